From an optimization exercise on the open Yosys and OpenROAD flow, aimed at small area; shortcuts taken in it are not production practice.
RTL that was checked went through simulation tests only; none was proved equivalent to the original.
Runs are listed by start time; runs that overlapped did not see each other's results, and the first one shown may already differ from the original design.
Not every run is shown, and edits may drop behaviour that the tests do not exercise.
For runs 1 to 6, 8 and 11, only the layout was checked, not whether the RTL still works.
The clock port is modelled as an ideal driver; clocking choices that lean on that would not hold on a real chip.
Power is estimated from default activity; no workload was simulated.

===== run.sh =====
#!/bin/bash
# synth_recipe.tcl (not shown) runs the flow's synth.tcl, then flattens the netlist and writes it again
# the make line also repeats each setting of config.mk as NAME=value (left out here)
make -C /OpenROAD-flow-scripts/flow DESIGN_CONFIG=/design/flow/config.mk WORK_HOME=/design/flow/orfs CLKGATE_MAP_FILE= SYNTH_SCRIPT=/design/flow/synth_recipe.tcl finish

===== config.mk =====
export PLATFORM = sky130hd
export DESIGN_NAME = directconnection
export DESIGN_NICKNAME = directconnection
export VERILOG_FILES = /design/flow/design.v
export SDC_FILE = /design/flow/constraint.sdc
export NUM_CORES = 4
export LEC_CHECK = 0
export ABC_AREA = 1
export CAP_MARGIN = 20
export CORE_MARGIN = 2
export CORE_UTILIZATION = 40
export SLEW_MARGIN = 20

===== constraint.sdc =====
create_clock -name core_clock -period 40.0 [get_ports {clk}]
set_input_delay 8.0000 -clock core_clock [delete_from_list [all_inputs] [get_ports {clk}]]
set_output_delay 8.0000 -clock core_clock [all_outputs]
set_load 0.01 [all_outputs]

===== design.v =====
`timescale 1ns / 1ps
module ButtonDebounce
    #(
        parameter NR_OF_CLKS=4096
    )
    (
        input wire clk,
        input wire reset,
        input wire sig,
        output wire pls
    );
    localparam COUNTER_WIDTH=$clog2(NR_OF_CLKS);
    reg [COUNTER_WIDTH-1:0] counter;
    reg lastSig;
    reg stable;
    reg lastStable;
    assign pls = ((lastStable == 1'b0) && (stable == 1'b1)) ? 1'b1 : 1'b0;
    always @(posedge clk)
    begin
        if (reset)
        begin
            counter <= {COUNTER_WIDTH{1'b0}};
            lastSig <= 1'b0;
            stable <= 1'b0;
        end
        else if (sig == lastSig)
        begin
            if (counter == NR_OF_CLKS-1)
                stable <= lastSig;
            else
                counter <= counter + 1'b1;
        end
        else
        begin
            counter <= {COUNTER_WIDTH{1'b0}};
            lastSig <= sig;
        end
    end
    always @(posedge clk)
    begin
        if (reset)
            lastStable <= 1'b0;
        else
            lastStable <= stable;
    end
endmodule
`timescale 1ns / 1ps
module hex2bcd(sys_clk, reset, HexIn, BCD_out, busy);
        input [15:0] HexIn;     
    input sys_clk;
    input reset;
    output reg [15:0] BCD_out;
        output reg busy;
       reg [3:0] digit0, digit1, digit2, digit3;
       wire carry0, carry1, carry2;
       reg [4:0] counter;
       assign carry0=(digit0>4);
       assign carry1=(digit1>4);
       assign carry2=(digit2>4);
       always @(posedge sys_clk) begin
              if (reset) begin
                     BCD_out <= 16'd0;
                     busy <= 1'b0;
                     counter <= 5'd0;
                     digit0<=0;
                     digit1<=0;
                     digit2<=0;
                     digit3<=0;
              end
              else if (counter==0) begin
                     digit0<=0;
                     digit1<=0;
                     digit2<=0;
                     digit3<=0;
                     busy <= 1'b1;
                     counter <= counter + 1;
              end
              else if (counter<17) begin
                if (carry0)
                           digit0<={digit0-4'd5,HexIn[16-counter]};
                else
                           digit0<={digit0[2:0],HexIn[16-counter]};
                if (carry1)
                           digit1<={digit1-4'd5,carry0};
                else
                           digit1<={digit1[2:0],carry0};
                if (carry2)
                           digit2<={digit2-4'd5,carry1};
                else
                           digit2<={digit2[2:0],carry1};
                digit3<={digit3[2:0],carry2};
                counter <= counter + 1;
              end
              else if (counter == 17 ) begin
                     if( HexIn < 10000 )  
                           BCD_out <= {digit3,digit2,digit1,digit0};  
                     else
                           BCD_out <= 16'h9999;  
                     busy <= 1'b0;
                           counter <= 0;
              end
       end
endmodule
module LedDriver(input clk,
                 input reset,
                 input [15:0] value,
                 input [3:0] enable,
					  input bcd,
                 output reg [7:0] SSEG_CA,
                 output reg [3:0] SSEG_AN);
  reg [1:0] state;
  reg [3:0] digit;
  reg [16:0] timer;
  wire [15:0] BCD_out;
  wire busy;
  hex2bcd MyHex2BCD(clk, reset, value, BCD_out, busy);
  always @(*) begin
    case (state)
    2'd0: digit = bcd ? BCD_out[3:0] : value[3:0];
    2'd1: digit = bcd ? BCD_out[7:4] : value[7:4];
    2'd2: digit = bcd ? BCD_out[11:8] : value[11:8];
    default: digit = bcd ? BCD_out[15:12] : value[15:12];
    endcase
  end
  always @(posedge clk) begin
    if (reset) begin
      timer <= 17'd0;
      state <= 2'd0;
      SSEG_AN <= 4'b0000;
      SSEG_CA <= 8'b00000000;
    end else begin
    timer <= timer + 1'b1;
    if (timer == 17'd20000) begin
      timer <= 17'd0;
      state <= state + 1'b1;
    end
    case (state)
    2'd0: SSEG_AN <= enable[0] ? 4'b1110 : 4'b1111;
    2'd1: SSEG_AN <= enable[1] ? 4'b1101 : 4'b1111;
    2'd2: SSEG_AN <= enable[2] ? 4'b1011 : 4'b1111;
    default: SSEG_AN <= enable[3] ? 4'b0111 : 4'b1111;
    endcase
    case (digit)
    4'd0: SSEG_CA  <= 8'b11000000;
    4'd1: SSEG_CA  <= 8'b11111001;
    4'd2: SSEG_CA  <= 8'b10100100;
    4'd3: SSEG_CA  <= 8'b10110000;
    4'd4: SSEG_CA  <= 8'b10011001;
    4'd5: SSEG_CA  <= 8'b10010010;
    4'd6: SSEG_CA  <= 8'b10000010;
    4'd7: SSEG_CA  <= 8'b11111000;
    4'd8: SSEG_CA  <= 8'b10000000;
    4'd9: SSEG_CA  <= 8'b10010000;
    4'd10: SSEG_CA <= 8'b10001000;  
    4'd11: SSEG_CA <= 8'b10000011;  
    4'd12: SSEG_CA <= 8'b10100111;  
    4'd13: SSEG_CA <= 8'b10100001;  
    4'd14: SSEG_CA <= 8'b10000110;  
    default: SSEG_CA <= 8'b10001110;  
    endcase
    end
  end
endmodule
`timescale 1ns / 1ps
module directconnection(
	input wire clk,
	input wire reset,
   input wire [7:0] sw,
	input wire [4:0] btn,
   output wire [7:0] Led,
	output wire [7:0] seg,
	output wire [3:0] an
   );
	wire add;
	wire sub;
	wire mul;
	wire div;
	wire rst;
	wire [6:0] inp;
	reg [15:0] cnt;
	assign inp = sw[6:0];
	assign Led = sw;
	LedDriver Display(.clk(clk), .reset(reset), .value(cnt), .enable(4'b1111), .bcd(sw[7]), .SSEG_CA(seg), .SSEG_AN(an));
	ButtonDebounce add_button_debounce(.clk(clk), .reset(reset), .sig(btn[0]), .pls(add));
	ButtonDebounce sub_button_debounce(.clk(clk), .reset(reset), .sig(btn[4]), .pls(sub));
	ButtonDebounce mul_button_debounce(.clk(clk), .reset(reset), .sig(btn[2]), .pls(mul));
	ButtonDebounce div_button_debounce(.clk(clk), .reset(reset), .sig(btn[3]), .pls(div));
	ButtonDebounce rst_button_debounce(.clk(clk), .reset(reset), .sig(btn[1]), .pls(rst));
	always @(posedge clk)
	begin
		if (reset)
			cnt <= 16'b0;
		else if (add == 1'b1)
			cnt <= cnt + inp;
		else if (sub == 1'b1)
			cnt <= cnt - inp;
		else if (mul == 1'b1)
			cnt <= cnt * inp;
		else if (div == 1'b1)
			cnt <= (inp == 7'd0) ? 16'hFFFF : cnt / inp;
		else if (rst == 1'b1)
			cnt <= 16'b0;
	end
endmodule

==> impl_metrics.env, run 1 <==
export IMPL_post_drt_wl_per_cell_um=13.6
export IMPL_post_cts_resized=0
export IMPL_cp_startpoint="sw[0]"
export IMPL_worst_path_max_delay_cell="clkdlybuf4s50_1"
export IMPL_met2_usage_pct=34.1
export IMPL_outcome="finished clean"
export IMPL_worst_pin_slew_ns=1.04
export IMPL_place_gp_congestion=0.866
export IMPL_ys_types=65
export IMPL_dr_pass1_iters=5
export IMPL_fmax_ghz=0.0279
export IMPL_critical_path_class="in -> reg"
export IMPL_antenna_left=0
export IMPL_tritoncts="built"
export IMPL_vias=15441
export IMPL_cp_end_kind="flip-flop"
export IMPL_grt_max_degree=52
export IMPL_synthFlopType="dfxtp_1"
export IMPL_yosysSeqAreaShare_pct=19.3
export IMPL_cts_setup_buffers=0
export IMPL_clk_pin_slew_ns=0.06
export IMPL_rows=74
export IMPL_async_flop_share_pct=0
export IMPL_clkLatencyLatePin_ns=0.42
export IMPL_maxSlewHeadroom_pct=30.6
export IMPL_grt_busiest_layer="met2"
export IMPL_synth_warnings=4
export IMPL_cts_root_buffer="clkbuf_16"
export IMPL_post_route_period_util_pct=89.5
export IMPL_globalRouteMet3Util_pct=2.02
export IMPL_setup_violations=0
export IMPL_cp_max_fo=20
export IMPL_r2r_cells=182
export IMPL_synth_area_leaders="dfxtp_1 19%, ha_1 12%, nand2_1 12%"
export IMPL_critPathRequiredTime_ns=40.28
export IMPL_fin_nets=2699
export IMPL_first_global_vias=14766
export IMPL_area_growth_synth_to_final_pct=8.18
export IMPL_rrSetupSlack_ns=12.20
export IMPL_cts_htree_levels=4
export IMPL_grt_ovfl_total=0
export IMPL_crit_path_start_kind="input pin"
export IMPL_drcViolationCount=0
export IMPL_maxSlewViolCount=0
export IMPL_synth_top_area_share_pct=19.3
export IMPL_io_buffers=34
export IMPL_min_path_type="reg -> reg"
export IMPL_clkSinkCount=159
export IMPL_hpwl_um=31400
export IMPL_wl_um=41200
export IMPL_antenna_found_initial=0
export IMPL_synth_edf_count=0
export IMPL_rsz0062_at_grt="no"
export IMPL_die_y_um=207
export IMPL_layout_drive_gt1_share_pct=6.32
export IMPL_die_x_um=207
export IMPL_r2r_start="cnt[15]$_SDFFE_PP0P_"
export IMPL_synth_area_mm2=0.0165
export IMPL_slowest_delay_ns=0.46
export IMPL_crit_family="simple AND/OR/NAND/NOR gates"
export IMPL_path_depth=185
export IMPL_finalHoldViolCount=0
export IMPL_period_needed_ns=35.80
export IMPL_grt_pass1_wl_um=69600
export IMPL_syn_area_per_cell_um2=6.64
export IMPL_rr_endpoint="cnt[0]$_SDFFE_PP0P_"
export IMPL_synth_cells=2483
export IMPL_grt_use_total_pct=19.1
export IMPL_arrival_ns=36.08
export IMPL_diodes=0
export IMPL_initial_core_util_pct=40.5
export IMPL_cp_common_cell="nand2_1"
export IMPL_hold_buffers=0
export IMPL_synth_seq_cells=159
export IMPL_core_area_mm2=0.0407
export IMPL_io_pins=35
export IMPL_nFillCells=4243
export IMPL_use_met1_pct=24.8
export IMPL_viasPerCell=5.12
export IMPL_cts_made_buffers=17
export IMPL_synth_largest_area_cell="dfxtp_1"
export IMPL_cap_violations=0
export IMPL_clockBufferDepth=2
export IMPL_fp_dieArea_mm2=0.0429
export IMPL_crit_end="cnt[0]$_SDFFE_PP0P_"
export IMPL_setup_tns_ns=0
export IMPL_drt_iter0_markers=911
export IMPL_finClkSkew_ns=0.00683
export IMPL_critical_path_buf_inv_count=29
## synth_stat cells (12+ instances only)
cell	count
nand3_2	17
nor2_2	12
a21oi_1	144
xor2_1	65
or2_2	18
a31oi_1	20
nand2_2	24
fa_1	54
dfxtp_1	159
nand4_1	37
inv_1	402
nand2_1	525
xnor2_1	47
clkbuf_1	56
ha_1	158
nand3_1	159
nor3_1	36
buf_4	12
o21ai_0	196
nor2_1	175
o211ai_1	21
## state kept, by name (all words and copies together) (netlist names), 4 cells and up
name	count
Display.timer	17
Display.MyHex2BCD.digit3	4
sub_button_debounce.counter	12
rst_button_debounce.counter	12
div_button_debounce.counter	12
mul_button_debounce.counter	12
Display.MyHex2BCD.digit1	4
Display.MyHex2BCD.digit2	4
Display.SSEG_AN	4
Display.SSEG_CA	8
add_button_debounce.counter	12
cnt	16
Display.MyHex2BCD.counter	5
Display.MyHex2BCD.digit0	4
Display.MyHex2BCD.BCD_out	16
## layout make-up
| cell class | count | area, um2 | area share, % |
|---|---|---|---|
| Clock inverter | 10 | 101 | 0.568 |
| Multi-Input combinational cell | 1825 | 11400 | 63.7 |
| Inverter | 416 | 1560 | 8.77 |
| Tap cell | 532 | 666 | 3.73 |
| Timing Repair Buffer | 53 | 478 | 2.68 |
| Clock buffer | 22 | 484 | 2.71 |
| Sequential cell | 159 | 3180 | 17.8 |
## worst min path at each step
stage / endpoint / cells after the start / from / slack [ns]
after detailed placement: Display.timer[0]$_SDFF_PP0_ / 1 / Display.timer[0]$_SDFF_PP0_ / 0.44
after CTS: add_button_debounce.lastStable$_SDFF_PP0_ / 2 / add_button_debounce.stable$_SDFFE_PP0P_ / 0.45
after floorplan: Display.timer[0]$_SDFF_PP0_ / 1 / Display.timer[0]$_SDFF_PP0_ / 0.42
after global placement: Display.timer[0]$_SDFF_PP0_ / 1 / Display.timer[0]$_SDFF_PP0_ / 0.43
final: add_button_debounce.lastStable$_SDFF_PP0_ / 2 / add_button_debounce.stable$_SDFFE_PP0P_ / 0.45
after global routing: add_button_debounce.lastStable$_SDFF_PP0_ / 2 / add_button_debounce.stable$_SDFFE_PP0P_ / 0.46
## worst reg2reg max path, delay by kind of cell, from the launching register on
kind | cells | cell delay, ns
and+or+nand+nor | 89 | 10.44
AOI/OAI and AO/OA | 51 | 8.43
adders and majority gates | 16 | 5.04
buffers and inverters | 26 | 3.15
DFF | 1 | 0.63
## stage by stage
stage	setup WS [ns]	instance area [um2]	instances	utilization (%)	hold slack [ns]
after floorplan	8.28	16500	2483	-	0.417
after global placement	5.06	17300	2985	42.3	0.429
after detailed placement	4.07	17300	2985	42.3	0.436
after CTS	4.41	17800	3017	43.8	0.450
after global routing	0.600	17800	3017	43.8	0.462
final	4.20	17800	3017	43.8	0.445
## cells by family after synthesis
family,after synthesis,share of synthesized area (%)
simple gates,1044,28.7
buf+inv,499,11.9
compound gates,455,15.5
fa+ha+maj,212,18.5
flops,159,19.3
xor+xnor,112,5.95
mux,2,0.121
## layer usage
| layer | wire length (um) | part of all wire, % | vias to the layer above |
|---|---|---|---|
| li1 | - | - | 8018 |
| met1 | 19600 | 48 | 7141 |
| met2 | 19800 | 48 | 240 |
| met3 | 1290 | 3.1 | 42 |
| met4 | 509 | 1.2 | 0 |
| met5 | 0 | 0 | - |
## placed cells by master, fill, tap and decap left out, types with 12 or more instances in the layout
cell	netlist	routed
a31oi_1	20	20
nand2_1	525	525
buf_4	12	19
xor2_1	65	65
clkdlybuf4s50_1	0	33
or2_2	18	18
nor3_1	36	35
clkbuf_16	0	17
fa_1	54	54
xnor2_1	47	47
nand2_2	24	24
inv_1	402	402
o21ai_0	196	196
o211ai_1	21	21
a21oi_1	144	144
dfxtp_1	159	159
ha_1	158	158
nand3_2	17	17
nor2_2	12	12
nor2_1	175	175
nand4_1	37	37
nand3_1	159	159
Power of run 1 is not shown: default switching activity piles up to over one toggle a cycle in this logic, so the estimate is an artifact.
==> run 2: changes to the inputs <==
==> design.v (replaced) <==
`timescale 1ns / 1ps
module ButtonDebounce
    (
        input wire clk,
        input wire reset,
        input wire sig,
        output reg pls
    );
    reg [11:0] lf;
    reg lastSig;
    reg stable;
    wire low_zero = ~|lf[10:0];
    wire full = low_zero & ~lf[11];
    wire fb = (lf[11] ^ lf[5] ^ lf[3] ^ lf[0]) & ~low_zero;
    wire clr = reset | (sig ^ lastSig);
    always @(posedge clk)
    begin
        lf <= clr ? 12'h001 : {lf[10:0], fb};
        lastSig <= ~reset & sig;
        if (reset)
            stable <= 1'b0;
        else if (~(sig ^ lastSig) & full)
            stable <= lastSig;
        pls <= ~reset & ~stable & sig & lastSig & full;
    end
endmodule
`timescale 1ns / 1ps
module hex2bcd(
    input wire sys_clk,
    input wire reset,
    input wire [15:0] HexIn,
    output reg [15:0] BCD_out
    );
    reg [3:0] digit0, digit1, digit2, digit3;
    reg [4:0] j;
    wire carry0 = digit0[3] | (digit0[2] & (digit0[1] | digit0[0]));
    wire carry1 = digit1[3] | (digit1[2] & (digit1[1] | digit1[0]));
    wire carry2 = digit2[3] | (digit2[2] & (digit2[1] | digit2[0]));
    function [2:0] mod5(input [3:0] d);
        mod5 = {(d[2] & ~d[1] & ~d[0]) | (d[3] & d[0]),
                (d[1] & (~d[2] | d[0])) | (d[3] & ~d[0]),
                (d[0] & ~d[2] & ~d[3]) | (d[2] & d[1] & ~d[0]) | (d[3] & ~d[0])};
    endfunction
    wire shift = ~j[4];
    wire store = j[4] & ~j[0];
    wire start = j[4] & j[0];
    wire bitin = HexIn[~j[3:0]];
    always @(posedge sys_clk) begin
        if (reset | start) begin
            digit0 <= 4'd0;
            digit1 <= 4'd0;
            digit2 <= 4'd0;
            digit3 <= 4'd0;
        end else if (shift) begin
            digit0 <= {mod5(digit0), bitin};
            digit1 <= {mod5(digit1), carry0};
            digit2 <= {mod5(digit2), carry1};
            digit3 <= {digit3[2:0], carry2};
        end
        if (reset)
            BCD_out <= 16'd0;
        else if (store)
            BCD_out <= (HexIn < 16'd10000) ? {digit3, digit2, digit1, digit0} : 16'h9999;
        if (reset | store)
            j <= 5'd31;
        else
            j <= j + 5'd1;
    end
endmodule
module LedDriver(input clk,
                 input reset,
                 input [15:0] value,
                 input bcd,
                 output [7:0] SSEG_CA,
                 output [3:0] SSEG_AN);
  reg [1:0] state;
  reg [16:0] timer;
  reg [3:0] dr;       
  reg [1:0] pos;      
  reg valid;
  wire [15:0] BCD_out;
  hex2bcd MyHex2BCD(.sys_clk(clk), .reset(reset), .HexIn(value), .BCD_out(BCD_out));
  wire [15:0] src = bcd ? BCD_out : value;
  reg [3:0] digit;
  always @(*) begin
    case (state)
    2'd0: digit = src[3:0];
    2'd1: digit = src[7:4];
    2'd2: digit = src[11:8];
    default: digit = src[15:12];
    endcase
  end
  wire term = (timer == 17'h13243);
  wire tclr = reset | term;
  always @(posedge clk) begin
    timer <= tclr ? 17'h00001 : {timer[15:0], timer[16] ^ timer[13]};
    if (reset)
      state <= 2'd0;
    else if (term)
      state <= state + 2'd1;
    valid <= ~reset;
    dr <= digit;
    pos <= state;
  end
  reg [6:0] pat;
  always @(*) begin
    case (dr)
    4'd0: pat = 7'b1000000;
    4'd1: pat = 7'b1111001;
    4'd2: pat = 7'b0100100;
    4'd3: pat = 7'b0110000;
    4'd4: pat = 7'b0011001;
    4'd5: pat = 7'b0010010;
    4'd6: pat = 7'b0000010;
    4'd7: pat = 7'b1111000;
    4'd8: pat = 7'b0000000;
    4'd9: pat = 7'b0010000;
    4'd10: pat = 7'b0001000;  
    4'd11: pat = 7'b0000011;  
    4'd12: pat = 7'b0100111;  
    4'd13: pat = 7'b0100001;  
    4'd14: pat = 7'b0000110;  
    default: pat = 7'b0001110;  
    endcase
  end
  assign SSEG_CA = valid ? {1'b1, pat} : 8'b0;
  assign SSEG_AN = valid ? ~(4'b0001 << pos) : 4'b0;
endmodule
`timescale 1ns / 1ps
module directconnection(
	input wire clk,
	input wire reset,
	input wire [7:0] sw,
	input wire [4:0] btn,
	output wire [7:0] Led,
	output wire [7:0] seg,
	output wire [3:0] an
	);
	wire add;
	wire sub;
	wire mul;
	wire div;
	wire rst;
	wire [6:0] inp;
	reg [15:0] cnt;
	assign inp = sw[6:0];
	assign Led = sw;
	LedDriver Display(.clk(clk), .reset(reset), .value(cnt), .bcd(sw[7]), .SSEG_CA(seg), .SSEG_AN(an));
	ButtonDebounce add_button_debounce(.clk(clk), .reset(reset), .sig(btn[0]), .pls(add));
	ButtonDebounce sub_button_debounce(.clk(clk), .reset(reset), .sig(btn[4]), .pls(sub));
	ButtonDebounce mul_button_debounce(.clk(clk), .reset(reset), .sig(btn[2]), .pls(mul));
	ButtonDebounce div_button_debounce(.clk(clk), .reset(reset), .sig(btn[3]), .pls(div));
	ButtonDebounce rst_button_debounce(.clk(clk), .reset(reset), .sig(btn[1]), .pls(rst));
	wire nr     = ~reset;
	wire addsel = nr & add;
	wire subsel = nr & ~add & sub;
	wire mulsel = nr & ~add & ~sub & mul;
	wire divsel = nr & ~add & ~sub & ~mul & div;
	wire keep   = nr & ~add & ~sub & ~mul & ~div & ~rst;
	wire [6:0] m;
	assign m[0] = mulsel ? inp[0] : (addsel | subsel | keep);
	assign m[6:1] = {6{mulsel}} & inp[6:1];
	wire [15:0] a = {{9{subsel}}, ({7{addsel}} & inp) | ({7{subsel}} & ~inp)};
	wire [15:0] p;
	MulAdd u_muladd(.x(cnt), .m(m), .a(a), .cin(subsel), .p(p));
	wire [15:0] q;
	Div16by7 u_div(.n(cnt), .d(inp), .q(q));
	always @(posedge clk)
		cnt <= divsel ? q : p;
endmodule
module MulAdd(
	input wire [15:0] x,
	input wire [6:0] m,
	input wire [15:0] a,
	input wire cin,
	output wire [15:0] p
	);
	wire [15:0] s [0:6];
	genvar j, i;
	wire [16:0] c0;
	assign c0[0] = cin;
	generate
		for (i = 0; i < 16; i = i + 1) begin : r0
			wire pp = x[i] & m[0];
			assign s[0][i] = pp ^ a[i] ^ c0[i];
			assign c0[i+1] = (pp & a[i]) | (pp & c0[i]) | (a[i] & c0[i]);
		end
		for (j = 1; j < 7; j = j + 1) begin : row
			wire [16:0] c;
			assign c[j] = 1'b0;
			assign s[j][j-1:0] = s[j-1][j-1:0];
			for (i = j; i < 16; i = i + 1) begin : col
				wire pp = x[i-j] & m[j];
				assign s[j][i] = pp ^ s[j-1][i] ^ c[i];
				assign c[i+1] = (pp & s[j-1][i]) | (pp & c[i]) | (s[j-1][i] & c[i]);
			end
		end
	endgenerate
	assign p = s[6];
endmodule
module Div16by7(
	input wire [15:0] n,
	input wire [6:0] d,
	output wire [15:0] q
	);
	wire [6:0] r [0:16];
	assign r[0] = 7'd0;
	genvar k, i;
	generate
		for (k = 1; k <= 16; k = k + 1) begin : st
			localparam W = (k < 8) ? k : 8;    
			wire [7:0] w = {r[k-1], n[16-k]};
			wire [W:0] b;                       
			wire [W-1:0] df;
			assign b[0] = 1'b0;
			for (i = 0; i < W; i = i + 1) begin : bit_
				wire di = (i < 7) ? d[i] : 1'b0;
				assign df[i] = w[i] ^ di ^ b[i];
				assign b[i+1] = (~w[i] & di) | (~(w[i] ^ di) & b[i]);
			end
			wire hz;   
			if (W < 7) begin : hzg
				assign hz = ~|d[6:W];
			end else begin : hzn
				assign hz = 1'b1;
			end
			assign q[16-k] = hz & ~b[W];
			wire [7:0] rn = q[16-k] ? {{(8-W){1'b0}}, df} : {{(8-W){1'b0}}, w[W-1:0]};
			assign r[k] = rn[6:0];
		end
	endgenerate
endmodule
==> run 2 against run 1 <==
  * Wire length decreased by 28%
  * Cell area decreased by 21%
  * Clock skew increased by 0.012 ns
  * First-iteration DRC count decreased by 42%
  * Sequential share of layout area increased by 4.6 points
  * Critical path type unchanged
==> impl_metrics.env, run 2 <==
export IMPL_cts_made_buffers=17
export IMPL_diodes=0
export IMPL_largest_reg_flops=17
export IMPL_die_y_um=180
export IMPL_grt_max_degree=36
export IMPL_synthFlopType="dfxtp_1"
export IMPL_place_gp_congestion=0.858
export IMPL_final_common_cell="nand2_1"
export IMPL_clkSinkCount=157
export IMPL_min_path_type="reg -> reg"
export IMPL_cp_end_kind="flip-flop"
export IMPL_clk_pin_slew_ns=0.07
export IMPL_cp_max_fo=13
export IMPL_hold_buffers=0
export IMPL_io_buffers=34
export IMPL_layout_drive_gt1_share_pct=10.6
export IMPL_finalHoldViolCount=0
export IMPL_tritoncts="built"
export IMPL_crit_path_start_kind="input pin"
export IMPL_critical_path_class="in -> reg"
export IMPL_synth_edf_count=0
export IMPL_layout_common_cells="334 x nand2_1, 280 x inv_1, 176 x nor2_1, 157 x dfxtp_1, 125 x fa_1"
export IMPL_drt_iter0_markers=531
export IMPL_die_x_um=180
export IMPL_post_route_period_util_pct=96.2
export IMPL_synth_largest_area_cell="dfxtp_1"
export IMPL_area_growth_synth_to_final_pct=13.3
export IMPL_worst_pin_slew_ns=0.823
export IMPL_async_flop_share_pct=0
export IMPL_grt_ovfl_total=0
export IMPL_post_drt_wl_per_cell_um=14.6
export IMPL_cts_root_buffer="clkbuf_16"
export IMPL_synth_top_area_share_pct=25.4
export IMPL_grt_use_total_pct=18.8
export IMPL_synth_cells=1591
export IMPL_rows=64
export IMPL_slowest_delay_ns=0.42
export IMPL_drcViolationCount=0
export IMPL_synth_area_mm2=0.0124
export IMPL_clkLatencyLatePin_ns=0.44
export IMPL_hpwl_um=23000
export IMPL_cap_violations=0
export IMPL_dr_pass1_iters=5
export IMPL_dpl_instance_area_mm2=0.0132
export IMPL_largestRegisters="Display.timer x17, Display.MyHex2BCD.BCD_out x16, cnt x16"
export IMPL_clockBufferDepth=2
export IMPL_viasPerCell=4.92
export IMPL_fin_nets=1836
export IMPL_critPathRequiredTime_ns=40.38
export IMPL_wl_um=29800
export IMPL_maxSlewHeadroom_pct=45.0
export IMPL_initial_core_util_pct=40.6
export IMPL_vias=10063
export IMPL_syn_area_per_cell_um2=7.79
export IMPL_worst_path_max_delay_cell="fa_1"
export IMPL_yosysMostFrequentCell="nand2_1"
export IMPL_cts_htree_levels=4
export IMPL_top_register="Display.timer"
export IMPL_synth_seq_cells=157
export IMPL_finClkSkew_ns=0.0188
export IMPL_synth_area_leaders="dfxtp_1 25%, fa_1 24%, nand2_1 10%"
export IMPL_first_global_vias=9902
export IMPL_io_pins=35
export IMPL_maxSlewViolCount=0
export IMPL_outcome="finished clean"
export IMPL_ys_types=47
export IMPL_fmax_ghz=0.0260
export IMPL_synthTopCellsByCount="338 x nand2_1, 282 x inv_1, 178 x nor2_1"
export IMPL_arrival_ns=38.84
export IMPL_core_area_mm2=0.0305
export IMPL_cp_common_cell="fa_1"
export IMPL_fp_dieArea_mm2=0.0324
export IMPL_yosysSeqAreaShare_pct=25.4
export IMPL_stdcell_area_mm2=0.0140
export IMPL_setup_violations=0
export IMPL_period_needed_ns=38.47
export IMPL_antenna_left=0
export IMPL_antenna_found_initial=0
export IMPL_synth_warnings=6
export IMPL_grt_pass1_wl_um=49200
[run 2: cell count changes after synthesis, sizes merged, moves of 22 or more]
| cell | before | now |
|---|---|---|
| a21oi | 148 | 37 |
| clkbuf | 56 | 24 |
| fa | 54 | 146 |
| ha | 158 | 39 |
| inv | 410 | 287 |
| nand2 | 550 | 360 |
| nand3 | 178 | 115 |
| nand4 | 42 | 20 |
| nor3 | 38 | 1 |
| o21ai | 208 | 80 |
| xnor2 | 47 | 17 |
| xor2 | 65 | 16 |
[run 2: worst paths after layout]
check                                                   start                     end  slack, ns  cells after the start
worst max-delay path                                    sw[0]          cnt[0]$_DFF_P_       1.53                    149
worst min-delay path            Display.state[1]$_SDFFE_PP0P_  Display.pos[1]$_DFF_P_       0.39                      0
worst max register to register                cnt[15]$_DFF_P_          cnt[0]$_DFF_P_       8.78                    149
worst min register to register  Display.state[1]$_SDFFE_PP0P_  Display.pos[1]$_DFF_P_       0.39                      0
[run 2: per-stage QoR]
step                setup TNS, ns  hold slack [ns]  instances  util (%)  setup WS [ns]
floorplan                       0            0.371       1591         -         0.0542
global placement                0            0.387       2001      43.2         0.0554
detailed placement         -0.662            0.386       2001      43.2         -0.662
CTS                             0            0.393       2033      45.3         0.0292
global route              -0.0576            0.400       2045      46.0        -0.0576
finish                          0            0.389       2045      46.0           1.53
[run 2: what timing repair did]
action / in CTS / in global routing
setup buffers: 0 / 12
pin swaps: 0 / 14
setup endpoints to repair: 1 / 2
gates resized for setup: 4 / 42
[run 2: critical path: cells and delay by family]
kind            cells  cell delay, ns
buf+inv            31            2.17
compound gates     19            2.71
fa+ha+maj          70           23.41
simple gates       29            2.50
[run 2: cells by family after synthesis]
| logic type | count (synthesis) | synth area share [%] |
|---|---|---|
| adders and majority gates | 185 | 27.5 |
| buffers and inverters | 348 | 11.2 |
| DFF | 157 | 25.4 |
| xor gates and xnor gates | 33 | 2.33 |
| muxes | 1 | 0.0808 |
| AOI/OAI and AO/OA | 163 | 7.82 |
| and+or+nand+nor | 704 | 25.7 |
[run 2: layout make-up]
cell class	instances	area (um2)
Multi-Input combinational cell	1086	7970
Sequential cell	157	3140
Fill cell	3053	16500
Inverter	300	1130
Clock buffer	17	425
Clock inverter	15	200
Tap cell	396	495
Timing Repair Buffer	74	666
[run 2: metal layers]
layer | global-route usage (%) | routed length [um] | up-vias
li1 | - | - | 5003
met2 | 31.6 | 14400 | 194
met4 | 6.31 | 665 | 0
met3 | 2.88 | 1170 | 47
met5 | 0 | 0 | -
met1 | 24.8 | 13600 | 4819
Power of run 2 is left out for the same reason.
==> run 3: changes to the inputs <==
--- a/design.v
+++ b/design.v
@@ -203,6 +203,7 @@
 	input wire [6:0] d,
 	output wire [15:0] q
 	);
+	wire [6:0] dn = ~d;
 	wire [6:0] r [0:16];
 	assign r[0] = 7'd0;
 	genvar k, i;
@@ -210,21 +211,21 @@
 		for (k = 1; k <= 16; k = k + 1) begin : st
 			localparam W = (k < 8) ? k : 8;    
 			wire [7:0] w = {r[k-1], n[16-k]};
-			wire [W:0] b;                       
+			wire [W:0] c;                       
 			wire [W-1:0] df;
-			assign b[0] = 1'b0;
+			assign c[0] = 1'b1;
 			for (i = 0; i < W; i = i + 1) begin : bit_
-				wire di = (i < 7) ? d[i] : 1'b0;
-				assign df[i] = w[i] ^ di ^ b[i];
-				assign b[i+1] = (~w[i] & di) | (~(w[i] ^ di) & b[i]);
+				wire di = (i < 7) ? dn[i] : 1'b1;
+				assign df[i] = w[i] ^ di ^ c[i];
+				assign c[i+1] = (w[i] & di) | (w[i] & c[i]) | (di & c[i]);
 			end
 			wire hz;   
 			if (W < 7) begin : hzg
-				assign hz = ~|d[6:W];
+				assign hz = &dn[6:W];
 			end else begin : hzn
 				assign hz = 1'b1;
 			end
-			assign q[16-k] = hz & ~b[W];
+			assign q[16-k] = hz & c[W];
 			wire [7:0] rn = q[16-k] ? {{(8-W){1'b0}}, df} : {{(8-W){1'b0}}, w[W-1:0]};
 			assign r[k] = rn[6:0];
 		end
==> run 3 against run 2 <==
  * Cell area fell by 4.7%
  * Register-to-register slack improved by 0.27 ns
  * Count of clock-buffer cells in the layout rose by 2
  * Critical path type unchanged
==> impl_metrics.env, run 3 <==
export IMPL_outcome="finished clean"
export IMPL_yosysSeqAreaShare_pct=26.4
export IMPL_period_needed_ns=38.51
export IMPL_grt_pass1_wl_um=46700
export IMPL_first_global_vias=9428
export IMPL_die_y_um=177
export IMPL_maxSlewViolCount=0
export IMPL_synth_cells=1492
export IMPL_fmax_ghz=0.0260
export IMPL_die_x_um=177
export IMPL_cts_made_buffers=17
export IMPL_wl_um=28000
export IMPL_drt_iter0_markers=686
export IMPL_synth_area_mm2=0.0119
export IMPL_cp_end_kind="flip-flop"
export IMPL_synth_top_area_share_pct=26.4
export IMPL_io_pins=35
export IMPL_hpwl_um=21600
export IMPL_cp_startpoint="sw[0]"
export IMPL_cp_max_fo=9
export IMPL_crit_path_start_kind="input pin"
export IMPL_grt_max_degree=37
export IMPL_antenna_found_initial=0
export IMPL_synth_edf_count=0
export IMPL_dr_pass1_iters=7
export IMPL_cts_root_buffer="clkbuf_16"
export IMPL_grt_use_total_pct=18.9
export IMPL_hold_start="Display.state[1]$_SDFFE_PP0P_"
export IMPL_finalHoldViolCount=0
export IMPL_worst_pin_slew_ns=1.02
export IMPL_maxSlewHeadroom_pct=31.5
export IMPL_synth_warnings=6
export IMPL_async_flop_share_pct=0
export IMPL_drcViolationCount=0
export IMPL_layout_common_cells="287 x nand2_1, 258 x inv_1, 193 x nor2_1, 157 x dfxtp_1, 131 x fa_1"
export IMPL_vias=9466
export IMPL_rows=63
export IMPL_critical_path_class="in -> reg"
export IMPL_min_path_type="reg -> reg"
export IMPL_largest_reg_flops=17
export IMPL_syn_area_per_cell_um2=7.98
export IMPL_viasPerCell=4.88
export IMPL_synthFlopType="dfxtp_1"
export IMPL_grt_ovfl_total=0
export IMPL_cts_htree_levels=4
export IMPL_synth_area_leaders="dfxtp_1 26%, fa_1 24%, nand2_1 9.0%"
export IMPL_fp_dieArea_mm2=0.0312
export IMPL_post_route_period_util_pct=96.3
export IMPL_worst_path_max_delay_cell="clkdlybuf4s50_1"
export IMPL_arrival_ns=38.87
export IMPL_diodes=0
export IMPL_setup_violations=0
export IMPL_initial_core_util_pct=40.4
export IMPL_layout_drive_gt1_share_pct=9.69
export IMPL_synthTopCellsByCount="287 x nand2_1, 258 x inv_1, 195 x nor2_1"
export IMPL_ys_types=46
export IMPL_slowest_delay_ns=0.46
export IMPL_final_cells=1938
export IMPL_top_register="Display.timer"
export IMPL_tritoncts="built"
export IMPL_io_buffers=34
export IMPL_largestRegisters="Display.timer x17, Display.MyHex2BCD.BCD_out x16, cnt x16"
export IMPL_nFillCells=2962
export IMPL_clkLatencyLatePin_ns=0.44
export IMPL_antenna_left=0
export IMPL_placed_cells=1889
export IMPL_finClkSkew_ns=0.0193
export IMPL_core_area_mm2=0.0295
export IMPL_cap_violations=0
export IMPL_clk_pin_slew_ns=0.07
export IMPL_yosysMostFrequentCell="nand2_1"
export IMPL_final_common_cell="nand2_1"
export IMPL_r2r_start="cnt[15]$_DFF_P_"
export IMPL_clkSinkCount=157
export IMPL_area_growth_synth_to_final_pct=12.3
export IMPL_clockBufferDepth=2
export IMPL_post_drt_wl_per_cell_um=14.4
export IMPL_synth_largest_area_cell="dfxtp_1"
export IMPL_hold_buffers=0
export IMPL_cp_common_cell="fa_1"
export IMPL_place_gp_congestion=0.907
export IMPL_fin_nets=1729
export IMPL_critPathRequiredTime_ns=40.37
export IMPL_synth_seq_cells=157
[run 3: worst paths after layout]
kind | end | depth (start not counted) | slack [ns]
min reg2reg | Display.pos[1]$_DFF_P_ | 0 | 0.40
max | cnt[0]$_DFF_P_ | 138 | 1.49
min | Display.pos[1]$_DFF_P_ | 0 | 0.40
max reg2reg | cnt[0]$_DFF_P_ | 138 | 9.05
[run 3: stage by stage]
stage / hold slack [ns] / worst slack (ns) / setup TNS [ns] / utilization [%] / area, um2
final: 0.400 / 1.49 / 0 / 45.3 / 13400
after detailed placement: 0.392 / -0.472 / -0.568 / 42.8 / 12600
after global routing: 0.419 / -0.115 / -0.115 / 45.3 / 13400
after global placement: 0.381 / 0.227 / 0 / 42.8 / 12600
after floorplan: 0.371 / 0.935 / 0 / - / 11900
after CTS: 0.406 / 0.0199 / 0 / 44.7 / 13200
[run 3: logic make-up after synthesis]
family                   synth area share, %
flip-flops                              26.4
XOR/XNOR                                2.65
AND/OR/NAND/NOR                         23.7
AO/OA/AOI/OAI                           8.63
buffers and inverters                   10.7
adder cells (fa/ha/maj)                 27.9
[run 3: final cells by class]
type	count	area, um2	area share [%]
timing repair buffer	66	581	4.34
tap	390	488	3.65
sequential	157	3140	23.5
inverter	277	1040	7.79
clock buffer	19	433	3.24
multi-input combinational	1016	7550	56.5
clock inverter	13	129	0.964
[run 3: routing by layer]
layer  wire length (um)  global-route usage (%)
met2              13500                    32.2
met1              12500                    24.3
met3               1460                    3.88
met4                595                    5.65
met5                  0                       0
[run 3: critical path, delay by kind of cell]
family	cells	cell delay, ns
AND/OR/NAND/NOR	30	2.95
AO/OA/AOI/OAI	14	1.49
buffers and inverters	25	2.26
adder cells (fa/ha/maj)	69	24.21
[run 3: timing repair]
item,4_1_cts,5_1_grt
setup buffers,0,17
pin swaps,0,6
gates resized for setup,1,29
setup endpoints to repair,1,2
Power of run 3 is left out for the same reason.
==> run 4: changes to the inputs <==
==> flow/run.sh (new file) <==
#!/bin/bash
# Own layout flow: the standard ORFS flow (standard.sh) with
#  - an area-oriented ABC script for the combinational logic in synthesis
#  - CTS without dummy loads
#  - port buffers of the smallest buffer cell
# Each tool's output goes to a log file in this folder.
set -euo pipefail
W=$PWD
export OWN_WORK=$W
export OWN_ABC_SCRIPT=$W/flow/area.abc
CTS="-sink_clustering_enable -repair_clock_nets -dont_use_dummy_load"
BUFP="-buffer_cell sky130_fd_sc_hd__buf_1"
export CTS_ARGS="$CTS"
export BUFFER_PORTS_ARGS="$BUFP"
bash standard.sh SYNTH_SCRIPT=$W/flow/synth.tcl "CTS_ARGS=$CTS" "BUFFER_PORTS_ARGS=$BUFP" finish > $W/orfs_make.log 2>&1
==> flow/area.abc (new file) <==
strash; dch; amap; topo; stime -c
==> flow/synth.tcl (new file) <==
# The standard synthesis (synth_recipe.tcl, sourced unchanged) with one
# difference: ABC maps the combinational logic with an area-oriented script.
proc abc {args} {
  set i [lsearch $args -script]
  if {$i >= 0} {
    set args [lreplace $args [expr {$i + 1}] [expr {$i + 1}] $::env(OWN_ABC_SCRIPT)]
  }
  yosys abc {*}$args
}
source $::env(OWN_WORK)/synth_recipe.tcl
==> standard.sh (new file) <==
#!/bin/bash
# synth_recipe.tcl (not shown) runs the flow's synth.tcl, then flattens the netlist and writes it again
# the make line also repeats each setting of config.mk as NAME=value (left out here)
make -C /OpenROAD-flow-scripts/flow DESIGN_CONFIG=/design/flow/config.mk WORK_HOME=/design/flow/orfs CLKGATE_MAP_FILE= SYNTH_SCRIPT=/design/flow/synth_recipe.tcl "${@:-finish}"
removed: run.sh
==> run 4 against run 3 <==
  * Flip-flop and latch count did not move
  * Sequential share of layout area up 1.6 points
  * Via count decreased by 7.8%
  * Still clean
  * Maximum frequency decreased by 0.18%
  * Register-to-register slack lost 0.58 ns
  * Die area shrank 9.0%
  * Setup slack got worse by 0.068 ns
  * Core utilization rose by 1.5 points
  * Clock skew increased by 0.0028 ns
  * Largest cell class unchanged
  * Highest routed layer unchanged
  * First-iteration DRC count is 31% lower
  * Global-route usage rose by 0.46 points
==> impl_metrics.env, run 4 <==
export IMPL_diodes=0
export IMPL_cap_violations=0
export IMPL_synth_largest_area_cell="dfxtp_1"
export IMPL_synth_cells=1197
export IMPL_placed_cells=1600
export IMPL_final_cells=1639
export IMPL_synth_area_leaders="dfxtp_1 29%, fa_1 27%, nor2_1 7.3%"
export IMPL_synth_seq_cells=157
export IMPL_grt_pass1_wl_um=44000
export IMPL_wl_um=26100
export IMPL_cts_made_buffers=17
export IMPL_antenna_found_initial=0
export IMPL_hold_buffers=0
export IMPL_syn_area_per_cell_um2=9.03
export IMPL_finClkSkew_ns=0.0221
export IMPL_largestRegisters="Display.timer x17, Display.MyHex2BCD.BCD_out x16, cnt x16"
export IMPL_cp_common_cell="fa_1"
export IMPL_setup_violations=0
export IMPL_maxSlewHeadroom_pct=45.5
export IMPL_yosysMostFrequentCell="nor2_1"
export IMPL_viasPerCell=5.33
export IMPL_period_needed_ns=38.57
export IMPL_whs_ns=0.403
export IMPL_arrival_ns=38.88
export IMPL_setup_tns_ns=0
export IMPL_grt_ovfl_total=0
export IMPL_cp_max_fo=8
export IMPL_synth_warnings=6
export IMPL_largest_reg_flops=17
export IMPL_async_flop_share_pct=0
export IMPL_maxSlewViolCount=0
export IMPL_synthFlopType="dfxtp_1"
export IMPL_fp_dieArea_mm2=0.0284
export IMPL_slowest_delay_ns=0.42
export IMPL_final_common_cell="nor2_1"
export IMPL_outcome="finished clean"
export IMPL_min_path_type="reg -> reg"
export IMPL_tritoncts="built"
export IMPL_synthTopCellsByCount="209 x nor2_1, 207 x clkinv_1, 157 x dfxtp_1"
export IMPL_drt_iter0_markers=473
export IMPL_critical_path_class="in -> reg"
export IMPL_clockBufferDepth=2
export IMPL_synth_edf_count=0
export IMPL_crit_path_start_kind="input pin"
export IMPL_worst_pin_slew_ns=0.813
export IMPL_core_area_mm2=0.0267
export IMPL_synth_top_area_share_pct=29.1
export IMPL_io_pins=35
export IMPL_dr_pass1_iters=5
export IMPL_top_register="Display.timer"
export IMPL_place_gp_congestion=0.869
export IMPL_synth_area_mm2=0.0108
export IMPL_crit_family="adder cells"
export IMPL_clkLatencyLatePin_ns=0.43
export IMPL_critPathRequiredTime_ns=40.31
export IMPL_io_buffers=34
export IMPL_yosysSeqAreaShare_pct=29.1
export IMPL_layout_common_cells="206 x nor2_1, 188 x clkinv_1, 157 x dfxtp_1, 122 x fa_1, 69 x nand2_1"
export IMPL_post_route_period_util_pct=96.4
export IMPL_vias=8731
export IMPL_fin_util_pct=46.9
export IMPL_grt_max_degree=30
export IMPL_fin_nets=1494
export IMPL_area_growth_synth_to_final_pct=15.9
export IMPL_rows=60
export IMPL_first_global_vias=8756
export IMPL_drcViolationCount=0
export IMPL_initial_core_util_pct=40.5
export IMPL_fmax_ghz=0.0259
export IMPL_clkSinkCount=157
export IMPL_clk_pin_slew_ns=0.07
export IMPL_post_drt_wl_per_cell_um=15.9
export IMPL_ys_types=44
export IMPL_critical_path_buf_inv_count=30
export IMPL_grt_use_total_pct=19.4
export IMPL_layout_drive_gt1_share_pct=11.4
export IMPL_cp_end_kind="flip-flop"
export IMPL_cts_htree_levels=4
export IMPL_die_y_um=168
export IMPL_finalHoldViolCount=0
export IMPL_worst_path_max_delay_cell="fa_1"
export IMPL_die_x_um=168
export IMPL_antenna_left=0
export IMPL_hpwl_um=19900
export IMPL_cts_root_buffer="clkbuf_16"
## run 4: changes by cell type after synthesis, moves of 17 or more
cell	delta
o22ai_1	+38
nand3_2	-17
nor2b_1	+20
a22o_1	+26
clkbuf_1	-27
clkinv_1	+196
nand3_1	-30
xnor2_1	-19
o21ai_0	-25
nand2_1	-217
inv_1	-258
or2_0	+19
## run 4: cell families (layout without fill, tap and decap cells)
family / after synthesis / in the layout / share of synthesized area (%)
flip-flops: 157 / 157 / 29.1
AND/OR/NAND/NOR: 385 / 385 / 15.5
buffers and inverters: 216 / 317 / 7.81
adder cells (fa/ha/maj): 179 / 179 / 30.7
XOR/XNOR: 3 / 3 / 0.243
AO/OA/AOI/OAI: 257 / 257 / 16.7
## run 4: tightest hold or removal path, stage by stage, from the launching register on
cell,delay (ns)
dfxtp_1,0.30
clkinv_1,0.05
nor2_1,0.04
## run 4: stage by stage
| stage | setup slack, ns | cell area [um2] |
|---|---|---|
| floorplan | 0.0100 | 11000 |
| global placement | -0.0708 | 11800 |
| CTS | 0.00397 | 12300 |
| detailed placement | -0.900 | 11800 |
| global route | -0.0773 | 12500 |
| finish | 1.43 | 12500 |
## run 4: area by class of cell
type	instances	area [um2]
clock buffers	17	425
fillers	2629	14200
inverters	207	801
multi-input cells	824	7140
flip-flops and latches	157	3140
well taps	341	427
repair buffers	93	591
## run 4: final timing paths
path                                                            from  cells after the start  slack (ns)                                    to
worst min register to register  add_button_debounce.lf[6]$_SDFF_PP0_                      2        0.40  add_button_debounce.lf[7]$_SDFF_PP0_
worst min-delay path            add_button_debounce.lf[6]$_SDFF_PP0_                      2        0.40  add_button_debounce.lf[7]$_SDFF_PP0_
worst max-delay path                                           sw[5]                    137        1.43                        cnt[0]$_DFF_P_
worst max register to register                       cnt[15]$_DFF_P_                    134        8.47                        cnt[0]$_DFF_P_
## run 4: routing by layer
| layer | track usage, % | wire, um | part of all wire [%] |
|---|---|---|---|
| met1 | 24.4 | 11300 | 43 |
| met2 | 33.9 | 12900 | 49 |
| met3 | 3.95 | 1290 | 5.0 |
| met4 | 5.51 | 625 | 2.4 |
| met5 | 0 | 0 | 0 |
## run 4: what timing repair did
action	CTS	global route
pin swaps	3	15
resized for setup	3	51
buffers inserted	7	15
endpoints found under the setup margin	1	2
Power of run 4 is left out for the same reason.
==> run 5: changes to the inputs <==
--- a/flow/run.sh
+++ b/flow/run.sh
@@ -12,4 +12,4 @@
 BUFP="-buffer_cell sky130_fd_sc_hd__buf_1"
 export CTS_ARGS="$CTS"
 export BUFFER_PORTS_ARGS="$BUFP"
-bash standard.sh SYNTH_SCRIPT=$W/flow/synth.tcl "CTS_ARGS=$CTS" "BUFFER_PORTS_ARGS=$BUFP" finish > $W/orfs_make.log 2>&1
+bash standard.sh SYNTH_SCRIPT=$W/flow/synth.tcl "CTS_ARGS=$CTS" "BUFFER_PORTS_ARGS=$BUFP" RECOVER_POWER=100 finish > $W/orfs_make.log 2>&1
--- a/config.mk
+++ b/config.mk
@@ -9,4 +9,6 @@
 export CAP_MARGIN = 20
 export CORE_MARGIN = 2
 export CORE_UTILIZATION = 40
+export CTS_BUF_LIST = sky130_fd_sc_hd__clkbuf_2
+export GPL_TIMING_DRIVEN = 0
 export SLEW_MARGIN = 20
==> run 5 against run 4 <==
  * Now fails the layout checks on capacitance limit, slew limit
  * First-iteration DRC count down 0.85%
  * Maximum frequency down 0.60%
  * Synthesized cell count unchanged
  * Register-to-register slack better by 0.25 ns
  * Sequential share of layout area down 0.35 points
  * Final cell count up 0.12%
  * Count of clock-buffer cells in the layout unchanged
  * Via count down 0.64%
  * Critical path depth down 1
  * Non-clock buffer count up 2
  * Flip-flop and latch count unchanged
  * Critical path type unchanged
==> impl_metrics.env, run 5 <==
export IMPL_antenna_left=0
export IMPL_arrival_ns=39.11
export IMPL_maxSlewHeadroom_pct=-27.4
export IMPL_grt_ovfl_total=0
export IMPL_syn_area_per_cell_um2=9.03
export IMPL_die_x_um=168
export IMPL_synth_area_leaders="dfxtp_1 29%, fa_1 27%, nor2_1 7.3%"
export IMPL_multiInputGateArea_mm2=0.00727
export IMPL_critical_path_class="in -> reg"
export IMPL_hold_start="Display.timer[11]$_SDFF_PP0_"
export IMPL_cp_end_kind="flip-flop"
export IMPL_stdcell_area_mm2=0.0127
export IMPL_worst_path_max_delay_cell="fa_1"
export IMPL_largestRegisters="Display.timer x17, Display.MyHex2BCD.BCD_out x16, cnt x16"
export IMPL_viasPerCell=5.29
export IMPL_ys_types=44
export IMPL_holdPathEnd="Display.timer[12]$_SDFF_PP0_"
export IMPL_vias=8675
export IMPL_outcome="finished with violations"
export IMPL_cts_htree_levels=4
export IMPL_layout_common_cells="206 x nor2_1, 189 x clkinv_1, 157 x dfxtp_1, 101 x fa_1, 69 x nand2_1"
export IMPL_fin_nets=1496
export IMPL_r2r_start="cnt[15]$_DFF_P_"
export IMPL_io_buffers=34
export IMPL_hold_depth=2
export IMPL_synthTopCellsByCount="209 x nor2_1, 207 x clkinv_1, 157 x dfxtp_1"
export IMPL_cp_common_cell="fa_2"
export IMPL_final_common_cell="nor2_1"
export IMPL_antenna_found_initial=0
export IMPL_io_pins=35
export IMPL_synthFlopType="dfxtp_1"
export IMPL_synth_cells=1197
export IMPL_period_needed_ns=38.80
export IMPL_initial_core_util_pct=40.5
export IMPL_slowest_delay_ns=0.42
export IMPL_grt_use_total_pct=18.3
export IMPL_top_register="Display.timer"
export IMPL_first_global_vias=8375
export IMPL_nFillCells=2569
export IMPL_critPathRequiredTime_ns=40.30
export IMPL_post_route_period_util_pct=97.0
export IMPL_diodes=0
export IMPL_tritoncts="built"
export IMPL_wl_um=25400
export IMPL_core_area_mm2=0.0267
export IMPL_synth_warnings=6
export IMPL_hpwl_um=18100
export IMPL_finalHoldViolCount=0
export IMPL_clockBufferDepth=2
export IMPL_finClkSkew_ns=0.0270
export IMPL_yosysMostFrequentCell="nor2_1"
export IMPL_area_growth_synth_to_final_pct=17.5
export IMPL_setup_violations=0
export IMPL_hold_buffers=0
export IMPL_synth_largest_area_cell="dfxtp_1"
export IMPL_dr_pass1_iters=5
export IMPL_grt_max_degree=30
export IMPL_cp_max_fo=14
export IMPL_synth_area_mm2=0.0108
export IMPL_cts_made_buffers=17
export IMPL_min_path_type="reg -> reg"
export IMPL_dpl_instance_area_mm2=0.0116
export IMPL_layout_drive_gt1_share_pct=13.7
export IMPL_failed_checks="capacitance limit, slew limit"
export IMPL_cp_startpoint="sw[5]"
export IMPL_maxSlewViolCount=17
export IMPL_ff_latch_area_mm2=0.00314
export IMPL_rrSetupSlack_ns=8.72
export IMPL_cap_violations=2
export IMPL_rows=60
export IMPL_synth_edf_count=0
export IMPL_largest_reg_flops=17
export IMPL_async_flop_share_pct=0
export IMPL_fmax_ghz=0.0258
export IMPL_die_y_um=168
export IMPL_clk_pin_slew_ns=0.06
export IMPL_r2r_cells=133
export IMPL_synth_top_area_share_pct=29.1
export IMPL_place_gp_congestion=0.855
export IMPL_cts_root_buffer="clkbuf_16"
export IMPL_drt_iter0_markers=469
export IMPL_clkLatencyLatePin_ns=0.42
export IMPL_drcViolationCount=0
export IMPL_worst_pin_slew_ns=1.91
export IMPL_crit_path_start_kind="input pin"
export IMPL_synth_seq_cells=157
export IMPL_fp_dieArea_mm2=0.0284
export IMPL_rr_endpoint="cnt[0]$_DFF_P_"
export IMPL_clkSinkCount=157
export IMPL_grt_pass1_wl_um=41800
export IMPL_post_drt_wl_per_cell_um=15.5
export IMPL_yosysSeqAreaShare_pct=29.1
## run 5: repair_timing
item                       in CTS  in global routing
pin swaps                       9                 19
hold endpoints to repair        0                  0
resized for setup              57                 42
setup endpoints to repair       2                  2
buffers inserted               32                 19
## run 5: cell families (layout without fill, tap and decap cells)
logic type                 after synthesis  after routing  synth area share (%)
AOI/OAI and AO/OA                      257            257                  16.7
DFF                                    157            157                  29.1
xor gates and xnor gates                 3              3                 0.243
and+or+nand+nor                        385            385                  15.5
adders and majority gates              179            179                  30.7
buffers and inverters                  216            319                  7.81
## run 5: final cells by class
type	instances	share of cell area (%)
flip-flops and latches	157	24.7
repair buffers	86	4.36
plain buffers	9	0.532
well taps	341	3.36
multi-input cells	824	57.2
clock buffers	17	3.35
inverters	207	6.44
## run 5: how the worst max path moves through the flow
stage                     end  slack (ns)  cells after the start
2_1_floorplan  cnt[0]$_DFF_P_        0.01                    134
3_3_place_gp   cnt[0]$_DFF_P_       -4.47                    130
3_5_place_dp   cnt[0]$_DFF_P_       -3.88                    138
4_1_cts        cnt[0]$_DFF_P_        0.04                    134
5_1_grt        cnt[0]$_DFF_P_       -0.02                    137
6_report       cnt[0]$_DFF_P_        1.20                    136
## run 5: critical path, delay by kind of cell
family,cells,cell delay [ns]
AO/OA/AOI/OAI,32,4.19
adder cells (fa/ha/maj),68,22.87
buffers and inverters,25,2.46
AND/OR/NAND/NOR,11,1.55
## run 5: per-layer routing
layer | wire (um) | track usage, %
met4 | 390 | 4.31
met1 | 11300 | 23.4
met5 | 0 | 0
met2 | 12800 | 31.8
met3 | 962 | 3.69
## run 5: metrics by stage
step / hold WS (ns) / setup slack (ns) / TNS (ns) / util (%) / std cells
detailed placement: 0.403 / -3.88 / -6.17 / 43.3 / 1573
global placement: 0.395 / -4.47 / -7.31 / 43.1 / 1572
CTS: 0.400 / 0.0376 / 0 / 46.5 / 1622
floorplan: 0.386 / 0.0100 / 0 / - / 1197
finish: 0.401 / 1.20 / 0 / 47.5 / 1641
global route: 0.416 / -0.0235 / -0.0235 / 47.5 / 1641
Power of run 5 is left out for the same reason.
==> run 6: changes to the inputs <==
==> design.v (replaced) <==
`timescale 1ns / 1ps
module ButtonDebounce
    (
        input wire clk,
        input wire reset,
        input wire sig,
        output reg pls
    );
    localparam [11:0] INV = 12'hAAA;
    reg [11:0] s;
    reg lastSig;
    reg stable;
    wire [11:0] lf = s ^ INV;
    wire low_zero = ~|lf[10:0];
    wire full = low_zero & ~lf[11];
    wire fb = (lf[11] ^ lf[5] ^ lf[3] ^ lf[0]) & ~low_zero;
    wire clr = reset | (sig ^ lastSig);
    wire [11:0] lf_next = clr ? 12'h001 : {lf[10:0], fb};
    always @(posedge clk)
    begin
        s <= lf_next ^ INV;
        lastSig <= ~reset & sig;
        if (reset)
            stable <= 1'b0;
        else if (~(sig ^ lastSig) & full)
            stable <= lastSig;
        pls <= ~reset & ~stable & sig & lastSig & full;
    end
endmodule
`timescale 1ns / 1ps
module hex2bcd(
    input wire sys_clk,
    input wire reset,
    input wire [15:0] HexIn,
    output reg [15:0] BCD_out
    );
    reg [3:0] digit0, digit1, digit2, digit3;
    reg [4:0] j;
    wire carry0 = digit0[3] | (digit0[2] & (digit0[1] | digit0[0]));
    wire carry1 = digit1[3] | (digit1[2] & (digit1[1] | digit1[0]));
    wire carry2 = digit2[3] | (digit2[2] & (digit2[1] | digit2[0]));
    function [2:0] mod5(input [3:0] d);
        mod5 = {(d[2] & ~d[1] & ~d[0]) | (d[3] & d[0]),
                (d[1] & (~d[2] | d[0])) | (d[3] & ~d[0]),
                (d[0] & ~d[2] & ~d[3]) | (d[2] & d[1] & ~d[0]) | (d[3] & ~d[0])};
    endfunction
    wire store = j[4] & ~j[0];
    wire start = j[4] & j[0];
    wire bitin = HexIn[~j[3:0]];
    always @(posedge sys_clk) begin
        if (start) begin
            digit0 <= 4'd0;
            digit1 <= 4'd0;
            digit2 <= 4'd0;
            digit3 <= 4'd0;
        end else begin
            digit0 <= {mod5(digit0), bitin};
            digit1 <= {mod5(digit1), carry0};
            digit2 <= {mod5(digit2), carry1};
            digit3 <= {digit3[2:0], carry2};
        end
        if (reset)
            BCD_out <= 16'd0;
        else if (store)
            BCD_out <= (HexIn < 16'd10000) ? {digit3, digit2, digit1, digit0} : 16'h9999;
        if (reset | store)
            j <= 5'd31;
        else
            j <= j + 5'd1;
    end
endmodule
module LedDriver(input clk,
                 input reset,
                 input [15:0] value,
                 input bcd,
                 output [7:0] SSEG_CA,
                 output [3:0] SSEG_AN);
  reg [1:0] state;
  reg [3:0] dr;       
  reg [1:0] pos;      
  reg valid;
  wire [15:0] BCD_out;
  hex2bcd MyHex2BCD(.sys_clk(clk), .reset(reset), .HexIn(value), .BCD_out(BCD_out));
  wire [15:0] src = bcd ? BCD_out : value;
  wire [3:0] sel = {state[1] & state[0], state[1] & ~state[0],
                    ~state[1] & state[0], ~state[1] & ~state[0]};
  wire [3:0] digit = ({4{sel[0]}} & src[3:0]) | ({4{sel[1]}} & src[7:4]) |
                     ({4{sel[2]}} & src[11:8]) | ({4{sel[3]}} & src[15:12]);
  localparam [16:0] TINV = 17'h0AAAA;
  reg [16:0] tq;
  wire [16:0] timer = tq ^ TINV;
  wire term = (timer == 17'h13243);
  wire tclr = reset | term;
  wire [16:0] timer_next = tclr ? 17'h00001 : {timer[15:0], timer[16] ^ timer[13]};
  always @(posedge clk) begin
    tq <= timer_next ^ TINV;
    if (reset)
      state <= 2'd0;
    else if (term)
      state <= state + 2'd1;
    valid <= ~reset;
    dr <= digit;
    pos <= state;
  end
  localparam [15:0] PAT0 = 16'h3812, PAT1 = 16'hD860, PAT2 = 16'hD004, PAT3 = 16'h8492,
                    PAT4 = 16'h02BA, PAT5 = 16'h308E, PAT6 = 16'h0083;
  wire [15:0] oh;    
  genvar v;
  generate
    for (v = 0; v < 16; v = v + 1) begin : dec
      assign oh[v] = (dr == v);
    end
  endgenerate
  wire [6:0] pat = {|(oh & PAT6), |(oh & PAT5), |(oh & PAT4), |(oh & PAT3),
                    |(oh & PAT2), |(oh & PAT1), |(oh & PAT0)};
  assign SSEG_CA = valid ? {1'b1, pat} : 8'b0;
  assign SSEG_AN = {valid & ~(pos[1] & pos[0]), valid & ~(pos[1] & ~pos[0]),
                    valid & ~(~pos[1] & pos[0]), valid & ~(~pos[1] & ~pos[0])};
endmodule
`timescale 1ns / 1ps
module directconnection(
	input wire clk,
	input wire reset,
	input wire [7:0] sw,
	input wire [4:0] btn,
	output wire [7:0] Led,
	output wire [7:0] seg,
	output wire [3:0] an
	);
	wire add;
	wire sub;
	wire mul;
	wire div;
	wire rst;
	assign Led = sw;
	ButtonDebounce add_button_debounce(.clk(clk), .reset(reset), .sig(btn[0]), .pls(add));
	ButtonDebounce sub_button_debounce(.clk(clk), .reset(reset), .sig(btn[4]), .pls(sub));
	ButtonDebounce mul_button_debounce(.clk(clk), .reset(reset), .sig(btn[2]), .pls(mul));
	ButtonDebounce div_button_debounce(.clk(clk), .reset(reset), .sig(btn[3]), .pls(div));
	ButtonDebounce rst_button_debounce(.clk(clk), .reset(reset), .sig(btn[1]), .pls(rst));
	reg [2:0] op;
	reg [6:0] inp;               
	reg [15:0] accn;             
	wire [15:0] acc = ~accn;
	wire [6:0] m;
	assign m[0] = op[2] ? inp[0] : (op[1] | ~op[0]);
	assign m[6:1] = {6{op[2]}} & inp[6:1];
	wire subsel = op[1] & op[0];
	wire [15:0] a = {{9{subsel}}, {7{op[1]}} & (inp ^ {7{op[0]}})};
	wire divsel = op[2] & op[0];
	wire [15:0] p;
	MulAdd u_muladd(.x(acc), .m(m), .a(a), .cin(subsel), .p(p));
	wire [15:0] q;
	Div16by7 u_div(.nn(accn), .d(inp), .q(q));
	wire [15:0] val = divsel ? q : p;    
	LedDriver Display(.clk(clk), .reset(reset), .value(val), .bcd(sw[7]), .SSEG_CA(seg), .SSEG_AN(an));
	always @(posedge clk) begin
		accn <= ~val;
		inp <= sw[6:0];
		op[2] <= ~reset & ~add & ~sub & (mul | div);
		op[1] <= ~reset & (add | sub);
		op[0] <= reset | (~add & (sub | (~mul & (div | rst))));
	end
endmodule
module MulAdd(
	input wire [15:0] x,
	input wire [6:0] m,
	input wire [15:0] a,
	input wire cin,
	output wire [15:0] p
	);
	wire [15:0] s [0:6];
	genvar j, i;
	wire [16:0] c0;
	assign c0[0] = cin;
	generate
		for (i = 0; i < 16; i = i + 1) begin : r0
			wire pp = x[i] & m[0];
			assign s[0][i] = pp ^ a[i] ^ c0[i];
			assign c0[i+1] = (pp & a[i]) | (pp & c0[i]) | (a[i] & c0[i]);
		end
		for (j = 1; j < 7; j = j + 1) begin : row
			wire [16:0] c;
			assign c[j] = 1'b0;
			assign s[j][j-1:0] = s[j-1][j-1:0];
			for (i = j; i < 16; i = i + 1) begin : col
				wire pp = x[i-j] & m[j];
				assign s[j][i] = pp ^ s[j-1][i] ^ c[i];
				assign c[i+1] = (pp & s[j-1][i]) | (pp & c[i]) | (s[j-1][i] & c[i]);
			end
		end
	endgenerate
	assign p = s[6];
endmodule
module Div16by7(
	input wire [15:0] nn,
	input wire [6:0] d,
	output wire [15:0] q
	);
	wire [15:0] n = ~nn;
	wire [6:0] dn = ~d;
	wire [7:0] rr [0:16];   
	assign rr[0] = 8'd0;
	genvar k, i;
	generate
		for (k = 1; k <= 16; k = k + 1) begin : st
			localparam W = (k < 8) ? k : 8;    
			localparam POS = k % 2;             
			wire [7:0] w;                       
			if (W > 1) begin : wg
				assign w = {{(9-W){1'b0}}, rr[k-1][W-2:0], POS ? n[16-k] : nn[16-k]};
			end else begin : w1
				assign w = {7'd0, POS ? n[16-k] : nn[16-k]};
			end
			wire [W:0] c;
			wire [W-1:0] df;
			assign c[0] = POS ? 1'b1 : 1'b0;
			for (i = 0; i < W; i = i + 1) begin : bit_
				wire di = (i < 7) ? (POS ? dn[i] : d[i]) : (POS ? 1'b1 : 1'b0);
				assign df[i] = w[i] ^ di ^ c[i];
				assign c[i+1] = (w[i] & di) | (w[i] & c[i]) | (di & c[i]);
			end
			wire hz;   
			if (W < 7) begin : hzg
				assign hz = &dn[6:W];
			end else begin : hzn
				assign hz = 1'b1;
			end
			assign q[16-k] = hz & (POS ? c[W] : ~c[W]);
			wire [W-1:0] sel = q[16-k] ? df : w[W-1:0];
			assign rr[k] = {{(8-W){1'b0}}, ~sel};
		end
	endgenerate
endmodule
==> flow/run.sh (replaced) <==
#!/bin/bash
# Own layout flow: the standard ORFS flow (standard.sh) with
#  - an area-oriented ABC script for the combinational logic in synthesis
#  - CTS without dummy loads and with small clock buffers
#  - port buffers of the smallest buffer cell
# Each tool's output goes to a log file in this folder.
set -euo pipefail
W=$PWD
export OWN_WORK=$W
export OWN_ABC_SCRIPT=$W/flow/area.abc
CTS="-sink_clustering_enable -repair_clock_nets -dont_use_dummy_load -buf_list {sky130_fd_sc_hd__clkbuf_4 sky130_fd_sc_hd__clkbuf_8}"
BUFP="-buffer_cell sky130_fd_sc_hd__buf_1"
export CTS_ARGS="$CTS"
export BUFFER_PORTS_ARGS="$BUFP"
bash standard.sh SYNTH_SCRIPT=$W/flow/synth.tcl "CTS_ARGS=$CTS" "BUFFER_PORTS_ARGS=$BUFP" finish > $W/orfs_make.log 2>&1
--- a/config.mk
+++ b/config.mk
@@ -9,6 +9,4 @@
 export CAP_MARGIN = 20
 export CORE_MARGIN = 2
 export CORE_UTILIZATION = 40
-export CTS_BUF_LIST = sky130_fd_sc_hd__clkbuf_2
-export GPL_TIMING_DRIVEN = 0
 export SLEW_MARGIN = 20
==> run 6 against run 5 <==
  * Now clean on timing, DRC and antenna
  * Core utilization fell by 3.6 points
  * Count of clock-buffer cells in the layout did not move
  * Final cell count fell by 5.9%
  * Non-clock buffer count fell by 42
  * Maximum frequency rose by 5.0%
  * Via count fell by 4.4%
  * Critical endpoint is now Display.dr[0]$_DFF_P_
==> impl_metrics.env, run 6 <==
export IMPL_rsz0062_at_grt="no"
export IMPL_maxSlewViolCount=0
export IMPL_yosysMostFrequentCell="nor2_1"
export IMPL_drt_iter0_markers=452
export IMPL_top_register="Display.tq"
export IMPL_tritoncts="built"
export IMPL_dr_pass1_iters=6
export IMPL_cp_max_fo=11
export IMPL_slowest_delay_ns=0.54
export IMPL_cp_end_kind="flip-flop"
export IMPL_synth_edf_count=0
export IMPL_first_global_vias=8149
export IMPL_initial_core_util_pct=40.6
export IMPL_arrival_ns=37.25
export IMPL_vias=8293
export IMPL_synthFlopType="dfxtp_1"
export IMPL_ys_types=44
export IMPL_grt_use_total_pct=18.3
export IMPL_async_flop_share_pct=0
export IMPL_hpwl_um=18500
export IMPL_final_common_cell="nor2_1"
export IMPL_hold_buffers=0
export IMPL_synth_seq_cells=164
export IMPL_post_drt_wl_per_cell_um=15.7
export IMPL_finClkSkew_ns=0.0338
export IMPL_cap_violations=0
export IMPL_cp_common_cell="fa_1"
export IMPL_grt_max_degree=38
export IMPL_layout_drive_gt1_share_pct=3.64
export IMPL_antenna_found_initial=0
export IMPL_final_cells=1544
export IMPL_fp_dieArea_mm2=0.0277
export IMPL_maxSlewHeadroom_pct=34.2
export IMPL_critPathRequiredTime_ns=40.30
export IMPL_cts_htree_levels=4
export IMPL_clkSinkCount=164
export IMPL_critical_path_buf_inv_count=23
export IMPL_whs_ns=0.371
export IMPL_placed_cells=1517
export IMPL_place_gp_congestion=0.879
export IMPL_fin_util_pct=44.0
export IMPL_critical_path_class="reg -> reg"
export IMPL_viasPerCell=5.37
export IMPL_grt_pass1_wl_um=40900
export IMPL_min_path_type="reg -> reg"
export IMPL_crit_path_start_kind="flip-flop"
export IMPL_die_x_um=166
export IMPL_layout_common_cells="207 x nor2_1, 164 x dfxtp_1, 133 x fa_1, 126 x clkinv_1, 71 x nand2_1"
export IMPL_clkLatencyLatePin_ns=0.45
export IMPL_die_y_um=166
export IMPL_synth_top_area_share_pct=31.2
export IMPL_syn_area_per_cell_um2=9.18
export IMPL_fmax_ghz=0.0271
export IMPL_wl_um=24300
export IMPL_outcome="finished clean"
export IMPL_cts_root_buffer="clkbuf_8"
export IMPL_crit_family="adder cells"
export IMPL_synth_largest_area_cell="dfxtp_1"
export IMPL_clk_pin_slew_ns=0.08
export IMPL_post_route_period_util_pct=92.4
export IMPL_synth_cells=1148
export IMPL_worst_path_max_delay_cell="or4_1"
export IMPL_drcViolationCount=0
export IMPL_fin_nets=1385
export IMPL_grt_ovfl_total=0
export IMPL_setup_tns_ns=0
export IMPL_worst_pin_slew_ns=0.976
export IMPL_period_needed_ns=36.95
export IMPL_synth_warnings=6
export IMPL_core_area_mm2=0.0260
export IMPL_area_growth_synth_to_final_pct=8.42
export IMPL_largest_reg_flops=17
export IMPL_clockBufferDepth=2
export IMPL_antenna_left=0
export IMPL_yosysSeqAreaShare_pct=31.2
export IMPL_finalHoldViolCount=0
export IMPL_io_pins=35
export IMPL_cts_made_buffers=17
export IMPL_synth_area_leaders="dfxtp_1 31%, fa_1 25%, nor2_1 7.5%"
export IMPL_rows=59
export IMPL_io_buffers=34
export IMPL_setup_violations=0
export IMPL_synth_area_mm2=0.0105
export IMPL_largestRegisters="Display.tq x17, Display.MyHex2BCD.BCD_out x16, accn x16"
export IMPL_synthTopCellsByCount="210 x nor2_1, 164 x dfxtp_1, 133 x fa_1"
export IMPL_diodes=0
-- run 6: layout make-up --
class / instances / area (um2)
Multi-Input combinational cell: 846 / 6720
Timing Repair Buffer: 53 / 270
Fill cell: 2616 / 14600
Inverter: 129 / 495
Sequential cell: 164 / 3280
Clock buffer: 17 / 234
Tap cell: 335 / 419
-- run 6: kinds of logic (layout without fill, tap and decap cells) --
logic type	after synthesis	in the layout	synth area share [%]
simple gates	436	436	19.0
compound gates	242	242	15.5
buf+inv	138	199	5.24
fa+ha+maj	159	159	28.4
xor+xnor	9	9	0.748
flops	164	164	31.2
-- run 6: through the flow --
step | area [um2] | setup WS [ns]
floorplan | 10500 | 5.70
global placement | 11100 | 3.11
detailed placement | 11100 | 1.86
CTS | 11300 | 1.80
global route | 11400 | 0.117
finish | 11400 | 3.05
-- run 6: timing repair --
item	CTS	global route
buffers inserted	0	10
gates resized for setup	0	7
setup endpoints to repair	0	4
-- run 6: path summary, 6_finish.rpt --
path | startpoint | slack (ns) | depth (start not counted) | endpoint
setup reg to reg | inp[6]$_DFF_P_ | 3.05 | 131 | Display.dr[0]$_DFF_P_
setup / recovery | inp[6]$_DFF_P_ | 3.05 | 131 | Display.dr[0]$_DFF_P_
hold / removal | add_button_debounce.s[2]$_SDFF_PP0_ | 0.37 | 1 | add_button_debounce.s[3]$_DFF_P_
hold reg to reg | add_button_debounce.s[2]$_SDFF_PP0_ | 0.37 | 1 | add_button_debounce.s[3]$_DFF_P_
-- run 6: metal layers --
metal | part of all wire (%) | global-route usage (%) | up-vias
met5 | 0 | 0 | -
met4 | 3.2 | 7.05 | 0
met3 | 3.7 | 3.05 | 36
met2 | 47 | 30.4 | 169
met1 | 46 | 24.1 | 4001
li1 | - | - | 4087
Power of run 6 is not shown: the default activity estimate is doubtful for this run.
==> run 7: changes to the inputs <==
--- a/design.v
+++ b/design.v
@@ -39,26 +39,24 @@
     wire carry0 = digit0[3] | (digit0[2] & (digit0[1] | digit0[0]));
     wire carry1 = digit1[3] | (digit1[2] & (digit1[1] | digit1[0]));
     wire carry2 = digit2[3] | (digit2[2] & (digit2[1] | digit2[0]));
-    function [2:0] mod5(input [3:0] d);
-        mod5 = {(d[2] & ~d[1] & ~d[0]) | (d[3] & d[0]),
-                (d[1] & (~d[2] | d[0])) | (d[3] & ~d[0]),
-                (d[0] & ~d[2] & ~d[3]) | (d[2] & d[1] & ~d[0]) | (d[3] & ~d[0])};
-    endfunction
+    wire [2:0] md0, md1, md2;
+    assign md0 = {(digit0[2] & ~digit0[1] & ~digit0[0]) | (digit0[3] & digit0[0]),
+                  (digit0[1] & (~digit0[2] | digit0[0])) | (digit0[3] & ~digit0[0]),
+                  (digit0[0] & ~digit0[2] & ~digit0[3]) | (digit0[2] & digit0[1] & ~digit0[0]) | (digit0[3] & ~digit0[0])};
+    assign md1 = {(digit1[2] & ~digit1[1] & ~digit1[0]) | (digit1[3] & digit1[0]),
+                  (digit1[1] & (~digit1[2] | digit1[0])) | (digit1[3] & ~digit1[0]),
+                  (digit1[0] & ~digit1[2] & ~digit1[3]) | (digit1[2] & digit1[1] & ~digit1[0]) | (digit1[3] & ~digit1[0])};
+    assign md2 = {(digit2[2] & ~digit2[1] & ~digit2[0]) | (digit2[3] & digit2[0]),
+                  (digit2[1] & (~digit2[2] | digit2[0])) | (digit2[3] & ~digit2[0]),
+                  (digit2[0] & ~digit2[2] & ~digit2[3]) | (digit2[2] & digit2[1] & ~digit2[0]) | (digit2[3] & ~digit2[0])};
     wire store = j[4] & ~j[0];
     wire start = j[4] & j[0];
     wire bitin = HexIn[~j[3:0]];
     always @(posedge sys_clk) begin
-        if (start) begin
-            digit0 <= 4'd0;
-            digit1 <= 4'd0;
-            digit2 <= 4'd0;
-            digit3 <= 4'd0;
-        end else begin
-            digit0 <= {mod5(digit0), bitin};
-            digit1 <= {mod5(digit1), carry0};
-            digit2 <= {mod5(digit2), carry1};
-            digit3 <= {digit3[2:0], carry2};
-        end
+        digit0 <= {md0, bitin} & {4{~start}};
+        digit1 <= {md1, carry0} & {4{~start}};
+        digit2 <= {md2, carry1} & {4{~start}};
+        digit3 <= {digit3[2:0], carry2} & {4{~start}};
         if (reset)
             BCD_out <= 16'd0;
         else if (store)
==> run 7 against run 6 <==
  * Still clean on timing, DRC and antenna
  * Core utilization barely moved
  * Synthesized cell count barely moved
  * Hold slack improved by 0.0014 ns
  * Sequential share of layout area rose by 0.11 points
  * Count of clock-buffer cells in the layout did not move
  * Final cell count fell by 0.52%
  * Flip-flop and latch count did not move
  * Non-clock buffer count fell by 7
  * Critical endpoint is now Display.MyHex2BCD.digit0[0]$_DFF_P_
==> impl_metrics.env, run 7 <==
export IMPL_outcome="finished clean"
export IMPL_cp_startpoint="inp[6]$_DFF_P_"
export IMPL_hpwl_um=18700
export IMPL_finalHoldViolCount=0
export IMPL_grt_use_total_pct=18.7
export IMPL_layout_drive_gt1_share_pct=3.41
export IMPL_cp_common_cell="fa_1"
export IMPL_crit_path_start_kind="flip-flop"
export IMPL_fmax_ghz=0.0269
export IMPL_drcViolationCount=0
export IMPL_place_gp_congestion=0.855
export IMPL_wl_um=24800
export IMPL_synth_seq_cells=164
export IMPL_worst_path_max_delay_cell="fa_1"
export IMPL_synth_area_mm2=0.0105
export IMPL_cts_htree_levels=4
export IMPL_r2r_cells=136
export IMPL_worst_pin_slew_ns=0.819
export IMPL_initial_core_util_pct=40.6
export IMPL_clk_pin_slew_ns=0.10
export IMPL_use_met1_pct=25.5
export IMPL_layout_setup_ws_ns=2.87
export IMPL_met2_usage_pct=30.7
export IMPL_synth_largest_area_cell="dfxtp_1"
export IMPL_top_register="Display.tq"
export IMPL_syn_area_per_cell_um2=9.17
export IMPL_crit_family="adder cells"
export IMPL_yosysSeqAreaShare_pct=31.2
export IMPL_clkSinkCount=164
export IMPL_critical_path_class="reg -> reg"
export IMPL_drt_iter0_markers=529
export IMPL_synth_area_leaders="dfxtp_1 31%, fa_1 25%, nor2_1 7.0%"
export IMPL_async_flop_share_pct=0
export IMPL_fin_nets=1377
export IMPL_finClkSkew_ns=0.0445
export IMPL_synth_edf_count=0
export IMPL_first_global_vias=8117
export IMPL_clockBufferDepth=2
export IMPL_layout_common_cells="191 x nor2_1, 163 x dfxtp_1, 135 x clkinv_1, 133 x fa_1, 71 x o22ai_1"
export IMPL_grt_max_degree=51
export IMPL_ys_types=43
export IMPL_grt_pass1_wl_um=41600
export IMPL_dr_pass1_iters=5
export IMPL_rrSetupSlack_ns=2.87
export IMPL_place_ws_ns=1.04
export IMPL_period_needed_ns=37.13
export IMPL_die_x_um=166
export IMPL_post_drt_wl_per_cell_um=16.2
export IMPL_grt_ovfl_total=0
export IMPL_synthTopCellsByCount="195 x nor2_1, 164 x dfxtp_1, 136 x clkinv_1"
export IMPL_area_growth_synth_to_final_pct=8.31
export IMPL_synth_warnings=6
export IMPL_maxSlewViolCount=0
export IMPL_cap_violations=0
export IMPL_critPathRequiredTime_ns=40.31
export IMPL_viasPerCell=5.43
export IMPL_path_depth=136
export IMPL_crit_end="Display.MyHex2BCD.digit0[0]$_DFF_P_"
export IMPL_setup_tns_ns=0
export IMPL_slowest_delay_ns=0.49
export IMPL_r2r_start="inp[6]$_DFF_P_"
export IMPL_cts_made_buffers=17
export IMPL_fp_dieArea_mm2=0.0276
export IMPL_critical_path_buf_inv_count=16
export IMPL_vias=8341
export IMPL_post_route_period_util_pct=92.8
export IMPL_min_path_type="reg -> reg"
export IMPL_synth_top_area_share_pct=31.2
export IMPL_core_area_mm2=0.0259
export IMPL_largestRegisters="Display.tq x17, Display.MyHex2BCD.BCD_out x16, accn x16"
export IMPL_tritoncts="built"
export IMPL_die_y_um=166
export IMPL_cts_root_buffer="clkbuf_8"
export IMPL_final_common_cell="nor2_1"
export IMPL_diodes=0
export IMPL_grt_busiest_layer="met2"
export IMPL_clkLatencyLatePin_ns=0.46
export IMPL_antenna_left=0
export IMPL_cp_max_fo=10
export IMPL_largest_reg_flops=17
export IMPL_nFillCells=2535
export IMPL_synth_cells=1147
export IMPL_hold_buffers=0
export IMPL_yosysMostFrequentCell="nor2_1"
export IMPL_antenna_found_initial=0
export IMPL_setup_violations=0
export IMPL_rows=59
export IMPL_synthFlopType="dfxtp_1"
export IMPL_io_pins=35
export IMPL_maxSlewHeadroom_pct=45.1
export IMPL_rr_endpoint="Display.MyHex2BCD.digit0[0]$_DFF_P_"
export IMPL_io_buffers=34
export IMPL_cp_end_kind="flip-flop"
export IMPL_globalRouteMet3Util_pct=2.79
export IMPL_arrival_ns=37.44
run 7: changes by cell type after synthesis, sizes merged, moves of 3 or more:
cell	delta
o31ai	+3
o221ai	+3
a21oi	+14
o311ai	-4
clkinv	+7
nor2b	-5
nand2	-7
nand2b	-13
nor2	-15
nand3	+12
o211ai	+4
or3	-4
a22oi	-4
nor3	+12
run 7: repair_timing:
action	4_1_cts	5_1_grt
resized for setup	0	14
endpoints found under the hold margin	0	0
buffers inserted	0	0
endpoints found under the setup margin	0	5
run 7: stage by stage:
step | util [%] | hold WS (ns) | instances | cell area, um2
6_report | 43.9 | 0.372 | 1536 | 11400
3_3_place_gp | 42.8 | 0.373 | 1519 | 11100
5_1_grt | 43.9 | 0.382 | 1536 | 11400
3_5_place_dp | 42.8 | 0.376 | 1519 | 11100
4_1_cts | 43.7 | 0.372 | 1536 | 11300
2_1_floorplan | - | 0.365 | 1147 | 10500
run 7: worst min path at each step:
stage                                                   start                          endpoint  slack [ns]  depth (start not counted)
after floorplan           rst_button_debounce.s[8]$_SDFF_PP0_  rst_button_debounce.s[9]$_DFF_P_        0.37                          1
after global placement    rst_button_debounce.s[8]$_SDFF_PP0_  rst_button_debounce.s[9]$_DFF_P_        0.37                          1
after detailed placement  rst_button_debounce.s[8]$_SDFF_PP0_  rst_button_debounce.s[9]$_DFF_P_        0.38                          1
after CTS                 add_button_debounce.s[4]$_SDFF_PP0_  add_button_debounce.s[5]$_DFF_P_        0.37                          1
after global routing      add_button_debounce.s[2]$_SDFF_PP0_  add_button_debounce.s[3]$_DFF_P_        0.38                          1
final                     add_button_debounce.s[4]$_SDFF_PP0_  add_button_debounce.s[5]$_DFF_P_        0.37                          1
run 7: cell families (layout without fill, tap and decap cells):
kind of cell | Yosys count | in the layout | synth area share, %
simple gates | 414 | 414 | 18.0
compound gates | 258 | 258 | 16.3
fa+ha+maj | 159 | 159 | 28.4
buf+inv | 145 | 199 | 5.50
xor+xnor | 7 | 7 | 0.583
flops | 164 | 164 | 31.2
run 7: routing by layer:
metal / part of all wire (%) / vias to the layer above
li1: - / 4087
met1: 47 / 4042
met2: 47 / 180
met3: 4.1 / 32
met4: 2.1 / 0
met5: 0 / -
run 7: layout make-up:
cell class              instances  area, um2  area share [%]
repair buffers                 46        218            1.91
inverters                     136        514            4.52
clock buffers                  17        234            2.05
multi-input cells             838       6720            59.0
well taps                     335        419            3.68
flip-flops and latches        164       3280            28.8
Power of run 7 is not shown: the default activity estimate is doubtful for this run.
==> run 8: changes to the inputs <==
--- a/design.v
+++ b/design.v
@@ -4,7 +4,7 @@
         input wire clk,
         input wire reset,
         input wire sig,
-        output reg pls
+        output wire pnext
     );
     localparam [11:0] INV = 12'hAAA;
     reg [11:0] s;
@@ -15,6 +15,7 @@
     wire full = low_zero & ~lf[11];
     wire fb = (lf[11] ^ lf[5] ^ lf[3] ^ lf[0]) & ~low_zero;
     wire clr = reset | (sig ^ lastSig);
+    assign pnext = ~stable & sig & lastSig & full;
     wire [11:0] lf_next = clr ? 12'h001 : {lf[10:0], fb};
     always @(posedge clk)
     begin
@@ -24,7 +25,6 @@
             stable <= 1'b0;
         else if (~(sig ^ lastSig) & full)
             stable <= lastSig;
-        pls <= ~reset & ~stable & sig & lastSig & full;
     end
 endmodule
 `timescale 1ns / 1ps
@@ -32,7 +32,9 @@
     input wire sys_clk,
     input wire reset,
     input wire [15:0] HexIn,
-    output reg [15:0] BCD_out
+    output wire [15:0] digits,    
+    output wire lt,               
+    output wire store             
     );
     reg [3:0] digit0, digit1, digit2, digit3;
     reg [4:0] j;
@@ -49,7 +51,9 @@
     assign md2 = {(digit2[2] & ~digit2[1] & ~digit2[0]) | (digit2[3] & digit2[0]),
                   (digit2[1] & (~digit2[2] | digit2[0])) | (digit2[3] & ~digit2[0]),
                   (digit2[0] & ~digit2[2] & ~digit2[3]) | (digit2[2] & digit2[1] & ~digit2[0]) | (digit2[3] & ~digit2[0])};
-    wire store = j[4] & ~j[0];
+    assign store = j[4] & ~j[0];
+    assign digits = {digit3, digit2, digit1, digit0};
+    assign lt = (HexIn < 16'd10000);
     wire start = j[4] & j[0];
     wire bitin = HexIn[~j[3:0]];
     always @(posedge sys_clk) begin
@@ -57,10 +61,6 @@
         digit1 <= {md1, carry0} & {4{~start}};
         digit2 <= {md2, carry1} & {4{~start}};
         digit3 <= {digit3[2:0], carry2} & {4{~start}};
-        if (reset)
-            BCD_out <= 16'd0;
-        else if (store)
-            BCD_out <= (HexIn < 16'd10000) ? {digit3, digit2, digit1, digit0} : 16'h9999;
         if (reset | store)
             j <= 5'd31;
         else
@@ -77,25 +77,43 @@
   reg [3:0] dr;       
   reg [1:0] pos;      
   reg valid;
-  wire [15:0] BCD_out;
-  hex2bcd MyHex2BCD(.sys_clk(clk), .reset(reset), .HexIn(value), .BCD_out(BCD_out));
-  wire [15:0] src = bcd ? BCD_out : value;
-  wire [3:0] sel = {state[1] & state[0], state[1] & ~state[0],
-                    ~state[1] & state[0], ~state[1] & ~state[0]};
-  wire [3:0] digit = ({4{sel[0]}} & src[3:0]) | ({4{sel[1]}} & src[7:4]) |
-                     ({4{sel[2]}} & src[11:8]) | ({4{sel[3]}} & src[15:12]);
   localparam [16:0] TINV = 17'h0AAAA;
   reg [16:0] tq;
   wire [16:0] timer = tq ^ TINV;
   wire term = (timer == 17'h13243);
   wire tclr = reset | term;
   wire [16:0] timer_next = tclr ? 17'h00001 : {timer[15:0], timer[16] ^ timer[13]};
+  wire [15:0] digits;
+  wire lt, store;
+  hex2bcd MyHex2BCD(.sys_clk(clk), .reset(reset), .HexIn(value), .digits(digits), .lt(lt), .store(store));
+  reg [3:0] bcur, bnxt;
+  function [3:0] nib(input [15:0] x, input [3:0] oh);
+    nib = ({4{oh[0]}} & x[3:0]) | ({4{oh[1]}} & x[7:4]) |
+          ({4{oh[2]}} & x[11:8]) | ({4{oh[3]}} & x[15:12]);
+  endfunction
+  wire [1:0] stn = state + {1'b0, term};
+  wire [3:0] ohc = {stn == 2'd3, stn == 2'd2, stn == 2'd1, stn == 2'd0};
+  wire [3:0] ohn = {ohc[2:0], ohc[3]};
+  wire [3:0] dc = nib(digits, ohc);
+  wire [3:0] dn = nib(digits, ohn);
+  wire [3:0] rc = lt ? dc : 4'd9;
+  wire [3:0] rn = lt ? dn : 4'd9;
+  wire [3:0] ohs = {state == 2'd3, state == 2'd2, state == 2'd1, state == 2'd0};
+  wire [3:0] digit = bcd ? bcur : nib(value, ohs);
   always @(posedge clk) begin
     tq <= timer_next ^ TINV;
     if (reset)
       state <= 2'd0;
     else if (term)
       state <= state + 2'd1;
+    if (reset) begin
+      bcur <= 4'd0;
+      bnxt <= 4'd0;
+    end else if (store) begin
+      bcur <= rc;
+      bnxt <= rn;
+    end else if (term)
+      bcur <= bnxt;
     valid <= ~reset;
     dr <= digit;
     pos <= state;
@@ -125,17 +143,18 @@
 	output wire [7:0] seg,
 	output wire [3:0] an
 	);
-	wire add;
+	wire add;    
 	wire sub;
 	wire mul;
 	wire div;
 	wire rst;
 	assign Led = sw;
-	ButtonDebounce add_button_debounce(.clk(clk), .reset(reset), .sig(btn[0]), .pls(add));
-	ButtonDebounce sub_button_debounce(.clk(clk), .reset(reset), .sig(btn[4]), .pls(sub));
-	ButtonDebounce mul_button_debounce(.clk(clk), .reset(reset), .sig(btn[2]), .pls(mul));
-	ButtonDebounce div_button_debounce(.clk(clk), .reset(reset), .sig(btn[3]), .pls(div));
-	ButtonDebounce rst_button_debounce(.clk(clk), .reset(reset), .sig(btn[1]), .pls(rst));
+	ButtonDebounce add_button_debounce(.clk(clk), .reset(reset), .sig(btn[0]), .pnext(add));
+	ButtonDebounce sub_button_debounce(.clk(clk), .reset(reset), .sig(btn[4]), .pnext(sub));
+	ButtonDebounce mul_button_debounce(.clk(clk), .reset(reset), .sig(btn[2]), .pnext(mul));
+	ButtonDebounce div_button_debounce(.clk(clk), .reset(reset), .sig(btn[3]), .pnext(div));
+	ButtonDebounce rst_button_debounce(.clk(clk), .reset(reset), .sig(btn[1]), .pnext(rst));
+	reg [2:0] pend;
 	reg [2:0] op;
 	reg [6:0] inp;               
 	reg [15:0] accn;             
@@ -155,9 +174,10 @@
 	always @(posedge clk) begin
 		accn <= ~val;
 		inp <= sw[6:0];
-		op[2] <= ~reset & ~add & ~sub & (mul | div);
-		op[1] <= ~reset & (add | sub);
-		op[0] <= reset | (~add & (sub | (~mul & (div | rst))));
+		pend[2] <= ~reset & ~add & ~sub & (mul | div);
+		pend[1] <= ~reset & (add | sub);
+		pend[0] <= ~reset & ~add & (sub | (~mul & (div | rst)));
+		op <= reset ? 3'b001 : pend;
 	end
 endmodule
 module MulAdd(
==> flow/area.abc (replaced) <==
strash; &get -n; &deepsyn -T 60; &put; dc2; dch -f; amap; strash; dch -f; amap; topo; stime -c
==> run 8 against run 7 <==
  * Hold slack worse by 0.012 ns
  * Sequential share of layout area decreased by 1.1 points
  * Final cell count increased by 0.78%
  * First-iteration DRC count shrank 37%
  * Maximum frequency increased by 0.66%
  * Setup slack gained 0.24 ns
  * Die area is 3.0% lower
  * Count of clock-buffer cells in the layout unchanged
  * Synthesized cell count rose by 0.44%
  * Flip-flop and latch count shrank 10
  * Core utilization increased by 0.30 points
  * Critical endpoint unchanged
  * Largest cell class unchanged
==> impl_metrics.env, run 8 <==
export IMPL_outcome="finished clean"
export IMPL_die_x_um=164
export IMPL_syn_area_per_cell_um2=8.84
export IMPL_largestRegisters="Display.tq x17, accn x16"
export IMPL_critPathRequiredTime_ns=40.33
export IMPL_clk_pin_slew_ns=0.11
export IMPL_rsz0062_at_grt="no"
export IMPL_cp_end_kind="flip-flop"
export IMPL_async_flop_share_pct=0
export IMPL_maxSlewViolCount=0
export IMPL_synth_warnings=6
export IMPL_grt_pass1_wl_um=39400
export IMPL_post_route_period_util_pct=92.2
export IMPL_hold_start="add_button_debounce.s[6]$_SDFF_PP0_"
export IMPL_diodes=0
export IMPL_clkLatencyLatePin_ns=0.47
export IMPL_synth_area_mm2=0.0102
export IMPL_hpwl_um=17800
export IMPL_grt_use_total_pct=18.5
export IMPL_synth_edf_count=0
export IMPL_globalRouteMet3Util_pct=3.02
export IMPL_r2r_cells=137
export IMPL_rrSetupSlack_ns=3.12
export IMPL_r2r_start="inp[6]$_DFF_P_"
export IMPL_largest_reg_flops=17
export IMPL_hold_depth=1
export IMPL_arrival_ns=37.22
export IMPL_cp_max_fo=9
export IMPL_cts_htree_levels=4
export IMPL_synth_top_area_share_pct=30.3
export IMPL_io_pins=35
export IMPL_grt_busiest_layer="met2"
export IMPL_cap_violations=0
export IMPL_setup_tns_ns=0
export IMPL_yosysSeqAreaShare_pct=30.3
export IMPL_crit_path_start_kind="flip-flop"
export IMPL_drcViolationCount=0
export IMPL_core_area_mm2=0.0251
export IMPL_grt_max_degree=33
export IMPL_period_needed_ns=36.88
export IMPL_rows=58
export IMPL_initial_core_util_pct=40.6
export IMPL_synth_area_leaders="dfxtp_1 30%, fa_1 26%, nor2_1 8.6%"
export IMPL_vias=8064
export IMPL_die_y_um=164
export IMPL_dr_pass1_iters=4
export IMPL_finClkSkew_ns=0.0398
export IMPL_synthFlopType="dfxtp_1"
export IMPL_min_path_type="reg -> reg"
export IMPL_maxSlewHeadroom_pct=45.6
export IMPL_finalHoldViolCount=0
export IMPL_met2_usage_pct=30.9
export IMPL_yosysMostFrequentCell="nor2_1"
export IMPL_synth_largest_area_cell="dfxtp_1"
export IMPL_nFillCells=2583
export IMPL_top_register="Display.tq"
export IMPL_critical_path_class="reg -> reg"
export IMPL_slowest_delay_ns=0.56
export IMPL_wl_um=23100
export IMPL_layout_drive_gt1_share_pct=4.11
export IMPL_clockBufferDepth=2
export IMPL_area_growth_synth_to_final_pct=9.08
export IMPL_cp_common_cell="fa_1"
export IMPL_fp_dieArea_mm2=0.0268
export IMPL_io_buffers=34
export IMPL_tritoncts="built"
export IMPL_setup_violations=0
export IMPL_post_drt_wl_per_cell_um=14.9
export IMPL_fin_util_pct=44.2
export IMPL_drt_iter0_markers=334
export IMPL_use_met1_pct=25.1
export IMPL_place_gp_congestion=0.896
export IMPL_final_common_cell="nor2_1"
export IMPL_rr_endpoint="Display.MyHex2BCD.digit0[0]$_DFF_P_"
export IMPL_worst_path_max_delay_cell="fa_1"
export IMPL_clkSinkCount=154
export IMPL_layout_common_cells="232 x nor2_1, 153 x dfxtp_1, 133 x fa_1, 120 x clkinv_1, 100 x nand2_1"
export IMPL_antenna_left=0
export IMPL_fin_nets=1395
export IMPL_first_global_vias=7912
export IMPL_grt_ovfl_total=0
export IMPL_fmax_ghz=0.0271
export IMPL_ys_types=39
export IMPL_synthTopCellsByCount="233 x nor2_1, 154 x dfxtp_1, 133 x fa_1"
export IMPL_cts_root_buffer="clkbuf_8"
export IMPL_cts_made_buffers=17
export IMPL_synth_seq_cells=154
export IMPL_synth_cells=1152
export IMPL_viasPerCell=5.21
export IMPL_worst_pin_slew_ns=0.813
export IMPL_hold_buffers=0
export IMPL_antenna_found_initial=0
export IMPL_holdPathEnd="add_button_debounce.s[7]$_DFF_P_"
-- run 8: cell count changes after synthesis, sizes merged, moves of 8 or more --
| cell | previous run | this run |
|---|---|---|
| a21oi | 48 | 70 |
| a221oi | 22 | 10 |
| clkinv | 136 | 123 |
| dfxtp | 164 | 154 |
| nand2 | 64 | 100 |
| nand3 | 40 | 11 |
| nor2 | 195 | 233 |
| o211ai | 9 | 1 |
| o21ai | 36 | 45 |
-- run 8: area by class of cell --
cell class	instances	area (um2)	share of cell area, %
multi-input cells	866	6600	59.4
flip-flops and latches	154	3080	27.8
inverters	123	473	4.26
well taps	330	413	3.72
repair buffers	58	308	2.77
clock buffers	17	234	2.11
-- run 8: stage by stage --
| step | setup WS [ns] | instance area, um2 | hold slack, ns | instances |
|---|---|---|---|---|
| after floorplan | 5.30 | 10200 | 0.354 | 1152 |
| after global placement | 1.59 | 10700 | 0.363 | 1518 |
| after detailed placement | 1.08 | 10700 | 0.364 | 1518 |
| after CTS | 0.958 | 11000 | 0.362 | 1535 |
| after global routing | 0.0376 | 11100 | 0.384 | 1548 |
| final | 3.12 | 11100 | 0.360 | 1548 |
-- run 8: critical path, delay by kind of cell, from the launching register on --
family	cells	cell delay, ns
buf+inv	17	3.19
fa+ha+maj	55	21.08
compound gates	32	6.30
simple gates	33	5.66
flops	1	0.55
-- run 8: how the worst max path moves through the flow --
| stage | from | to | slack (ns) | cells past startpoint |
|---|---|---|---|---|
| floorplan | inp[1]$_DFF_P_ | Display.MyHex2BCD.digit0[0]$_DFF_P_ | 5.30 | 133 |
| global placement | inp[4]$_DFF_P_ | Display.MyHex2BCD.digit0[0]$_DFF_P_ | 1.59 | 136 |
| detailed placement | inp[6]$_DFF_P_ | Display.MyHex2BCD.digit0[0]$_DFF_P_ | 1.08 | 137 |
| CTS | inp[4]$_DFF_P_ | Display.MyHex2BCD.digit0[0]$_DFF_P_ | 0.96 | 137 |
| global route | inp[6]$_DFF_P_ | Display.MyHex2BCD.digit0[0]$_DFF_P_ | 0.04 | 138 |
| finish | inp[6]$_DFF_P_ | Display.MyHex2BCD.digit0[0]$_DFF_P_ | 3.12 | 137 |
-- run 8: kinds of logic after synthesis --
logic type / Yosys count / share of synthesized area, %
XOR/XNOR: 1 / 0.0860
flip-flops: 154 / 30.3
buffers and inverters: 132 / 5.20
AO/OA/AOI/OAI: 256 / 16.0
adder cells (fa/ha/maj): 160 / 29.5
AND/OR/NAND/NOR: 449 / 19.0
-- run 8: timing repair --
action,4_1_cts,5_1_grt
buffers inserted,0,13
gates resized for setup,0,9
hold endpoints to repair,0,0
endpoints found under the setup margin,0,5
-- run 8: per-layer routing --
layer / up-vias / wire length [um]
met5: - / 0
met2: 139 / 11200
met4: 0 / 280
met3: 23 / 888
li1: 4042 / -
met1: 3860 / 10700
Power of run 8 is not shown: the default activity estimate is doubtful for this run.
==> run 9: changes to the inputs <==
--- a/design.v
+++ b/design.v
@@ -158,21 +158,26 @@
 	reg [2:0] op;
 	reg [6:0] inp;               
 	reg [15:0] accn;             
+	reg [6:0] rem;               
 	wire [15:0] acc = ~accn;
 	wire [6:0] m;
 	assign m[0] = op[2] ? inp[0] : (op[1] | ~op[0]);
 	assign m[6:1] = {6{op[2]}} & inp[6:1];
 	wire subsel = op[1] & op[0];
 	wire [15:0] a = {{9{subsel}}, {7{op[1]}} & (inp ^ {7{op[0]}})};
-	wire divsel = op[2] & op[0];
 	wire [15:0] p;
 	MulAdd u_muladd(.x(acc), .m(m), .a(a), .cin(subsel), .p(p));
-	wire [15:0] q;
-	Div16by7 u_div(.nn(accn), .d(inp), .q(q));
-	wire [15:0] val = divsel ? q : p;    
+	wire pass1 = pend[2] & pend[0];    
+	wire pass2 = op[2] & op[0];        
+	wire [7:0] q8;
+	wire [6:0] rout;
+	DivBlock8 u_div(.r(rem), .n(pass2 ? acc[7:0] : p[15:8]), .d(pass2 ? inp : sw[6:0]),
+	                .q(q8), .ro(rout));
+	wire [15:0] val = pass2 ? {acc[15:8], q8} : p;    
 	LedDriver Display(.clk(clk), .reset(reset), .value(val), .bcd(sw[7]), .SSEG_CA(seg), .SSEG_AN(an));
 	always @(posedge clk) begin
-		accn <= ~val;
+		accn <= ~(pass1 ? {q8, p[7:0]} : val);
+		rem <= {7{pass1}} & rout;
 		inp <= sw[6:0];
 		pend[2] <= ~reset & ~add & ~sub & (mul | div);
 		pend[1] <= ~reset & (add | sub);
@@ -210,43 +215,34 @@
 	endgenerate
 	assign p = s[6];
 endmodule
-module Div16by7(
-	input wire [15:0] nn,
+module DivBlock8(
+	input wire [6:0] r,
+	input wire [7:0] n,
 	input wire [6:0] d,
-	output wire [15:0] q
+	output wire [7:0] q,
+	output wire [6:0] ro
 	);
-	wire [15:0] n = ~nn;
+	wire [7:0] nn = ~n;
 	wire [6:0] dn = ~d;
-	wire [7:0] rr [0:16];   
-	assign rr[0] = 8'd0;
+	wire [6:0] rr [0:8];   
+	assign rr[0] = r;
 	genvar k, i;
 	generate
-		for (k = 1; k <= 16; k = k + 1) begin : st
-			localparam W = (k < 8) ? k : 8;    
+		for (k = 1; k <= 8; k = k + 1) begin : st
 			localparam POS = k % 2;             
-			wire [7:0] w;                       
-			if (W > 1) begin : wg
-				assign w = {{(9-W){1'b0}}, rr[k-1][W-2:0], POS ? n[16-k] : nn[16-k]};
-			end else begin : w1
-				assign w = {7'd0, POS ? n[16-k] : nn[16-k]};
-			end
-			wire [W:0] c;
-			wire [W-1:0] df;
+			wire [7:0] w = {rr[k-1], POS ? n[8-k] : nn[8-k]};
+			wire [8:0] c;
+			wire [7:0] df;
 			assign c[0] = POS ? 1'b1 : 1'b0;
-			for (i = 0; i < W; i = i + 1) begin : bit_
+			for (i = 0; i < 8; i = i + 1) begin : bit_
 				wire di = (i < 7) ? (POS ? dn[i] : d[i]) : (POS ? 1'b1 : 1'b0);
 				assign df[i] = w[i] ^ di ^ c[i];
 				assign c[i+1] = (w[i] & di) | (w[i] & c[i]) | (di & c[i]);
 			end
-			wire hz;   
-			if (W < 7) begin : hzg
-				assign hz = &dn[6:W];
-			end else begin : hzn
-				assign hz = 1'b1;
-			end
-			assign q[16-k] = hz & (POS ? c[W] : ~c[W]);
-			wire [W-1:0] sel = q[16-k] ? df : w[W-1:0];
-			assign rr[k] = {{(8-W){1'b0}}, ~sel};
+			assign q[8-k] = POS ? c[8] : ~c[8];
+			wire [6:0] sel = q[8-k] ? df[6:0] : w[6:0];
+			assign rr[k] = ~sel;
 		end
 	endgenerate
-endmodule
+	assign ro = rr[8];
+endmodule
==> flow/area.abc (replaced) <==
strash; &get -n; &deepsyn -T 60; &put; dch -f; amap; topo; stime -c
==> run 9 against run 8 <==
  * Setup slack worse by 0.84 ns
  * Critical path type unchanged
  * Final cell count down 6.7%
  * Critical endpoint unchanged
  * Cell area down 5.2%
==> impl_metrics.env, run 9 <==
export IMPL_outcome="finished clean"
export IMPL_period_needed_ns=37.72
export IMPL_die_y_um=160
export IMPL_grt_max_degree=35
export IMPL_crit_path_start_kind="flip-flop"
export IMPL_yosysMostFrequentCell="nor2_1"
export IMPL_min_path_type="reg -> reg"
export IMPL_setup_violations=0
export IMPL_diodes=0
export IMPL_cts_made_buffers=17
export IMPL_layout_drive_gt1_share_pct=3.12
export IMPL_die_x_um=160
export IMPL_clkLatencyLatePin_ns=0.47
export IMPL_final_cells=1445
export IMPL_critical_path_class="reg -> reg"
export IMPL_multiInputGateArea_mm2=0.00600
export IMPL_finClkSkew_ns=0.0406
export IMPL_clockBufferDepth=2
export IMPL_synth_simple_gate_area_share_pct=18.1
export IMPL_cp_max_fo=15
export IMPL_fin_nets=1282
export IMPL_tritoncts="built"
export IMPL_leakagePower_uw=0.00404
export IMPL_area_growth_synth_to_final_pct=8.45
export IMPL_largestRegisters="Display.tq x17, accn x16"
export IMPL_cts_htree_levels=4
export IMPL_ir_drop_uv=22.6
export IMPL_fp_dieArea_mm2=0.0255
export IMPL_hold_start="Display.tq[10]$_SDFF_PP0_"
export IMPL_grt_use_total_pct=18.6
export IMPL_wl_um=22600
export IMPL_grt_ovfl_total=0
export IMPL_r2r_cells=113
export IMPL_hold_depth=1
export IMPL_synth_edf_count=0
export IMPL_hpwl_um=17900
export IMPL_ff_latch_area_mm2=0.00322
export IMPL_nFillCells=2435
export IMPL_crit_family="adder cells"
export IMPL_synth_top_area_share_pct=33.2
export IMPL_cap_violations=0
export IMPL_finalHoldViolCount=0
export IMPL_rsz0062_at_grt="no"
export IMPL_cts_root_buffer="clkbuf_8"
export IMPL_clk_pin_slew_ns=0.09
export IMPL_slowest_delay_ns=0.78
export IMPL_synth_cells=1065
export IMPL_cp_end_kind="flip-flop"
export IMPL_layout_common_cells="217 x nor2_1, 161 x dfxtp_1, 124 x fa_1, 117 x clkinv_1, 85 x nand2_1"
export IMPL_viasPerCell=5.29
export IMPL_maxSlewViolCount=0
export IMPL_io_pins=35
export IMPL_drcViolationCount=0
export IMPL_fmax_ghz=0.0265
export IMPL_placed_cells=1428
export IMPL_synth_area_mm2=0.00971
export IMPL_post_route_period_util_pct=94.3
export IMPL_cp_common_cell="fa_1"
export IMPL_setup_tns_ns=0
export IMPL_synth_warnings=6
export IMPL_powerDensity_mw_per_mm2=37.4
export IMPL_synth_adder_area_share_pct=28.1
export IMPL_yosysSeqAreaShare_pct=33.2
export IMPL_top_register="Display.tq"
export IMPL_synth_largest_area_cell="dfxtp_1"
export IMPL_synth_top_family_by_area="adder cells"
export IMPL_critPathRequiredTime_ns=40.38
export IMPL_clkSinkCount=161
export IMPL_rrSetupSlack_ns=2.28
export IMPL_synth_area_leaders="dfxtp_1 33%, fa_1 26%, nor2_1 8.4%"
export IMPL_antenna_left=0
export IMPL_worst_path_max_delay_cell="a221oi_1"
export IMPL_async_flop_share_pct=0
export IMPL_rr_endpoint="Display.MyHex2BCD.digit0[0]$_DFF_P_"
export IMPL_antenna_found_initial=0
export IMPL_place_gp_congestion=0.927
export IMPL_dr_pass1_iters=5
export IMPL_grt_pass1_wl_um=38300
export IMPL_io_buffers=34
export IMPL_core_area_mm2=0.0241
export IMPL_worst_pin_slew_ns=0.985
export IMPL_syn_area_per_cell_um2=9.12
export IMPL_first_global_vias=7686
export IMPL_arrival_ns=38.10
export IMPL_fin_util_pct=43.7
export IMPL_rows=57
export IMPL_ys_types=47
export IMPL_drt_iter0_markers=421
export IMPL_synth_seq_cells=161
export IMPL_synth_compound_area_share_pct=15.2
export IMPL_post_drt_wl_per_cell_um=15.7
export IMPL_final_common_cell="nor2_1"
export IMPL_synthFlopType="dfxtp_1"
export IMPL_r2r_start="op[2]$_SDFF_PP0_"
export IMPL_holdPathEnd="Display.tq[11]$_DFF_P_"
export IMPL_largest_reg_flops=17
export IMPL_initial_core_util_pct=40.3
export IMPL_vias=7650
export IMPL_synthTopCellsByCount="218 x nor2_1, 161 x dfxtp_1, 124 x fa_1"
export IMPL_synth_area_mux_share_pct=0
export IMPL_hold_buffers=0
export IMPL_synth_xor_xnor_area_share_pct=0.180
export IMPL_maxSlewHeadroom_pct=34.3
export IMPL_critical_path_buf_inv_count=20
[run 9: area by class of cell]
class                   count  share of cell area (%)
flip-flops and latches    161                    30.6
repair buffers             48                    2.22
inverters                 117                    4.17
clock buffers              17                    2.22
well taps                 324                    3.85
multi-input cells         778                    56.9
[run 9: cells by family (layout without fill, tap and decap cells)]
group / count (synthesis) / after routing
adder cells (fa/ha/maj): 144 / 144
AND/OR/NAND/NOR: 403 / 403
XOR/XNOR: 2 / 2
AO/OA/AOI/OAI: 229 / 229
flip-flops: 161 / 161
buffers and inverters: 126 / 182
[run 9: power by group]
part	switching [uW]	total, uW	internal (uW)
clock network	52.8	90.3	37.6
registers	10.3	177	167
logic	76.9	126	49.2
total	140	394	254
[run 9: through the flow]
stage	hold slack [ns]	power [uW]	cell area, um2	worst slack [ns]
6_report	0.359	394	10500	2.28
3_5_place_dp	0.361	305	10300	1.87
2_1_floorplan	0.353	272	9710	4.76
5_1_grt	0.372	423	10500	0.0158
3_3_place_gp	0.358	303	10300	2.85
4_1_cts	0.365	396	10500	1.89
[run 9: layer usage]
| layer | track usage [%] | part of all wire (%) | vias to the layer above |
|---|---|---|---|
| met3 | 4.83 | 5.3 | 33 |
| met4 | 5.73 | 1.7 | 0 |
| li1 | - | - | 3735 |
| met2 | 31.6 | 49 | 165 |
| met1 | 23.4 | 44 | 3717 |
| met5 | 0 | 0 | - |
[run 9: what timing repair did]
item	in CTS	in global routing
endpoints found under the setup margin	0	11
setup buffers	0	0
gates resized for setup	0	2
[run 9: worst max-delay path by stage]
stage                     start                                   to  slack, ns  cells after the start
2_1_floorplan  op[0]$_SDFF_PP1_  Display.MyHex2BCD.digit0[0]$_DFF_P_       4.76                    112
3_3_place_gp   op[2]$_SDFF_PP0_  Display.MyHex2BCD.digit0[0]$_DFF_P_       2.85                    117
3_5_place_dp   op[2]$_SDFF_PP0_  Display.MyHex2BCD.digit0[0]$_DFF_P_       1.87                    113
4_1_cts        op[2]$_SDFF_PP0_  Display.MyHex2BCD.digit0[0]$_DFF_P_       1.89                    113
5_1_grt        op[2]$_SDFF_PP0_  Display.MyHex2BCD.digit0[0]$_DFF_P_       0.02                    118
6_report       op[2]$_SDFF_PP0_  Display.MyHex2BCD.digit0[0]$_DFF_P_       2.28                    113
==> run 10: changes to the inputs <==
--- a/design.v
+++ b/design.v
@@ -115,7 +115,7 @@
     end else if (term)
       bcur <= bnxt;
     valid <= ~reset;
-    dr <= digit;
+    dr <= reset ? 4'd8 : digit;
     pos <= state;
   end
   localparam [15:0] PAT0 = 16'h3812, PAT1 = 16'hD860, PAT2 = 16'hD004, PAT3 = 16'h8492,
@@ -129,7 +129,7 @@
   endgenerate
   wire [6:0] pat = {|(oh & PAT6), |(oh & PAT5), |(oh & PAT4), |(oh & PAT3),
                     |(oh & PAT2), |(oh & PAT1), |(oh & PAT0)};
-  assign SSEG_CA = valid ? {1'b1, pat} : 8'b0;
+  assign SSEG_CA = {valid, pat};
   assign SSEG_AN = {valid & ~(pos[1] & pos[0]), valid & ~(pos[1] & ~pos[0]),
                     valid & ~(~pos[1] & pos[0]), valid & ~(~pos[1] & ~pos[0])};
 endmodule
@@ -160,9 +160,10 @@
 	reg [15:0] accn;             
 	reg [6:0] rem;               
 	wire [15:0] acc = ~accn;
+	wire mulsel = op[2] & ~op[0];
 	wire [6:0] m;
-	assign m[0] = op[2] ? inp[0] : (op[1] | ~op[0]);
-	assign m[6:1] = {6{op[2]}} & inp[6:1];
+	assign m[0] = mulsel ? inp[0] : (op[2] | op[1] | ~op[0]);
+	assign m[6:1] = {6{mulsel}} & inp[6:1];
 	wire subsel = op[1] & op[0];
 	wire [15:0] a = {{9{subsel}}, {7{op[1]}} & (inp ^ {7{op[0]}})};
 	wire [15:0] p;
@@ -173,7 +174,7 @@
 	wire [6:0] rout;
 	DivBlock8 u_div(.r(rem), .n(pass2 ? acc[7:0] : p[15:8]), .d(pass2 ? inp : sw[6:0]),
 	                .q(q8), .ro(rout));
-	wire [15:0] val = pass2 ? {acc[15:8], q8} : p;    
+	wire [15:0] val = {p[15:8], pass2 ? q8 : p[7:0]};    
 	LedDriver Display(.clk(clk), .reset(reset), .value(val), .bcd(sw[7]), .SSEG_CA(seg), .SSEG_AN(an));
 	always @(posedge clk) begin
 		accn <= ~(pass1 ? {q8, p[7:0]} : val);
==> run 10 against run 9 <==
  * Still clean
  * Sequential power shrank 6%
  * Global-route usage grew 0.18 points
  * Sequential share of layout area increased by 0.19 points
  * Die area is 0.21% lower
  * Final cell count up 0.14%
  * Critical path depth rose by 10
  * Flip-flop and latch count unchanged
  * Critical endpoint unchanged
==> impl_metrics.env, run 10 <==
export IMPL_initial_core_util_pct=41.0
export IMPL_synth_cells=1075
export IMPL_cp_max_fo=19
export IMPL_cap_violations=0
export IMPL_clockBufferDepth=2
export IMPL_syn_area_per_cell_um2=9.01
export IMPL_clkSinkCount=161
export IMPL_cts_made_buffers=17
export IMPL_diodes=0
export IMPL_maxSlewHeadroom_pct=38.4
export IMPL_post_cts_resized=0
export IMPL_crit_path_start_kind="flip-flop"
export IMPL_synth_largest_area_cell="dfxtp_1"
export IMPL_wl_um=22800
export IMPL_synthTopCellsByCount="211 x nor2_1, 161 x dfxtp_1, 123 x clkinv_1"
export IMPL_clkLatencyLatePin_ns=0.45
export IMPL_synth_warnings=6
export IMPL_grt_use_total_pct=18.8
export IMPL_clk_pin_slew_ns=0.09
export IMPL_grt_max_degree=33
export IMPL_synth_area_leaders="dfxtp_1 33%, fa_1 25%, nor2_1 8.2%"
export IMPL_first_global_vias=7571
export IMPL_rsz0062_at_grt="no"
export IMPL_synthFlopType="dfxtp_1"
export IMPL_globalRouteMet3Util_pct=3.58
export IMPL_maxSlewViolCount=0
export IMPL_place_gp_congestion=0.903
export IMPL_hold_depth=1
export IMPL_core_area_mm2=0.0236
export IMPL_synth_edf_count=0
export IMPL_critical_path_class="reg -> reg"
export IMPL_grt_pass1_wl_um=38600
export IMPL_r2r_cells=123
export IMPL_grt_busiest_layer="met2"
export IMPL_fp_dieArea_mm2=0.0255
export IMPL_place_ws_ns=3.16
export IMPL_io_pins=35
export IMPL_die_y_um=160
export IMPL_powerDensity_mw_per_mm2=32.8
export IMPL_top_register="Display.tq"
export IMPL_cp_end_kind="flip-flop"
export IMPL_layout_setup_ws_ns=2.89
export IMPL_grt_ovfl_total=0
export IMPL_slowest_delay_ns=0.75
export IMPL_finClkSkew_ns=0.0349
export IMPL_io_buffers=34
export IMPL_finalHoldViolCount=0
export IMPL_post_route_period_util_pct=92.8
export IMPL_synth_top_area_share_pct=33.3
export IMPL_yosysMostFrequentCell="nor2_1"
export IMPL_r2r_start="op[2]$_SDFF_PP0_"
export IMPL_die_x_um=160
export IMPL_layout_common_cells="210 x nor2_1, 161 x dfxtp_1, 123 x clkinv_1, 120 x fa_1, 99 x nand2_1"
export IMPL_outcome="finished clean"
export IMPL_cts_htree_levels=4
export IMPL_synth_area_mm2=0.00969
export IMPL_worst_path_max_delay_cell="a221oi_1"
export IMPL_min_path_type="reg -> reg"
export IMPL_cts_root_buffer="clkbuf_8"
export IMPL_final_common_cell="nor2_1"
export IMPL_arrival_ns=37.46
export IMPL_area_growth_synth_to_final_pct=8.03
export IMPL_period_needed_ns=37.11
export IMPL_vias=7605
export IMPL_antenna_found_initial=0
export IMPL_nFillCells=2377
export IMPL_hold_start="add_button_debounce.s[2]$_SDFF_PP0_"
export IMPL_async_flop_share_pct=0
export IMPL_largest_reg_flops=17
export IMPL_path_depth=123
export IMPL_cp_common_cell="fa_1"
export IMPL_drcViolationCount=0
export IMPL_leakagePower_uw=0.00388
export IMPL_yosysSeqAreaShare_pct=33.3
export IMPL_worst_pin_slew_ns=0.924
export IMPL_layout_drive_gt1_share_pct=2.57
export IMPL_critical_path_buf_inv_count=23
export IMPL_use_met1_pct=25.9
export IMPL_hpwl_um=17900
export IMPL_synth_seq_cells=161
export IMPL_antenna_left=0
export IMPL_rr_endpoint="Display.MyHex2BCD.digit0[0]$_DFF_P_"
export IMPL_holdPathEnd="add_button_debounce.s[3]$_DFF_P_"
export IMPL_ys_types=43
export IMPL_hold_buffers=0
export IMPL_rrSetupSlack_ns=2.89
export IMPL_post_drt_wl_per_cell_um=15.7
export IMPL_cts_setup_buffers=0
export IMPL_drt_iter0_markers=472
export IMPL_crit_family="adder cells"
export IMPL_fmax_ghz=0.0269
export IMPL_fin_nets=1285
export IMPL_ir_drop_uv=17.4
export IMPL_rows=56
export IMPL_setup_tns_ns=0
export IMPL_tritoncts="built"
export IMPL_critPathRequiredTime_ns=40.36
export IMPL_setup_violations=0
export IMPL_viasPerCell=5.26
export IMPL_dr_pass1_iters=5
export IMPL_met2_usage_pct=30.6
export IMPL_largestRegisters="Display.tq x17, accn x16"
-- run 10: area by class of cell --
cell class	instances	area [um2]	share of cell area, %
Inverter	123	462	4.41
Timing Repair Buffer	45	210	2.01
Multi-Input combinational cell	782	5940	56.7
Tap cell	319	399	3.81
Clock buffer	17	234	2.23
Sequential cell	161	3220	30.8
-- run 10: report_power, final --
group / switching [uW] / internal (uW)
logic: 54.4 / 31.5
registers: 3.27 / 164
clock network: 52.8 / 37.6
-- run 10: worst reg2reg max path, delay by kind of cell, from the launching register on --
kind | cells | cell delay [ns]
AO/OA/AOI/OAI | 23 | 6.07
flip-flops | 1 | 0.32
AND/OR/NAND/NOR | 14 | 2.85
buffers and inverters | 23 | 4.37
adder cells (fa/ha/maj) | 63 | 23.48
-- run 10: layer usage --
metal,part of all wire (%),wire (um)
met5,0,0
met4,1.0,229
met3,5.7,1310
met2,47,10700
met1,46,10500
-- run 10: how the worst max path moves through the flow --
stage	to	slack, ns	from
6_report	Display.MyHex2BCD.digit0[0]$_DFF_P_	2.89	op[2]$_SDFF_PP0_
5_1_grt	Display.MyHex2BCD.digit0[0]$_DFF_P_	0.63	op[0]$_SDFF_PP1_
4_1_cts	Display.MyHex2BCD.digit0[0]$_DFF_P_	3.07	op[2]$_SDFF_PP0_
3_5_place_dp	Display.MyHex2BCD.digit0[0]$_DFF_P_	3.16	op[2]$_SDFF_PP0_
3_3_place_gp	Display.MyHex2BCD.digit0[0]$_DFF_P_	3.97	op[2]$_SDFF_PP0_
2_1_floorplan	Display.MyHex2BCD.digit0[0]$_DFF_P_	6.30	op[2]$_SDFF_PP0_
-- run 10: cell families (layout without fill, tap and decap cells) --
logic type	count (synthesis)	in the layout	share of synthesized area, %
flops	161	161	33.3
buf+inv	132	185	5.46
compound gates	232	232	15.5
fa+ha+maj	140	140	27.4
simple gates	410	410	18.4
-- run 10: through the flow --
step	util, %	total power, uW	std cells	cell area, um2	hold WS, ns
detailed placement	43.3	256	1430	10200	0.361
global route	44.3	365	1447	10500	0.375
global placement	43.3	254	1430	10200	0.358
finish	44.3	344	1447	10500	0.351
floorplan	-	233	1075	9690	0.353
CTS	44.3	347	1447	10500	0.347
==> run 11: changes to the inputs <==
--- a/design.v
+++ b/design.v
@@ -102,10 +102,7 @@
   wire [3:0] digit = bcd ? bcur : nib(value, ohs);
   always @(posedge clk) begin
     tq <= timer_next ^ TINV;
-    if (reset)
-      state <= 2'd0;
-    else if (term)
-      state <= state + 2'd1;
+    state <= reset ? 2'd0 : stn;
     if (reset) begin
       bcur <= 4'd0;
       bnxt <= 4'd0;
==> flow/synth.tcl (replaced) <==
# The standard synthesis script (synth_recipe.tcl, read from the work
# folder) with two differences in the combinational logic only:
#  - Yosys's synth runs without its quick internal ABC pass (-noabc), so the
#    full adders extracted later keep the polarity the RTL gives them;
#  - the technology-mapping ABC call uses an area-oriented script.
# Registers, their names and cell types are those of the standard synthesis.
set f [open $::env(OWN_WORK)/synth_recipe.tcl r]
set synth_recipe [read $f]
close $f
set n0 [string length $synth_recipe]
set synth_recipe [string map {"yosys synth -nofsm -noshare " "yosys synth -nofsm -noshare -noabc "} $synth_recipe]
if {[string length $synth_recipe] == $n0} { error "synth_recipe.tcl has no synth line to change" }
proc abc {args} {
  set i [lsearch $args -script]
  if {$i >= 0} {
    set args [lreplace $args [expr {$i + 1}] [expr {$i + 1}] $::env(OWN_ABC_SCRIPT)]
  }
  yosys abc {*}$args
}
eval $synth_recipe
==> run 11 against run 10 <==
  * Die area shrank 1.7%
  * Synthesized area shrank 1.8%
  * Critical path depth shrank 12
  * Register-to-register slack lost 0.91 ns
  * First-iteration DRC count shrank 5.1%
  * Core utilization grew 0.20 points
  * Combinational power grew 11%
  * Largest cell class unchanged
==> impl_metrics.env, run 11 <==
export IMPL_outcome="finished clean"
export IMPL_grt_ovfl_total=0
export IMPL_yosysSeqAreaShare_pct=33.9
export IMPL_powerDensity_mw_per_mm2=33.6
export IMPL_initial_core_util_pct=40.7
export IMPL_fmax_ghz=0.0263
export IMPL_maxSlewViolCount=0
export IMPL_drt_iter0_markers=448
export IMPL_synth_edf_count=0
export IMPL_synth_adder_area_share_pct=29.1
export IMPL_cp_end_kind="flip-flop"
export IMPL_die_x_um=158
export IMPL_finalPower_uw=350
export IMPL_cp_startpoint="op[2]$_SDFF_PP0_"
export IMPL_synth_xor_xnor_area_share_pct=0.276
export IMPL_rr_endpoint="Display.MyHex2BCD.digit0[0]$_DFF_P_"
export IMPL_period_needed_ns=38.02
export IMPL_maxSlewHeadroom_pct=38.2
export IMPL_antenna_found_initial=0
export IMPL_synth_simple_gate_area_share_pct=17.4
export IMPL_clkSinkCount=161
export IMPL_synth_top_family_by_area="adder cells"
export IMPL_io_buffers=34
export IMPL_diodes=0
export IMPL_io_pins=35
export IMPL_synth_top_area_share_pct=33.9
export IMPL_drcViolationCount=0
export IMPL_setup_violations=0
export IMPL_slowest_delay_ns=0.54
export IMPL_cap_violations=0
export IMPL_async_flop_share_pct=0
export IMPL_fin_util_pct=44.5
export IMPL_r2r_cells=111
export IMPL_cts_htree_levels=4
export IMPL_cp_common_cell="fa_1"
export IMPL_critPathRequiredTime_ns=40.34
export IMPL_core_area_mm2=0.0234
export IMPL_rows=56
export IMPL_min_path_type="reg -> reg"
export IMPL_crit_path_start_kind="flip-flop"
export IMPL_whs_ns=0.367
export IMPL_top_register="Display.tq"
export IMPL_antenna_left=0
export IMPL_synth_area_mux_share_pct=0
export IMPL_largest_reg_flops=17
export IMPL_cts_root_buffer="clkbuf_8"
export IMPL_wl_um=22000
export IMPL_arrival_ns=38.35
export IMPL_synth_area_leaders="dfxtp_1 34%, fa_1 26%, nor2_1 8.3%"
export IMPL_finalHoldViolCount=0
export IMPL_clk_pin_slew_ns=0.10
export IMPL_hpwl_um=17500
export IMPL_syn_area_per_cell_um2=9.27
export IMPL_cts_made_buffers=17
export IMPL_yosysMostFrequentCell="nor2_1"
export IMPL_rrSetupSlack_ns=1.98
export IMPL_worst_pin_slew_ns=0.927
export IMPL_stdcell_area_mm2=0.0104
export IMPL_crit_family="adder cells"
export IMPL_grt_max_degree=35
export IMPL_synthFlopType="dfxtp_1"
export IMPL_post_route_period_util_pct=95.0
export IMPL_layout_common_cells="207 x nor2_1, 161 x dfxtp_1, 126 x fa_1, 98 x nand2_1, 91 x clkinv_1"
export IMPL_area_growth_synth_to_final_pct=9.49
export IMPL_grt_pass1_wl_um=37200
export IMPL_tritoncts="built"
export IMPL_final_common_cell="nor2_1"
export IMPL_place_gp_congestion=0.941
export IMPL_synth_area_mm2=0.00952
export IMPL_synth_seq_cells=161
export IMPL_synth_warnings=6
export IMPL_synth_compound_area_share_pct=14.8
export IMPL_finClkSkew_ns=0.0365
export IMPL_dr_pass1_iters=7
export IMPL_post_drt_wl_per_cell_um=15.6
export IMPL_critical_path_class="reg -> reg"
export IMPL_first_global_vias=7423
export IMPL_r2r_start="op[2]$_SDFF_PP0_"
export IMPL_synthTopCellsByCount="210 x nor2_1, 161 x dfxtp_1, 126 x fa_1"
export IMPL_largestRegisters="Display.tq x17, accn x16"
export IMPL_critical_path_buf_inv_count=9
export IMPL_setup_tns_ns=0
export IMPL_worst_path_max_delay_cell="fa_1"
export IMPL_ir_drop_uv=21.5
export IMPL_fin_nets=1250
export IMPL_viasPerCell=5.26
export IMPL_die_y_um=158
export IMPL_path_depth=111
export IMPL_clockBufferDepth=2
export IMPL_crit_end="Display.MyHex2BCD.digit0[0]$_DFF_P_"
export IMPL_leakagePower_uw=0.00406
export IMPL_clkLatencyLatePin_ns=0.46
export IMPL_vias=7395
export IMPL_dpl_instance_area_mm2=0.0101
export IMPL_fp_dieArea_mm2=0.0250
export IMPL_cp_max_fo=12
export IMPL_synth_largest_area_cell="dfxtp_1"
export IMPL_layout_drive_gt1_share_pct=4.32
export IMPL_ys_types=39
export IMPL_hold_buffers=0
export IMPL_grt_use_total_pct=19.1
export IMPL_synth_cells=1027
## run 11: cell count changes in the layout (fill, tap and decap cells not counted), sizes merged, moves of 6 or more
cell    previous run  this run
or4b               6         0
a21oi             50        34
or2               28        15
buf               45        52
clkinv           123        91
a22o              12         0
or4                0         7
o22ai             68        86
nor3              14        22
nand4              6         0
fa               120       126
## run 11: repair_timing
| item | 4_1_cts | 5_1_grt |
|---|---|---|
| buffers inserted | 0 | 7 |
| setup endpoints to repair | 0 | 11 |
| hold endpoints to repair | 0 | 0 |
| gates resized for setup | 0 | 14 |
## run 11: metrics by stage
step	worst slack [ns]	std cells
after floorplan	2.40	1027
after global placement	0.892	1382
after detailed placement	0.0671	1382
after CTS	0.0119	1399
after global routing	-0.0382	1406
final	1.98	1406
## run 11: cell families (layout without fill, tap and decap cells)
| logic type | Yosys count | count (layout) |
|---|---|---|
| and+or+nand+nor | 393 | 393 |
| AOI/OAI and AO/OA | 220 | 220 |
| DFF | 161 | 161 |
| adders and majority gates | 146 | 146 |
| buffers and inverters | 104 | 164 |
| xor gates and xnor gates | 3 | 3 |
## run 11: routing by layer
layer	global-route usage [%]	vias to the layer above	wire [um]	share of wire, %
li1	-	3622	-	-
met1	25.1	3585	10000	46
met2	32.6	155	10800	49
met3	2.69	33	728	3.3
met4	6.44	0	415	1.9
met5	0	-	0	0
## run 11: report_power, final
group	internal (uW)	total (uW)	switching [uW]
combinational	33.8	95.1	61.4
clock	37.4	88.0	50.5
sequential	164	167	3.33
## run 11: layout make-up
type | count | area, um2
repair buffers | 52 | 275
clock buffers | 17 | 234
flip-flops and latches | 161 | 3220
multi-input cells | 762 | 5930
inverters | 95 | 364
fillers | 2371 | 13000
well taps | 319 | 399
## run 11: worst reg2reg max path, delay by kind of cell (launching register included)
family / cells / cell delay (ns)
AO/OA/AOI/OAI: 17 / 3.49
buffers and inverters: 9 / 1.55
AND/OR/NAND/NOR: 15 / 2.37
adder cells (fa/ha/maj): 70 / 30.07
flip-flops: 1 / 0.38
## run 11: worst min path at each step
| stage | from | slack, ns | endpoint | cells after the start |
|---|---|---|---|---|
| 5_1_grt | mul_button_debounce.s[2]$_SDFF_PP0_ | 0.39 | mul_button_debounce.s[3]$_DFF_P_ | 1 |
| 4_1_cts | div_button_debounce.s[2]$_SDFF_PP0_ | 0.37 | div_button_debounce.s[3]$_DFF_P_ | 1 |
| 6_report | div_button_debounce.s[2]$_SDFF_PP0_ | 0.37 | div_button_debounce.s[3]$_DFF_P_ | 1 |
| 2_1_floorplan | mul_button_debounce.s[4]$_SDFF_PP0_ | 0.35 | mul_button_debounce.s[5]$_DFF_P_ | 1 |
| 3_3_place_gp | Display.tq[14]$_SDFF_PP0_ | 0.36 | Display.tq[15]$_DFF_P_ | 1 |
| 3_5_place_dp | Display.tq[14]$_SDFF_PP0_ | 0.36 | Display.tq[15]$_DFF_P_ | 1 |
==> run 12: changes to the inputs <==
--- a/design.v
+++ b/design.v
@@ -77,12 +77,12 @@
   reg [3:0] dr;       
   reg [1:0] pos;      
   reg valid;
-  localparam [16:0] TINV = 17'h0AAAA;
-  reg [16:0] tq;
-  wire [16:0] timer = tq ^ TINV;
-  wire term = (timer == 17'h13243);
+  localparam [14:0] TINV = 15'h2AAA;
+  reg [14:0] tq;
+  wire [14:0] timer = tq ^ TINV;
+  wire term = (timer == 15'h4E2A);
   wire tclr = reset | term;
-  wire [16:0] timer_next = tclr ? 17'h00001 : {timer[15:0], timer[16] ^ timer[13]};
+  wire [14:0] timer_next = tclr ? 15'h0001 : {timer[13:0], timer[14] ^ timer[13]};
   wire [15:0] digits;
   wire lt, store;
   hex2bcd MyHex2BCD(.sys_clk(clk), .reset(reset), .HexIn(value), .digits(digits), .lt(lt), .store(store));
==> run 12 against run 11 <==
  * Global-route usage is 0.31 points lower
  * Hold slack better by 0.0078 ns
  * Via count is 1.4% lower
  * Largest cell class unchanged
  * Still clean
  * Final cell count is 1.4% lower
  * Synthesized cell count is 1.4% lower
  * Critical path type unchanged
==> impl_metrics.env, run 12 <==
export IMPL_area_growth_synth_to_final_pct=8.71
export IMPL_layout_setup_ws_ns=1.96
export IMPL_die_y_um=158
export IMPL_vias=7293
export IMPL_synth_area_mm2=0.00943
export IMPL_cp_common_cell="fa_1"
export IMPL_synthTopCellsByCount="205 x nor2_1, 159 x dfxtp_1, 126 x fa_1"
export IMPL_first_global_vias=7295
export IMPL_critical_path_class="reg -> reg"
export IMPL_hold_buffers=0
export IMPL_ir_drop_uv=21.2
export IMPL_cap_violations=0
export IMPL_synth_cells=1013
export IMPL_leakagePower_uw=0.00396
export IMPL_dr_pass1_iters=5
export IMPL_setup_violations=0
export IMPL_tritoncts="built"
export IMPL_io_buffers=34
export IMPL_yosysMostFrequentCell="nor2_1"
export IMPL_antenna_found_initial=0
export IMPL_slowest_delay_ns=0.50
export IMPL_synthFlopType="dfxtp_1"
export IMPL_place_gp_congestion=0.846
export IMPL_synth_top_family_by_area="adder cells"
export IMPL_crit_family="adder cells"
export IMPL_die_x_um=158
export IMPL_powerDensity_mw_per_mm2=35.5
export IMPL_grt_use_total_pct=18.8
export IMPL_maxSlewViolCount=0
export IMPL_cp_end_kind="flip-flop"
export IMPL_finalHoldViolCount=0
export IMPL_post_route_period_util_pct=95.1
export IMPL_critical_path_buf_inv_count=10
export IMPL_cts_root_buffer="clkbuf_8"
export IMPL_synth_area_leaders="dfxtp_1 34%, fa_1 27%, nor2_1 8.2%"
export IMPL_clkSinkCount=159
export IMPL_outcome="finished clean"
export IMPL_cts_made_buffers=17
export IMPL_grt_ovfl_total=0
export IMPL_largestRegisters="accn x16, Display.tq x15"
export IMPL_viasPerCell=5.26
export IMPL_layout_drive_gt1_share_pct=3.56
export IMPL_synth_compound_area_share_pct=15.7
export IMPL_finClkSkew_ns=0.0333
export IMPL_core_area_mm2=0.0233
export IMPL_io_pins=35
export IMPL_fin_nets=1230
export IMPL_min_path_type="reg -> reg"
export IMPL_setup_tns_ns=0
export IMPL_synth_warnings=6
export IMPL_hpwl_um=17000
export IMPL_diodes=0
export IMPL_synth_seq_cells=159
export IMPL_worst_path_max_delay_cell="fa_1"
export IMPL_crit_path_start_kind="flip-flop"
export IMPL_synth_xor_xnor_area_share_pct=0
export IMPL_synth_area_mux_share_pct=0
export IMPL_syn_area_per_cell_um2=9.31
export IMPL_post_drt_wl_per_cell_um=15.5
export IMPL_r2r_cells=110
export IMPL_nFillCells=2288
export IMPL_period_needed_ns=38.04
export IMPL_rows=56
export IMPL_clockBufferDepth=2
export IMPL_ys_types=36
export IMPL_async_flop_share_pct=0
export IMPL_rr_endpoint="rem[6]$_DFF_P_"
export IMPL_layout_common_cells="202 x nor2_1, 159 x dfxtp_1, 126 x fa_1, 97 x clkinv_1, 95 x nand2_1"
export IMPL_cts_htree_levels=4
export IMPL_largest_reg_flops=16
export IMPL_wl_um=21500
export IMPL_synth_edf_count=0
export IMPL_hold_depth=1
export IMPL_hold_start="add_button_debounce.s[6]$_SDFF_PP0_"
export IMPL_place_ws_ns=0.774
export IMPL_top_register="accn"
export IMPL_r2r_start="op[2]$_SDFF_PP0_"
export IMPL_grt_max_degree=31
export IMPL_synth_adder_area_share_pct=29.4
export IMPL_synth_largest_area_cell="dfxtp_1"
export IMPL_yosysSeqAreaShare_pct=33.8
export IMPL_rsz0062_at_grt="no"
export IMPL_antenna_left=0
export IMPL_grt_pass1_wl_um=36200
export IMPL_worst_pin_slew_ns=0.922
export IMPL_maxSlewHeadroom_pct=38.5
export IMPL_fmax_ghz=0.0263
export IMPL_arrival_ns=38.36
export IMPL_drt_iter0_markers=533
export IMPL_drcViolationCount=0
export IMPL_critPathRequiredTime_ns=40.32
export IMPL_initial_core_util_pct=40.4
export IMPL_final_common_cell="nor2_1"
export IMPL_cp_max_fo=17
export IMPL_fp_dieArea_mm2=0.0248
export IMPL_synth_simple_gate_area_share_pct=16.5
export IMPL_clk_pin_slew_ns=0.10
export IMPL_synth_top_area_share_pct=33.8
export IMPL_clkLatencyLatePin_ns=0.46
export IMPL_rrSetupSlack_ns=1.96
export IMPL_holdPathEnd="add_button_debounce.s[7]$_DFF_P_"
-- run 12: power by group --
part | internal (uW) | switching, uW | total, uW
sequential | 163 | 6.66 | 170
combinational | 38.0 | 67.1 | 105
clock | 37.5 | 51.5 | 89.1
-- run 12: metal layers --
layer / global-route usage [%] / wire, um / vias to the layer above
met2: 31.0 / 10200 / 164
li1: - / - / 3594
met1: 25.0 / 9950 / 3509
met4: 5.84 / 418 / 0
met5: 0 / 0 / -
met3: 3.72 / 917 / 26
-- run 12: worst register-to-register path: cells and delay by family (launching register included) --
family / cells / cell delay [ns]
adder cells (fa/ha/maj): 70 / 30.00
AND/OR/NAND/NOR: 13 / 2.27
AO/OA/AOI/OAI: 17 / 3.45
buffers and inverters: 10 / 1.88
flip-flops: 1 / 0.35
-- run 12: stage by stage --
stage          utilization [%]  total power, uW  cells  area (um2)  hold WS [ns]
6_report                  43.9              364   1386       10200         0.375
5_1_grt                   43.9              392   1386       10200         0.392
4_1_cts                   43.8              366   1386       10200         0.378
3_5_place_dp              42.8              276   1369        9980         0.365
3_3_place_gp              42.8              275   1369        9980         0.361
2_1_floorplan                -              249   1013        9430         0.352
-- run 12: logic make-up (layout without fill, tap and decap cells) --
family | count (synthesis) | after routing
adder cells (fa/ha/maj) | 146 | 146
AND/OR/NAND/NOR | 371 | 371
flip-flops | 159 | 159
AO/OA/AOI/OAI | 229 | 229
buffers and inverters | 108 | 162
-- run 12: worst max-delay path by stage --
stage                           startpoint                       end  slack [ns]  depth (start not counted)
after floorplan           op[0]$_SDFF_PP1_  Display.dr[0]$_SDFF_PP0_        2.30                        107
after global placement    op[2]$_SDFF_PP0_            rem[5]$_DFF_P_        1.53                        112
after detailed placement  op[2]$_SDFF_PP0_            rem[6]$_DFF_P_        0.77                        112
after CTS                 op[2]$_SDFF_PP0_            rem[6]$_DFF_P_        0.72                        112
after global routing      op[2]$_SDFF_PP0_            rem[6]$_DFF_P_       0.002                        112
final                     op[2]$_SDFF_PP0_            rem[6]$_DFF_P_        1.96                        110
-- run 12: layout make-up --
type | count | area (um2) | share of cell area (%)
sequential | 159 | 3180 | 31.1
clock buffer | 17 | 234 | 2.28
tap | 319 | 399 | 3.90
inverter | 99 | 375 | 3.66
multi-input combinational | 746 | 5840 | 57.0
timing repair buffer | 46 | 218 | 2.12
-- run 12: what timing repair did --
item / 4_1_cts / 5_1_grt
resized for setup: 0 / 10
setup buffers: 0 / 0
setup endpoints to repair: 0 / 11
==> run 13: changes to the inputs <==
==> flow/run.sh (replaced) <==
#!/bin/bash
# Own layout flow: the standard ORFS flow (standard.sh) with
#  - synthesis: synth_recipe.tcl with Yosys synth run with -noabc and an
#    area-oriented ABC script for the combinational logic (flow/synth.tcl)
#  - CTS without dummy loads and with small clock buffers (clkbuf_4 leaves;
#    post_cts.tcl upsizes the leaves that would give slow clock edges)
#  - port buffers of the smallest buffer cell
# Each tool's output goes to a log file in this folder.
set -euo pipefail
W=$PWD
export OWN_WORK=$W
export OWN_ABC_SCRIPT=$W/flow/area.abc
CTS="-sink_clustering_enable -repair_clock_nets -dont_use_dummy_load -root_buf sky130_fd_sc_hd__clkbuf_8 -buf_list {sky130_fd_sc_hd__clkbuf_4}"
BUFP="-buffer_cell sky130_fd_sc_hd__buf_1"
export CTS_ARGS="$CTS"
export BUFFER_PORTS_ARGS="$BUFP"
export POST_CTS_TCL=$W/flow/post_cts.tcl
bash standard.sh SYNTH_SCRIPT=$W/flow/synth.tcl "CTS_ARGS=$CTS" "BUFFER_PORTS_ARGS=$BUFP" "POST_CTS_TCL=$W/flow/post_cts.tcl" finish > $W/orfs_make.log 2>&1
==> flow/post_cts.tcl (new file) <==
# After CTS: a clock-tree leaf buffer (clkbuf_4) that drives many flip-flops
# would give them slow clock edges; upsize those to clkbuf_8.
estimate_parasitics -placement
set changed 0
foreach inst [get_cells clkbuf_*] {
  if {[get_property $inst ref_name] ne "sky130_fd_sc_hd__clkbuf_4"} { continue }
  set net [get_nets -of_objects [get_pins [get_name $inst]/X]]
  set mx 0.0
  set n 0
  foreach l [get_pins -of_objects $net -filter "direction == input"] {
    incr n
    set s [get_property $l slew_max]
    if {$s > $mx} { set mx $s }
  }
  set up [expr {$n >= 13 || $mx > 0.115}]
  puts "clock leaf [get_name $inst]: fanout $n, estimated slew [format %.3f $mx], upsize $up"
  if {$up} {
    replace_cell $inst sky130_fd_sc_hd__clkbuf_8
    incr changed
  }
}
if {$changed > 0} {
  detailed_placement
  check_placement -verbose
  estimate_parasitics -placement
}
==> run 13 against run 12 <==
  * Sequential power about the same
  * First-iteration DRC count increased by 4.9%
  * Hold slack got worse by 0.020 ns
  * Synthesized cell count unchanged
  * Via count increased by 0.53%
  * Flip-flop and latch count unchanged
  * Core utilization decreased by 0.24 points
  * Global-route usage about the same
  * Die area unchanged
  * Final cell count unchanged
  * Highest routed layer unchanged
==> impl_metrics.env, run 13 <==
export IMPL_outcome="finished clean"
export IMPL_grt_use_total_pct=18.8
export IMPL_rows=56
export IMPL_cp_end_kind="flip-flop"
export IMPL_arrival_ns=38.40
export IMPL_fp_dieArea_mm2=0.0248
export IMPL_area_growth_synth_to_final_pct=8.11
export IMPL_sw_frac_of_total_pct=35.0
export IMPL_grt_ovfl_total=0
export IMPL_switchingPower_uw=124
export IMPL_antenna_left=0
export IMPL_cp_common_cell="fa_1"
export IMPL_stdcell_area_mm2=0.0102
export IMPL_synth_edf_count=0
export IMPL_maxSlewHeadroom_pct=37.5
export IMPL_vias=7332
export IMPL_place_gp_congestion=0.846
export IMPL_diodes=0
export IMPL_multiInputGateArea_mm2=0.00584
export IMPL_finalHoldViolCount=0
export IMPL_setup_violations=0
export IMPL_cap_violations=0
export IMPL_finClkSkew_ns=0.0367
export IMPL_io_buffers=34
export IMPL_post_drt_wl_per_cell_um=15.6
export IMPL_final_common_cell="nor2_1"
export IMPL_ys_types=36
export IMPL_post_route_period_util_pct=95.2
export IMPL_critical_path_buf_inv_count=10
export IMPL_fin_nets=1230
export IMPL_crit_path_start_kind="flip-flop"
export IMPL_min_path_type="reg -> reg"
export IMPL_wl_met2_um=10300
export IMPL_wl_met1_um=10100
export IMPL_synthTopCellsByCount="205 x nor2_1, 159 x dfxtp_1, 126 x fa_1"
export IMPL_final_cells=1386
export IMPL_synth_largest_area_cell="dfxtp_1"
export IMPL_clkSinkCount=159
export IMPL_power_frac_seq_pct=48.1
export IMPL_die_y_um=158
export IMPL_synth_cells=1013
export IMPL_combinationalPowerShare_pct=29.8
export IMPL_synth_seq_cells=159
export IMPL_clk_pin_slew_ns=0.10
export IMPL_period_needed_ns=38.10
export IMPL_syn_area_per_cell_um2=9.31
export IMPL_place_ws_ns=0.774
export IMPL_tritoncts="built"
export IMPL_ir_drop_uv=24.6
export IMPL_leakagePower_uw=0.00393
export IMPL_powerDensity_mw_per_mm2=34.6
export IMPL_layout_drive_gt1_share_pct=3.56
export IMPL_async_flop_share_pct=0
export IMPL_io_pins=35
export IMPL_cp_max_fo=17
export IMPL_synth_top_area_share_pct=33.8
export IMPL_core_area_mm2=0.0233
export IMPL_antenna_found_initial=0
export IMPL_largestRegisters="accn x16, Display.tq x15"
export IMPL_synth_area_mm2=0.00943
export IMPL_whs_ns=0.355
export IMPL_p_clk_share_pct=22.1
export IMPL_yosysSeqAreaShare_pct=33.8
export IMPL_initial_core_util_pct=40.4
export IMPL_yosysMostFrequentCell="nor2_1"
export IMPL_hpwl_um=17000
export IMPL_wl_um=21600
export IMPL_first_global_vias=7314
export IMPL_synth_warnings=6
export IMPL_layout_setup_ws_ns=1.90
export IMPL_grt_max_degree=31
export IMPL_setup_tns_ns=0
export IMPL_crit_family="adder cells"
export IMPL_nFillCells=2301
export IMPL_critical_path_class="reg -> reg"
export IMPL_clkLatencyLatePin_ns=0.44
export IMPL_synthFlopType="dfxtp_1"
export IMPL_grt_pass1_wl_um=36300
export IMPL_fmax_ghz=0.0263
export IMPL_placed_cells=1369
export IMPL_viasPerCell=5.29
export IMPL_critPathRequiredTime_ns=40.31
export IMPL_worst_path_max_delay_cell="fa_1"
export IMPL_maxSlewViolCount=0
export IMPL_worst_pin_slew_ns=0.938
export IMPL_drcViolationCount=0
export IMPL_ff_latch_area_mm2=0.00318
export IMPL_die_x_um=158
export IMPL_slowest_delay_ns=0.50
export IMPL_synth_area_leaders="dfxtp_1 34%, fa_1 27%, nor2_1 8.2%"
export IMPL_layout_common_cells="202 x nor2_1, 159 x dfxtp_1, 126 x fa_1, 97 x clkinv_1, 95 x nand2_1"
export IMPL_dr_pass1_iters=5
export IMPL_largest_reg_flops=16
export IMPL_power_internal_uw=229
export IMPL_top_register="accn"
export IMPL_met3_length_um=830
export IMPL_dpl_instance_area_mm2=0.00998
export IMPL_drt_iter0_markers=559
export IMPL_top_layer="met4"
[run 13: cell counts after synthesis]
No cell type changed its count.
[run 13: final timing paths]
check / from / endpoint / slack, ns / depth (start not counted)
worst max-delay path: op[2]$_SDFF_PP0_ / rem[4]$_DFF_P_ / 1.90 / 110
worst min-delay path: Display.tq[8]$_SDFF_PP0_ / Display.tq[9]$_DFF_P_ / 0.35 / 1
worst max register to register: op[2]$_SDFF_PP0_ / rem[4]$_DFF_P_ / 1.90 / 110
worst min register to register: Display.tq[8]$_SDFF_PP0_ / Display.tq[9]$_DFF_P_ / 0.35 / 1
[run 13: kinds of logic after synthesis]
family | Yosys count | share of synthesized area (%)
and+or+nand+nor | 371 | 16.5
AOI/OAI and AO/OA | 229 | 15.7
DFF | 159 | 33.8
adders and majority gates | 146 | 29.4
buffers and inverters | 108 | 4.66
[run 13: area by class of cell]
type,count,area share (%)
Inverter,99,3.68
Tap cell,319,3.92
Timing Repair Buffer,46,2.14
Multi-Input combinational cell,746,57.3
Clock buffer,17,1.74
Sequential cell,159,31.2
[run 13: through the flow]
stage / utilization, % / total power, uW
2_1_floorplan: - / 249
3_3_place_gp: 42.8 / 275
3_5_place_dp: 42.8 / 276
5_1_grt: 43.7 / 381
6_report: 43.7 / 353
[run 13: routing by layer]
metal	up-vias	GRT usage (%)
met5	-	0
met4	0	5.37
met3	29	3.61
met2	166	31.1
met1	3539	25.2
li1	3598	-
[run 13: power by group through the flow]
stage	combinational, uW	clock [uW]	sequential (uW)
floorplan	78.1	0	171
global placement	101	0	173
detailed placement	103	0	173
global route	123	87.3	171
finish	105	77.9	170
==> run 14: changes to the inputs <==
==> flow/area.abc (replaced) <==
strash; &get -n; &deepsyn -T 60; &put; dch -f; amap; strash; &get -n; &deepsyn -T 30; &put; dch -f; amap; topo; stime -c
==> run 14 against run 13 <==
  * Combinational power shrank 9%
  * Clock skew grew 0.0033 ns
  * Sequential share of layout area shrank 0.12 points
  * Register-to-register slack gained 0.05 ns
  * Sequential power is essentially flat
  * Hold slack gained 0.016 ns
  * Non-clock buffer count grew 2
  * Via count shrank 0.15%
  * Maximum frequency grew 0.13%
  * Clock power shrank 3%
  * Critical path type unchanged
==> impl_metrics.env, run 14 <==
export IMPL_slowest_delay_ns=0.54
export IMPL_use_met1_pct=25.1
export IMPL_clk_pin_slew_ns=0.12
export IMPL_viasPerCell=5.29
export IMPL_whs_ns=0.371
export IMPL_ys_types=38
export IMPL_dr_pass1_iters=5
export IMPL_antenna_left=0
export IMPL_synthTopCellsByCount="200 x nor2_1, 159 x dfxtp_1, 126 x fa_1"
export IMPL_rows=56
export IMPL_async_flop_share_pct=0
export IMPL_min_path_type="reg -> reg"
export IMPL_wl_um=21300
export IMPL_fmax_ghz=0.0263
export IMPL_stdcell_area_mm2=0.0102
export IMPL_layout_drive_gt1_share_pct=4.23
export IMPL_drt_iter0_markers=484
export IMPL_vias=7321
export IMPL_first_global_vias=7373
export IMPL_synth_warnings=6
export IMPL_synth_area_leaders="dfxtp_1 34%, fa_1 27%, nor2_1 8.0%"
export IMPL_placed_cells=1364
export IMPL_drcViolationCount=0
export IMPL_synth_area_mm2=0.00943
export IMPL_place_gp_congestion=0.868
export IMPL_fin_nets=1227
export IMPL_diodes=0
export IMPL_cp_end_kind="flip-flop"
export IMPL_layout_common_cells="196 x nor2_1, 159 x dfxtp_1, 126 x fa_1, 95 x clkinv_1, 93 x o22ai_1"
export IMPL_final_common_cell="nor2_1"
export IMPL_synthFlopType="dfxtp_1"
export IMPL_area_growth_synth_to_final_pct=8.49
export IMPL_synth_cells=1008
export IMPL_powerDensity_mw_per_mm2=33.1
export IMPL_syn_area_per_cell_um2=9.36
export IMPL_synth_top_area_share_pct=33.8
export IMPL_yosysMostFrequentCell="nor2_1"
export IMPL_period_needed_ns=38.05
export IMPL_grt_use_total_pct=18.6
export IMPL_core_area_mm2=0.0233
export IMPL_maxSlewViolCount=0
export IMPL_globalRouteMet3Util_pct=2.92
export IMPL_final_cells=1383
export IMPL_largest_reg_flops=16
export IMPL_finalHoldViolCount=0
export IMPL_grt_busiest_layer="met2"
export IMPL_worst_path_max_delay_cell="fa_1"
export IMPL_clkSinkCount=159
export IMPL_yosysSeqAreaShare_pct=33.8
export IMPL_grt_pass1_wl_um=36200
export IMPL_cp_common_cell="fa_1"
export IMPL_post_route_period_util_pct=95.1
export IMPL_finClkSkew_ns=0.0400
export IMPL_cp_max_fo=16
export IMPL_worst_pin_slew_ns=0.771
export IMPL_maxSlewHeadroom_pct=48.3
export IMPL_setup_violations=0
export IMPL_cap_violations=0
export IMPL_leakagePower_uw=0.00389
export IMPL_tritoncts="built"
export IMPL_synth_seq_cells=159
export IMPL_io_pins=35
export IMPL_grt_ovfl_total=0
export IMPL_ir_drop_uv=19.6
export IMPL_clkLatencyLatePin_ns=0.44
export IMPL_grt_max_degree=29
export IMPL_synth_largest_area_cell="dfxtp_1"
export IMPL_post_drt_wl_per_cell_um=15.4
export IMPL_crit_path_start_kind="flip-flop"
export IMPL_die_x_um=158
export IMPL_critPathRequiredTime_ns=40.28
export IMPL_dpl_instance_area_mm2=0.00999
export IMPL_setup_tns_ns=0
export IMPL_largestRegisters="accn x16, Display.tq x15"
export IMPL_synth_edf_count=0
export IMPL_io_buffers=34
export IMPL_antenna_found_initial=0
export IMPL_critical_path_class="reg -> reg"
export IMPL_arrival_ns=38.32
export IMPL_initial_core_util_pct=40.4
export IMPL_fp_dieArea_mm2=0.0248
export IMPL_finalPower_uw=338
export IMPL_top_register="accn"
export IMPL_met2_usage_pct=31.0
export IMPL_outcome="finished clean"
export IMPL_die_y_um=158
export IMPL_hpwl_um=16900
==> run 14: layout make-up <==
| type | count | area [um2] |
|---|---|---|
| clock buffer | 17 | 178 |
| fill | 2278 | 13100 |
| inverter | 99 | 383 |
| multi-input combinational | 741 | 5860 |
| sequential | 159 | 3180 |
| tap | 319 | 399 |
| timing repair buffer | 48 | 233 |
==> run 14: final timing paths <==
kind | slack (ns) | startpoint | endpoint | cells past startpoint
min reg2reg | 0.37 | Display.tq[9]$_DFF_P_ | Display.tq[10]$_SDFF_PP0_ | 1
max reg2reg | 1.95 | op[2]$_SDFF_PP0_ | Display.dr[0]$_SDFF_PP0_ | 113
min | 0.37 | Display.tq[9]$_DFF_P_ | Display.tq[10]$_SDFF_PP0_ | 1
max | 1.95 | op[2]$_SDFF_PP0_ | Display.dr[0]$_SDFF_PP0_ | 113
==> run 14: cells by family (layout without fill, tap and decap cells) <==
family / Yosys count / after routing / synth area share, %
simple gates: 368 / 368 / 16.5
xor+xnor: 3 / 3 / 0.279
buf+inv: 108 / 164 / 4.66
flops: 159 / 159 / 33.8
compound gates: 224 / 224 / 15.4
fa+ha+maj: 146 / 146 / 29.4
==> run 14: per-layer routing <==
metal,vias up,share of wire (%)
met1,3560,47
met2,159,48
met5,-,0
met4,0,1.4
met3,21,4.1
li1,3581,-
==> run 14: worst max-delay path: cells and delay by family, from the launching register on <==
family                     cells  cell delay (ns)
DFF                            1             0.38
xor gates and xnor gates       1             0.18
adders and majority gates     70            30.18
AOI/OAI and AO/OA             17             3.29
and+or+nand+nor               16             2.29
buffers and inverters          9             1.61
==> run 14: power by group <==
group          internal [uW]  switching (uW)  total (uW)
combinational           34.6            61.0        95.7
clock                   28.3            47.6        75.9
sequential               162            4.55         167
total                    225             113         338
==> run 14: through the flow <==
| stage | utilization (%) | worst slack (ns) |
|---|---|---|
| after global placement | 42.8 | 0.979 |
| after floorplan | - | 2.21 |
| after detailed placement | 42.8 | 0.223 |
| after global routing | 43.8 | -0.0267 |
| final | 43.8 | 1.95 |
==> run 15: changes to the inputs <==
--- a/flow/post_cts.tcl
+++ b/flow/post_cts.tcl
@@ -12,7 +12,7 @@
     set s [get_property $l slew_max]
     if {$s > $mx} { set mx $s }
   }
-  set up [expr {$n >= 13 || $mx > 0.115}]
+  set up [expr {$n >= 12 || $mx > 0.100}]
   puts "clock leaf [get_name $inst]: fanout $n, estimated slew [format %.3f $mx], upsize $up"
   if {$up} {
     replace_cell $inst sky130_fd_sc_hd__clkbuf_8
==> run 15 against run 14 <==
  * Still clean on timing, DRC and antenna
  * Global-route usage is essentially flat
  * Register-to-register slack gained 0.06 ns
  * Synthesized cell count is the same
  * Total power grew 1.0%
  * Die area is the same
  * Flip-flop and latch count is the same
  * Setup slack gained 0.058 ns
  * Final cell count is the same
  * Count of clock-buffer cells in the layout is the same
  * Core utilization grew 0.080 points
  * Critical path type unchanged
  * Largest power group unchanged
==> impl_metrics.env, run 15 <==
export IMPL_outcome="finished clean"
export IMPL_rsz0062_at_grt="no"
export IMPL_met3_length_um=791
export IMPL_largestRegisters="accn x16, Display.tq x15"
export IMPL_setup_violations=0
export IMPL_arrival_ns=38.26
export IMPL_critPathRequiredTime_ns=40.27
export IMPL_synth_simple_gate_area_share_pct=16.5
export IMPL_grt_ovfl_total=0
export IMPL_layout_drive_gt1_share_pct=4.23
export IMPL_yosysSeqAreaShare_pct=33.8
export IMPL_vias=7352
export IMPL_core_area_mm2=0.0233
export IMPL_multiInputGateArea_mm2=0.00586
export IMPL_io_buffers=34
export IMPL_clk_pin_slew_ns=0.09
export IMPL_synthFlopType="dfxtp_1"
export IMPL_layout_common_cells="196 x nor2_1, 159 x dfxtp_1, 126 x fa_1, 95 x clkinv_1, 93 x o22ai_1"
export IMPL_hpwl_um=16900
export IMPL_maxSlewViolCount=0
export IMPL_initial_core_util_pct=40.4
export IMPL_powerDensity_mw_per_mm2=33.3
export IMPL_grt_use_total_pct=18.6
export IMPL_period_needed_ns=37.99
export IMPL_synthTopCellsByCount="200 x nor2_1, 159 x dfxtp_1, 126 x fa_1"
export IMPL_top_layer="met4"
export IMPL_cp_max_fo=16
export IMPL_synth_area_mux_share_pct=0
export IMPL_synth_adder_area_share_pct=29.4
export IMPL_io_pins=35
export IMPL_finalHoldViolCount=0
export IMPL_synth_xor_xnor_area_share_pct=0.279
export IMPL_nFillCells=2274
export IMPL_whs_ns=0.377
export IMPL_worst_pin_slew_ns=0.766
export IMPL_ff_latch_area_mm2=0.00318
export IMPL_post_route_period_util_pct=95.0
export IMPL_ir_drop_uv=20.4
export IMPL_finClkSkew_ns=0.0300
export IMPL_cp_end_kind="flip-flop"
export IMPL_place_gp_congestion=0.868
export IMPL_rows=56
export IMPL_synth_seq_cells=159
export IMPL_post_drt_wl_per_cell_um=15.4
export IMPL_synth_edf_count=0
export IMPL_largest_reg_flops=16
export IMPL_syn_area_per_cell_um2=9.36
export IMPL_setup_tns_ns=0
export IMPL_top_register="accn"
export IMPL_fin_nets=1227
export IMPL_wl_met2_um=10200
export IMPL_maxSlewHeadroom_pct=48.6
export IMPL_worst_path_max_delay_cell="fa_1"
export IMPL_synth_top_family_by_area="adder cells"
export IMPL_antenna_left=0
export IMPL_cap_violations=0
export IMPL_drcViolationCount=0
export IMPL_wl_um=21300
export IMPL_drt_iter0_markers=494
export IMPL_synth_top_area_share_pct=33.8
export IMPL_leakagePower_uw=0.00390
export IMPL_dr_pass1_iters=5
export IMPL_crit_path_start_kind="flip-flop"
export IMPL_area_growth_synth_to_final_pct=8.69
export IMPL_yosysMostFrequentCell="nor2_1"
export IMPL_clkLatencyLatePin_ns=0.43
export IMPL_grt_max_degree=29
export IMPL_synth_compound_area_share_pct=15.4
export IMPL_fp_dieArea_mm2=0.0248
export IMPL_tritoncts="built"
export IMPL_antenna_found_initial=0
export IMPL_die_y_um=158
export IMPL_async_flop_share_pct=0
export IMPL_first_global_vias=7376
export IMPL_fmax_ghz=0.0263
export IMPL_ys_types=38
export IMPL_cp_common_cell="fa_1"
export IMPL_slowest_delay_ns=0.54
export IMPL_die_x_um=158
export IMPL_grt_pass1_wl_um=36100
export IMPL_critical_path_class="reg -> reg"
export IMPL_synth_area_leaders="dfxtp_1 34%, fa_1 27%, nor2_1 8.0%"
export IMPL_min_path_type="reg -> reg"
export IMPL_wl_met1_um=10000
export IMPL_synth_cells=1008
export IMPL_viasPerCell=5.32
export IMPL_clkSinkCount=159
export IMPL_synth_warnings=6
export IMPL_synth_area_mm2=0.00943
export IMPL_diodes=0
export IMPL_synth_largest_area_cell="dfxtp_1"
export IMPL_final_common_cell="nor2_1"
## run 15: cell counts after synthesis
No cell type changed its count.
## run 15: per-layer routing
metal	vias up	GRT usage, %
met5	-	0
met4	0	5.02
met3	24	2.92
met2	148	31.0
met1	3597	25.2
li1	3583	-
## run 15: worst paths after layout
kind	slack, ns	endpoint	start	depth (start not counted)
worst min-delay path	0.38	mul_button_debounce.s[11]$_DFF_P_	mul_button_debounce.s[10]$_SDFF_PP0_	1
worst max-delay path	2.01	Display.MyHex2BCD.digit0[0]$_DFF_P_	op[2]$_SDFF_PP0_	113
worst max register to register	2.01	Display.MyHex2BCD.digit0[0]$_DFF_P_	op[2]$_SDFF_PP0_	113
worst min register to register	0.38	mul_button_debounce.s[11]$_DFF_P_	mul_button_debounce.s[10]$_SDFF_PP0_	1
## run 15: cells by family after synthesis
kind of cell             count (synthesis)
flip-flops                             159
buffers and inverters                  108
adder cells (fa/ha/maj)                146
AND/OR/NAND/NOR                        368
AO/OA/AOI/OAI                          224
XOR/XNOR                                 3
## run 15: where the power goes
part / switching, uW / leakage (uW) / internal, uW
combinational: 60.8 / 0.00250 / 34.6
clock: 48.0 / 0.000107 / 31.4
sequential: 4.57 / 0.00129 / 162
total: 113 / 0.00390 / 228
## run 15: metrics by stage
| step | worst slack [ns] | instance area, um2 | util [%] | power [uW] | std cells |
|---|---|---|---|---|---|
| 6_report | 2.01 | 10200 | 43.9 | 342 | 1383 |
| 3_3_place_gp | 0.979 | 9990 | 42.8 | 262 | 1364 |
| 3_5_place_dp | 0.223 | 9990 | 42.8 | 265 | 1364 |
| 5_1_grt | 0.0106 | 10200 | 43.9 | 368 | 1383 |
| 2_1_floorplan | 2.21 | 9430 | - | 241 | 1008 |
## run 15: cell type report
cell class	count	share of cell area [%]
inverter	99	3.74
multi-input combinational	741	57.1
timing repair buffer	48	2.27
tap	319	3.89
sequential	159	31.1
clock buffer	17	1.92
## run 15: critical path, delay by kind of cell, from the launching register on
kind,cells,cell delay [ns]
xor+xnor,1,0.18
compound gates,18,3.40
buf+inv,9,1.61
flops,1,0.36
simple gates,15,2.17
fa+ha+maj,70,30.16
==> run 16: changes to the inputs <==
--- a/flow/post_cts.tcl
+++ b/flow/post_cts.tcl
@@ -12,7 +12,7 @@
     set s [get_property $l slew_max]
     if {$s > $mx} { set mx $s }
   }
-  set up [expr {$n >= 12 || $mx > 0.100}]
+  set up [expr {$n >= 12 || $mx > 0.108}]
   puts "clock leaf [get_name $inst]: fanout $n, estimated slew [format %.3f $mx], upsize $up"
   if {$up} {
     replace_cell $inst sky130_fd_sc_hd__clkbuf_8
--- a/flow/synth.tcl
+++ b/flow/synth.tcl
@@ -1,7 +1,9 @@
 # The standard synthesis script (synth_recipe.tcl, read from the work
-# folder) with two differences in the combinational logic only:
+# folder) with three differences in the combinational logic only:
 #  - Yosys's synth runs without its quick internal ABC pass (-noabc), so the
 #    full adders extracted later keep the polarity the RTL gives them;
+#  - only full adders are extracted (no half-adder cells, which are often
+#    left with one output unused);
 #  - the technology-mapping ABC call uses an area-oriented script.
 # Registers, their names and cell types are those of the standard synthesis.
 set f [open $::env(OWN_WORK)/synth_recipe.tcl r]
@@ -17,4 +19,5 @@
   }
   yosys abc {*}$args
 }
+proc extract_fa {args} { yosys extract_fa -fa {*}$args }
 eval $synth_recipe
==> run 16 against run 15 <==
  * Synthesized cell count is 3.2% higher
  * Via count is 0.97% higher
  * Maximum frequency is 0.14% higher
  * Total power is 6.5% higher
  * Critical path type unchanged
==> impl_metrics.env, run 16 <==
export IMPL_cp_end_kind="flip-flop"
export IMPL_synthFlopType="dfxtp_1"
export IMPL_largestRegisters="accn x16, Display.tq x15"
export IMPL_finClkSkew_ns=0.0335
export IMPL_vias=7423
export IMPL_finalPower_uw=364
export IMPL_synth_seq_cells=159
export IMPL_first_global_vias=7114
export IMPL_dpl_instance_area_mm2=0.00991
export IMPL_fin_nets=1237
export IMPL_clk_pin_slew_ns=0.09
export IMPL_cp_max_fo=9
export IMPL_grt_pass1_wl_um=36500
export IMPL_nFillCells=2319
export IMPL_clkSinkCount=159
export IMPL_dr_pass1_iters=5
export IMPL_hpwl_um=17500
export IMPL_rsz0062_at_grt="no"
export IMPL_critical_path_class="reg -> reg"
export IMPL_cap_violations=0
export IMPL_clkLatencyLatePin_ns=0.45
export IMPL_fin_util_pct=44.5
export IMPL_maxSlewViolCount=0
export IMPL_period_needed_ns=37.93
export IMPL_die_y_um=157
export IMPL_worst_pin_slew_ns=0.862
export IMPL_slowest_delay_ns=0.50
export IMPL_ys_types=39
export IMPL_yosysMostFrequentCell="nor2_1"
export IMPL_synth_largest_area_cell="dfxtp_1"
export IMPL_syn_area_per_cell_um2=9.01
export IMPL_synth_edf_count=0
export IMPL_leakagePower_uw=0.00386
export IMPL_async_flop_share_pct=0
export IMPL_io_pins=35
export IMPL_antenna_left=0
export IMPL_synth_top_area_share_pct=34.0
export IMPL_largest_reg_flops=16
export IMPL_critPathRequiredTime_ns=40.30
export IMPL_synthTopCellsByCount="248 x nor2_1, 159 x dfxtp_1, 126 x fa_1"
export IMPL_final_common_cell="nor2_1"
export IMPL_core_area_mm2=0.0228
export IMPL_synth_warnings=6
export IMPL_cp_common_cell="fa_1"
export IMPL_viasPerCell=5.28
export IMPL_outcome="finished clean"
export IMPL_grt_ovfl_total=0
export IMPL_synth_cells=1040
export IMPL_place_gp_congestion=0.860
export IMPL_grt_max_degree=32
export IMPL_synth_area_leaders="dfxtp_1 34%, fa_1 27%, nor2_1 9.9%"
export IMPL_rows=55
export IMPL_ir_drop_uv=18.4
export IMPL_post_route_period_util_pct=94.8
export IMPL_stdcell_area_mm2=0.0102
export IMPL_io_buffers=34
export IMPL_wl_um=22400
export IMPL_fmax_ghz=0.0264
export IMPL_grt_use_total_pct=18.9
export IMPL_synth_area_mm2=0.00937
export IMPL_top_register="accn"
export IMPL_tritoncts="built"
export IMPL_drt_iter0_markers=537
export IMPL_powerDensity_mw_per_mm2=35.8
export IMPL_setup_tns_ns=0
export IMPL_post_drt_wl_per_cell_um=15.9
export IMPL_area_growth_synth_to_final_pct=8.45
export IMPL_crit_path_start_kind="flip-flop"
export IMPL_layout_drive_gt1_share_pct=3.56
export IMPL_finalHoldViolCount=0
export IMPL_yosysSeqAreaShare_pct=34.0
export IMPL_die_x_um=157
export IMPL_setup_violations=0
export IMPL_diodes=0
export IMPL_layout_common_cells="244 x nor2_1, 159 x dfxtp_1, 126 x fa_1, 91 x clkinv_1, 89 x nand2_1"
export IMPL_maxSlewHeadroom_pct=41.9
export IMPL_drcViolationCount=0
export IMPL_min_path_type="reg -> reg"
export IMPL_worst_path_max_delay_cell="fa_1"
export IMPL_initial_core_util_pct=41.0
export IMPL_antenna_found_initial=0
export IMPL_fp_dieArea_mm2=0.0247
export IMPL_arrival_ns=38.24
## run 16: report_power, final
group	switching, uW	total [uW]	internal (uW)
Clock	51.9	82.3	30.3
Combinational	68.6	109	40.1
Sequential	8.89	173	164
Total	129	364	235
## run 16: cell type report
type	count	area [um2]	area share (%)
Multi-Input combinational cell	778	5820	57.3
Timing Repair Buffer	46	218	2.14
Clock buffer	17	190	1.87
Inverter	94	360	3.55
Sequential cell	159	3180	31.3
Tap cell	313	392	3.85
## run 16: cell families (layout without fill, tap and decap cells)
family	after synthesis	after routing	share of synthesized area [%]
buf+inv	103	157	4.49
fa+ha+maj	126	126	26.9
compound gates	230	230	15.5
flops	159	159	34.0
simple gates	422	422	19.1
## run 16: metal layers
layer | up-vias | GRT usage (%) | wire length (um)
met4 | 0 | 5.54 | 411
met1 | 3587 | 26.0 | 10700
met2 | 167 | 30.5 | 10300
li1 | 3642 | - | -
met3 | 27 | 3.77 | 1010
met5 | - | 0 | 0
## run 16: worst paths after layout
kind	from	to	slack, ns	cells past startpoint
worst max-delay path	op[2]$_SDFF_PP0_	Display.MyHex2BCD.digit0[0]$_DFF_P_	2.07	116
worst min-delay path	div_button_debounce.s[2]$_SDFF_PP0_	div_button_debounce.s[3]$_DFF_P_	0.36	1
worst max register to register	op[2]$_SDFF_PP0_	Display.MyHex2BCD.digit0[0]$_DFF_P_	2.07	116
worst min register to register	div_button_debounce.s[2]$_SDFF_PP0_	div_button_debounce.s[3]$_DFF_P_	0.36	1
## run 16: metrics by stage
step | setup slack (ns) | hold slack [ns] | instances
3_3_place_gp | 1.47 | 0.358 | 1389
5_1_grt | 0.0792 | 0.366 | 1407
3_5_place_dp | 0.881 | 0.362 | 1389
6_report | 2.07 | 0.357 | 1407
2_1_floorplan | 2.61 | 0.352 | 1040
## run 16: worst max-delay path, delay by kind of cell, from the launching register on
| family | cells | cell delay [ns] |
|---|---|---|
| adder cells (fa/ha/maj) | 69 | 29.95 |
| AO/OA/AOI/OAI | 17 | 3.02 |
| buffers and inverters | 7 | 1.26 |
| flip-flops | 1 | 0.39 |
| AND/OR/NAND/NOR | 23 | 3.17 |
==> run 17: changes to the inputs <==
--- a/flow/run.sh
+++ b/flow/run.sh
@@ -5,6 +5,8 @@
 #  - CTS without dummy loads and with small clock buffers (clkbuf_4 leaves;
 #    post_cts.tcl upsizes the leaves that would give slow clock edges)
 #  - port buffers of the smallest buffer cell
+#  - timing-driven global placement keeps none of its trial buffering
+#    (GPL_KEEP_OVERFLOW=0); later repair steps fix timing as usual
 # Each tool's output goes to a log file in this folder.
 set -euo pipefail
 W=$PWD
@@ -15,4 +17,5 @@
 export CTS_ARGS="$CTS"
 export BUFFER_PORTS_ARGS="$BUFP"
 export POST_CTS_TCL=$W/flow/post_cts.tcl
-bash standard.sh SYNTH_SCRIPT=$W/flow/synth.tcl "CTS_ARGS=$CTS" "BUFFER_PORTS_ARGS=$BUFP" "POST_CTS_TCL=$W/flow/post_cts.tcl" finish > $W/orfs_make.log 2>&1
+export GPL_KEEP_OVERFLOW=0
+bash standard.sh SYNTH_SCRIPT=$W/flow/synth.tcl "CTS_ARGS=$CTS" "BUFFER_PORTS_ARGS=$BUFP" "POST_CTS_TCL=$W/flow/post_cts.tcl" GPL_KEEP_OVERFLOW=0 finish > $W/orfs_make.log 2>&1
==> run 17 against run 16 <==
  * Still clean
  * Critical path depth is 1 lower
  * Hold slack better by 0.013 ns
  * Count of clock-buffer cells in the layout stayed put
  * Sequential power hardly changed
  * Combinational power hardly changed
  * Final cell count is 0.50% lower
  * Total power is 0.57% higher
  * Cell area is 0.42% lower
  * Flip-flop and latch count stayed put
  * Synthesized cell count stayed put
  * Via count is 1.1% lower
==> impl_metrics.env, run 17 <==
export IMPL_worst_pin_slew_ns=1.01
export IMPL_synth_seq_cells=159
export IMPL_top_register="accn"
export IMPL_cap_violations=0
export IMPL_layout_common_cells="243 x nor2_1, 159 x dfxtp_1, 126 x fa_1, 91 x clkinv_1, 89 x nand2_1"
export IMPL_antenna_left=0
export IMPL_critPathRequiredTime_ns=40.26
export IMPL_largest_reg_flops=16
export IMPL_post_route_period_util_pct=95.2
export IMPL_grt_use_total_pct=19.2
export IMPL_cp_end_kind="flip-flop"
export IMPL_yosysMostFrequentCell="nor2_1"
export IMPL_hpwl_um=17500
export IMPL_synth_warnings=6
export IMPL_clk_pin_slew_ns=0.10
export IMPL_fmax_ghz=0.0263
export IMPL_core_area_mm2=0.0228
export IMPL_outcome="finished clean"
export IMPL_place_gp_congestion=0.872
export IMPL_synth_area_leaders="dfxtp_1 34%, fa_1 27%, nor2_1 9.9%"
export IMPL_synth_top_area_share_pct=34.0
export IMPL_grt_max_degree=32
export IMPL_antenna_found_initial=0
export IMPL_cp_common_cell="fa_1"
export IMPL_r2r_start="op[2]$_SDFF_PP0_"
export IMPL_yosysSeqAreaShare_pct=34.0
export IMPL_r2r_cells=115
export IMPL_drcViolationCount=0
export IMPL_hold_start="div_button_debounce.s[2]$_SDFF_PP0_"
export IMPL_io_buffers=34
export IMPL_synthFlopType="dfxtp_1"
export IMPL_largestRegisters="accn x16, Display.tq x15"
export IMPL_synth_cells=1040
export IMPL_syn_area_per_cell_um2=9.01
export IMPL_slowest_delay_ns=0.52
export IMPL_clkLatencyLatePin_ns=0.44
export IMPL_first_global_vias=7186
export IMPL_crit_end="Display.MyHex2BCD.digit0[0]$_DFF_P_"
export IMPL_post_drt_wl_per_cell_um=16.0
export IMPL_leakagePower_uw=0.00384
export IMPL_synth_edf_count=0
export IMPL_async_flop_share_pct=0
export IMPL_ys_types=39
export IMPL_setup_violations=0
export IMPL_powerDensity_mw_per_mm2=36.2
export IMPL_finClkSkew_ns=0.0286
export IMPL_wl_um=22400
export IMPL_viasPerCell=5.24
export IMPL_synth_area_mm2=0.00937
export IMPL_grt_pass1_wl_um=37100
export IMPL_maxSlewViolCount=0
export IMPL_cp_startpoint="op[2]$_SDFF_PP0_"
export IMPL_die_y_um=157
export IMPL_maxSlewHeadroom_pct=32.8
export IMPL_setup_tns_ns=0
export IMPL_period_needed_ns=38.08
export IMPL_synthTopCellsByCount="248 x nor2_1, 159 x dfxtp_1, 126 x fa_1"
export IMPL_vias=7339
export IMPL_initial_core_util_pct=41.0
export IMPL_dr_pass1_iters=5
export IMPL_crit_path_start_kind="flip-flop"
export IMPL_ir_drop_uv=20.7
export IMPL_rrSetupSlack_ns=1.92
export IMPL_grt_ovfl_total=0
export IMPL_cp_max_fo=9
export IMPL_critical_path_class="reg -> reg"
export IMPL_min_path_type="reg -> reg"
export IMPL_rr_endpoint="Display.MyHex2BCD.digit0[0]$_DFF_P_"
export IMPL_finalHoldViolCount=0
export IMPL_whs_ns=0.370
export IMPL_layout_drive_gt1_share_pct=3.31
export IMPL_diodes=0
export IMPL_synth_largest_area_cell="dfxtp_1"
export IMPL_final_common_cell="nor2_1"
export IMPL_drt_iter0_markers=454
export IMPL_fp_dieArea_mm2=0.0247
export IMPL_clkSinkCount=159
export IMPL_die_x_um=157
export IMPL_rows=55
export IMPL_io_pins=35
export IMPL_fin_nets=1230
export IMPL_arrival_ns=38.34
export IMPL_area_growth_synth_to_final_pct=8.00
export IMPL_worst_path_max_delay_cell="fa_1"
export IMPL_tritoncts="built"
## run 17: cell type report
| class | count | area [um2] |
|---|---|---|
| clock buffers | 17 | 190 |
| repair buffers | 39 | 174 |
| flip-flops and latches | 159 | 3180 |
| inverters | 94 | 357 |
| multi-input cells | 778 | 5820 |
| fillers | 2304 | 12700 |
| well taps | 313 | 392 |
## run 17: cells by family (layout without fill, tap and decap cells)
family / Yosys count / in the layout / share of synthesized area (%)
compound gates: 230 / 230 / 15.5
flops: 159 / 159 / 34.0
fa+ha+maj: 126 / 126 / 26.9
buf+inv: 103 / 150 / 4.49
simple gates: 422 / 422 / 19.1
## run 17: worst min path at each step
| stage | to | slack [ns] | depth (start not counted) |
|---|---|---|---|
| after floorplan | mul_button_debounce.s[7]$_DFF_P_ | 0.35 | 1 |
| after global placement | rst_button_debounce.s[3]$_DFF_P_ | 0.36 | 1 |
| final | div_button_debounce.s[3]$_DFF_P_ | 0.37 | 1 |
| after detailed placement | div_button_debounce.s[3]$_DFF_P_ | 0.36 | 1 |
| after global routing | div_button_debounce.s[3]$_DFF_P_ | 0.37 | 1 |
## run 17: worst max-delay path: cells and delay by family, from the launching register on
family,cells,cell delay (ns)
simple gates,23,3.24
fa+ha+maj,69,30.23
compound gates,17,3.14
buf+inv,6,0.92
flops,1,0.36
## run 17: per-layer routing
layer	track usage, %	wire, um
met1	26.5	10600
met2	31.3	10400
met3	3.50	996
met4	4.55	364
met5	0	0
## run 17: where the power goes
| group | switching, uW | internal [uW] |
|---|---|---|
| clock | 51.3 | 30.4 |
| sequential | 9.10 | 164 |
| combinational | 70.7 | 40.3 |
| total | 131 | 235 |
## run 17: per-stage QoR
step                util, %  area (um2)  instances  total power, uW  setup WS, ns
finish                 44.3       10100       1400              366          1.92
global route           44.3       10100       1400              392      -0.00623
detailed placement     43.2        9860       1380              286         0.607
global placement       43.0        9820       1378              284         0.189
floorplan                 -        9370       1040              256          2.61
==> run 18: changes to the inputs <==
--- a/flow/run.sh
+++ b/flow/run.sh
@@ -6,7 +6,8 @@
 #    post_cts.tcl upsizes the leaves that would give slow clock edges)
 #  - port buffers of the smallest buffer cell
 #  - timing-driven global placement keeps none of its trial buffering
-#    (GPL_KEEP_OVERFLOW=0); later repair steps fix timing as usual
+#    (GPL_KEEP_OVERFLOW=0), and floorplan only removes synthesis buffers
+#    (REMOVE_ABC_BUFFERS=1); later repair steps fix timing as usual
 # Each tool's output goes to a log file in this folder.
 set -euo pipefail
 W=$PWD
@@ -18,4 +19,5 @@
 export BUFFER_PORTS_ARGS="$BUFP"
 export POST_CTS_TCL=$W/flow/post_cts.tcl
 export GPL_KEEP_OVERFLOW=0
-bash standard.sh SYNTH_SCRIPT=$W/flow/synth.tcl "CTS_ARGS=$CTS" "BUFFER_PORTS_ARGS=$BUFP" "POST_CTS_TCL=$W/flow/post_cts.tcl" GPL_KEEP_OVERFLOW=0 finish > $W/orfs_make.log 2>&1
+export REMOVE_ABC_BUFFERS=1
+bash standard.sh SYNTH_SCRIPT=$W/flow/synth.tcl "CTS_ARGS=$CTS" "BUFFER_PORTS_ARGS=$BUFP" "POST_CTS_TCL=$W/flow/post_cts.tcl" GPL_KEEP_OVERFLOW=0 REMOVE_ABC_BUFFERS=1 finish > $W/orfs_make.log 2>&1
==> run 18 against run 17 <==
  * Synthesized area unchanged
  * Total power decreased by 2.2%
  * Sequential share of layout area about the same
  * Final cell count about the same
  * Still clean on timing, DRC and antenna
  * Critical path type unchanged
==> impl_metrics.env, run 18 <==
export IMPL_outcome="finished clean"
export IMPL_synth_seq_cells=159
export IMPL_largest_reg_flops=16
export IMPL_leakagePower_uw=0.00383
export IMPL_slowest_delay_ns=0.50
export IMPL_power_internal_uw=232
export IMPL_tritoncts="built"
export IMPL_synth_edf_count=0
export IMPL_place_gp_congestion=0.885
export IMPL_yosysSeqAreaShare_pct=34.0
export IMPL_crit_path_start_kind="flip-flop"
export IMPL_cp_end_kind="flip-flop"
export IMPL_maxSlewHeadroom_pct=30.1
export IMPL_post_drt_wl_per_cell_um=15.7
export IMPL_combinationalPowerShare_pct=30.1
export IMPL_stdcell_area_mm2=0.0101
export IMPL_synth_warnings=6
export IMPL_cp_max_fo=9
export IMPL_async_flop_share_pct=0
export IMPL_dpl_instance_area_mm2=0.00986
export IMPL_yosysMostFrequentCell="nor2_1"
export IMPL_place_ws_ns=0.611
export IMPL_finClkSkew_ns=0.0348
export IMPL_initial_core_util_pct=41.0
export IMPL_ys_types=39
export IMPL_p_clk_share_pct=21.5
export IMPL_synth_area_leaders="dfxtp_1 34%, fa_1 27%, nor2_1 9.9%"
export IMPL_powerDensity_mw_per_mm2=35.4
export IMPL_first_global_vias=7403
export IMPL_clkSinkCount=159
export IMPL_maxSlewViolCount=0
export IMPL_layout_common_cells="243 x nor2_1, 159 x dfxtp_1, 126 x fa_1, 92 x clkinv_1, 89 x nand2_1"
export IMPL_layout_setup_ws_ns=1.95
export IMPL_die_y_um=157
export IMPL_synth_cells=1040
export IMPL_arrival_ns=38.34
export IMPL_viasPerCell=5.33
export IMPL_antenna_found_initial=0
export IMPL_switchingPower_uw=126
export IMPL_synth_top_area_share_pct=34.0
export IMPL_ir_drop_uv=19.1
export IMPL_hpwl_um=17300
export IMPL_final_common_cell="nor2_1"
export IMPL_die_x_um=157
export IMPL_finalHoldViolCount=0
export IMPL_antenna_left=0
export IMPL_largestRegisters="accn x16, Display.tq x15"
export IMPL_setup_tns_ns=0
export IMPL_post_route_period_util_pct=95.1
export IMPL_whs_ns=0.380
export IMPL_area_growth_synth_to_final_pct=7.96
export IMPL_grt_ovfl_total=0
export IMPL_io_buffers=34
export IMPL_power_frac_seq_pct=48.4
export IMPL_ff_latch_area_mm2=0.00318
export IMPL_grt_pass1_wl_um=37000
export IMPL_layout_drive_gt1_share_pct=3.31
export IMPL_syn_area_per_cell_um2=9.01
export IMPL_drt_iter0_markers=421
export IMPL_vias=7461
export IMPL_core_area_mm2=0.0228
export IMPL_min_path_type="reg -> reg"
export IMPL_fin_nets=1231
export IMPL_grt_use_total_pct=19.1
export IMPL_period_needed_ns=38.05
export IMPL_synth_largest_area_cell="dfxtp_1"
export IMPL_dr_pass1_iters=8
export IMPL_sw_frac_of_total_pct=35.3
export IMPL_synthTopCellsByCount="248 x nor2_1, 159 x dfxtp_1, 126 x fa_1"
export IMPL_nFillCells=2288
export IMPL_fp_dieArea_mm2=0.0247
export IMPL_synth_area_mm2=0.00937
export IMPL_drcViolationCount=0
export IMPL_wl_um=22000
export IMPL_clk_pin_slew_ns=0.09
export IMPL_worst_pin_slew_ns=1.05
export IMPL_rows=55
export IMPL_grt_max_degree=32
export IMPL_clkLatencyLatePin_ns=0.44
export IMPL_fmax_ghz=0.0263
export IMPL_io_pins=35
export IMPL_top_register="accn"
export IMPL_critPathRequiredTime_ns=40.29
export IMPL_setup_violations=0
export IMPL_multiInputGateArea_mm2=0.00583
export IMPL_cap_violations=0
export IMPL_synthFlopType="dfxtp_1"
export IMPL_diodes=0
export IMPL_cp_common_cell="fa_1"
export IMPL_fin_util_pct=44.3
export IMPL_critical_path_class="reg -> reg"
export IMPL_worst_path_max_delay_cell="fa_1"
run 18: cell counts after synthesis:
No cell type changed its count.
run 18: final cells by class:
| class | instances | share of cell area (%) |
|---|---|---|
| clock buffer | 17 | 1.76 |
| multi-input combinational | 778 | 57.6 |
| timing repair buffer | 40 | 1.76 |
| inverter | 94 | 3.53 |
| tap | 313 | 3.87 |
| sequential | 159 | 31.5 |
run 18: cell families (layout without fill, tap and decap cells):
group                      count (synthesis)  in the layout  share of synthesized area, %
and+or+nand+nor                          422            422                          19.1
adders and majority gates                126            126                          26.9
AOI/OAI and AO/OA                        230            230                          15.5
buffers and inverters                    103            151                          4.49
DFF                                      159            159                          34.0
run 18: path summary, 6_finish.rpt:
path                                       startpoint                                   to  slack (ns)  cells after the start
hold reg to reg   rst_button_debounce.s[2]$_SDFF_PP0_     rst_button_debounce.s[3]$_DFF_P_        0.38                      1
setup reg to reg                     op[0]$_SDFF_PP1_  Display.MyHex2BCD.digit0[0]$_DFF_P_        1.95                    113
setup / recovery                     op[0]$_SDFF_PP1_  Display.MyHex2BCD.digit0[0]$_DFF_P_        1.95                    113
hold / removal    rst_button_debounce.s[2]$_SDFF_PP0_     rst_button_debounce.s[3]$_DFF_P_        0.38                      1
run 18: routing by layer:
| metal | up-vias | track usage, % | share of wire [%] |
|---|---|---|---|
| li1 | 3622 | - | - |
| met1 | 3585 | 26.0 | 46 |
| met2 | 213 | 30.3 | 46 |
| met3 | 41 | 3.69 | 5.4 |
| met4 | 0 | 6.93 | 2.6 |
| met5 | - | 0 | 0 |
run 18: metrics by stage:
stage,power [uW],std cells
finish,358,1401
global route,386,1401
detailed placement,283,1380
global placement,282,1378
floorplan,255,1031
run 18: critical path, delay by kind of cell (launching register included):
family	cells	cell delay (ns)
adders and majority gates	69	30.18
buffers and inverters	5	1.02
AOI/OAI and AO/OA	17	3.31
and+or+nand+nor	22	3.01
DFF	1	0.46
run 18: power by group through the flow:
stage                     Clock, uW  Sequential, uW  Combinational [uW]
final                          76.9             173                 108
after global routing           87.4             174                 125
after detailed placement          0             177                 106
after global placement            0             177                 105
after floorplan                   0             173                82.1

-- separate check: timing with driven ports --
How much do the figures lean on ideal ports? The routed layouts below were timed once more, with nothing changed but the port constraints.
Step 1 assumes that a clkbuf_16 drives the clock port and a buf_2 every other input.
Step 2 times the ports against the registers' clock, not the clock port: input delays grow and output delays shrink by t, the midpoint of the rising clock arrivals with the driver on.
a / b / c = no drivers / after step 1 / after step 2; a / b = the first two.
| run | t, ns | setup slack, ns | worst setup path at the end |
|---|---|---|---|
| run 1 | 0.467 | 4.205 / 4.227 / 3.761 | input to register |
| run 2 | 0.473 | 1.534 / 1.557 / 1.085 | input to register |
| run 3 | 0.476 | 1.495 / 1.523 / 1.048 | input to register |
| run 4 | 0.461 | 1.427 / 1.447 / 0.986 | input to register |
| run 5 | 0.461 | 1.196 / 1.216 / 0.755 | input to register |
| run 6 | 0.472 | 3.049 / 3.049 / 3.049 | register to register |
| run 7 | 0.480 | 2.874 / 2.874 / 2.874 | register to register |
| run 8 | 0.485 | 3.117 / 3.117 / 3.117 | register to register |
| run 9 | 0.490 | 2.281 / 2.281 / 2.281 | register to register |
| run 10 | 0.475 | 2.892 / 2.892 / 2.892 | register to register |
| run 11 | 0.477 | 1.981 / 1.981 / 1.981 | register to register |
| run 12 | 0.484 | 1.960 / 1.960 / 1.960 | register to register |
| run 13 | 0.459 | 1.905 / 1.905 / 1.905 | register to register |
| run 14 | 0.459 | 1.953 / 1.953 / 1.953 | register to register |
| run 15 | 0.458 | 2.011 / 2.011 / 2.011 | register to register |
| run 16 | 0.478 | 2.065 / 2.065 / 2.065 | register to register |
| run 17 | 0.466 | 1.917 / 1.917 / 1.917 | register to register |
| run 18 | 0.469 | 1.949 / 1.949 / 1.949 | register to register |
The setup slack of run 2, which loses most, moves by +0.023 ns with the drivers and by -0.449 ns with both steps.
